This is an optimization exercise on Yosys and OpenROAD, whose aim is small area, not a production implementation.
RTL that was checked went through simulation tests only; none was proved equivalent to the original.
The runs stand in the order in which they began. Some may have run side by side, so a run need not build on the results above it, and the first need not be the original design.
The series may have gaps, and a smaller design here may also do less where the tests do not look.
No functional check of the RTL was part of runs 4, 5 and 7.

$ cat config.mk
export PLATFORM = sky130hd
export DESIGN_NAME = isc_cpu_top
export DESIGN_NICKNAME = isc_cpu_top
export VERILOG_FILES = /design/flow/design.v
export SDC_FILE = /design/flow/constraint.sdc
export NUM_CORES = 4
export LEC_CHECK = 0
export CAP_MARGIN = 20
export CORE_MARGIN = 2
export CORE_UTILIZATION = 40
export PLACE_DENSITY = 0.6
export SLEW_MARGIN = 20
$ cat constraint.sdc
create_clock -name core_clock -period 40.0 [get_ports {clk_i}]
set_input_delay 8.0000 -clock core_clock [delete_from_list [all_inputs] [get_ports {clk_i}]]
set_output_delay 8.0000 -clock core_clock [all_outputs]
set_load 0.01 [all_outputs]
$ cat design.v
module rom
(
     clk_i
    ,rst_i
    ,pc_i
    ,w_rom_data_i
    ,w_rom_addr_i
    ,en_w_rom_i
    ,inst_o
);
    input clk_i;
    input rst_i;
    input [15:0] pc_i;
    input [31:0] w_rom_data_i;
    input [15:0] w_rom_addr_i;
    input en_w_rom_i; 
    output reg [31:0] inst_o;
reg [31:0] ROM[31:0];
integer row;
always @(posedge clk_i) begin
    if (rst_i == 1'b1) begin
        inst_o <= 32'b00010001010000000000000000000000;
        for(row = 0; row <= 31; row = row + 1)
            ROM[row] <= 32'b00010001010000000000000000000000;
    end
    else if (en_w_rom_i == 1'b1) begin
        inst_o <= 32'b00010001000000000000000000000000;
        ROM[w_rom_addr_i[4:0]] <= w_rom_data_i;
    end
    else begin
        inst_o <= ROM[pc_i[4:0]];
    end
end
endmodule
module ram
(
     clk_i
    ,rst_i
    ,en_w_ram_i
    ,w_ram_data_i
    ,w_ram_addr_i
    ,r_ram_addr_i
    ,r_ram_data_o
);
    input clk_i;
    input rst_i;
    input en_w_ram_i;
    input [7:0] w_ram_data_i;
    input [15:0] w_ram_addr_i;
    input [15:0] r_ram_addr_i;
    output reg [7:0] r_ram_data_o;
reg [7:0] RAM[31:0];
integer row;
always @(posedge clk_i) begin
    if (rst_i == 1'b1) begin
        r_ram_data_o <= 0;
        for(row = 0; row <= 31; row = row + 1)
            RAM[row] <= 0;
    end
    else if (en_w_ram_i == 1'b1) begin
        r_ram_data_o <= 0;
        RAM[w_ram_addr_i[4:0]] <= w_ram_data_i;
    end
    else begin
        r_ram_data_o <= RAM[r_ram_addr_i[4:0]];
    end
end
endmodule
module register
(
     clk_i
    ,rst_i
    ,en_w_reg_i
    ,w_reg_data_1_i
    ,w_reg_data_2_i
    ,w_reg_addr_1_i
    ,w_reg_addr_2_i
    ,r_reg_addr_1_i
    ,r_reg_addr_2_i
    ,r_reg_addr_3_i
    ,r_reg_addr_4_i
    ,r_reg_data_1_o
    ,r_reg_data_2_o
    ,r_reg_data_3_o
    ,r_reg_data_4_o
    ,reg_watcher_o
);
    input clk_i;
    input rst_i;
    input en_w_reg_i;
    input [7:0] w_reg_data_1_i;
    input [7:0] w_reg_data_2_i;
    input [4:0] w_reg_addr_1_i;
    input [4:0] w_reg_addr_2_i;
    input [4:0] r_reg_addr_1_i;
    input [4:0] r_reg_addr_2_i;
    input [4:0] r_reg_addr_3_i;
    input [4:0] r_reg_addr_4_i;
    output reg [7:0] r_reg_data_1_o;
    output reg [7:0] r_reg_data_2_o;
    output reg [7:0] r_reg_data_3_o;
    output reg [7:0] r_reg_data_4_o;
    output wire [7:0] reg_watcher_o;
reg [7:0] REG[31:0];  
integer row;
always @(posedge clk_i) begin
    if (rst_i == 1'b1) begin
        r_reg_data_1_o <= 0;
        r_reg_data_2_o <= 0;
        r_reg_data_3_o <= 0;
        r_reg_data_4_o <= 0;
        for(row = 0; row <= 31; row = row + 1)
            REG[row] <= 0;
    end
    else if (en_w_reg_i == 1'b1) begin
        r_reg_data_1_o <= 0;
        r_reg_data_2_o <= 0;
        r_reg_data_3_o <= 0;
        r_reg_data_4_o <= 0;
        REG[w_reg_addr_1_i] <= w_reg_data_1_i;
        REG[w_reg_addr_2_i] <= w_reg_data_2_i;
    end
    else begin
        r_reg_data_1_o <= REG[r_reg_addr_1_i];
        r_reg_data_2_o <= REG[r_reg_addr_2_i];
        r_reg_data_3_o <= REG[r_reg_addr_3_i];
        r_reg_data_4_o <= REG[r_reg_addr_4_i];
    end
end
assign reg_watcher_o = REG[5'd22];
endmodule
module inst_mode
(
     clk_i
    ,rst_i
    ,mode_sel_i
    ,imm_inst_i
    ,rom_inst_i
    ,inst_o
);
    input clk_i;
    input rst_i;
    input mode_sel_i;
    input [31:0] imm_inst_i;
    input [31:0] rom_inst_i;
    output [31:0] inst_o;
reg [1:0] bubble_counter;
always @(posedge clk_i) begin
    if (rst_i == 1'b1) begin
        bubble_counter <= 0;
    end
    else if(mode_sel_i == 1'b1) begin
        if (bubble_counter == 3) begin
            bubble_counter <= 0;
        end
        else begin
            bubble_counter <= bubble_counter + 1;
        end
    end
    else begin
        bubble_counter <= 0;
    end
end
assign inst_o = (bubble_counter == 0)?((mode_sel_i)?rom_inst_i:imm_inst_i):32'b00010001000000000000000000000000;
endmodule
module decode
(
     inst_i
    ,alu_o
    ,pc_o
    ,reg_o
    ,imm_o
    ,mem_o
    ,reg_addr_1_o
    ,reg_addr_2_o
    ,reg_addr_3_o
    ,reg_addr_4_o
    ,ram_addr_o
    ,imm_data_1_o
    ,imm_data_2_o
    ,npu_ram_addr_o
    ,npu_w_reg_addr_o
);
    input [31:0] inst_i;
    output [7:0] alu_o;
    output [1:0] pc_o;
    output [1:0] reg_o;
    output imm_o;
    output mem_o;
    output [4:0] reg_addr_1_o;
    output [4:0] reg_addr_2_o;
    output [4:0] reg_addr_3_o;
    output [4:0] reg_addr_4_o;
    output [15:0] ram_addr_o;
    output [7:0] imm_data_1_o;
    output [7:0] imm_data_2_o;
    output [7:0] npu_ram_addr_o;
    output [4:0] npu_w_reg_addr_o;
function [4:0] reg_addr_1;
    input [31:0] inst_i;
    case(inst_i[19])
        1'b1: begin
            case(inst_i[31:24])
                8'b00000001: reg_addr_1 = inst_i[9:5];
                8'b00000010: reg_addr_1 = inst_i[9:5];
                8'b00000101: reg_addr_1 = inst_i[9:5];
                8'b00000110: reg_addr_1 = inst_i[9:5];
                8'b00000111: reg_addr_1 = inst_i[9:5];
                8'b00001000: reg_addr_1 = inst_i[9:5];
                8'b00001001: reg_addr_1 = inst_i[9:5];
                8'b00001010: reg_addr_1 = inst_i[9:5];
                default: reg_addr_1 = 8'b00000000;
            endcase
        end
        1'b0: begin
            case(inst_i[31:24])
                8'b00000001: reg_addr_1 = inst_i[17:13];
                8'b00000010: reg_addr_1 = inst_i[17:13];
                8'b00000011: reg_addr_1 = inst_i[17:13];
                8'b00000100: reg_addr_1 = inst_i[17:13];
                8'b00000101: reg_addr_1 = inst_i[17:13];
                8'b00000110: reg_addr_1 = inst_i[17:13];
                8'b00000111: reg_addr_1 = inst_i[17:13];
                8'b00001000: reg_addr_1 = inst_i[17:13];
                8'b00001001: reg_addr_1 = inst_i[17:13];
                8'b00001010: reg_addr_1 = inst_i[17:13];            
                8'b00001011: reg_addr_1 = inst_i[17:13];
                8'b00001101: reg_addr_1 = inst_i[17:13];
                8'b00001110: reg_addr_1 = inst_i[17:13];
                8'b00001111: reg_addr_1 = inst_i[17:13];
                8'b00010000: reg_addr_1 = inst_i[17:13];
                8'b00010001: reg_addr_1 = 8'b00000000;
                8'b00010010:  reg_addr_1 = 5'd27;
                default: reg_addr_1 = 8'b00000000;
            endcase
        end
        default: reg_addr_1 = 8'b00000000;
    endcase
endfunction
function [4:0] reg_addr_2;
    input [31:0] inst_i;
    case(inst_i[19])
        1'b1: begin
            case(inst_i[31:24])
                8'b00000001: reg_addr_2 = inst_i[4:0];
                8'b00000010: reg_addr_2 = inst_i[4:0];
                8'b00000101: reg_addr_2 = inst_i[4:0];
                8'b00000110: reg_addr_2 = inst_i[4:0];
                8'b00001000: reg_addr_2 = inst_i[4:0];
                8'b00001001: reg_addr_2 = inst_i[4:0];
                default: reg_addr_2 = 8'b00000000;
            endcase
        end
        1'b0: begin
            case(inst_i[31:24])
                8'b00000001: reg_addr_2 = inst_i[12:8];
                8'b00000010: reg_addr_2 = inst_i[12:8];
                8'b00000011: reg_addr_2 = inst_i[12:8];
                8'b00000100: reg_addr_2 = inst_i[12:8];
                8'b00000101: reg_addr_2 = inst_i[12:8];
                8'b00000110: reg_addr_2 = inst_i[12:8];
                8'b00000111: reg_addr_2 = inst_i[12:8];
                8'b00001000: reg_addr_2 = inst_i[12:8];
                8'b00001001: reg_addr_2 = inst_i[12:8];
                8'b00001010: reg_addr_2 = inst_i[12:8];            
                8'b00001011: reg_addr_2 = inst_i[12:8];
                8'b00001101: reg_addr_2 = inst_i[12:8];
                8'b00001110: reg_addr_2 = inst_i[12:8];
                8'b00001111: reg_addr_2 = inst_i[12:8];
                8'b00010000: reg_addr_2 = inst_i[12:8];
                8'b00010001: reg_addr_2 = 8'b00000000;
                default: reg_addr_2 = 8'b00000000;
            endcase
        end
        default: reg_addr_2 = 8'b00000000;
    endcase
endfunction
function [4:0] reg_addr_3;
    input [31:0] inst_i;
    case(inst_i[19])
        1'b1: begin
            case(inst_i[31:24])
                default: reg_addr_3 = 8'b00000000;
            endcase
        end
        1'b0: begin
            case(inst_i[31:24])
                8'b00000001: reg_addr_3 = inst_i[7:3];
                8'b00000010: reg_addr_3 = inst_i[7:3];
                8'b00000011: reg_addr_3 = inst_i[7:3];
                8'b00000100: reg_addr_3 = 5'd24;
                8'b00000101: reg_addr_3 = inst_i[7:3];
                8'b00000110: reg_addr_3 = inst_i[7:3];
                8'b00001000: reg_addr_3 = inst_i[7:3];
                8'b00001001: reg_addr_3 = inst_i[7:3];           
                8'b00001011: reg_addr_3 = inst_i[7:3];
                8'b00001110: reg_addr_3 = 5'd30;
                8'b00001111: reg_addr_3 = 5'd30;
                8'b00010000: reg_addr_3 = inst_i[7:3];
                8'b00010001: reg_addr_3 = 8'b00000000;
                default: reg_addr_3 = 8'b00000000;
            endcase
        end
        default: reg_addr_3 = 8'b00000000;
    endcase
endfunction
function [4:0] reg_addr_4;
    input [31:0] inst_i;
    case(inst_i[19])
        1'b1: begin
            case(inst_i[31:24])
                default: reg_addr_4 = 8'b00000000;
            endcase
        end
        1'b0: begin
            case(inst_i[31:24])
                8'b00000100: reg_addr_4 = 5'd23;
                8'b00001110: reg_addr_4 = 5'd29;
                8'b00001111: reg_addr_4 = 5'd29;
                8'b00010001: reg_addr_4 = 8'b00000000;
                default: reg_addr_4 = 8'b00000000;
            endcase
        end
        default: reg_addr_4 = 8'b00000000;
    endcase
endfunction
function [7:0] imm_data_1;
    input [31:0]inst_i;
    case(inst_i[19])
        1'b1: begin
            case(inst_i[31:24])
                8'b00000001: imm_data_1 = inst_i[17:10];
                8'b00000010: imm_data_1 = inst_i[17:10];
                8'b00000101: imm_data_1 = inst_i[17:10];
                8'b00000110: imm_data_1 = inst_i[17:10];
                8'b00000111: imm_data_1 = inst_i[17:10];
                8'b00001000: imm_data_1 = inst_i[17:10];
                8'b00001001: imm_data_1 = inst_i[17:10];
                8'b00001010: imm_data_1 = inst_i[17:10];
                8'b00001100: imm_data_1 = inst_i[17:10];
                default: imm_data_1 = 8'b00000000;
            endcase
        end
        1'b0: begin
            case(inst_i[31:24])
                default: imm_data_1 = 8'b00000000;
            endcase
        end
        default: imm_data_1 = 8'b00000000;
    endcase
endfunction
function [7:0] imm_data_2;
    input [31:0]inst_i;
    case(inst_i[19])
        1'b1: begin
            case(inst_i[31:24])
                8'b00001100: imm_data_2 = inst_i[9:2];
                default: imm_data_2 = 8'b00000000;
            endcase
        end
        1'b0: begin
            case(inst_i[31:24])
                default: imm_data_2 = 8'b00000000;
            endcase
        end
        default: imm_data_2 = 8'b00000000;
    endcase
endfunction
assign alu_o = inst_i[31:24];
assign pc_o = inst_i[23:22];
assign reg_o = inst_i[21:20];
assign imm_o = inst_i[19];
assign mem_o = inst_i[18];
assign reg_addr_1_o = reg_addr_1(inst_i);
assign reg_addr_2_o = reg_addr_2(inst_i);
assign reg_addr_3_o = reg_addr_3(inst_i);
assign reg_addr_4_o = reg_addr_4(inst_i);
assign ram_addr_o = (alu_o == 8'b00001100)?inst_i[17:2]:8'b00000000;
assign imm_data_1_o = imm_data_1(inst_i);
assign imm_data_2_o = imm_data_2(inst_i);
assign npu_ram_addr_o = inst_i[17:10];
assign npu_w_reg_addr_o = inst_i[9:5];
endmodule
module inst_buffer
(
     clk_i
    ,rst_i
    ,alu_i
    ,pc_i
    ,reg_i
    ,imm_i
    ,mem_i
    ,reg_addr_1_i
    ,reg_addr_2_i
    ,reg_addr_3_i
    ,reg_addr_4_i
    ,ram_addr_i
    ,imm_data_1_i
    ,imm_data_2_i
    ,npu_ram_addr_i
    ,npu_w_reg_addr_i
    ,alu_o
    ,pc_o
    ,reg_o
    ,imm_o
    ,mem_o
    ,reg_addr_1_o
    ,reg_addr_2_o
    ,reg_addr_3_o
    ,reg_addr_4_o
    ,ram_addr_o
    ,imm_data_1_o
    ,imm_data_2_o
    ,npu_ram_addr_o
    ,npu_w_reg_addr_o
);
    input clk_i;
    input rst_i;
    input [7:0] alu_i;
    input [1:0] pc_i;
    input [1:0] reg_i;
    input imm_i;
    input mem_i;
    input [4:0] reg_addr_1_i;
    input [4:0] reg_addr_2_i;
    input [4:0] reg_addr_3_i;
    input [4:0] reg_addr_4_i;
    input [15:0] ram_addr_i;
    input [7:0] imm_data_1_i;
    input [7:0] imm_data_2_i;
    input [7:0] npu_ram_addr_i;
    input [4:0] npu_w_reg_addr_i;
    output reg [7:0] alu_o;
    output reg [1:0] pc_o;
    output reg [1:0] reg_o;
    output reg imm_o;
    output reg mem_o;
    output reg [4:0] reg_addr_1_o;
    output reg [4:0] reg_addr_2_o;
    output reg [4:0] reg_addr_3_o;
    output reg [4:0] reg_addr_4_o;
    output reg [15:0] ram_addr_o;
    output reg [7:0] imm_data_1_o;
    output reg [7:0] imm_data_2_o;
    output reg [7:0] npu_ram_addr_o;
    output reg [4:0] npu_w_reg_addr_o;
always @(posedge clk_i) begin
    if (rst_i == 1'b1) begin
        alu_o <= 0;
        pc_o <= 0;
        reg_o <= 0;
        imm_o <= 0;
        mem_o <= 0;
        reg_addr_1_o <= 0;
        reg_addr_2_o <= 0;
        reg_addr_3_o <= 0;
        reg_addr_4_o <= 0;
        ram_addr_o <= 0;
        npu_ram_addr_o <= 0;
        npu_w_reg_addr_o <= 0;
    end
    else begin
        alu_o <= alu_i;
        pc_o <= pc_i;
        reg_o <= reg_i;
        imm_o <= imm_i;
        mem_o <= mem_i;
        reg_addr_1_o <= reg_addr_1_i;
        reg_addr_2_o <= reg_addr_2_i;
        reg_addr_3_o <= reg_addr_3_i;
        reg_addr_4_o <= reg_addr_4_i;
        ram_addr_o <= ram_addr_i;
        imm_data_1_o <= imm_data_1_i;
        imm_data_2_o <= imm_data_2_i;
        npu_ram_addr_o <= npu_ram_addr_i;
        npu_w_reg_addr_o <= npu_w_reg_addr_i;
    end
end
endmodule
module alu
(
     clk_i
    ,rst_i
    ,mode_sel_i
    ,alu_i
    ,pc_i
    ,reg_i
    ,imm_i
    ,mem_i
    ,reg_addr_1_i
    ,reg_addr_2_i
    ,reg_addr_3_i
    ,reg_addr_4_i
    ,ram_addr_i
    ,imm_data_1_i
    ,imm_data_2_i
    ,r_ram_data_i
    ,r_reg_data_1_i
    ,r_reg_data_2_i
    ,r_reg_data_3_i
    ,r_reg_data_4_i
    ,r_pc_data_i
    ,en_w_reg_o
    ,en_w_ram_o
    ,w_ram_data_o
    ,w_ram_addr_o
    ,w_reg_data_1_o
    ,w_reg_data_2_o
    ,w_reg_addr_1_o
    ,w_reg_addr_2_o
    ,w_pc_data_o
);
    input clk_i;
    input rst_i;
    input mode_sel_i;
    input [7:0] alu_i;
    input [1:0] pc_i;
    input [1:0] reg_i;
    input imm_i;
    input mem_i;
    input [4:0] reg_addr_1_i;
    input [4:0] reg_addr_2_i;
    input [4:0] reg_addr_3_i;
    input [4:0] reg_addr_4_i;
    input [15:0] ram_addr_i;
    input [7:0] imm_data_1_i;
    input [7:0] imm_data_2_i;
    input [7:0] r_ram_data_i;
    input [7:0] r_reg_data_1_i;
    input [7:0] r_reg_data_2_i;
    input [7:0] r_reg_data_3_i;
    input [7:0] r_reg_data_4_i;
    input [15:0] r_pc_data_i;
    output reg en_w_reg_o;
    output reg en_w_ram_o;
    output reg [7:0] w_ram_data_o;
    output reg [15:0] w_ram_addr_o;
    output reg [7:0] w_reg_data_1_o;
    output reg [7:0] w_reg_data_2_o;
    output reg [4:0] w_reg_addr_1_o;
    output reg [4:0] w_reg_addr_2_o;
    output reg [15:0] w_pc_data_o;
wire [15:0] mul_imm_rslt;
wire [15:0] mul_reg_rslt;
wire [15:0] div_rslt;
assign mul_imm_rslt = r_reg_data_1_i * imm_data_1_i;
assign mul_reg_rslt = r_reg_data_1_i * r_reg_data_2_i;
assign div_rslt = ({r_reg_data_1_i, r_reg_data_2_i} == 16'd0) ? 16'hFFFF :
                  {r_reg_data_3_i, r_reg_data_4_i}/{r_reg_data_1_i, r_reg_data_2_i};
always @(posedge clk_i) begin
    if (rst_i == 1'b1) begin
        en_w_reg_o <= 0;
        en_w_ram_o <= 0;
        w_ram_data_o <= 0;
        w_ram_addr_o <= 0;
        w_reg_data_1_o <= 0;
        w_reg_data_2_o <= 0;
        w_reg_addr_1_o <= 0;
        w_reg_addr_2_o <= 0;
        w_pc_data_o <= 0;
    end
    else begin
        case(alu_i)
            8'b00000001: begin
                if (imm_i == 1'b1) begin
                    if (imm_data_1_i[7] == 1 && r_reg_data_1_i[7] == 1) begin
                        w_reg_addr_1_o <= reg_addr_2_i;
                        w_reg_addr_2_o <= 5'd26;
                        w_reg_data_1_o <= imm_data_1_i + r_reg_data_1_i;
                        w_reg_data_2_o <= 8'b11111111;
                    end
                    else begin
                        w_reg_addr_1_o <= reg_addr_2_i;
                        w_reg_addr_2_o <= 5'd26;
                        w_reg_data_1_o <= imm_data_1_i + r_reg_data_1_i;
                        w_reg_data_2_o <= 8'b00000000;
                    end
                end
                else begin
                    if (r_reg_data_2_i[7] == 1 && r_reg_data_1_i[7] == 1) begin
                        w_reg_addr_1_o <= reg_addr_3_i;
                        w_reg_addr_2_o <= 5'd26;
                        w_reg_data_1_o <= r_reg_data_2_i + r_reg_data_1_i;
                        w_reg_data_2_o <= 8'b11111111;
                    end
                    else begin
                        w_reg_addr_1_o <= reg_addr_3_i;
                        w_reg_addr_2_o <= 5'd26;
                        w_reg_data_1_o <= r_reg_data_2_i + r_reg_data_1_i;
                        w_reg_data_2_o <= 8'b00000000;
                    end
                end
                en_w_reg_o <= 1;
                en_w_ram_o <= 0;
                w_ram_data_o <= 0;
                w_ram_addr_o <= 0;
                if (mode_sel_i == 1'b0) begin
                    w_pc_data_o <= r_pc_data_i;
                end
                else begin
                    if (r_pc_data_i >= 31) begin
                        w_pc_data_o <= 0;
                    end
                    else begin
                        w_pc_data_o <= r_pc_data_i + 1;
                    end
                end
            end
            8'b00000010: begin
                if (imm_i == 1'b1) begin
                    w_reg_addr_1_o <= reg_addr_2_i;
                    w_reg_addr_2_o <= 5'd25;
                    w_reg_data_1_o <= r_reg_data_1_i - imm_data_1_i;
                    if (imm_data_1_i <= r_reg_data_1_i) begin
                        w_reg_data_2_o <= 8'b00000000;
                    end
                    else begin
                        w_reg_data_2_o <= 8'b11111111;
                    end
                end
                else begin
                    w_reg_addr_1_o <= reg_addr_3_i;
                    w_reg_addr_2_o <= 5'd25;
                    w_reg_data_1_o <= r_reg_data_1_i - r_reg_data_2_i;
                    if (r_reg_data_2_i <= r_reg_data_1_i) begin
                        w_reg_data_2_o <= 8'b00000000;
                    end
                    else begin
                        w_reg_data_2_o <= 8'b11111111;
                    end
                end
                en_w_reg_o <= 1;
                en_w_ram_o <= 0;
                w_ram_data_o <= 0;
                w_ram_addr_o <= 0;
                if (mode_sel_i == 1'b0) begin
                    w_pc_data_o <= r_pc_data_i;
                end
                else begin
                    if (r_pc_data_i >= 31) begin
                        w_pc_data_o <= 0;
                    end
                    else begin
                        w_pc_data_o <= r_pc_data_i + 1;
                    end
                end
            end
            8'b00000011: begin
                if (imm_i == 1'b1) begin
                    w_reg_addr_1_o <= 5'd24;
                    w_reg_addr_2_o <= 5'd23;
                    w_reg_data_1_o <= mul_imm_rslt[15:8];
                    w_reg_data_2_o <= mul_imm_rslt[7:0];
                end
                else begin
                    w_reg_addr_1_o <= 5'd24;
                    w_reg_addr_2_o <= 5'd23;
                    w_reg_data_1_o <= mul_reg_rslt[15:8];
                    w_reg_data_2_o <= mul_reg_rslt[7:0];
                end
                en_w_reg_o <= 1;
                en_w_ram_o <= 0;
                w_ram_data_o <= 0;
                w_ram_addr_o <= 0;
                if (mode_sel_i == 1'b0) begin
                    w_pc_data_o <= r_pc_data_i;
                end
                else begin
                    if (r_pc_data_i >= 31) begin
                        w_pc_data_o <= 0;
                    end
                    else begin
                        w_pc_data_o <= r_pc_data_i + 1;
                    end
                end
            end
            8'b00000100: begin
                if (imm_i == 1'b1) begin
                    en_w_reg_o <= 0;
                    en_w_ram_o <= 0;
                    w_ram_data_o <= 0;
                    w_ram_addr_o <= 0;
                    w_reg_data_1_o <= 0;
                    w_reg_data_2_o <= 0;
                    w_reg_addr_1_o <= 0;
                    w_reg_addr_2_o <= 0;
                end
                else begin
                    w_reg_addr_1_o <= 5'd24;
                    w_reg_addr_2_o <= 5'd23;
                    w_reg_data_1_o <= div_rslt[15:8];
                    w_reg_data_2_o <= div_rslt[7:0];
                end
                en_w_reg_o <= 1;
                en_w_ram_o <= 0;
                w_ram_data_o <= 0;
                w_ram_addr_o <= 0;
                if (mode_sel_i == 1'b0) begin
                    w_pc_data_o <= r_pc_data_i;
                end
                else begin
                    if (r_pc_data_i >= 31) begin
                        w_pc_data_o <= 0;
                    end
                    else begin
                        w_pc_data_o <= r_pc_data_i + 1;
                    end
                end
            end
            8'b00000101: begin
                if (imm_i == 1'b1) begin
                    w_reg_addr_1_o <= reg_addr_2_i;
                    w_reg_data_1_o <= imm_data_1_i & r_reg_data_1_i;
                end
                else begin
                    w_reg_addr_1_o <= reg_addr_3_i;
                    w_reg_data_1_o <= r_reg_data_2_i & r_reg_data_1_i;
                end
                w_reg_addr_2_o <= 5'd0;
                w_reg_data_2_o <= 8'b00000000;
                en_w_reg_o <= 1;
                en_w_ram_o <= 0;
                w_ram_data_o <= 0;
                w_ram_addr_o <= 0;
                if (mode_sel_i == 1'b0) begin
                    w_pc_data_o <= r_pc_data_i;
                end
                else begin
                    if (r_pc_data_i >= 31) begin
                        w_pc_data_o <= 0;
                    end
                    else begin
                        w_pc_data_o <= r_pc_data_i + 1;
                    end
                end
            end
            8'b00000110: begin
                if (imm_i == 1'b1) begin
                    w_reg_addr_1_o <= reg_addr_2_i;
                    w_reg_data_1_o <= imm_data_1_i | r_reg_data_1_i;
                end
                else begin
                    w_reg_addr_1_o <= reg_addr_3_i;
                    w_reg_data_1_o <= r_reg_data_2_i | r_reg_data_1_i;
                end
                w_reg_addr_2_o <= 5'd0;
                w_reg_data_2_o <= 8'b00000000;
                en_w_reg_o <= 1;
                en_w_ram_o <= 0;
                w_ram_data_o <= 0;
                w_ram_addr_o <= 0;
                if (mode_sel_i == 1'b0) begin
                    w_pc_data_o <= r_pc_data_i;
                end
                else begin
                    if (r_pc_data_i >= 31) begin
                        w_pc_data_o <= 0;
                    end
                    else begin
                        w_pc_data_o <= r_pc_data_i + 1;
                    end
                end
            end
            8'b00000111: begin
                if (imm_i == 1'b1) begin
                    w_reg_addr_1_o <= reg_addr_1_i;
                    w_reg_data_1_o <= ~ imm_data_1_i;
                end
                else begin
                    w_reg_addr_1_o <= reg_addr_2_i;
                    w_reg_data_1_o <= ~ r_reg_data_1_i;
                end
                w_reg_addr_2_o <= 5'd0;
                w_reg_data_2_o <= 8'b00000000;
                en_w_reg_o <= 1;
                en_w_ram_o <= 0;
                w_ram_data_o <= 0;
                w_ram_addr_o <= 0;
                if (mode_sel_i == 1'b0) begin
                    w_pc_data_o <= r_pc_data_i;
                end
                else begin
                    if (r_pc_data_i >= 31) begin
                        w_pc_data_o <= 0;
                    end
                    else begin
                        w_pc_data_o <= r_pc_data_i + 1;
                    end
                end
            end
            8'b00001000: begin
                if (imm_i == 1'b1) begin
                    w_reg_addr_1_o <= reg_addr_2_i;
                    w_reg_data_1_o <= r_reg_data_1_i >> imm_data_1_i;
                end
                else begin
                    w_reg_addr_1_o <= reg_addr_3_i;
                    w_reg_data_1_o <= r_reg_data_1_i >> r_reg_data_2_i;
                end
                w_reg_addr_2_o <= 5'd0;
                w_reg_data_2_o <= 8'b00000000;
                en_w_reg_o <= 1;
                en_w_ram_o <= 0;
                w_ram_data_o <= 0;
                w_ram_addr_o <= 0;
                if (mode_sel_i == 1'b0) begin
                    w_pc_data_o <= r_pc_data_i;
                end
                else begin
                    if (r_pc_data_i >= 31) begin
                        w_pc_data_o <= 0;
                    end
                    else begin
                        w_pc_data_o <= r_pc_data_i + 1;
                    end
                end
            end
            8'b00001001: begin
                if (imm_i == 1'b1) begin
                    w_reg_addr_1_o <= reg_addr_2_i;
                    w_reg_data_1_o <= r_reg_data_1_i << imm_data_1_i;
                end
                else begin
                    w_reg_addr_1_o <= reg_addr_3_i;
                    w_reg_data_1_o <= r_reg_data_1_i << r_reg_data_2_i;
                end
                w_reg_addr_2_o <= 5'd0;
                w_reg_data_2_o <= 8'b00000000;
                en_w_reg_o <= 1;
                en_w_ram_o <= 0;
                w_ram_data_o <= 0;
                w_ram_addr_o <= 0;
                if (mode_sel_i == 1'b0) begin
                    w_pc_data_o <= r_pc_data_i;
                end
                else begin
                    if (r_pc_data_i >= 31) begin
                        w_pc_data_o <= 0;
                    end
                    else begin
                        w_pc_data_o <= r_pc_data_i + 1;
                    end
                end
            end
            8'b00001010: begin
                if (imm_i == 1'b1) begin
                    w_reg_addr_1_o <= reg_addr_1_i;
                    w_reg_data_1_o <= imm_data_1_i;
                end
                else begin
                    w_reg_addr_1_o <= reg_addr_2_i;
                    w_reg_data_1_o <= r_reg_data_1_i;
                end
                w_reg_addr_2_o <= 5'd0;
                w_reg_data_2_o <= 8'b00000000;
                en_w_reg_o <= 1;
                en_w_ram_o <= 0;
                w_ram_data_o <= 0;
                w_ram_addr_o <= 0;
                if (mode_sel_i == 1'b0) begin
                    w_pc_data_o <= r_pc_data_i;
                end
                else begin
                    if (r_pc_data_i >= 31) begin
                        w_pc_data_o <= 0;
                    end
                    else begin
                        w_pc_data_o <= r_pc_data_i + 1;
                    end
                end
            end
            8'b00001011: begin
                if (imm_i == 1'b1) begin
                    en_w_reg_o <= 0;
                    en_w_ram_o <= 0;
                    w_ram_data_o <= 0;
                    w_ram_addr_o <= 0;
                    w_reg_data_1_o <= 0;
                    w_reg_data_2_o <= 0;
                    w_reg_addr_1_o <= 0;
                    w_reg_addr_2_o <= 0;
                end
                else begin
                    w_reg_addr_1_o <= 5'd0;
                    w_reg_data_1_o <= 8'b00000000;
                    w_reg_addr_2_o <= 5'd0;
                    w_reg_data_2_o <= 8'b00000000;
                    en_w_reg_o <= 0;
                    en_w_ram_o <= 1;
                    w_ram_data_o <= r_reg_data_1_i;
                    w_ram_addr_o <= {r_reg_data_2_i,r_reg_data_3_i};
                end
                if (mode_sel_i == 1'b0) begin
                    w_pc_data_o <= r_pc_data_i;
                end
                else begin
                    if (r_pc_data_i >= 31) begin
                        w_pc_data_o <= 0;
                    end
                    else begin
                        w_pc_data_o <= r_pc_data_i + 1;
                    end
                end
            end
            8'b00001100: begin
                if (imm_i == 1'b1) begin
                    en_w_reg_o <= 1;
                    en_w_ram_o <= 0;
                    w_ram_data_o <= 0;
                    w_ram_addr_o <= 0;
                    w_reg_data_1_o <= r_ram_data_i;
                    w_reg_data_2_o <= 5'd0;
                    w_reg_addr_1_o <= 5'd28;
                    w_reg_addr_2_o <= 8'b00000000;
                end
                else begin
                    en_w_reg_o <= 0;
                    en_w_ram_o <= 0;
                    w_ram_data_o <= 0;
                    w_ram_addr_o <= 0;
                    w_reg_data_1_o <= 0;
                    w_reg_data_2_o <= 0;
                    w_reg_addr_1_o <= 0;
                    w_reg_addr_2_o <= 0;
                end
                if (mode_sel_i == 1'b0) begin
                    w_pc_data_o <= r_pc_data_i;
                end
                else begin
                    if (r_pc_data_i >= 31) begin
                        w_pc_data_o <= 0;
                    end
                    else begin
                        w_pc_data_o <= r_pc_data_i + 1;
                    end
                end
            end
            8'b00001101: begin
                if (imm_i == 1'b1) begin
                    en_w_reg_o <= 0;
                    en_w_ram_o <= 0;
                    w_ram_data_o <= 0;
                    w_ram_addr_o <= 0;
                    w_reg_data_1_o <= 0;
                    w_reg_data_2_o <= 0;
                    w_reg_addr_1_o <= 0;
                    w_reg_addr_2_o <= 0;
                    w_pc_data_o <= r_pc_data_i + 1;
                end
                else begin
                    w_pc_data_o <= {r_reg_data_1_i,r_reg_data_2_i};
                end
            end
            8'b00001110: begin
                if (imm_i == 1'b1) begin
                    en_w_reg_o <= 0;
                    en_w_ram_o <= 0;
                    w_ram_data_o <= 0;
                    w_ram_addr_o <= 0;
                    w_reg_data_1_o <= 0;
                    w_reg_data_2_o <= 0;
                    w_reg_addr_1_o <= 0;
                    w_reg_addr_2_o <= 0;
                    w_pc_data_o <= r_pc_data_i + 1;
                end
                else begin
                    if (r_reg_data_1_i == r_reg_data_2_i) begin
                        w_pc_data_o <= {r_reg_data_3_i,r_reg_data_4_i};
                    end
                    else begin
                        w_pc_data_o <= r_pc_data_i + 1;
                    end
                end
            end
            8'b00001111: begin
                if (imm_i == 1'b1) begin
                    en_w_reg_o <= 0;
                    en_w_ram_o <= 0;
                    w_ram_data_o <= 0;
                    w_ram_addr_o <= 0;
                    w_reg_data_1_o <= 0;
                    w_reg_data_2_o <= 0;
                    w_reg_addr_1_o <= 0;
                    w_reg_addr_2_o <= 0;
                    w_pc_data_o <= r_pc_data_i + 1;
                end
                else begin
                    if (r_reg_data_1_i != r_reg_data_2_i) begin
                        w_pc_data_o <= {r_reg_data_3_i,r_reg_data_4_i};
                    end
                    else begin
                        w_pc_data_o <= r_pc_data_i + 1;
                    end
                end
            end
            8'b00010000: begin
                if (imm_i == 1'b1) begin
                    en_w_reg_o <= 0;
                    w_reg_data_1_o <= 0;
                    w_reg_data_2_o <= 0;
                    w_reg_addr_1_o <= 0;
                    w_reg_addr_2_o <= 0;
                end
                else begin
                    en_w_reg_o <= 1;
                    w_reg_data_1_o <= (r_reg_data_1_i > r_reg_data_2_i)?r_reg_data_1_i:r_reg_data_2_i;
                    w_reg_data_2_o <= (r_reg_data_1_i > r_reg_data_2_i)?8'b11111111:8'b00000000;
                    w_reg_addr_1_o <= r_reg_data_3_i;
                    w_reg_addr_2_o <= 5'd31;
                end
                en_w_ram_o <= 0;
                w_ram_data_o <= 0;
                w_ram_addr_o <= 0;
                if (mode_sel_i == 1'b0) begin
                    w_pc_data_o <= r_pc_data_i;
                end
                else begin
                    if (r_pc_data_i >= 31) begin
                        w_pc_data_o <= 0;
                    end
                    else begin
                        w_pc_data_o <= r_pc_data_i + 1;
                    end
                end
            end
            8'b00010001: begin
                en_w_ram_o <= 0;
                en_w_reg_o <= 0;
                w_ram_data_o <= 0;
                w_ram_addr_o <= 0;
                w_reg_data_1_o <= 0;
                w_reg_data_2_o <= 0;
                w_reg_addr_1_o <= 0;
                w_reg_addr_2_o <= 0;
                if (pc_i == 2'b00 || pc_i == 2'b11 || mode_sel_i == 1'b0) begin
                    w_pc_data_o <= r_pc_data_i;
                end
                else begin
                    if (r_pc_data_i >= 31) begin
                        w_pc_data_o <= 0;
                    end
                    else begin
                        w_pc_data_o <= r_pc_data_i + 1;
                    end
                end
            end
            8'b00010010: begin  
                if (imm_i == 1'b1) begin
                    en_w_reg_o <= 0;
                    en_w_ram_o <= 0;
                    w_ram_data_o <= 0;
                    w_ram_addr_o <= 0;
                    w_reg_data_1_o <= 0;
                    w_reg_data_2_o <= 0;
                    w_reg_addr_1_o <= 0;
                    w_reg_addr_2_o <= 0;
                    if (mode_sel_i == 1'b0) begin
                        w_pc_data_o <= r_pc_data_i;
                    end
                    else begin
                        if (r_pc_data_i >= 31) begin
                            w_pc_data_o <= 0;
                        end
                        else begin
                            w_pc_data_o <= r_pc_data_i + 1;
                        end
                    end
                end
                else begin
                    en_w_reg_o <= 0;
                    en_w_ram_o <= 0;
                    w_ram_data_o <= 0;
                    w_ram_addr_o <= 0;
                    w_reg_data_1_o <= 0;
                    w_reg_data_2_o <= 0;
                    w_reg_addr_1_o <= 0;
                    w_reg_addr_2_o <= 0;
                    if (mode_sel_i == 1'b0) begin
                        w_pc_data_o <= r_pc_data_i;
                    end
                    else begin
                        if (r_pc_data_i >= 31) begin
                            w_pc_data_o <= 0;
                        end
                        else begin
                            w_pc_data_o <= r_pc_data_i + 1;
                        end
                    end
                end
            end
            default: begin
                en_w_ram_o <= 0;
                en_w_reg_o <= 0;
                w_ram_data_o <= 0;
                w_ram_addr_o <= 0;
                w_reg_data_1_o <= 0;
                w_reg_data_2_o <= 0;
                w_reg_addr_1_o <= 0;
                w_reg_addr_2_o <= 0;
                if (mode_sel_i == 1'b0) begin
                    w_pc_data_o <= r_pc_data_i;
                end
                else begin
                    if (r_pc_data_i >= 31) begin
                        w_pc_data_o <= 0;
                    end
                    else begin
                        w_pc_data_o <= r_pc_data_i + 1;
                    end
                end
            end
        endcase
    end
end
endmodule
module isc_cpu_top
(
     clk_i
    ,rst_i
    ,rst_rom_i
    ,mode_sel_i
    ,en_w_rom_i
    ,w_rom_addr_i
    ,w_rom_data_i
    ,instruction_i
    ,reg_watcher_o
    ,pc_o
    ,wb_en_o
    ,wb_addr_1_o
    ,wb_data_1_o
    ,wb_addr_2_o
    ,wb_data_2_o
);
    input clk_i;
    input rst_i;
    input rst_rom_i;
    input mode_sel_i;
    input en_w_rom_i;
    input [15:0] w_rom_addr_i;
    input [31:0] w_rom_data_i;
    input [31:0] instruction_i;
    output [7:0] reg_watcher_o;
    output [15:0] pc_o;
    output wb_en_o;
    output [4:0] wb_addr_1_o;
    output [7:0] wb_data_1_o;
    output [4:0] wb_addr_2_o;
    output [7:0] wb_data_2_o;
wire [15:0] pc_s30;
wire [1:0] pc_sgin_s12;
wire [1:0] pc_sgin_s23;
wire [31:0] rom_inst_s12;
wire [31:0] inst_s12;
wire [7:0] alu_s12;
wire [1:0] reg_s12;
wire imm_s12;
wire mem_s12;
wire [4:0] r_reg_addr_1_s12;
wire [4:0] r_reg_addr_2_s12;
wire [4:0] r_reg_addr_3_s12;
wire [4:0] r_reg_addr_4_s12;
wire [15:0] r_ram_addr_s12;
wire [7:0] imm_data_1_s12;
wire [7:0] imm_data_2_s12;
wire [7:0] npu_ram_addr_s12;
wire [4:0] npu_w_reg_addr_s12;
wire [7:0] alu_s23;
wire [1:0] reg_s23;
wire imm_s23;
wire mem_s23;
wire [4:0] r_reg_addr_1_s23;
wire [4:0] r_reg_addr_2_s23;
wire [4:0] r_reg_addr_3_s23;
wire [4:0] r_reg_addr_4_s23;
wire [15:0] r_ram_addr_s23;
wire [7:0] imm_data_1_s23;
wire [7:0] imm_data_2_s23;
wire [7:0] npu_ram_addr_s23;
wire [4:0] npu_w_reg_addr_s23;
wire [7:0] r_reg_data_1;
wire [7:0] r_reg_data_2;
wire [7:0] r_reg_data_3;
wire [7:0] r_reg_data_4;
wire [7:0] r_ram_data;
wire en_w_reg;
wire en_w_ram;
wire [7:0] w_ram_data;
wire [15:0] w_ram_addr;
wire [7:0] w_reg_data_1;
wire [7:0] w_reg_data_2;
wire [4:0] w_reg_addr_1;
wire [4:0] w_reg_addr_2;
rom rom(
     .clk_i(clk_i)
    ,.rst_i(rst_rom_i)
    ,.pc_i(pc_s30)
    ,.w_rom_data_i(w_rom_data_i)
    ,.w_rom_addr_i(w_rom_addr_i)
    ,.en_w_rom_i(en_w_rom_i)
    ,.inst_o(rom_inst_s12)
);
inst_mode inst_mode(
     .clk_i(clk_i)
    ,.rst_i(rst_i)
    ,.mode_sel_i(mode_sel_i)
    ,.imm_inst_i(instruction_i)
    ,.rom_inst_i(rom_inst_s12)
    ,.inst_o(inst_s12)
);
decode decode(
     .inst_i(inst_s12)
    ,.alu_o(alu_s12)
    ,.pc_o(pc_sgin_s12)
    ,.reg_o(reg_s12)
    ,.imm_o(imm_s12)
    ,.mem_o(mem_s12)
    ,.reg_addr_1_o(r_reg_addr_1_s12)
    ,.reg_addr_2_o(r_reg_addr_2_s12)
    ,.reg_addr_3_o(r_reg_addr_3_s12)
    ,.reg_addr_4_o(r_reg_addr_4_s12)
    ,.ram_addr_o(r_ram_addr_s12)
    ,.imm_data_1_o(imm_data_1_s12)
    ,.imm_data_2_o(imm_data_2_s12)
    ,.npu_ram_addr_o(npu_ram_addr_s12)
    ,.npu_w_reg_addr_o(npu_w_reg_addr_s12)
);
ram ram(
     .clk_i(clk_i)
    ,.rst_i(rst_i)
    ,.en_w_ram_i(en_w_ram)
    ,.w_ram_data_i(w_ram_data)
    ,.w_ram_addr_i(w_ram_addr)
    ,.r_ram_addr_i(r_ram_addr_s12)
    ,.r_ram_data_o(r_ram_data)
);
register register(
     .clk_i(clk_i)
    ,.rst_i(rst_i)
    ,.en_w_reg_i(en_w_reg)
    ,.w_reg_data_1_i(w_reg_data_1)
    ,.w_reg_data_2_i(w_reg_data_2)
    ,.w_reg_addr_1_i(w_reg_addr_1)
    ,.w_reg_addr_2_i(w_reg_addr_2)
    ,.r_reg_addr_1_i(r_reg_addr_1_s12)
    ,.r_reg_addr_2_i(r_reg_addr_2_s12)
    ,.r_reg_addr_3_i(r_reg_addr_3_s12)
    ,.r_reg_addr_4_i(r_reg_addr_4_s12)
    ,.r_reg_data_1_o(r_reg_data_1)
    ,.r_reg_data_2_o(r_reg_data_2)
    ,.r_reg_data_3_o(r_reg_data_3)
    ,.r_reg_data_4_o(r_reg_data_4)
    ,.reg_watcher_o(reg_watcher_o)
);
inst_buffer inst_buffer(
     .clk_i(clk_i)
    ,.rst_i(rst_i)
    ,.alu_i(alu_s12)
    ,.pc_i(pc_sgin_s12)
    ,.reg_i(reg_s12)
    ,.imm_i(imm_s12)
    ,.mem_i(mem_s12)
    ,.reg_addr_1_i(r_reg_addr_1_s12)
    ,.reg_addr_2_i(r_reg_addr_2_s12)
    ,.reg_addr_3_i(r_reg_addr_3_s12)
    ,.reg_addr_4_i(r_reg_addr_4_s12)
    ,.ram_addr_i(r_ram_addr_s12)
    ,.imm_data_1_i(imm_data_1_s12)
    ,.imm_data_2_i(imm_data_2_s12)
    ,.npu_ram_addr_i(npu_ram_addr_s12)
    ,.npu_w_reg_addr_i(npu_w_reg_addr_s12)
    ,.alu_o(alu_s23)
    ,.pc_o(pc_sgin_s23)
    ,.reg_o(reg_s23)
    ,.imm_o(imm_s23)
    ,.mem_o(mem_s23)
    ,.reg_addr_1_o(r_reg_addr_1_s23)
    ,.reg_addr_2_o(r_reg_addr_2_s23)
    ,.reg_addr_3_o(r_reg_addr_3_s23)
    ,.reg_addr_4_o(r_reg_addr_4_s23)
    ,.ram_addr_o(r_ram_addr_s23)
    ,.imm_data_1_o(imm_data_1_s23)
    ,.imm_data_2_o(imm_data_2_s23)
    ,.npu_ram_addr_o(npu_ram_addr_s23)
    ,.npu_w_reg_addr_o(npu_w_reg_addr_s23)
);
alu alu(
     .clk_i(clk_i)
    ,.rst_i(rst_i)
    ,.mode_sel_i(mode_sel_i)
    ,.alu_i(alu_s23)
    ,.pc_i(pc_sgin_s23)
    ,.reg_i(reg_s23)
    ,.imm_i(imm_s23)
    ,.mem_i(mem_s23)
    ,.reg_addr_1_i(r_reg_addr_1_s23)
    ,.reg_addr_2_i(r_reg_addr_2_s23)
    ,.reg_addr_3_i(r_reg_addr_3_s23)
    ,.reg_addr_4_i(r_reg_addr_4_s23)
    ,.ram_addr_i(r_ram_addr_s23)
    ,.imm_data_1_i(imm_data_1_s23)
    ,.imm_data_2_i(imm_data_2_s23)
    ,.r_ram_data_i(r_ram_data)
    ,.r_reg_data_1_i(r_reg_data_1)
    ,.r_reg_data_2_i(r_reg_data_2)
    ,.r_reg_data_3_i(r_reg_data_3)
    ,.r_reg_data_4_i(r_reg_data_4)
    ,.r_pc_data_i(pc_s30)
    ,.en_w_reg_o(en_w_reg)
    ,.en_w_ram_o(en_w_ram)
    ,.w_ram_data_o(w_ram_data)
    ,.w_ram_addr_o(w_ram_addr)
    ,.w_reg_data_1_o(w_reg_data_1)
    ,.w_reg_data_2_o(w_reg_data_2)
    ,.w_reg_addr_1_o(w_reg_addr_1)
    ,.w_reg_addr_2_o(w_reg_addr_2)
    ,.w_pc_data_o(pc_s30)
);
assign pc_o = pc_s30;
assign wb_en_o = en_w_reg;
assign wb_addr_1_o = w_reg_addr_1;
assign wb_data_1_o = w_reg_data_1;
assign wb_addr_2_o = w_reg_addr_2;
assign wb_data_2_o = w_reg_data_2;
endmodule
$ cat run.sh
#!/bin/bash
# synth_recipe.tcl (not shown) runs the flow's synth.tcl, then flattens the netlist and writes it again
# the make line also repeats each setting of config.mk as NAME=value (left out here)
make -C /OpenROAD-flow-scripts/flow DESIGN_CONFIG=/design/flow/config.mk WORK_HOME=/design/flow/orfs CLKGATE_MAP_FILE= SYNTH_SCRIPT=/design/flow/synth_recipe.tcl finish
==> results of run 1 <==
## layout make-up
type | instances | area [um2] | area share
antenna | 6 | 15.0 | 0.000147
clock buffer | 217 | 4640 | 0.0454
clock inverter | 104 | 1160 | 0.0114
inverter | 204 | 766 | 0.00749
multi-input combinational | 5534 | 42800 | 0.418
sequential | 1607 | 46700 | 0.457
tap | 3026 | 3790 | 0.0370
timing repair buffer | 278 | 2440 | 0.0239
## cells in the mapped netlist, types with 68 or more instances
cell / count
nand2_1: 590
dfxtp_1: 159
buf_2: 77
a211oi_1: 179
mux2i_1: 249
a31oi_1: 88
o211ai_1: 68
edfxtp_1: 1448
fa_1: 75
clkbuf_1: 499
or3_1: 176
inv_1: 194
o21ai_0: 202
nor3_1: 120
nand3_1: 110
and2_1: 1137
mux4_2: 296
ha_1: 260
a21o_1: 73
a21oi_1: 276
a22o_1: 280
nor2_1: 410
## cells in the final DEF, fill, tap and decap left out, types with 130 or more instances in the layout
| cell type | netlist | layout |
|---|---|---|
| and2_1 | 1137 | 1136 |
| mux4_2 | 296 | 296 |
| a211oi_1 | 179 | 178 |
| or3_1 | 176 | 176 |
| nand2_1 | 590 | 587 |
| inv_1 | 194 | 194 |
| o21ai_0 | 202 | 180 |
| clkbuf_16 | 0 | 178 |
| buf_4 | 17 | 154 |
| mux2i_1 | 249 | 249 |
| dfxtp_1 | 159 | 130 |
| a21oi_1 | 276 | 276 |
| edfxtp_1 | 1448 | 1448 |
| nor2_1 | 410 | 376 |
| ha_1 | 260 | 260 |
| a22o_1 | 280 | 280 |
## per-stage QoR
stage	setup WS [ns]	cell area, um2	cells	hold WS [ns]
after floorplan	14.90	92600	7997	0.428
after global placement	9.18	96400	10600	0.440
after detailed placement	8.57	96400	10600	0.459
after CTS	8.43	102000	11000	0.467
after global routing	5.73	102000	11000	0.484
final	8.14	102000	11000	0.466
## state kept, by name, indices dropped and copies added (netlist names), 2 cells and up, named ones only
signal                    cells
alu.w_pc_data_o              16
alu.w_ram_addr_o              5
alu.w_ram_data_o              8
alu.w_reg_addr_1_o            5
alu.w_reg_addr_2_o            5
alu.w_reg_data_1_o            8
alu.w_reg_data_2_o            8
inst_buffer.alu_o             8
inst_buffer.imm_data_1_o      8
inst_buffer.pc_o              2
inst_buffer.reg_addr_1_o      5
inst_buffer.reg_addr_2_o      5
inst_buffer.reg_addr_3_o      5
inst_mode.bubble_counter      2
ram.RAM                     256
ram.r_ram_data_o              8
register.REG                256
register.r_reg_data_1_o       8
register.r_reg_data_2_o       8
register.r_reg_data_3_o       8
register.r_reg_data_4_o       8
rom.ROM                     928
rom.inst_o                   29
## path summary, 6_finish.rpt
path | startpoint | endpoint | cells after the start
setup / recovery | register.r_reg_data_1_o[4] | alu.w_reg_data_2_o[0] | 111
hold / removal | inst_mode.bubble_counter[0] | inst_mode.bubble_counter[0] | 1
setup reg to reg | register.r_reg_data_1_o[4] | alu.w_reg_data_2_o[0] | 111
hold reg to reg | inst_mode.bubble_counter[0] | inst_mode.bubble_counter[0] | 1
## routing by layer
metal | routed length, um | GRT usage
met1 | 125000 | 0.334
met2 | 148000 | 0.426
met3 | 24100 | 0.0468
met4 | 15800 | 0.119
met5 | 133 | 0
## cells by family (layout without fill, tap and decap cells)
kind of cell / count (synthesis) / after routing / share of synthesized area
flip-flops: 1607 / 1607 / 0.504
AND/OR/NAND/NOR: 2853 / 2853 / 0.165
other: 0 / 6 / 0
XOR/XNOR: 115 / 115 / 0.0109
buffers and inverters: 856 / 803 / 0.0370
AO/OA/AOI/OAI: 1631 / 1631 / 0.126
multiplexers: 600 / 600 / 0.106
adder cells (fa/ha/maj): 335 / 335 / 0.0514
==> summary.md, run 1 <==
| Metric | Value |
|---|---|
| Vias | `67.3k` |
| Synth Instances | `7997` |
| Slew HR | `0.196` |
| Worst Setup End Kind | `register` |
| Max Cap Viol | `0` |
| I/O Pins | `136` |
| CTS H-tree lvls | `4` |
| Clock Latency Late Sink | `0.87 ns` |
| Worst Max-Slew Pin Slew | `1.20 ns` |
| Total GRT Usage | `0.260` |
| Ranking of synthesized cells by area | `edfxtp_1 (47%), and2_1 (7.7%), mux4_2 (7.2%)` |
| Sequential cell area fraction in the yosys report | `0.504` |
| Slowest cell on crit path | `a21oi_1` |
| DP HPWL | `198000 um` |
| F_max | `31.4 MHz` |
| Postcts setup bufs | `0` |
| Die Height | `485 um` |
| Layout Area Growth over Synthesis | `10.5%` |
| Fill count | `21.0k` |
| CTS tree | `yes` |
| CP max FO | `30` |
| WS Path Type | `reg2reg` |
| Resize count post-CTS | `0` |
| Flop-to-flop setup slack | `8.14 ns` |
| WP buf/inv | `6` |
| Share of cells above drive strength 1 | `0.120` |
| Die ar. | `0.235 mm2` |
| Fin crit share | `0.797` |
| Final core utilization | `0.445` |
| Synth async-reset ratio | `0` |
| Synth warn | `7` |
| Final setup fails | `0` |
| Setup TNS | `0 ns` |
| Final Max Slew Viols | `0` |
| # rows | `176` |
| CTS sink count | `1607` |
| Bufs on Longest Clock Path | `3` |
| Run status | `complete, no violations` |
| Port buffer count | `118` |
| Initial antenna violation count | `18` |
| First-pass DRT Iterations | `8` |
| Final hold vios | `0` |
| Worst Skew | `0.0800 ns` |
| Worst-path clk slew | `0.07 ns` |
| CTS buffer count | `175` |
| Cell Area, Synth | `0.0926 mm2` |
| Remaining Overflow, GRT | `0` |
| Worst Path Required | `40.75 ns` |
| Max incr delay on CP | `0.81 ns` |
| Number of global-route vias before repair | `66.0k` |
| Largest area contributor in the netlist | `edfxtp_1` |
| First-pass GRT wire length | `453000 um` |
| RSZ-0062 raised after global routing | `no` |
| Routed WL | `313000 um` |
| Distinct cell type count after synthesis | `106` |
| Synth Register Bits | `1607` |
| DR iter-0 viols | `7370` |
| Worst min path class | `reg2reg` |
| Avg Cell Area, Syn | `11.6 um2` |
| GP Congestion | `0.970` |
| Number of enable flip-flop cells after synthesis | `1448` |
| Core Region | `0.230 mm2` |
| Initial core utilization | `0.402` |
| Avg WL per Cell | `28.5 um` |
| Post-synth top area share | `0.470` |
| Drt drc | `0` |
| Layout Nets | `8220` |
| Critical Path AT | `32.61 ns` |
| Clock root cell | `clkbuf_16` |
| Hold Buf Count CTS | `0` |
| Final ANT Viol Nets | `0` |
| Die width | `485 um` |
| Worst path most repeated cell | `ha_1` |
| Delay-heaviest family, CP | `compound AO/OA/AOI/OAI gates` |
| Post-layout min period | `31.86 ns` |
| Primary FF master, synth | `edfxtp_1` |
| Largest net degree at the start of global routing | `129` |
| Avg Vias per Cell | `6.13` |
| Startpoint Class | `register` |
Power of run 1 is not shown: default switching activity piles up to over one toggle a cycle in this logic, so the estimate is an artifact.
==> run 2, diff against run 1 <==
==> design.v (replaced) <==
module isc_cpu_top (
     clk_i
    ,rst_i
    ,rst_rom_i
    ,mode_sel_i
    ,en_w_rom_i
    ,w_rom_addr_i
    ,w_rom_data_i
    ,instruction_i
    ,reg_watcher_o
    ,pc_o
    ,wb_en_o
    ,wb_addr_1_o
    ,wb_data_1_o
    ,wb_addr_2_o
    ,wb_data_2_o
);
    input clk_i;
    input rst_i;
    input rst_rom_i;
    input mode_sel_i;
    input en_w_rom_i;
    input [15:0] w_rom_addr_i;
    input [31:0] w_rom_data_i;
    input [31:0] instruction_i;
    output [7:0] reg_watcher_o;
    output [15:0] pc_o;
    output wb_en_o;
    output [4:0] wb_addr_1_o;
    output [7:0] wb_data_1_o;
    output [4:0] wb_addr_2_o;
    output [7:0] wb_data_2_o;
function [20:0] enc;
    input [31:0] i;
    begin
        enc = 21'b111_111_10_00000000000_00;
        case (i[31:24])
            8'b00000001:    enc = i[19] ? {3'd0, i[17:0]} : {3'd6, 3'd0, i[12:8], i[17:13], i[7:3]};
            8'b00000010:    enc = i[19] ? {3'd1, i[17:0]} : {3'd6, 3'd1, i[12:8], i[17:13], i[7:3]};
            8'b00000101:    enc = i[19] ? {3'd2, i[17:0]} : {3'd6, 3'd2, i[12:8], i[17:13], i[7:3]};
            8'b00000110:     enc = i[19] ? {3'd3, i[17:0]} : {3'd6, 3'd3, i[12:8], i[17:13], i[7:3]};
            8'b00001000: enc = i[19] ? {3'd4, i[17:0]} : {3'd6, 3'd4, i[12:8], i[17:13], i[7:3]};
            8'b00001001: enc = i[19] ? {3'd5, i[17:0]} : {3'd6, 3'd5, i[12:8], i[17:13], i[7:3]};
            8'b00010000:  enc = i[19] ? 21'b111_111_10_00000000000_00 : {3'd6, 3'd6, i[12:8], i[17:13], i[7:3]};
            8'b00001010:   enc = i[19] ? {3'd7, 3'd7, 2'b00, i[17:10], i[9:5]}
                                 : {3'd3, 8'h00, i[17:13], i[12:8]};
            8'b00000111:    enc = i[19] ? {3'd7, 3'd7, 2'b00, ~i[17:10], i[9:5]}
                                 : {3'd7, 3'd5, i[12:8], i[17:13], i[12:8]};
            8'b00000011:    enc = i[19] ? 21'b111_111_10_00000000000_11 : {3'd7, 3'd0, i[12:8], i[17:13], i[7:3]};
            8'b00000100:    enc = i[19] ? {3'd7, 3'd7, 2'b00, 8'h00, 5'd0}
                                 : {3'd7, 3'd1, i[12:8], i[17:13], i[7:3]};
            8'b00001101:   enc = i[19] ? 21'b111_111_10_00000000000_10 : {3'd7, 3'd2, i[12:8], i[17:13], i[7:3]};
            8'b00001110:  enc = i[19] ? 21'b111_111_10_00000000000_10 : {3'd7, 3'd3, i[12:8], i[17:13], i[7:3]};
            8'b00001111: enc = i[19] ? 21'b111_111_10_00000000000_10 : {3'd7, 3'd4, i[12:8], i[17:13], i[7:3]};
            8'b00001011: enc = i[19] ? 21'b111_111_10_00000000000_00 : {3'd7, 3'd6, i[12:8], i[17:13], i[7:3]};
            8'b00001100: enc = i[19] ? {3'd7, 3'd7, 2'b01, 8'h00, i[6:2]} : 21'b111_111_10_00000000000_00;
            8'b00010001:   enc = (i[23] == i[22]) ? 21'b111_111_10_00000000000_01 : 21'b111_111_10_00000000000_00;
            default: enc = 21'b111_111_10_00000000000_00;
        endcase
    end
endfunction
reg        en_reg_q;
reg        en_ram_q;
reg [7:0]  d1_q;       
reg [4:0]  a1_q;       
reg [7:0]  d2_q;
reg [2:0]  a2_q;       
reg [15:0] pc_q;
reg [1:0]  bub_q;
reg [4:0]  pcf_q;      
reg        romw_q;     
reg [20:0] c_q;        
reg        zr_q;       
reg        zm_q;       
wire [20:0] rom_wd = rst_rom_i ? 21'b111_111_10_00000000000_00 : enc(w_rom_data_i);
wire [20:0] rom_q [0:31];
genvar g;
generate
    for (g = 0; g < 32; g = g + 1) begin : romw
        reg [20:0] q;
        always @(posedge clk_i)
            if (rst_rom_i | (en_w_rom_i & (w_rom_addr_i[4:0] == g)))
                q <= rom_wd;
        assign rom_q[g] = q;
    end
endgenerate
wire [7:0] wd1 = d1_q & {8{~rst_i}};
wire [7:0] wd2 = d2_q & {8{~rst_i}};
wire [7:0] reg_q [0:31];
wire [7:0] ram_q [0:31];
generate
    for (g = 0; g < 32; g = g + 1) begin : regw
        reg [7:0] q;
        wire w1 = en_reg_q & (a1_q == g);
        wire w2;
        if (g == 0)       assign w2 = en_reg_q & (a2_q == 3'd0);
        else if (g == 23) assign w2 = en_reg_q & (a2_q == 3'd1);
        else if (g == 25) assign w2 = en_reg_q & (a2_q == 3'd2);
        else if (g == 26) assign w2 = en_reg_q & (a2_q == 3'd3);
        else if (g == 31) assign w2 = en_reg_q & (a2_q == 3'd4);
        else              assign w2 = 1'b0;
        always @(posedge clk_i)
            if (rst_i | w1 | w2)
                q <= w2 ? wd2 : wd1;
        assign reg_q[g] = q;
    end
    for (g = 0; g < 32; g = g + 1) begin : ramw
        reg [7:0] q;
        always @(posedge clk_i)
            if (rst_i | (en_ram_q & (a1_q == g)))
                q <= wd1;
        assign ram_q[g] = q;
    end
endgenerate
assign reg_watcher_o = reg_q[5'd22];
wire [20:0] rom_rd = rom_q[pcf_q];
wire [20:0] fetch = (bub_q != 2'd0) ? 21'b111_111_10_00000000000_01 :
                    mode_sel_i ? (romw_q ? 21'b111_111_10_00000000000_01 : rom_rd) :
                    enc(instruction_i);
always @(posedge clk_i) begin
    pcf_q  <= pc_q[4:0];
    romw_q <= en_w_rom_i & ~rst_rom_i;
    if (rst_i) begin
        bub_q <= 2'd0;
        c_q   <= 21'b111_111_10_00000000000_00;
    end
    else begin
        bub_q <= mode_sel_i ? bub_q + 2'd1 : 2'd0;
        c_q   <= fetch;
    end
end
wire [2:0] top = c_q[20:18];
wire [2:0] sub = c_q[17:15];
wire is_regf = (top == 3'd6);
wire is_misc = (top == 3'd7);
wire is_immf = ~is_regf & ~is_misc;
wire [2:0] opx = is_regf ? sub : top;
wire arith   = ~is_misc & (opx != 3'd6);
wire op_add  = arith & (opx == 3'd0);
wire op_sub  = arith & (opx == 3'd1);
wire op_and  = arith & (opx == 3'd2);
wire op_or   = arith & (opx == 3'd3);
wire op_rsh  = arith & (opx == 3'd4);
wire op_lsh  = arith & (opx == 3'd5);
wire op_mth  = is_regf & (sub == 3'd6);
wire op_mul  = is_misc & (sub == 3'd0);
wire op_div  = is_misc & (sub == 3'd1);
wire op_jmp  = is_misc & (sub == 3'd2);
wire op_ej   = is_misc & (sub == 3'd3);
wire op_nej  = is_misc & (sub == 3'd4);
wire op_not  = is_misc & (sub == 3'd5);
wire op_mvo  = is_misc & (sub == 3'd6);
wire oth     = is_misc & (sub == 3'd7);
wire op_ldi  = oth & (c_q[14:13] == 2'b00);
wire op_mvi  = oth & (c_q[14:13] == 2'b01);
wire sml   = oth & c_q[14];
wire op_ws   = sml & (c_q[1:0] == 2'b01);
wire op_jmpi = sml & (c_q[1:0] == 2'b10);
wire op_muli = sml & (c_q[1:0] == 2'b11);
wire [4:0] a_addr = c_q[9:5];
wire [4:0] b_addr = c_q[14:10];
wire [4:0] d_addr = c_q[4:0];
wire [7:0] imm    = c_q[17:10];
wire [7:0] R1  = zr_q ? 8'd0 : reg_q[a_addr];
wire [7:0] R2  = zr_q ? 8'd0 : reg_q[b_addr];
wire [4:0] R3  = zr_q ? 5'd0 : reg_q[d_addr][4:0];
wire [7:0] R23 = zr_q ? 8'd0 : reg_q[23];
wire [7:0] R24 = zr_q ? 8'd0 : reg_q[24];
wire [7:0] R29 = zr_q ? 8'd0 : reg_q[29];
wire [7:0] R30 = zr_q ? 8'd0 : reg_q[30];
wire [7:0] RM  = zm_q ? 8'd0 : ram_q[d_addr];
wire [7:0] opB = is_immf ? imm : R2;
wire inv = op_sub | op_mth | op_ej | op_nej;
wire cin = op_sub | op_ej | op_nej;
wire [8:0] sum = {1'b0, R1} + {1'b0, opB ^ {8{inv}}} + {8'd0, cin};
wire carry = opB[7] & R1[7];
wire neg   = ~sum[8];
wire gt    = sum[8];
wire eq    = (sum[7:0] == 8'd0);
function [7:0] rev8;
    input [7:0] x;
    rev8 = {x[0], x[1], x[2], x[3], x[4], x[5], x[6], x[7]};
endfunction
wire [7:0] shx = op_lsh ? rev8(R1) : R1;
wire [7:0] shr = (|opB[7:3]) ? 8'd0 : (shx >> opB[2:0]);
wire [15:0] prod = R1 * R2;
wire [15:0] dvn = {R24, R23};
wire [15:0] dvd = {R1, R2};
wire [15:0] quo;
wire [15:0] rem [0:15];
generate
    for (g = 0; g < 16; g = g + 1) begin : dv
        wire [g:0] t;
        if (g == 0) begin : t0
            assign t = dvn[15];
        end else begin : tn
            assign t = {rem[g-1][g-1:0], dvn[15-g]};
        end
        wire [g+1:0] df = {1'b0, t} - {1'b0, dvd[g:0]};
        wire hz;
        if (g < 15) begin : h0
            assign hz = |dvd[15:g+1];
        end else begin : h1
            assign hz = 1'b0;
        end
        assign quo[15-g] = ~hz & ~df[g+1];
        assign rem[g] = quo[15-g] ? df[g:0] : t;
    end
endgenerate
wire [7:0] mx = gt ? R1 : R2;
reg [7:0] d1_n;
reg [7:0] d2_n;
reg [4:0] a1_n;
reg [2:0] a2_n;
always @(*) begin
    d1_n = 8'd0;
    d2_n = 8'd0;
    a1_n = d_addr;
    a2_n = 3'd0;
    if (op_add | op_sub) d1_n = sum[7:0];
    if (op_and) d1_n = R1 & opB;
    if (op_or)  d1_n = R1 | opB;
    if (op_rsh) d1_n = shr;
    if (op_lsh) d1_n = rev8(shr);
    if (op_mth) d1_n = mx;
    if (op_mul) d1_n = prod[15:8];
    if (op_div) d1_n = quo[15:8];
    if (op_not) d1_n = ~R1;
    if (op_mvo) d1_n = R1;
    if (op_ldi) d1_n = c_q[12:5];
    if (op_mvi) d1_n = RM;
    if (op_add) d2_n = {8{carry}};
    if (op_sub) d2_n = {8{neg}};
    if (op_mth) d2_n = {8{gt}};
    if (op_mul) d2_n = prod[7:0];
    if (op_div) d2_n = quo[7:0];
    if (op_mth | op_mvo) a1_n = R3;
    if (op_mul | op_div | op_muli) a1_n = 5'd24;
    if (op_mvi) a1_n = 5'd28;
    if (op_add) a2_n = 3'd3;
    if (op_sub) a2_n = 3'd2;
    if (op_mth) a2_n = 3'd4;
    if (op_mul | op_div | op_muli) a2_n = 3'd1;
end
wire hold  = op_jmp | op_ej | op_nej;
wire wrreg = ~(op_mvo | op_ws | op_jmpi | (sml & (c_q[1:0] == 2'b00)));
wire [15:0] pc_inc = pc_q + 16'd1;
wire wrap = (|pc_q[15:5]) | (&pc_q[4:0]);
wire [15:0] pc_adv = mode_sel_i ? (wrap ? 16'd0 : pc_inc) : pc_q;
reg [15:0] pc_n;
always @(*) begin
    pc_n = pc_adv;
    if (op_jmp) pc_n = {R1, R2};
    if (op_ej)  pc_n = eq ? {R30, R29} : pc_inc;
    if (op_nej) pc_n = eq ? pc_inc : {R30, R29};
    if (op_jmpi) pc_n = pc_inc;
    if (op_ws)  pc_n = pc_q;
end
always @(posedge clk_i) begin
    zr_q <= en_reg_q;
    zm_q <= en_ram_q;
    if (rst_i) begin
        en_reg_q <= 1'b0;
        en_ram_q <= 1'b0;
        pc_q     <= 16'd0;
    end
    else begin
        pc_q <= pc_n;
        if (~hold) begin
            en_reg_q <= wrreg;
            en_ram_q <= op_mvo;
        end
    end
    if (~hold) begin
        d1_q <= d1_n;
        d2_q <= d2_n;
        a1_q <= a1_n;
        a2_q <= a2_n;
    end
end
assign pc_o = pc_q;
assign wb_en_o = en_reg_q;
assign wb_addr_1_o = a1_q;
assign wb_data_1_o = d1_q;
assign wb_data_2_o = d2_q;
assign wb_addr_2_o = (a2_q == 3'd1) ? 5'd23 :
                     (a2_q == 3'd2) ? 5'd25 :
                     (a2_q == 3'd3) ? 5'd26 :
                     (a2_q == 3'd4) ? 5'd31 : 5'd0;
endmodule
--- a/config.mk
+++ b/config.mk
@@ -7,2 +7,3 @@
 export LEC_CHECK = 0
+export ABC_AREA = 1
 export CAP_MARGIN = 20
==> summary.md, run 2 <==
| Metric | Value |
|---|---|
| DR iter-0 viols | `7006 (was 7370)` |
| Initial core utilization | `0.403 (was 0.402)` |
| F_max | `27.6 MHz (was 31.4 MHz)` |
| Die Height | `406 um (was 485 um)` |
| Layout Area Growth over Synthesis | `14.2% (was 10.5%)` |
| Fin crit share | `0.907 (was 0.797)` |
| Sequential cell area fraction in the yosys report | `0.576 (was 0.504)` |
| First-pass GRT wire length | `350000 um (was 453000 um)` |
| Max incr delay on CP | `0.64 ns (was 0.81 ns)` |
| Distinct cell type count after synthesis | `66 (was 106)` |
| First-pass DRT Iterations | `6 (was 8)` |
| Run status | `complete, no violations (unchanged)` |
| DP HPWL | `175000 um (was 198000 um)` |
| Final ANT Viol Nets | `0 (unchanged)` |
| Avg WL per Cell | `27.5 um (was 28.5 um)` |
| CP max FO | `27 (was 30)` |
| Worst Path Required | `40.47 ns (was 40.75 ns)` |
| Worst R2R End | `d2_q[0] (was alu.w_reg_data_2_o[0])` |
| Largest area contributor in the netlist | `edfxtp_1 (unchanged)` |
| Avg Cell Area, Syn | `9.93 um2 (was 11.6 um2)` |
| Worst path most repeated cell | `a21oi_1 (was ha_1)` |
| Synth warn | `1 (was 7)` |
| Cell Area, Synth | `0.0647 mm2 (was 0.0926 mm2)` |
| Diode count | `0 (was 6)` |
| Port buffer count | `118 (unchanged)` |
| Avg Vias per Cell | `5.83 (was 6.13)` |
| WP buf/inv | `24 (was 6)` |
| Final Max Slew Viols | `0 (unchanged)` |
| R2R cell count | `205 (was 111)` |
| Clock Latency Late Sink | `0.81 ns (was 0.87 ns)` |
| Worst Max-Slew Pin Slew | `1.22 ns (was 1.20 ns)` |
| CTS sink count | `1257 (was 1607)` |
| I/O Pins | `136 (unchanged)` |
| CP Depth | `205 (was 111)` |
| Most frequent cells in the layout | `nand2_1 (1668), edfxtp_1 (1208), nor2_1 (549) (was edfxtp_1 (1448), and2_1 (1136), nand2_1 (587))` |
| Critical Path AT | `36.75 ns (was 32.61 ns)` |
| Largest net degree at the start of global routing | `74 (was 129)` |
| Number of enable flip-flop cells after synthesis | `1208 (was 1448)` |
| Setup crit end | `d2_q[0] (was alu.w_reg_data_2_o[0])` |
| Die width | `406 um (was 485 um)` |
| WS Path Type | `reg2reg (unchanged)` |
| Worst min path class | `reg2reg (unchanged)` |
| Primary FF master, synth | `edfxtp_1 (unchanged)` |
| RSZ-0062 raised after global routing | `no (unchanged)` |
| CTS tree | `yes (unchanged)` |
| Remaining Overflow, GRT | `0 (unchanged)` |
| Drt drc | `0 (unchanged)` |
| Largest register FFs | `672 (was 928)` |
| Post-synth top cells | `nand2_1 (1670), edfxtp_1 (1208), nor2_1 (570) (was edfxtp_1 (1448), and2_1 (1137), nand2_1 (590))` |
| Number of global-route vias before repair | `48.5k (was 66.0k)` |
| Max Cap Viol | `0 (unchanged)` |
| Synth Register Bits | `1257 (was 1607)` |
| Flop-to-flop setup slack | `3.72 ns (was 8.14 ns)` |
| Slowest cell on crit path | `nor4_1 (was a21oi_1)` |
| Total GRT Usage | `0.296 (was 0.260)` |
| Slew HR | `0.182 (was 0.196)` |
| Worst hold path cell count | `0 (was 1)` |
| Setup TNS | `0 ns (unchanged)` |
| Share of cells above drive strength 1 | `0.0846 (was 0.120)` |
| Die ar. | `0.165 mm2 (was 0.235 mm2)` |
| Final hold vios | `0 (unchanged)` |
| Routed WL | `247000 um (was 313000 um)` |
| Post-layout min period | `36.28 ns (was 31.86 ns)` |
| Most common cell in the netlist | `nand2_1 (was edfxtp_1)` |
| # rows | `147 (was 176)` |
| Biggest regs | `romw.q x672, ramw.q x256, regw.q x256 (was rom.ROM x928, ram.RAM x256, register.REG x256)` |
| CTS buffer count | `135 (was 175)` |
| Delay-heaviest family, CP | `compound AO/OA/AOI/OAI gates (unchanged)` |
| Min Hold Slack | `0.377 ns (was 0.466 ns)` |
| Clock root cell | `clkbuf_16 (unchanged)` |
| Worst Setup End Kind | `register (unchanged)` |
| Leading cell type in the layout, fill and taps excluded | `nand2_1 (was edfxtp_1)` |
| Worst Skew | `0.0437 ns (was 0.0800 ns)` |
| Fill count | `15.0k (was 21.0k)` |
| Initial antenna violation count | `7 (was 18)` |
| Layout Nets | `7043 (was 8220)` |
| Post-synth top area share | `0.560 (was 0.470)` |
| Worst Setup SP | `c_q[14] (was register.r_reg_data_1_o[4])` |
| Startpoint Class | `register (unchanged)` |
| Final setup fails | `0 (unchanged)` |
| CTS H-tree lvls | `4 (unchanged)` |
| Reg with most FFs | `romw.q (was rom.ROM)` |
| Core Region | `0.161 mm2 (was 0.230 mm2)` |
| Bufs on Longest Clock Path | `3 (unchanged)` |
| Postcts setup bufs | `0 (unchanged)` |
| Synth async-reset ratio | `0 (unchanged)` |
| GP Congestion | `1.03 (was 0.970)` |
| Vias | `52.4k (was 67.3k)` |
| Synth Instances | `6519 (was 7997)` |
| Ranking of synthesized cells by area | `edfxtp_1 (56%), nand2_1 (9.7%), ha_1 (3.5%) (was edfxtp_1 (47%), and2_1 (7.7%), mux4_2 (7.2%))` |
| Worst-path clk slew | `0.06 ns (was 0.07 ns)` |
| Worst reg2reg path startpoint | `c_q[14] (was register.r_reg_data_1_o[4])` |
run 2: per-layer routing:
metal  up-vias  wire [um]  track usage
met5         -         47            0
li1      23600          -            -
met1     25800     105000        0.419
met4         6      10200        0.113
met3       423      23800       0.0582
met2      2619     109000        0.447
run 2: through the flow:
step / cell area (um2) / worst slack (ns) / std cells / utilization
6_report: 73900 / 3.72 / 8990 / 0.460
3_5_place_dp: 69500 / 2.60 / 8748 / 0.433
4_1_cts: 73800 / 2.47 / 8989 / 0.460
2_1_floorplan: 64700 / 12.70 / 6519 / -
5_1_grt: 73900 / 0.226 / 8990 / 0.460
3_3_place_gp: 69400 / 3.22 / 8747 / 0.433
run 2: area by class of cell:
| class | instances | area, um2 | area share |
|---|---|---|---|
| clock buffer | 174 | 3580 | 0.0484 |
| clock inverter | 67 | 795 | 0.0108 |
| inverter | 549 | 2060 | 0.0279 |
| multi-input combinational | 4476 | 24900 | 0.337 |
| sequential | 1257 | 37300 | 0.504 |
| tap | 2160 | 2700 | 0.0366 |
| timing repair buffer | 307 | 2620 | 0.0355 |
run 2: kinds of logic after synthesis:
kind of cell / Yosys count / share of synthesized area
AND/OR/NAND/NOR: 2982 / 0.195
flip-flops: 1257 / 0.576
AO/OA/AOI/OAI: 1151 / 0.117
buffers and inverters: 786 / 0.0469
adder cells (fa/ha/maj): 232 / 0.0509
XOR/XNOR: 109 / 0.0147
multiplexers: 2 / 0.000309
run 2: worst min-delay path by stage:
stage,startpoint,to
after floorplan,en_ram_q,zm_q
after global placement,en_ram_q,zm_q
after detailed placement,en_ram_q,zm_q
after CTS,en_ram_q,zm_q
after global routing,en_ram_q,zm_q
final,en_ram_q,zm_q
run 2: worst register-to-register path, delay by kind of cell, from the launching register on:
family	cells	cell delay [ns]
AND/OR/NAND/NOR	72	11.83
adder cells (fa/ha/maj)	16	5.91
buffers and inverters	24	3.64
AO/OA/AOI/OAI	93	14.29
flip-flops	1	0.31
run 2: timing repair:
action,in CTS,in global routing
hold buffers,0,0
setup endpoints to repair,0,1
resized for setup,0,7
endpoints found under the hold margin,0,0
Power of run 2 is not shown: the default activity estimate is doubtful for this run.
==> run 3, diff against run 2 <==
==> design.v (replaced) <==
module ao32 (d, s, y);
    input [31:0] d;
    input [31:0] s;
    output y;
    assign y = |(d & s);
endmodule
module inst_mode (inst_i, code_o);
    input [31:0] inst_i;
    output [20:0] code_o;
wire [7:0] op = inst_i[31:24];
wire im = inst_i[19];
wire o_add = (op == 8'b00000001);
wire o_sub = (op == 8'b00000010);
wire o_and = (op == 8'b00000101);
wire o_or  = (op == 8'b00000110);
wire o_rsh = (op == 8'b00001000);
wire o_lsh = (op == 8'b00001001);
wire o_mul = (op == 8'b00000011);
wire o_div = (op == 8'b00000100);
wire o_not = (op == 8'b00000111);
wire o_mov = (op == 8'b00001010);
wire o_mvo = (op == 8'b00001011);
wire o_mvi = (op == 8'b00001100);
wire o_jmp = (op == 8'b00001101);
wire o_ej  = (op == 8'b00001110);
wire o_nej = (op == 8'b00001111);
wire o_mth = (op == 8'b00010000);
wire o_wt  = (op == 8'b00010001);
wire ar = o_add | o_sub | o_and | o_or | o_rsh | o_lsh;
wire [2:0] arx = o_sub ? 3'd1 : o_and ? 3'd2 : o_or ? 3'd3 :
                 o_rsh ? 3'd4 : o_lsh ? 3'd5 : 3'd0;
wire imf  = im & ar;
wire rgf  = ~im & (ar | o_mth | o_mvo);
wire grp  = ~im & (o_mul | o_div | o_jmp | o_ej | o_nej | o_not | o_mov);
wire movi = im & o_mov;
wire noti = im & o_not;
wire mvi  = im & o_mvi;
wire sgl  = ~(imf | rgf | grp | movi | noti | mvi);
wire [2:0] rsub = o_mth ? 3'd6 : o_mvo ? 3'd7 : arx;
wire [2:0] gcls = sgl ? 3'd7 :
                  o_mul ? 3'd0 : o_div ? 3'd1 : o_jmp ? 3'd2 :
                  o_ej ? 3'd3 : o_nej ? 3'd4 : o_not ? 3'd5 : 3'd6;
wire [2:0] scode = (o_wt & (inst_i[23] == inst_i[22])) ? 3'd1 :
                   (im & (o_jmp | o_ej | o_nej)) ? 3'd2 :
                   (im & o_mul) ? 3'd3 :
                   (im & o_div) ? 3'd4 : 3'd0;
wire [1:0] msub = movi ? 2'd0 : noti ? 2'd1 : mvi ? 2'd3 : 2'd2;
wire [20:0] c;
assign c[20:18] = imf ? arx : rgf ? 3'd6 : 3'd7;
assign c[17:11] = inst_i[17:11];
assign c[10:8]  = sgl ? scode : inst_i[10:8];
assign c[7:5]   = (grp | sgl) ? gcls : inst_i[7:5];
assign c[4:3]   = inst_i[4:3];
assign c[2]     = rgf ? rsub[2] : inst_i[2];
assign c[1:0]   = imf ? inst_i[1:0] : rgf ? rsub[1:0] : msub;
assign code_o = c ^ 21'b111_0000000_001_111_000_10;
endmodule
module add8 (a, b, ci, s, co);
    input [7:0] a;
    input [7:0] b;
    input ci;
    output [7:0] s;
    output co;
    wire [8:0] c;
    assign c[0] = ci;
    genvar k;
    generate
        for (k = 0; k < 8; k = k + 1) begin : fa
            assign s[k] = a[k] ^ b[k] ^ c[k];
            assign c[k+1] = (a[k] & b[k]) | (a[k] & c[k]) | (b[k] & c[k]);
        end
    endgenerate
    assign co = c[8];
endmodule
module mul8 (a, b, p);
    input [7:0] a;
    input [7:0] b;
    output [15:0] p;
    wire [7:0] s [0:7];
    wire [7:0] c [0:7];
    genvar i, j;
    assign s[0] = a & {8{b[0]}};
    assign c[0] = 8'd0;
    generate
        for (i = 1; i < 8; i = i + 1) begin : row
            for (j = 0; j < 8; j = j + 1) begin : col
                wire x = a[j] & b[i];
                wire y;
                if (j < 7) begin : yi
                    assign y = s[i-1][j+1];
                end else begin : yz
                    assign y = 1'b0;
                end
                wire z = c[i-1][j];
                assign s[i][j] = x ^ y ^ z;
                assign c[i][j] = (x & y) | (x & z) | (y & z);
            end
        end
        for (i = 0; i < 8; i = i + 1) begin : lo
            assign p[i] = s[i][0];
        end
    endgenerate
    wire [7:0] fc;
    assign fc[0] = 1'b0;
    generate
        for (j = 0; j < 7; j = j + 1) begin : fin
            wire x = s[7][j+1];
            wire z = c[7][j];
            assign p[8+j] = x ^ z ^ fc[j];
            if (j < 6) begin : cc
                assign fc[j+1] = (x & z) | (x & fc[j]) | (z & fc[j]);
            end else begin : cl
                assign p[15] = c[7][7] ^ ((x & z) | (x & fc[j]) | (z & fc[j]));
            end
        end
    endgenerate
endmodule
module div16 (n, d, q);
    input [15:0] n;
    input [15:0] d;
    output [15:0] q;
    wire [15:0] nd = ~d;
    wire [15:0] rem [0:15];
    genvar g, b;
    generate
        for (g = 0; g < 16; g = g + 1) begin : row
            wire [g:0] t;
            if (g == 0) begin : t0
                assign t = n[15];
            end else begin : tn
                assign t = {rem[g-1][g-1:0], n[15-g]};
            end
            wire [g+1:0] c;
            wire [g:0] s;
            assign c[0] = 1'b1;
            for (b = 0; b <= g; b = b + 1) begin : fa
                assign s[b] = t[b] ^ nd[b] ^ c[b];
                assign c[b+1] = (t[b] & nd[b]) | (t[b] & c[b]) | (nd[b] & c[b]);
            end
            wire hz;
            if (g < 15) begin : h0
                assign hz = |d[15:g+1];
            end else begin : h1
                assign hz = 1'b0;
            end
            assign q[15-g] = ~hz & c[g+1];
            assign rem[g] = q[15-g] ? s : t;
        end
    endgenerate
endmodule
module isc_cpu_top (
     clk_i
    ,rst_i
    ,rst_rom_i
    ,mode_sel_i
    ,en_w_rom_i
    ,w_rom_addr_i
    ,w_rom_data_i
    ,instruction_i
    ,reg_watcher_o
    ,pc_o
    ,wb_en_o
    ,wb_addr_1_o
    ,wb_data_1_o
    ,wb_addr_2_o
    ,wb_data_2_o
);
    input clk_i;
    input rst_i;
    input rst_rom_i;
    input mode_sel_i;
    input en_w_rom_i;
    input [15:0] w_rom_addr_i;
    input [31:0] w_rom_data_i;
    input [31:0] instruction_i;
    output [7:0] reg_watcher_o;
    output [15:0] pc_o;
    output wb_en_o;
    output [4:0] wb_addr_1_o;
    output [7:0] wb_data_1_o;
    output [4:0] wb_addr_2_o;
    output [7:0] wb_data_2_o;
genvar g, b;
reg        en_reg_q;
reg        en_ram_q;
reg [7:0]  d1_q;       
reg [4:0]  a1_q;       
reg [7:0]  d2_q;
reg [2:0]  a2_q;       
reg [15:0] pc_q;
reg [1:0]  bub_q;
reg [4:0]  pcf_q;      
reg        romw_q;     
reg [20:0] c_q;        
reg        zr_q;       
reg        zm_q;       
wire [20:0] enc_w;
wire [20:0] enc_i;
inst_mode enc_rom (.inst_i(w_rom_data_i), .code_o(enc_w));
inst_mode enc_imm (.inst_i(instruction_i), .code_o(enc_i));
wire [20:0] rom_wd = rst_rom_i ? (21'b111_0000000_000_111_000_10 ^ 21'b111_0000000_001_111_000_10) : enc_w;
wire [31:0] rom_col [0:20];
generate
    for (g = 0; g < 32; g = g + 1) begin : romw
        reg [20:0] q;
        always @(posedge clk_i)
            if (rst_rom_i | (en_w_rom_i & (w_rom_addr_i[4:0] == g)))
                q <= rom_wd;
        for (b = 0; b < 21; b = b + 1) begin : c
            assign rom_col[b][g] = q[b];
        end
    end
endgenerate
wire [7:0] wd1 = d1_q & {8{~rst_i}};
wire [7:0] wd2 = d2_q & {8{~rst_i}};
wire [7:0]  reg_q [0:31];
wire [31:0] reg_col [0:7];
wire [31:0] ram_col [0:7];
generate
    for (g = 0; g < 32; g = g + 1) begin : regw
        reg [7:0] q;
        wire w1 = en_reg_q & (a1_q == g);
        wire w2;
        if (g == 0) begin : p0
            assign w2 = en_reg_q & (a2_q == 3'd0);
        end else if (g == 23) begin : p23
            assign w2 = en_reg_q & (a2_q == 3'd1);
        end else if (g == 25) begin : p25
            assign w2 = en_reg_q & (a2_q == 3'd2);
        end else if (g == 26) begin : p26
            assign w2 = en_reg_q & (a2_q == 3'd3);
        end else if (g == 31) begin : p31
            assign w2 = en_reg_q & (a2_q == 3'd4);
        end else begin : pn
            assign w2 = 1'b0;
        end
        always @(posedge clk_i)
            if (rst_i | w1 | w2)
                q <= w2 ? wd2 : wd1;
        assign reg_q[g] = q;
        for (b = 0; b < 8; b = b + 1) begin : c
            assign reg_col[b][g] = q[b];
        end
    end
    for (g = 0; g < 32; g = g + 1) begin : ramw
        reg [7:0] q;
        always @(posedge clk_i)
            if (rst_i | (en_ram_q & (a1_q == g)))
                q <= wd1;
        for (b = 0; b < 8; b = b + 1) begin : c
            assign ram_col[b][g] = q[b];
        end
    end
endgenerate
assign reg_watcher_o = reg_q[5'd22];
wire slot    = (bub_q == 2'd0);
wire rom_en  = slot & mode_sel_i & ~romw_q;
wire imm_en  = slot & ~mode_sel_i;
wire [31:0] rom_sel;
generate
    for (g = 0; g < 32; g = g + 1) begin : rsel
        assign rom_sel[g] = rom_en & (pcf_q == g);
    end
endgenerate
wire [20:0] rom_rd;
generate
    for (b = 0; b < 21; b = b + 1) begin : rrd
        ao32 u (.d(rom_col[b]), .s(rom_sel), .y(rom_rd[b]));
    end
endgenerate
wire [20:0] fetch = rom_rd | (enc_i & {21{imm_en}});
always @(posedge clk_i) begin
    pcf_q  <= pc_q[4:0];
    romw_q <= en_w_rom_i & ~rst_rom_i;
    if (rst_i) begin
        bub_q <= 2'd0;
        c_q   <= 21'b111_0000000_000_111_000_10 ^ 21'b111_0000000_001_111_000_10;
    end
    else begin
        bub_q <= mode_sel_i ? bub_q + 2'd1 : 2'd0;
        c_q   <= fetch;
    end
end
wire [20:0] c = c_q ^ 21'b111_0000000_001_111_000_10;
wire [2:0] top = c[20:18];
wire is_regf = (top == 3'd6);
wire is_misc = (top == 3'd7);
wire is_immf = ~is_regf & ~is_misc;
wire [2:0] opx = is_regf ? c[2:0] : top;
wire arith   = ~is_misc & ~(opx[2] & opx[1]);
wire op_add  = arith & (opx == 3'd0);
wire op_sub  = arith & (opx == 3'd1);
wire op_and  = arith & (opx == 3'd2);
wire op_or   = arith & (opx == 3'd3);
wire op_rsh  = arith & (opx == 3'd4);
wire op_lsh  = arith & (opx == 3'd5);
wire op_mth  = is_regf & (c[2:0] == 3'd6);
wire op_mvo  = is_regf & (c[2:0] == 3'd7);
wire op_movi = is_misc & (c[1:0] == 2'd0);
wire op_noti = is_misc & (c[1:0] == 2'd1);
wire grp     = is_misc & (c[1:0] == 2'd2);
wire op_mvi  = is_misc & (c[1:0] == 2'd3);
wire [2:0] gc = c[7:5];
wire op_mul  = grp & (gc == 3'd0);
wire op_div  = grp & (gc == 3'd1);
wire op_jmp  = grp & (gc == 3'd2);
wire op_ej   = grp & (gc == 3'd3);
wire op_nej  = grp & (gc == 3'd4);
wire op_not  = grp & (gc == 3'd5);
wire op_mov  = grp & (gc == 3'd6);
wire sgl     = grp & (gc == 3'd7);
wire op_nop  = sgl & (c[10:8] == 3'd0);
wire op_ws   = sgl & (c[10:8] == 3'd1);
wire op_jmpi = sgl & (c[10:8] == 3'd2);
wire op_muli = sgl & (c[10:8] == 3'd3);
wire op_divi = sgl & (c[10:8] == 3'd4);
wire [4:0] a_addr = is_immf ? c[9:5] : c[17:13];
wire [4:0] b_addr = c[12:8];
wire [4:0] d_addr = c[7:3];
wire [4:0] m_addr = c[6:2];
wire [7:0] imm    = c[17:10];
wire [31:0] sel_a, sel_b, sel_d, sel_m;
generate
    for (g = 0; g < 32; g = g + 1) begin : dsel
        assign sel_a[g] = ~zr_q & (a_addr == g);
        assign sel_b[g] = ~zr_q & (b_addr == g);
        assign sel_d[g] = ~zr_q & (d_addr == g);
        assign sel_m[g] = ~zm_q & (m_addr == g);
    end
endgenerate
wire [7:0] R1;
wire [7:0] R2;
wire [4:0] R3;
wire [7:0] RM;
generate
    for (b = 0; b < 8; b = b + 1) begin : rd
        ao32 u1 (.d(reg_col[b]), .s(sel_a), .y(R1[b]));
        ao32 u2 (.d(reg_col[b]), .s(sel_b), .y(R2[b]));
        ao32 um (.d(ram_col[b]), .s(sel_m), .y(RM[b]));
        if (b < 5) begin : r3
            ao32 u3 (.d(reg_col[b]), .s(sel_d), .y(R3[b]));
        end
    end
endgenerate
wire [7:0] opB = is_immf ? imm : R2;
wire inv = op_sub | op_mth | op_ej | op_nej;
wire cin = op_sub | op_ej | op_nej;
wire [7:0] sum;
wire cout;
add8 u_add (.a(R1), .b(opB ^ {8{inv}}), .ci(cin), .s(sum), .co(cout));
wire carry = opB[7] & R1[7];
wire neg   = ~cout;
wire gt    = cout;
wire eq    = (sum == 8'd0);
function [7:0] rev8;
    input [7:0] x;
    rev8 = {x[0], x[1], x[2], x[3], x[4], x[5], x[6], x[7]};
endfunction
wire [7:0] shx = op_lsh ? rev8(R1) : R1;
wire [7:0] shr = (|opB[7:3]) ? 8'd0 : (shx >> opB[2:0]);
wire [15:0] prod;
mul8 u_mul (.a(R1), .b(R2), .p(prod));
wire [15:0] quo;
div16 u_div (.n({reg_q[24], reg_q[23]}), .d({R1, R2}), .q(quo));
wire [7:0] mx = gt ? R1 : R2;
reg [7:0] d1_n;
reg [7:0] d2_n;
reg [4:0] a1_n;
reg [2:0] a2_n;
always @(*) begin
    d1_n = 8'd0;
    d2_n = 8'd0;
    a1_n = 5'd0;
    a2_n = 3'd0;
    if (op_add | op_sub) d1_n = sum;
    if (op_and) d1_n = R1 & opB;
    if (op_or)  d1_n = R1 | opB;
    if (op_rsh) d1_n = shr;
    if (op_lsh) d1_n = rev8(shr);
    if (op_mth) d1_n = mx;
    if (op_mul) d1_n = prod[15:8];
    if (op_div) d1_n = quo[15:8];
    if (op_not) d1_n = ~R1;
    if (op_mov | op_mvo) d1_n = R1;
    if (op_movi) d1_n = imm;
    if (op_noti) d1_n = ~imm;
    if (op_mvi) d1_n = RM;
    if (op_add) d2_n = {8{carry}};
    if (op_sub) d2_n = {8{neg}};
    if (op_mth) d2_n = {8{gt}};
    if (op_mul) d2_n = prod[7:0];
    if (op_div) d2_n = quo[7:0];
    if (arith) a1_n = is_immf ? c[4:0] : c[7:3];
    if (op_movi | op_noti) a1_n = c[9:5];
    if (op_not | op_mov) a1_n = c[12:8];
    if (op_mth | op_mvo) a1_n = R3;
    if (op_mul | op_div | op_muli) a1_n = 5'd24;
    if (op_mvi) a1_n = 5'd28;
    if (op_add) a2_n = 3'd3;
    if (op_sub) a2_n = 3'd2;
    if (op_mth) a2_n = 3'd4;
    if (op_mul | op_div | op_muli) a2_n = 3'd1;
end
wire hold  = op_jmp | op_ej | op_nej;
wire wrreg = ~(op_mvo | op_ws | op_jmpi | op_nop);
wire [15:0] pc_inc;
wire [16:0] ic;
assign ic[0] = 1'b1;
generate
    for (b = 0; b < 16; b = b + 1) begin : inc
        assign pc_inc[b] = pc_q[b] ^ ic[b];
        assign ic[b+1] = pc_q[b] & ic[b];
    end
endgenerate
wire wrap = (|pc_q[15:5]) | (&pc_q[4:0]);
wire [15:0] pc_adv = mode_sel_i ? (wrap ? 16'd0 : pc_inc) : pc_q;
wire [15:0] tgt = zr_q ? 16'd0 : {reg_q[30], reg_q[29]};
reg [15:0] pc_n;
always @(*) begin
    pc_n = pc_adv;
    if (op_jmp) pc_n = {R1, R2};
    if (op_ej)  pc_n = eq ? tgt : pc_inc;
    if (op_nej) pc_n = eq ? pc_inc : tgt;
    if (op_jmpi) pc_n = pc_inc;
    if (op_ws)  pc_n = pc_q;
end
always @(posedge clk_i) begin
    zr_q <= en_reg_q;
    zm_q <= en_ram_q;
    if (rst_i) begin
        en_reg_q <= 1'b0;
        en_ram_q <= 1'b0;
        pc_q     <= 16'd0;
    end
    else begin
        pc_q <= pc_n;
        if (~hold) begin
            en_reg_q <= wrreg;
            en_ram_q <= op_mvo;
        end
    end
    if (~hold) begin
        d1_q <= d1_n;
        d2_q <= d2_n;
        a1_q <= a1_n;
        a2_q <= a2_n;
    end
end
assign pc_o = pc_q;
assign wb_en_o = en_reg_q;
assign wb_addr_1_o = a1_q;
assign wb_data_1_o = d1_q;
assign wb_data_2_o = d2_q;
assign wb_addr_2_o = (a2_q == 3'd1) ? 5'd23 :
                     (a2_q == 3'd2) ? 5'd25 :
                     (a2_q == 3'd3) ? 5'd26 :
                     (a2_q == 3'd4) ? 5'd31 : 5'd0;
endmodule
--- a/config.mk
+++ b/config.mk
@@ -7,3 +7,3 @@
 export LEC_CHECK = 0
-export ABC_AREA = 1
+export ABC_AREA = 0
 export CAP_MARGIN = 20
@@ -13 +13,2 @@
 export SLEW_MARGIN = 20
+export SYNTH_HIERARCHICAL = 1
==> summary.md, run 3 <==
| Metric | Value |
|---|---|
| Clock root cell | `clkbuf_16 (unchanged)` |
| Slowest cell on crit path | `or4_4 (was nor4_1)` |
| DR iter-0 viols | `5858 (was 7006)` |
| Avg WL per Cell | `30.0 um (was 27.5 um)` |
| Synth async-reset ratio | `0 (unchanged)` |
| CTS sink count | `1257 (unchanged)` |
| Final setup fails | `3 (was 0)` |
| Avg Cell Area, Syn | `13.2 um2 (was 9.93 um2)` |
| Violated checks | `negative setup slack` |
| Leading cell type in the layout, fill and taps excluded | `edfxtp_1 (was nand2_1)` |
| Largest area contributor in the netlist | `edfxtp_1 (unchanged)` |
| Most frequent cells in the layout | `edfxtp_1 (1208), a22oi_1 (745), buf_4 (622) (was nand2_1 (1668), edfxtp_1 (1208), nor2_1 (549))` |
| WP buf/inv | `8 (was 24)` |
| Worst Path Required | `40.60 ns (was 40.47 ns)` |
| Final Max Slew Viols | `0 (unchanged)` |
| Core Region | `0.150 mm2 (was 0.161 mm2)` |
| Max Cap Viol | `0 (unchanged)` |
| Fin crit share | `1.30 (was 0.907)` |
| Delay-heaviest family, CP | `adder cells (was compound AO/OA/AOI/OAI gates)` |
| Routed WL | `223000 um (was 247000 um)` |
| Layout Nets | `5584 (was 7043)` |
| Die ar. | `0.155 mm2 (was 0.165 mm2)` |
| DP HPWL | `156000 um (was 175000 um)` |
| CTS H-tree lvls | `4 (unchanged)` |
| Share of cells above drive strength 1 | `0.239 (was 0.0846)` |
| Hold Buf Count CTS | `0 (unchanged)` |
| Run status | `complete, but fails checks (was complete, no violations)` |
| # rows | `142 (was 147)` |
| Die Height | `393 um (was 406 um)` |
| First-pass GRT wire length | `318000 um (was 350000 um)` |
| Worst Max-Slew Pin Slew | `1.12 ns (was 1.22 ns)` |
| Avg Vias per Cell | `6.17 (was 5.83)` |
| Worst Skew | `0.0708 ns (was 0.0437 ns)` |
| Synth Register Bits | `1257 (unchanged)` |
| Primary FF master, synth | `edfxtp_1 (unchanged)` |
| Initial antenna violation count | `23 (was 7)` |
| Largest register FFs | `672 (unchanged)` |
| Worst min path class | `reg2reg (unchanged)` |
| Post-synth top area share | `0.599 (was 0.560)` |
| F_max | `19.3 MHz (was 27.6 MHz)` |
| Post-layout min period | `51.87 ns (was 36.28 ns)` |
| Total GRT Usage | `0.285 (was 0.296)` |
| Port buffer count | `118 (unchanged)` |
| Cell Area, Synth | `0.0606 mm2 (was 0.0647 mm2)` |
| Sequential cell area fraction in the yosys report | `0.615 (was 0.576)` |
| Ranking of synthesized cells by area | `edfxtp_1 (60%), a22oi_1 (9.5%), fa_1 (5.3%) (was edfxtp_1 (56%), nand2_1 (9.7%), ha_1 (3.5%))` |
| Layout Area Growth over Synthesis | `22.4% (was 14.2%)` |
| Number of global-route vias before repair | `44.3k (was 48.5k)` |
| Max incr delay on CP | `0.52 ns (was 0.64 ns)` |
| GP Congestion | `1.03 (about the same)` |
| Worst-path clk slew | `0.06 ns (about the same)` |
| Clock Latency Late Sink | `0.82 ns (was 0.81 ns)` |
| Slew HR | `0.245 (was 0.182)` |
| CTS buffer count | `137 (was 135)` |
| Worst path most repeated cell | `fa_2 (was a21oi_1)` |
| Worst Setup End Kind | `register (unchanged)` |
| Most common cell in the netlist | `edfxtp_1 (was nand2_1)` |
| Final ANT Viol Nets | `0 (unchanged)` |
| Vias | `45.9k (was 52.4k)` |
| Drt drc | `0 (unchanged)` |
| Number of enable flip-flop cells after synthesis | `1208 (unchanged)` |
| Synth warn | `9 (was 1)` |
| WS Path Type | `reg2reg (unchanged)` |
| Bufs on Longest Clock Path | `3 (unchanged)` |
| Reg with most FFs | `romw.q (unchanged)` |
| Final core utilization | `0.494 (was 0.460)` |
| Post-synth top cells | `edfxtp_1 (1208), a22oi_1 (763), nor2_1 (328) (was nand2_1 (1670), edfxtp_1 (1208), nor2_1 (570))` |
| Setup WS pre-CTS | `-12.14 ns (was 2.60 ns)` |
| Synth Instances | `4586 (was 6519)` |
| Setup ws final | `-11.87 ns (was 3.72 ns)` |
| CP max FO | `6 (was 27)` |
| I/O Pins | `136 (unchanged)` |
| Remaining Overflow, GRT | `0 (unchanged)` |
| First-pass DRT Iterations | `8 (was 6)` |
| Critical Path AT | `52.47 ns (was 36.75 ns)` |
| Distinct cell type count after synthesis | `101 (was 66)` |
| Die width | `393 um (was 406 um)` |
| Startpoint Class | `register (unchanged)` |
| Initial core utilization | `0.404 (was 0.403)` |
| RSZ-0062 raised after global routing | `yes (was no)` |
| CTS tree | `yes (unchanged)` |
| Final hold vios | `0 (unchanged)` |
| Largest net degree at the start of global routing | `78 (was 74)` |
| Biggest regs | `romw.q x672, ramw.q x256, regw.q x256 (unchanged)` |
-- run 3: cell count changes after synthesis, sizes merged, moves of 62 or more --
cell    before  now
a21oi      238  128
a221oi     132   11
a22o        76   10
a22oi       37  813
clkbuf     167  101
fa          52  160
ha         180   39
inv        530  137
nand2     1697  241
nand3      369   49
nor2       589  330
o21ai      408  133
or4          1   63
xor2        80   10
-- run 3: final cells by class --
| class | count | area (um2) |
|---|---|---|
| sequential | 1257 | 37300 |
| fill | 13100 | 76000 |
| timing repair buffer | 756 | 6160 |
| antenna | 6 | 15.0 |
| inverter | 143 | 542 |
| tap | 2016 | 2520 |
| multi-input combinational | 3005 | 23000 |
| clock buffer | 168 | 3570 |
| clock inverter | 83 | 1050 |
-- run 3: repair_timing --
| action | 4_1_cts | 5_1_grt |
|---|---|---|
| setup endpoints to repair | 3 | 3 |
| gates resized for setup | 33 | 26 |
| setup buffers | 29 | 5 |
| pin swaps | 23 | 13 |
-- run 3: Yosys stat by module (local to each module, per instance) --
module | area [um2] | cells | flip-flops and latches
mul8 | 1580 | 165 | 0
div16 | 5060 | 615 | 0
inst_mode | 734 | 113 | 0
ao32 | 158 | 21 | 0
add8 | 198 | 18 | 0
isc_cpu_top | 44400 | 2512 | 1257
-- run 3: stage by stage --
stage,hold WS (ns),setup TNS (ns),cells,instance area [um2]
global route,0.439,-28.14,7430,74200
CTS,0.422,-24.21,7423,74000
finish,0.417,-24.79,7434,74200
floorplan,0.380,-27.42,4586,61300
detailed placement,0.414,-25.42,7143,69000
global placement,0.406,-23.37,7142,69000
-- run 3: logic make-up after synthesis --
| family | after synthesis | synth area share |
|---|---|---|
| adder cells (fa/ha/maj) | 208 | 0.0625 |
| flip-flops | 1257 | 0.615 |
| AND/OR/NAND/NOR | 1290 | 0.112 |
| multiplexers | 64 | 0.0115 |
| AO/OA/AOI/OAI | 1426 | 0.174 |
| XOR/XNOR | 17 | 0.00246 |
| buffers and inverters | 324 | 0.0233 |
-- run 3: worst register-to-register path, delay by kind of cell, from the launching register on --
kind | cells | cell delay, ns
buffers and inverters | 8 | 1.16
and+or+nand+nor | 34 | 6.95
DFF | 1 | 0.34
muxes | 3 | 0.95
adders and majority gates | 112 | 39.30
AOI/OAI and AO/OA | 17 | 2.96
-- run 3: layer usage --
metal,track usage,vias to the layer above,wire [um]
met5,0,-,101
met4,0.112,14,9540
met3,0.0588,482,20600
met2,0.443,2509,102000
met1,0.392,23000,91000
li1,-,19900,-
-- run 3: worst paths after layout --
| kind | from | to | slack (ns) | depth (start not counted) |
|---|---|---|---|---|
| min reg2reg | bub_q[0] | bub_q[0] | 0.42 | 1 |
| min | bub_q[0] | bub_q[0] | 0.42 | 1 |
| max reg2reg | c_q[19] | d2_q[0] | -11.87 | 174 |
| max | c_q[19] | d2_q[0] | -11.87 | 174 |
Power of run 3 is not shown: default switching activity piles up to over one toggle a cycle in this logic, so the estimate is an artifact.
==> run 4, diff against run 3 <==
--- a/design.v
+++ b/design.v
@@ -117,2 +117,29 @@
 endmodule
+module dpg (t, nd, x, g);
+    input t, nd;
+    output x, g;
+    assign x = t ^ nd;
+    assign g = t & nd;
+endmodule
+module dpgn (t, nd, xn, gn);
+    input t, nd;
+    output xn, gn;
+    assign xn = ~(t ^ nd);
+    assign gn = ~(t & nd);
+endmodule
+module dcye (x, g, c, cn);
+    input x, g, c;
+    output cn;
+    assign cn = ~(g | (x & c));
+endmodule
+module dcyo (xn, gn, cn, c);
+    input xn, gn, cn;
+    output c;
+    assign c = ~(gn & (xn | cn));
+endmodule
+module dsm (x, c, t, q, r);
+    input x, c, t, q;
+    output r;
+    assign r = q ? (x ^ c) : t;
+endmodule
 module div16 (n, d, q);
@@ -133,7 +160,16 @@
             wire [g+1:0] c;
-            wire [g:0] s;
+            wire [g:0] r;
             assign c[0] = 1'b1;
-            for (b = 0; b <= g; b = b + 1) begin : fa
-                assign s[b] = t[b] ^ nd[b] ^ c[b];
-                assign c[b+1] = (t[b] & nd[b]) | (t[b] & c[b]) | (nd[b] & c[b]);
+            for (b = 0; b <= g; b = b + 1) begin : bt
+                wire x, gg;
+                if (b % 2 == 0) begin : ev
+                    dpg  p (.t(t[b]), .nd(nd[b]), .x(x), .g(gg));
+                    dcye y (.x(x), .g(gg), .c(c[b]), .cn(c[b+1]));
+                end else begin : od
+                    dpgn p (.t(t[b]), .nd(nd[b]), .xn(x), .gn(gg));
+                    dcyo y (.xn(x), .gn(gg), .cn(c[b]), .c(c[b+1]));
+                end
+                if (g < 15) begin : s
+                    dsm m (.x(x), .c(c[b]), .t(t[b]), .q(q[15-g]), .r(r[b]));
+                end
             end
@@ -145,4 +181,12 @@
             end
-            assign q[15-g] = ~hz & c[g+1];
-            assign rem[g] = q[15-g] ? s : t;
+            if ((g + 1) % 2 == 0) begin : qe
+                assign q[15-g] = ~hz & c[g+1];
+            end else begin : qo
+                assign q[15-g] = ~hz & ~c[g+1];
+            end
+            if (g < 15) begin : rr
+                assign rem[g] = r;
+            end else begin : rz
+                assign rem[g] = 16'd0;
+            end
         end
--- a/config.mk
+++ b/config.mk
@@ -11,3 +11,5 @@
 export CORE_UTILIZATION = 40
-export PLACE_DENSITY = 0.6
+export CTS_BUF_LIST = sky130_fd_sc_hd__clkbuf_8 sky130_fd_sc_hd__clkbuf_16
+export CTS_CLUSTER_DIAMETER = 60
+export CTS_CLUSTER_SIZE = 24
 export SLEW_MARGIN = 20
==> summary.md, run 4 <==
| Metric | Value |
|---|---|
| Worst Skew | `0.0737 ns (was 0.0708 ns)` |
| Port buffer count | `118 (unchanged)` |
| Initial core utilization | `0.402 (was 0.404)` |
| Core Region | `0.152 mm2 (was 0.150 mm2)` |
| Synth Register Bits | `1257 (unchanged)` |
| Ranking of synthesized cells by area | `edfxtp_1 (60%), a22oi_1 (9.3%), ha_1 (3.3%) (was edfxtp_1 (60%), a22oi_1 (9.5%), fa_1 (5.3%))` |
| CP max FO | `29 (was 6)` |
| WS Path Type | `reg2reg (unchanged)` |
| Slew HR | `0.217 (was 0.245)` |
| Vias | `43.7k (was 45.9k)` |
| F_max | `27.2 MHz (was 19.3 MHz)` |
| Worst path most repeated cell | `o21ai_1 (was fa_2)` |
| Worst min path class | `reg2reg (unchanged)` |
| Fin crit share | `0.918 (was 1.30)` |
| Worst Max-Slew Pin Slew | `1.17 ns (was 1.12 ns)` |
| Synth warn | `9 (unchanged)` |
| Primary FF master, synth | `edfxtp_1 (unchanged)` |
| Final instance area | `0.0692 mm2 (was 0.0742 mm2)` |
| CTS tree | `yes (unchanged)` |
| Post-DP Area | `0.0654 mm2 (was 0.0690 mm2)` |
| Largest net degree at the start of global routing | `71 (was 78)` |
| Worst Setup SP | `c_q[19] (unchanged)` |
| Most common cell in the netlist | `edfxtp_1 (unchanged)` |
| Layout Area Growth over Synthesis | `13.6% (was 22.4%)` |
| Setup TNS | `0 ns (was -24.79 ns)` |
| Leading cell type in the layout, fill and taps excluded | `edfxtp_1 (unchanged)` |
| Clock root cell | `clkbuf_16 (unchanged)` |
| CTS H-tree lvls | `3 (was 4)` |
| Post-layout min period | `36.70 ns (was 51.87 ns)` |
| Final Max Slew Viols | `0 (unchanged)` |
| Synth async-reset ratio | `0 (unchanged)` |
| Max Cap Viol | `0 (unchanged)` |
| Remaining Overflow, GRT | `0 (unchanged)` |
| Worst reg2reg path startpoint | `c_q[19] (unchanged)` |
| Worst-path clk slew | `0.08 ns (was 0.06 ns)` |
| Largest area contributor in the netlist | `edfxtp_1 (unchanged)` |
| Sequential cell area fraction in the yosys report | `0.611 (was 0.615)` |
| Critical Path AT | `37.26 ns (was 52.47 ns)` |
| Worst Path Required | `40.56 ns (was 40.60 ns)` |
| Flop-to-flop setup slack | `3.30 ns (was -11.87 ns)` |
| Final ANT Viol Nets | `0 (unchanged)` |
| Reg with most FFs | `romw.q (unchanged)` |
| Layout Nets | `5332 (was 5584)` |
| Avg Vias per Cell | `6.11 (was 6.17)` |
| First-pass GRT wire length | `291000 um (was 318000 um)` |
| Worst Setup End Kind | `register (unchanged)` |
| Die ar. | `0.156 mm2 (was 0.155 mm2)` |
| I/O Pins | `136 (unchanged)` |
| Min Hold Slack | `0.430 ns (was 0.417 ns)` |
| Startpoint Class | `register (unchanged)` |
| Biggest regs | `romw.q x672, ramw.q x256, regw.q x256 (unchanged)` |
| DP HPWL | `141000 um (was 156000 um)` |
| Initial antenna violation count | `8 (was 23)` |
| Avg WL per Cell | `28.6 um (was 30.0 um)` |
| CTS sink count | `1257 (unchanged)` |
| Synth Instances | `4782 (was 4586)` |
| First-pass DRT Iterations | `8 (unchanged)` |
| Avg Cell Area, Syn | `12.7 um2 (was 13.2 um2)` |
| Number of global-route vias before repair | `41.5k (was 44.3k)` |
| Run status | `complete, no violations (was complete, but fails checks)` |
| Routed WL | `204000 um (was 223000 um)` |
| CTS buffer count | `94 (was 137)` |
| # rows | `143 (was 142)` |
| Setup crit end | `d2_q[0] (unchanged)` |
| Drt drc | `0 (unchanged)` |
| Total GRT Usage | `0.255 (was 0.285)` |
| Post-synth top area share | `0.595 (was 0.599)` |
| GP Congestion | `0.994 (was 1.03)` |
| Worst R2R End | `d2_q[0] (unchanged)` |
| Die Height | `394 um (was 393 um)` |
| Cell Area, Synth | `0.0610 mm2 (was 0.0606 mm2)` |
| Max incr delay on CP | `0.76 ns (was 0.52 ns)` |
| Die width | `394 um (was 393 um)` |
| Hold Buf Count CTS | `0 (unchanged)` |
| Number of enable flip-flop cells after synthesis | `1208 (unchanged)` |
| Share of cells above drive strength 1 | `0.122 (was 0.239)` |
| Most frequent cells in the layout | `edfxtp_1 (1208), a22oi_1 (755), nor2_1 (371) (was edfxtp_1 (1208), a22oi_1 (745), buf_4 (622))` |
| DR iter-0 viols | `5094 (was 5858)` |
| Clock Latency Late Sink | `0.77 ns (was 0.82 ns)` |
| Slowest cell on crit path | `or4_1 (was or4_4)` |
| Final setup fails | `0 (was 3)` |
| Final hold vios | `0 (unchanged)` |
| Post-synth top cells | `edfxtp_1 (1208), a22oi_1 (756), nor2_1 (391) (was edfxtp_1 (1208), a22oi_1 (763), nor2_1 (328))` |
| Distinct cell type count after synthesis | `95 (was 101)` |
| Largest register FFs | `672 (unchanged)` |
| Bufs on Longest Clock Path | `3 (unchanged)` |
| R2R cell count | `202 (was 174)` |
## run 4: cell count changes after synthesis, sizes merged, moves of 20 or more
cell   delta
xnor2   +127
o21ai    +61
ha      +120
nand3    -20
a21oi   +173
fa      -104
nand2    -84
inv     +103
nor2     +63
nor3     -32
## run 4: worst min-delay path by stage
stage	start	endpoint	slack [ns]	cells past startpoint
floorplan	en_ram_q	zm_q	0.38	0
global placement	bub_q[0]	bub_q[0]	0.40	1
detailed placement	bub_q[0]	bub_q[0]	0.42	1
CTS	bub_q[0]	bub_q[0]	0.43	1
global route	bub_q[0]	bub_q[0]	0.46	1
finish	bub_q[0]	bub_q[0]	0.43	1
## run 4: cell type report
| class | count | area, um2 |
|---|---|---|
| flip-flops and latches | 1257 | 37300 |
| well taps | 2030 | 2540 |
| inverters | 240 | 902 |
| multi-input cells | 3161 | 22600 |
| repair buffers | 278 | 2410 |
| clock buffers | 94 | 2350 |
| fillers | 13900 | 82500 |
| clock inverters | 84 | 1160 |
| diodes | 3 | 7.51 |
## run 4: worst max-delay path, delay by kind of cell, from the launching register on
family	cells	cell delay (ns)
AO/OA/AOI/OAI	136	22.39
AND/OR/NAND/NOR	32	7.33
adder cells (fa/ha/maj)	15	4.20
buffers and inverters	19	2.20
flip-flops	1	0.30
## run 4: cells by family (layout without fill, tap and decap cells)
family | after synthesis | after routing | share of synthesized area
compound gates | 1548 | 1548 | 0.181
xor+xnor | 136 | 136 | 0.0195
fa+ha+maj | 215 | 215 | 0.0510
buf+inv | 395 | 696 | 0.0272
flops | 1257 | 1257 | 0.611
mux | 49 | 49 | 0.00862
other cells | 1 | 34 | 0.0000615
simple gates | 1181 | 1182 | 0.101
## run 4: metal layers
layer | up-vias | global-route usage | wire length (um)
met4 | 6 | 0.0945 | 8560
met1 | 21800 | 0.345 | 83300
met5 | - | 0 | 39
met2 | 2069 | 0.408 | 95000
met3 | 366 | 0.0510 | 17300
li1 | 19400 | - | -
## run 4: Yosys stat by module, one instance, submodules excluded, excerpt
| module | copies in the design | cell area (um2) | cells inside |
|---|---|---|---|
| inst_mode | 2 | 734 | 113 |
| ao32 | 50 | 158 | 21 |
| dsm | 120 | 17.5 | 3 |
| dcyo | 64 | 5.00 | 1 |
| add8 | 1 | 198 | 18 |
| dpgn | 64 | 20.0 | 3 |
| isc_cpu_top | 1 | 44300 | 2521 |
| dcye | 72 | 8.76 | 1 |
## run 4: stage by stage
step | util | setup WS [ns] | cells
after CTS | 0.454 | 1.21 | 7127
final | 0.456 | 3.30 | 7147
after detailed placement | 0.431 | 1.42 | 6949
after global routing | 0.456 | -0.0367 | 7144
after global placement | 0.431 | 2.06 | 6946
after floorplan | - | 0.272 | 4812
## run 4: repair_timing
| action | in CTS | in global routing |
|---|---|---|
| setup buffers | 0 | 15 |
| gates resized for setup | 0 | 46 |
| endpoints found under the setup margin | 0 | 1 |
Power of run 4 is left out for the same reason.
==> run 5, diff against run 4 <==
--- a/config.mk
+++ b/config.mk
@@ -11,5 +11,6 @@
 export CORE_UTILIZATION = 40
-export CTS_BUF_LIST = sky130_fd_sc_hd__clkbuf_8 sky130_fd_sc_hd__clkbuf_16
-export CTS_CLUSTER_DIAMETER = 60
-export CTS_CLUSTER_SIZE = 24
+export CTS_BUF_LIST = sky130_fd_sc_hd__clkbuf_8
+export CTS_CLUSTER_DIAMETER = 50
+export CTS_CLUSTER_SIZE = 20
+export GPL_TIMING_DRIVEN = 0
 export SLEW_MARGIN = 20
==> summary.md, run 5 <==
| Metric | Value |
|---|---|
| Avg WL per Cell | `29.3 um (was 28.6 um)` |
| Avg Vias per Cell | `6.14 (was 6.11)` |
| WS Path Type | `reg2reg (unchanged)` |
| Worst Setup SP | `c_q[6] (was c_q[19])` |
| CTS tree | `yes (unchanged)` |
| Total GRT Usage | `0.264 (was 0.255)` |
| Distinct cell type count after synthesis | `95 (unchanged)` |
| Reg with most FFs | `romw.q (unchanged)` |
| Core Region | `0.152 mm2 (unchanged)` |
| Worst Path Required | `40.56 ns (about the same)` |
| Largest register FFs | `672 (unchanged)` |
| Max incr delay on CP | `0.77 ns (was 0.76 ns)` |
| Layout Area Growth over Synthesis | `15.1% (was 13.6%)` |
| Worst Skew | `0.0986 ns (was 0.0737 ns)` |
| Hold Buf Count CTS | `0 (unchanged)` |
| CTS H-tree lvls | `3 (unchanged)` |
| Post-layout min period | `37.41 ns (was 36.70 ns)` |
| Slew HR | `0.164 (was 0.217)` |
| Post-Layout Cell Count | `7287 (was 7147)` |
| Die ar. | `0.156 mm2 (unchanged)` |
| Final hold vios | `0 (unchanged)` |
| Number of enable flip-flop cells after synthesis | `1208 (unchanged)` |
| Worst Max-Slew Pin Slew | `1.24 ns (was 1.17 ns)` |
| Primary FF master, synth | `edfxtp_1 (unchanged)` |
| Clock Latency Late Sink | `0.93 ns (was 0.77 ns)` |
| Final setup fails | `0 (unchanged)` |
| Final ANT Viol Nets | `0 (unchanged)` |
| Routed WL | `213000 um (was 204000 um)` |
| I/O Pins | `136 (unchanged)` |
| Slowest cell on crit path | `or4_4 (was or4_1)` |
| Die width | `394 um (unchanged)` |
| Leading cell type in the layout, fill and taps excluded | `edfxtp_1 (unchanged)` |
| Layout Nets | `5454 (was 5332)` |
| Worst min path class | `reg2reg (unchanged)` |
| CP max FO | `14 (was 29)` |
| Synth Register Bits | `1257 (unchanged)` |
| Bufs on Longest Clock Path | `3 (unchanged)` |
| Startpoint Class | `register (unchanged)` |
| Ranking of synthesized cells by area | `edfxtp_1 (60%), a22oi_1 (9.3%), ha_1 (3.3%) (unchanged)` |
| Most frequent cells in the layout | `edfxtp_1 (1208), a22oi_1 (750), nor2_1 (349) (was edfxtp_1 (1208), a22oi_1 (755), nor2_1 (371))` |
| DR iter-0 viols | `5113 (was 5094)` |
| Synth Instances | `4782 (unchanged)` |
| Post-synth top cells | `edfxtp_1 (1208), a22oi_1 (756), nor2_1 (391) (unchanged)` |
| Remaining Overflow, GRT | `0 (unchanged)` |
| Initial core utilization | `0.402 (unchanged)` |
| Number of global-route vias before repair | `42.1k (was 41.5k)` |
| Critical Path AT | `37.97 ns (was 37.26 ns)` |
| # rows | `143 (unchanged)` |
| Synth warn | `9 (unchanged)` |
| First-pass GRT wire length | `301000 um (was 291000 um)` |
| Fin crit share | `0.935 (was 0.918)` |
| Biggest regs | `romw.q x672, ramw.q x256, regw.q x256 (unchanged)` |
| CTS buffer count | `117 (was 94)` |
| Initial antenna violation count | `15 (was 8)` |
| Worst path most repeated cell | `a21oi_2 (was o21ai_1)` |
| Worst-path clk slew | `0.10 ns (was 0.08 ns)` |
| Max Cap Viol | `0 (unchanged)` |
| F_max | `26.7 MHz (was 27.2 MHz)` |
| Die Height | `394 um (unchanged)` |
| Register area | `0.0373 mm2 (about the same)` |
| Clock root cell | `clkbuf_8 (was clkbuf_16)` |
| Cells after DPL | `7005 (was 6949)` |
| Port buffer count | `97 (was 118)` |
| Largest net degree at the start of global routing | `61 (was 71)` |
| Sequential cell area fraction in the yosys report | `0.611 (unchanged)` |
| Multi-input gate area | `0.0233 mm2 (was 0.0226 mm2)` |
| Drt drc | `0 (unchanged)` |
| Synth async-reset ratio | `0 (unchanged)` |
| Avg Cell Area, Syn | `12.7 um2 (unchanged)` |
| Largest area contributor in the netlist | `edfxtp_1 (unchanged)` |
| First-pass DRT Iterations | `9 (was 8)` |
| Final Max Slew Viols | `0 (unchanged)` |
| CTS sink count | `1257 (unchanged)` |
| Share of cells above drive strength 1 | `0.147 (was 0.122)` |
| Cell Area, Synth | `0.0610 mm2 (unchanged)` |
| Worst reg2reg path startpoint | `c_q[6] (was c_q[19])` |
| Post-synth top area share | `0.595 (unchanged)` |
| DP HPWL | `152000 um (was 141000 um)` |
| GP Congestion | `0.989 (was 0.994)` |
| Most common cell in the netlist | `edfxtp_1 (unchanged)` |
| Fill count | `13.8k (was 13.9k)` |
| Worst Setup End Kind | `register (unchanged)` |
| Run status | `complete, no violations (unchanged)` |
| Hold Startpoint | `en_ram_q (was bub_q[0])` |
| Vias | `44.8k (was 43.7k)` |
## run 5: kinds of logic after synthesis
family,after synthesis,synth area share
simple gates,1181,0.101
mux,49,0.00862
compound gates,1548,0.181
other cells,1,0.0000615
buf+inv,395,0.0272
fa+ha+maj,215,0.0510
xor+xnor,136,0.0195
flops,1257,0.611
## run 5: layer usage
layer  part of all wire  vias up  global-route usage
met5            0.00030        -                   0
met4              0.045       10               0.101
met3              0.082      426              0.0390
met2               0.46     2150               0.426
met1               0.41    22500               0.361
li1                   -    19700                   -
## run 5: repair_timing
action	CTS	global route
resized for setup	43	86
endpoints found under the hold margin	0	0
setup buffers	7	47
setup endpoints to repair	2	2
gates cloned	1	5
pin swaps	5	26
## run 5: area by class of cell
| class | count | area share |
|---|---|---|
| sequential | 1257 | 0.531 |
| multi-input combinational | 3166 | 0.332 |
| tap | 2030 | 0.0362 |
| timing repair buffer | 220 | 0.0360 |
| clock buffer | 117 | 0.0229 |
| clock inverter | 101 | 0.0179 |
| inverter | 240 | 0.0133 |
| buffer | 152 | 0.0109 |
| antenna | 4 | 0.000143 |
## run 5: modules after synthesis, one instance, submodules excluded
module	times used	cell area, um2
isc_cpu_top	1	44300
mul8	1	1580
inst_mode	2	734
div16	1	248
add8	1	198
ao32	50	158
dpgn	64	20.0
dsm	120	17.5
dpg	72	12.5
dcye	72	8.76
dcyo	64	5.00
## run 5: per-stage QoR
stage | setup TNS, ns | hold WS, ns | utilization | area, um2 | worst slack, ns
5_1_grt | -0.0672 | 0.387 | 0.463 | 70200 | -0.0672
3_5_place_dp | -4.60 | 0.411 | 0.437 | 66400 | -3.50
6_report | 0 | 0.410 | 0.463 | 70200 | 2.59
2_1_floorplan | 0 | 0.380 | - | 61100 | 0.272
4_1_cts | 0 | 0.381 | 0.458 | 69500 | 0.0765
3_3_place_gp | -27.27 | 0.408 | 0.426 | 64600 | -11.95
## run 5: path summary, 6_finish.rpt
| check | end | slack, ns | depth (start not counted) |
|---|---|---|---|
| max | d2_q[0] | 2.59 | 208 |
| min | zm_q | 0.41 | 0 |
| max reg2reg | d2_q[0] | 2.59 | 208 |
| min reg2reg | zm_q | 0.41 | 0 |
## run 5: critical path: cells and delay by family (launching register included)
kind	cells	cell delay, ns
AO/OA/AOI/OAI	138	22.29
AND/OR/NAND/NOR	31	7.70
adder cells (fa/ha/maj)	15	3.69
buffers and inverters	24	2.80
flip-flops	1	0.42
Power of run 5 is left out for the same reason.
==> run 6, diff against run 5 <==
--- a/design.v
+++ b/design.v
@@ -1 +1,18 @@
+module ao3n (d, s, yn);
+    input [2:0] d;
+    input [2:0] s;
+    output yn;
+    assign yn = ~|(d & s);
+endmodule
+module ao2n (d, s, yn);
+    input [1:0] d;
+    input [1:0] s;
+    output yn;
+    assign yn = ~|(d & s);
+endmodule
+module nand11 (a, y);
+    input [10:0] a;
+    output y;
+    assign y = ~&a;
+endmodule
 module ao32 (d, s, y);
@@ -4,3 +21,77 @@
     output y;
-    assign y = |(d & s);
+    wire [10:0] t;
+    genvar k;
+    generate
+        for (k = 0; k < 10; k = k + 1) begin : g
+            ao3n u (.d(d[3*k+2:3*k]), .s(s[3*k+2:3*k]), .yn(t[k]));
+        end
+    endgenerate
+    ao2n u10 (.d(d[31:30]), .s(s[31:30]), .yn(t[10]));
+    nand11 c (.a(t), .y(y));
+endmodule
+module pdh (a, hn);
+    input [2:0] a;
+    output [7:0] hn;
+    genvar i;
+    generate
+        for (i = 0; i < 8; i = i + 1) begin : h
+            assign hn[i] = ~(a == i);
+        end
+    endgenerate
+endmodule
+module pdl (a, en, ln);
+    input [1:0] a;
+    input en;
+    output [3:0] ln;
+    genvar i;
+    generate
+        for (i = 0; i < 4; i = i + 1) begin : l
+            assign ln[i] = ~(en & (a == i));
+        end
+    endgenerate
+endmodule
+module pdhf (a, f, hn);
+    input [2:0] a;
+    input f;
+    output [7:0] hn;
+    genvar i;
+    generate
+        for (i = 0; i < 8; i = i + 1) begin : h
+            assign hn[i] = ~(f | (a == i));
+        end
+    endgenerate
+endmodule
+module pdlf (a, en, f, ln);
+    input [1:0] a;
+    input en, f;
+    output [3:0] ln;
+    genvar i;
+    generate
+        for (i = 0; i < 4; i = i + 1) begin : l
+            assign ln[i] = ~(f | (en & (a == i)));
+        end
+    endgenerate
+endmodule
+module sel32 (hn, ln, y);
+    input [7:0] hn;
+    input [3:0] ln;
+    output [31:0] y;
+    genvar i, j;
+    generate
+        for (i = 0; i < 8; i = i + 1) begin : h
+            for (j = 0; j < 4; j = j + 1) begin : l
+                assign y[4*i+j] = ~(hn[i] | ln[j]);
+            end
+        end
+    endgenerate
+endmodule
+module rdec (a, en, y);
+    input [4:0] a;
+    input en;
+    output [31:0] y;
+    wire [7:0] hn;
+    wire [3:0] ln;
+    pdh  h (.a(a[4:2]), .hn(hn));
+    pdl  l (.a(a[1:0]), .en(en), .ln(ln));
+    sel32 s (.hn(hn), .ln(ln), .y(y));
 endmodule
@@ -123,6 +214,10 @@
 endmodule
-module dpgn (t, nd, xn, gn);
+module dxn (t, nd, xn);
     input t, nd;
-    output xn, gn;
+    output xn;
     assign xn = ~(t ^ nd);
+endmodule
+module dgn (t, nd, gn);
+    input t, nd;
+    output gn;
     assign gn = ~(t & nd);
@@ -168,3 +263,4 @@
                 end else begin : od
-                    dpgn p (.t(t[b]), .nd(nd[b]), .xn(x), .gn(gg));
+                    dxn  p (.t(t[b]), .nd(nd[b]), .xn(x));
+                    dgn  h (.t(t[b]), .nd(nd[b]), .gn(gg));
                     dcyo y (.xn(x), .gn(gg), .cn(c[b]), .c(c[b+1]));
@@ -246,2 +342,8 @@
 wire [31:0] rom_col [0:20];
+wire [7:0] rwh;
+wire [3:0] rwl;
+wire [31:0] rom_we;
+pdhf  u_rwh (.a(w_rom_addr_i[4:2]), .f(rst_rom_i), .hn(rwh));
+pdlf  u_rwl (.a(w_rom_addr_i[1:0]), .en(en_w_rom_i), .f(rst_rom_i), .ln(rwl));
+sel32 u_rws (.hn(rwh), .ln(rwl), .y(rom_we));
 generate
@@ -250,3 +352,3 @@
         always @(posedge clk_i)
-            if (rst_rom_i | (en_w_rom_i & (w_rom_addr_i[4:0] == g)))
+            if (rom_we[g])
                 q <= rom_wd;
@@ -262,2 +364,10 @@
 wire [31:0] ram_col [0:7];
+wire [7:0] wh;
+wire [3:0] wl_reg, wl_ram;
+wire [31:0] reg_we, ram_we;
+pdhf  u_wh  (.a(a1_q[4:2]), .f(rst_i), .hn(wh));
+pdlf  u_wlg (.a(a1_q[1:0]), .en(en_reg_q), .f(rst_i), .ln(wl_reg));
+pdlf  u_wlm (.a(a1_q[1:0]), .en(en_ram_q), .f(rst_i), .ln(wl_ram));
+sel32 u_wsg (.hn(wh), .ln(wl_reg), .y(reg_we));
+sel32 u_wsm (.hn(wh), .ln(wl_ram), .y(ram_we));
 generate
@@ -265,3 +375,3 @@
         reg [7:0] q;
-        wire w1 = en_reg_q & (a1_q == g);
+        wire w1 = reg_we[g];
         wire w2;
@@ -281,3 +391,3 @@
         always @(posedge clk_i)
-            if (rst_i | w1 | w2)
+            if (w1 | w2)
                 q <= w2 ? wd2 : wd1;
@@ -291,3 +401,3 @@
         always @(posedge clk_i)
-            if (rst_i | (en_ram_q & (a1_q == g)))
+            if (ram_we[g])
                 q <= wd1;
@@ -303,7 +413,3 @@
 wire [31:0] rom_sel;
-generate
-    for (g = 0; g < 32; g = g + 1) begin : rsel
-        assign rom_sel[g] = rom_en & (pcf_q == g);
-    end
-endgenerate
+rdec u_rsel (.a(pcf_q), .en(rom_en), .y(rom_sel));
 wire [20:0] rom_rd;
@@ -366,10 +472,6 @@
 wire [31:0] sel_a, sel_b, sel_d, sel_m;
-generate
-    for (g = 0; g < 32; g = g + 1) begin : dsel
-        assign sel_a[g] = ~zr_q & (a_addr == g);
-        assign sel_b[g] = ~zr_q & (b_addr == g);
-        assign sel_d[g] = ~zr_q & (d_addr == g);
-        assign sel_m[g] = ~zm_q & (m_addr == g);
-    end
-endgenerate
+rdec u_sa (.a(a_addr), .en(~zr_q), .y(sel_a));
+rdec u_sb (.a(b_addr), .en(~zr_q), .y(sel_b));
+rdec u_sd (.a(d_addr), .en(~zr_q), .y(sel_d));
+rdec u_sm (.a(m_addr), .en(~zm_q), .y(sel_m));
 wire [7:0] R1;
--- a/config.mk
+++ b/config.mk
@@ -11,6 +11,5 @@
 export CORE_UTILIZATION = 40
-export CTS_BUF_LIST = sky130_fd_sc_hd__clkbuf_8
-export CTS_CLUSTER_DIAMETER = 50
-export CTS_CLUSTER_SIZE = 20
-export GPL_TIMING_DRIVEN = 0
+export CTS_BUF_LIST = sky130_fd_sc_hd__clkbuf_8 sky130_fd_sc_hd__clkbuf_16
+export CTS_CLUSTER_DIAMETER = 60
+export CTS_CLUSTER_SIZE = 24
 export SLEW_MARGIN = 20
==> summary.md, run 6 <==
| Metric | Value |
|---|---|
| Drt drc | `0 (unchanged)` |
| Synth Instances | `4353 (was 4782)` |
| Post-synth top cells | `edfxtp_1 (1208), a222oi_1 (500), nor2_1 (461) (was edfxtp_1 (1208), a22oi_1 (756), nor2_1 (391))` |
| Clock root cell | `clkbuf_16 (was clkbuf_8)` |
| CTS sink count | `1257 (unchanged)` |
| Worst min path class | `reg2reg (unchanged)` |
| DP HPWL | `123000 um (was 152000 um)` |
| GR Util met3 | `0.0511 (was 0.0390)` |
| CTS H-tree lvls | `3 (unchanged)` |
| Largest register FFs | `672 (unchanged)` |
| CTS buffer count | `93 (was 117)` |
| Largest area contributor in the netlist | `edfxtp_1 (unchanged)` |
| Met2 global-route usage | `0.377 (was 0.426)` |
| Bufs on Longest Clock Path | `3 (unchanged)` |
| Number of global-route vias before repair | `39.5k (was 42.1k)` |
| Final Max Slew Viols | `0 (unchanged)` |
| CTS tree | `yes (unchanged)` |
| Worst R2R End | `d2_q[0] (unchanged)` |
| Final hold vios | `0 (unchanged)` |
| Share of cells above drive strength 1 | `0.134 (was 0.147)` |
| Synth Register Bits | `1257 (unchanged)` |
| WHS Endpoint | `bub_q[0] (was zm_q)` |
| Layout Area Growth over Synthesis | `13.4% (was 15.1%)` |
| Post-layout min period | `36.78 ns (was 37.41 ns)` |
| Reg with most FFs | `romw.q (unchanged)` |
| F_max | `27.2 MHz (was 26.7 MHz)` |
| Synth async-reset ratio | `0 (unchanged)` |
| Avg WL per Cell | `27.9 um (was 29.3 um)` |
| Worst Max-Slew Pin Slew | `1.15 ns (was 1.24 ns)` |
| Biggest regs | `romw.q x672, ramw.q x256, regw.q x256 (unchanged)` |
| GP Congestion | `0.966 (was 0.989)` |
| Primary FF master, synth | `edfxtp_1 (unchanged)` |
| Distinct cell type count after synthesis | `96 (was 95)` |
| Number of enable flip-flop cells after synthesis | `1208 (unchanged)` |
| Worst Skew | `0.0570 ns (was 0.0986 ns)` |
| Final setup fails | `0 (unchanged)` |
| Worst Path Required | `40.57 ns (was 40.56 ns)` |
| Run status | `complete, no violations (unchanged)` |
| Layout Nets | `4865 (was 5454)` |
| Worst Setup End Kind | `register (unchanged)` |
| Sequential cell area fraction in the yosys report | `0.630 (was 0.611)` |
| Max incr delay on CP | `0.72 ns (was 0.77 ns)` |
| Final ANT Viol Nets | `0 (unchanged)` |
| Worst path most repeated cell | `o21ai_1 (was a21oi_2)` |
| Slowest cell on crit path | `a222oi_1 (was or4_4)` |
| Critical Path AT | `37.35 ns (was 37.97 ns)` |
| Most common cell in the netlist | `edfxtp_1 (unchanged)` |
| GRT busiest layer | `met2 (unchanged)` |
| Startpoint Class | `register (unchanged)` |
| Synth warn | `9 (unchanged)` |
| First-pass GRT wire length | `267000 um (was 301000 um)` |
| Max Cap Viol | `0 (unchanged)` |
| Met1 usage | `0.321 (was 0.361)` |
| Worst reg2reg path startpoint | `c_q[20] (was c_q[6])` |
| Die width | `389 um (was 394 um)` |
| WS Path Type | `reg2reg (unchanged)` |
| Avg Cell Area, Syn | `13.6 um2 (was 12.7 um2)` |
| Routed WL | `185000 um (was 213000 um)` |
| Vias | `41.9k (was 44.8k)` |
| Slew HR | `0.231 (was 0.164)` |
| Remaining Overflow, GRT | `0 (unchanged)` |
| DR iter-0 viols | `6671 (was 5113)` |
| # rows | `141 (was 143)` |
| Worst hold path cell count | `1 (was 0)` |
| Hold Startpoint | `bub_q[0] (was en_ram_q)` |
| Avg Vias per Cell | `6.31 (was 6.14)` |
| Setup TNS | `0 ns (unchanged)` |
| Leading cell type in the layout, fill and taps excluded | `edfxtp_1 (unchanged)` |
| Core Region | `0.147 mm2 (was 0.152 mm2)` |
| Post-synth top area share | `0.613 (was 0.595)` |
| Fill count | `13.1k (was 13.8k)` |
| I/O Pins | `136 (unchanged)` |
| Final instance area | `0.0671 mm2 (was 0.0702 mm2)` |
| Initial core utilization | `0.402 (about the same)` |
| Die Height | `389 um (was 394 um)` |
| Die ar. | `0.151 mm2 (was 0.156 mm2)` |
| Cell Area, Synth | `0.0592 mm2 (was 0.0610 mm2)` |
| Port buffer count | `118 (was 97)` |
| Ranking of synthesized cells by area | `edfxtp_1 (61%), a222oi_1 (8.5%), nor2_1 (2.9%) (was edfxtp_1 (60%), a22oi_1 (9.3%), ha_1 (3.3%))` |
| CP max FO | `27 (was 14)` |
| R2R cell count | `201 (was 208)` |
| Clock Latency Late Sink | `0.76 ns (was 0.93 ns)` |
| Worst-path clk slew | `0.08 ns (was 0.10 ns)` |
| Flop-to-flop setup slack | `3.22 ns (was 2.59 ns)` |
| Fin crit share | `0.920 (was 0.935)` |
| Post-DP Area | `0.0634 mm2 (was 0.0664 mm2)` |
| Register area | `0.0373 mm2 (about the same)` |
| Initial antenna violation count | `13 (was 15)` |
| Multi-input gate area | `0.0210 mm2 (was 0.0233 mm2)` |
| Most frequent cells in the layout | `edfxtp_1 (1208), a222oi_1 (500), nor2_1 (415) (was edfxtp_1 (1208), a22oi_1 (750), nor2_1 (349))` |
| Total GRT Usage | `0.238 (was 0.264)` |
| First-pass DRT Iterations | `17 (was 9)` |
| Largest net degree at the start of global routing | `74 (was 61)` |
==> run 6: worst max path at each step <==
stage | endpoint | cells past startpoint | from
after floorplan | d2_q[0] | 192 | c_q[5]
after global placement | d2_q[0] | 196 | c_q[19]
after detailed placement | d2_q[0] | 196 | c_q[19]
after CTS | d2_q[0] | 196 | c_q[19]
after global routing | d2_q[0] | 200 | c_q[8]
final | d2_q[0] | 201 | c_q[20]
==> run 6: modules after synthesis, one instance, submodules excluded, excerpt <==
module       cell area, um2  flops+latches  cells  copies in the design
ao3n                   10.0              0      1                   500
pdl                    28.8              0      4                     5
dsm                    17.5              0      3                   120
pdh                    60.1              0      8                     5
isc_cpu_top           42100           1257   2066                     1
dpg                    12.5              0      1                    72
dcyo                   5.00              0      1                    64
mul8                   1580              0    165                     1
==> run 6: metrics by stage <==
step | utilization | setup slack, ns | std cells | hold WS (ns)
2_1_floorplan | - | 0.604 | 4383 | 0.387
3_3_place_gp | 0.430 | 1.70 | 6448 | 0.407
3_5_place_dp | 0.430 | 1.14 | 6448 | 0.417
4_1_cts | 0.453 | 0.923 | 6619 | 0.429
5_1_grt | 0.455 | -0.0815 | 6635 | 0.429
6_report | 0.456 | 3.22 | 6639 | 0.428
==> run 6: layer usage <==
layer	routed length, um	up-vias
met5	79	-
met4	7380	12
met3	18300	372
met2	85300	2245
met1	74100	20800
li1	-	18400
==> run 6: what timing repair did <==
| item | in CTS | in global routing |
|---|---|---|
| setup endpoints to repair | 0 | 2 |
| buffers inserted | 0 | 16 |
| hold buffers | 0 | 0 |
| resized for setup | 0 | 31 |
==> run 6: kinds of logic after synthesis <==
group	after synthesis	share of synthesized area
AND/OR/NAND/NOR	1236	0.104
adder cells (fa/ha/maj)	151	0.0390
AO/OA/AOI/OAI	1187	0.164
other	1	0.0000634
XOR/XNOR	201	0.0298
multiplexers	57	0.0103
buffers and inverters	263	0.0236
flip-flops	1257	0.630
==> run 6: critical path, delay by kind of cell, from the launching register on <==
| family | cells | cell delay (ns) |
|---|---|---|
| flops | 1 | 0.31 |
| xor+xnor | 11 | 1.53 |
| fa+ha+maj | 4 | 1.22 |
| simple gates | 38 | 6.44 |
| buf+inv | 13 | 2.79 |
| mux | 1 | 0.12 |
| compound gates | 134 | 24.06 |
==> run 6: area by class of cell <==
| type | count | area share |
|---|---|---|
| Antenna cell | 4 | 0.000149 |
| Tap cell | 1930 | 0.0360 |
| Clock inverter | 78 | 0.0164 |
| Inverter | 118 | 0.00660 |
| Multi-Input combinational cell | 2863 | 0.313 |
| Clock buffer | 93 | 0.0347 |
| Timing Repair Buffer | 296 | 0.0380 |
| Sequential cell | 1257 | 0.555 |
Power of run 6 is left out for the same reason.
==> run 7, diff against run 6 <==
--- a/design.v
+++ b/design.v
@@ -31,2 +31,15 @@
 endmodule
+module ao33 (d, s, y);
+    input [32:0] d;
+    input [32:0] s;
+    output y;
+    wire [10:0] t;
+    genvar k;
+    generate
+        for (k = 0; k < 11; k = k + 1) begin : g
+            ao3n u (.d(d[3*k+2:3*k]), .s(s[3*k+2:3*k]), .yn(t[k]));
+        end
+    endgenerate
+    nand11 c (.a(t), .y(y));
+endmodule
 module pdh (a, hn);
@@ -146,3 +159,3 @@
 assign c[1:0]   = imf ? inst_i[1:0] : rgf ? rsub[1:0] : msub;
-assign code_o = c ^ 21'b111_0000000_001_111_000_10;
+assign code_o = c ^ 21'b111_0000000_000_111_000_10;
 endmodule
@@ -165,45 +178,2 @@
 endmodule
-module mul8 (a, b, p);
-    input [7:0] a;
-    input [7:0] b;
-    output [15:0] p;
-    wire [7:0] s [0:7];
-    wire [7:0] c [0:7];
-    genvar i, j;
-    assign s[0] = a & {8{b[0]}};
-    assign c[0] = 8'd0;
-    generate
-        for (i = 1; i < 8; i = i + 1) begin : row
-            for (j = 0; j < 8; j = j + 1) begin : col
-                wire x = a[j] & b[i];
-                wire y;
-                if (j < 7) begin : yi
-                    assign y = s[i-1][j+1];
-                end else begin : yz
-                    assign y = 1'b0;
-                end
-                wire z = c[i-1][j];
-                assign s[i][j] = x ^ y ^ z;
-                assign c[i][j] = (x & y) | (x & z) | (y & z);
-            end
-        end
-        for (i = 0; i < 8; i = i + 1) begin : lo
-            assign p[i] = s[i][0];
-        end
-    endgenerate
-    wire [7:0] fc;
-    assign fc[0] = 1'b0;
-    generate
-        for (j = 0; j < 7; j = j + 1) begin : fin
-            wire x = s[7][j+1];
-            wire z = c[7][j];
-            assign p[8+j] = x ^ z ^ fc[j];
-            if (j < 6) begin : cc
-                assign fc[j+1] = (x & z) | (x & fc[j]) | (z & fc[j]);
-            end else begin : cl
-                assign p[15] = c[7][7] ^ ((x & z) | (x & fc[j]) | (z & fc[j]));
-            end
-        end
-    endgenerate
-endmodule
 module dpg (t, nd, x, g);
@@ -239,10 +209,23 @@
 endmodule
-module div16 (n, d, q);
+module div16 (n, d, a, b, mul, q, p);
     input [15:0] n;
     input [15:0] d;
+    input [7:0] a;
+    input [7:0] b;
+    input mul;
     output [15:0] q;
-    wire [15:0] nd = ~d;
+    output [15:0] p;
+    wire [15:0] op;
+    wire [15:0] ne = n & {16{~mul}};
     wire [15:0] rem [0:15];
-    genvar g, b;
+    wire [15:0] qr;
+    genvar g, k;
     generate
+        for (k = 0; k < 16; k = k + 1) begin : opk
+            if (k < 8) begin : lo
+                assign op[k] = mul ? a[k] : ~d[k];
+            end else begin : hi
+                assign op[k] = ~mul & ~d[k];
+            end
+        end
         for (g = 0; g < 16; g = g + 1) begin : row
@@ -250,5 +233,5 @@
             if (g == 0) begin : t0
-                assign t = n[15];
+                assign t = ne[15];
             end else begin : tn
-                assign t = {rem[g-1][g-1:0], n[15-g]};
+                assign t = {rem[g-1][g-1:0], ne[15-g]};
             end
@@ -256,16 +239,14 @@
             wire [g:0] r;
-            assign c[0] = 1'b1;
-            for (b = 0; b <= g; b = b + 1) begin : bt
+            assign c[0] = ~mul;
+            for (k = 0; k <= g; k = k + 1) begin : bt
                 wire x, gg;
-                if (b % 2 == 0) begin : ev
-                    dpg  p (.t(t[b]), .nd(nd[b]), .x(x), .g(gg));
-                    dcye y (.x(x), .g(gg), .c(c[b]), .cn(c[b+1]));
+                if (k % 2 == 0) begin : ev
+                    dpg  p (.t(t[k]), .nd(op[k]), .x(x), .g(gg));
+                    dcye y (.x(x), .g(gg), .c(c[k]), .cn(c[k+1]));
                 end else begin : od
-                    dxn  p (.t(t[b]), .nd(nd[b]), .xn(x));
-                    dgn  h (.t(t[b]), .nd(nd[b]), .gn(gg));
-                    dcyo y (.xn(x), .gn(gg), .cn(c[b]), .c(c[b+1]));
-                end
-                if (g < 15) begin : s
-                    dsm m (.x(x), .c(c[b]), .t(t[b]), .q(q[15-g]), .r(r[b]));
+                    dxn  p (.t(t[k]), .nd(op[k]), .xn(x));
+                    dgn  h (.t(t[k]), .nd(op[k]), .gn(gg));
+                    dcyo y (.xn(x), .gn(gg), .cn(c[k]), .c(c[k+1]));
                 end
+                dsm m (.x(x), .c(c[k]), .t(t[k]), .q(qr[g]), .r(r[k]));
             end
@@ -277,14 +258,18 @@
             end
+            wire cy;
             if ((g + 1) % 2 == 0) begin : qe
-                assign q[15-g] = ~hz & c[g+1];
+                assign cy = c[g+1];
             end else begin : qo
-                assign q[15-g] = ~hz & ~c[g+1];
+                assign cy = ~c[g+1];
             end
-            if (g < 15) begin : rr
-                assign rem[g] = r;
-            end else begin : rz
-                assign rem[g] = 16'd0;
+            assign q[15-g] = ~hz & cy;
+            if (g < 8) begin : qd
+                assign qr[g] = ~mul & ~hz & cy;
+            end else begin : qm
+                assign qr[g] = mul ? b[15-g] : (~hz & cy);
             end
+            assign rem[g] = r;
         end
     endgenerate
+    assign p = rem[15];
 endmodule
@@ -340,3 +325,3 @@
 inst_mode enc_imm (.inst_i(instruction_i), .code_o(enc_i));
-wire [20:0] rom_wd = rst_rom_i ? (21'b111_0000000_000_111_000_10 ^ 21'b111_0000000_001_111_000_10) : enc_w;
+wire [20:0] rom_wd = enc_w & {21{~rst_rom_i}};    
 wire [31:0] rom_col [0:20];
@@ -410,13 +395,13 @@
 wire slot    = (bub_q == 2'd0);
-wire rom_en  = slot & mode_sel_i & ~romw_q;
-wire imm_en  = slot & ~mode_sel_i;
+wire rom_en  = ~rst_i & slot & mode_sel_i & ~romw_q;
+wire imm_en  = ~rst_i & slot & ~mode_sel_i;
+wire ws_en   = ~rst_i & (~slot | (mode_sel_i & romw_q));
 wire [31:0] rom_sel;
 rdec u_rsel (.a(pcf_q), .en(rom_en), .y(rom_sel));
-wire [20:0] rom_rd;
+wire [20:0] fetch;
 generate
     for (b = 0; b < 21; b = b + 1) begin : rrd
-        ao32 u (.d(rom_col[b]), .s(rom_sel), .y(rom_rd[b]));
+        ao33 u (.d({enc_i[b], rom_col[b]}), .s({imm_en, rom_sel}), .y(fetch[b]));
     end
 endgenerate
-wire [20:0] fetch = rom_rd | (enc_i & {21{imm_en}});
 always @(posedge clk_i) begin
@@ -424,12 +409,9 @@
     romw_q <= en_w_rom_i & ~rst_rom_i;
-    if (rst_i) begin
+    if (rst_i)
         bub_q <= 2'd0;
-        c_q   <= 21'b111_0000000_000_111_000_10 ^ 21'b111_0000000_001_111_000_10;
-    end
-    else begin
+    else
         bub_q <= mode_sel_i ? bub_q + 2'd1 : 2'd0;
-        c_q   <= fetch;
-    end
+    c_q <= fetch | ({21{ws_en}} & (21'b111_0000000_001_111_000_10 ^ 21'b111_0000000_000_111_000_10));
 end
-wire [20:0] c = c_q ^ 21'b111_0000000_001_111_000_10;
+wire [20:0] c = c_q ^ 21'b111_0000000_000_111_000_10;
 wire [2:0] top = c[20:18];
@@ -506,6 +488,6 @@
 wire [7:0] shr = (|opB[7:3]) ? 8'd0 : (shx >> opB[2:0]);
-wire [15:0] prod;
-mul8 u_mul (.a(R1), .b(R2), .p(prod));
 wire [15:0] quo;
-div16 u_div (.n({reg_q[24], reg_q[23]}), .d({R1, R2}), .q(quo));
+wire [15:0] prod;
+div16 u_div (.n({reg_q[24], reg_q[23]}), .d({R1, R2}), .a(R1), .b(R2), .mul(op_mul),
+             .q(quo), .p(prod));
 wire [7:0] mx = gt ? R1 : R2;
==> flow/run.sh (new file) <==
#!/bin/bash
# The standard layout (standard.sh: ORFS synthesis to finish) with
# two changes: the port buffers are the smallest buffer cell, and clock tree
# synthesis uses clkbuf_8 with sink clusters of at most 20 and inserts
# no dummy loads. Each tool's full output stays in the ORFS logs under
# orfs/logs/; make's own output goes to flow.log here.
set -euo pipefail
export BUFFER_PORTS_ARGS="-buffer_cell sky130_fd_sc_hd__buf_1"
export CTS_ARGS="-sink_clustering_enable -repair_clock_nets -dont_use_dummy_load -sink_clustering_size 20 -sink_clustering_max_diameter 50 -buf_list {sky130_fd_sc_hd__clkbuf_8}"
bash standard.sh > flow.log 2>&1
==> standard.sh (new file) <==
#!/bin/bash
# synth_recipe.tcl (not shown) runs the flow's synth.tcl, then flattens the netlist and writes it again
# the make line also repeats each setting of config.mk as NAME=value (left out here)
make -C /OpenROAD-flow-scripts/flow DESIGN_CONFIG=/design/flow/config.mk WORK_HOME=/design/flow/orfs CLKGATE_MAP_FILE= SYNTH_SCRIPT=/design/flow/synth_recipe.tcl "${@:-finish}"
--- a/config.mk
+++ b/config.mk
@@ -11,5 +11,2 @@
 export CORE_UTILIZATION = 40
-export CTS_BUF_LIST = sky130_fd_sc_hd__clkbuf_8 sky130_fd_sc_hd__clkbuf_16
-export CTS_CLUSTER_DIAMETER = 60
-export CTS_CLUSTER_SIZE = 24
 export SLEW_MARGIN = 20
removed: run.sh
==> summary.md, run 7 <==
| Metric | Value |
|---|---|
| Run status | `complete, no violations (unchanged)` |
| WP buf/inv | `20 (was 13)` |
| DR iter-0 viols | `6779 (was 6671)` |
| Post-synth top cells | `edfxtp_1 (1208), a222oi_1 (521), nor2_1 (492) (was edfxtp_1 (1208), a222oi_1 (500), nor2_1 (461))` |
| Min Hold Slack | `0.427 ns (was 0.428 ns)` |
| Core Region | `0.144 mm2 (was 0.147 mm2)` |
| CTS H-tree lvls | `3 (unchanged)` |
| I/O Pins | `136 (unchanged)` |
| First-pass GRT wire length | `266000 um (was 267000 um)` |
| Worst Setup SP | `zr_q (was c_q[20])` |
| Synth async-reset ratio | `0 (unchanged)` |
| Sequential cell area fraction in the yosys report | `0.641 (was 0.630)` |
| Distinct cell type count after synthesis | `90 (was 96)` |
| Slowest cell on crit path | `dfxtp_1 (was a222oi_1)` |
| Routed WL | `185000 um (about the same)` |
| Largest net degree at the start of global routing | `61 (was 74)` |
| Worst reg2reg path startpoint | `zr_q (was c_q[20])` |
| Clock root cell | `clkbuf_8 (was clkbuf_16)` |
| GP Congestion | `0.942 (was 0.966)` |
| CTS tree | `yes (unchanged)` |
| Die ar. | `0.148 mm2 (was 0.151 mm2)` |
| Total GRT Usage | `0.242 (was 0.238)` |
| First-pass DRT Iterations | `14 (was 17)` |
| Avg WL per Cell | `28.4 um (was 27.9 um)` |
| Reg with most FFs | `romw.q (unchanged)` |
| Largest register FFs | `672 (unchanged)` |
| Startpoint Class | `register (unchanged)` |
| Final hold vios | `0 (unchanged)` |
| Final setup fails | `0 (unchanged)` |
| Worst-path clk slew | `0.10 ns (was 0.08 ns)` |
| Drt drc | `0 (unchanged)` |
| CTS buffer count | `107 (was 93)` |
| Cell Area, Synth | `0.0581 mm2 (was 0.0592 mm2)` |
| Most frequent cells in the layout | `edfxtp_1 (1208), a222oi_1 (521), nor2_1 (430) (was edfxtp_1 (1208), a222oi_1 (500), nor2_1 (415))` |
| Initial core utilization | `0.404 (was 0.402)` |
| Biggest regs | `romw.q x672, ramw.q x256, regw.q x256 (unchanged)` |
| Remaining Overflow, GRT | `0 (unchanged)` |
| Avg Cell Area, Syn | `13.6 um2 (about the same)` |
| F_max | `26.7 MHz (was 27.2 MHz)` |
| Compound-Gate Fraction of Synth Area | `0.170 (was 0.164)` |
| Post-Layout Cell Count | `6516 (was 6639)` |
| Layout Nets | `4789 (was 4865)` |
| Delay-heaviest family, CP | `compound AO/OA/AOI/OAI gates (unchanged)` |
| Xor/xnor share of the synthesized area | `0.0327 (was 0.0298)` |
| Final ANT Viol Nets | `0 (unchanged)` |
| Max incr delay on CP | `0.68 ns (was 0.72 ns)` |
| Cells after DPL | `6389 (was 6448)` |
| Most common cell in the netlist | `edfxtp_1 (unchanged)` |
| Die width | `385 um (was 389 um)` |
| Worst Path Required | `40.52 ns (was 40.57 ns)` |
| Avg Vias per Cell | `6.40 (was 6.31)` |
| Die Height | `385 um (was 389 um)` |
| Post-synth top area share | `0.624 (was 0.613)` |
| Area fraction in and, or, nand and nor cells after synthesis | `0.104 (about the same)` |
| Leading cell type in the layout, fill and taps excluded | `edfxtp_1 (unchanged)` |
| Synth warn | `8 (was 9)` |
| Final Max Slew Viols | `0 (unchanged)` |
| Worst Max-Slew Pin Slew | `1.19 ns (was 1.15 ns)` |
| Vias | `41.7k (was 41.9k)` |
| Synth Register Bits | `1257 (unchanged)` |
| Fin crit share | `0.937 (was 0.920)` |
| CTS sink count | `1257 (unchanged)` |
| Bufs on Longest Clock Path | `3 (unchanged)` |
| Worst Setup End Kind | `register (unchanged)` |
| Ranking of synthesized cells by area | `edfxtp_1 (62%), a222oi_1 (9.0%), xnor2_1 (3.2%) (was edfxtp_1 (61%), a222oi_1 (8.5%), nor2_1 (2.9%))` |
| CP max FO | `14 (was 27)` |
| Primary FF master, synth | `edfxtp_1 (unchanged)` |
| Initial antenna violation count | `11 (was 13)` |
| Mux contribution to synthesized area | `0.0105 (was 0.0103)` |
| Worst min path class | `reg2reg (unchanged)` |
| Port buffer count | `118 (unchanged)` |
| Flop-to-flop setup slack | `2.52 ns (was 3.22 ns)` |
| Largest family of logic cells by synthesized area | `compound AO/OA/AOI/OAI gates (unchanged)` |
| WS Path Type | `reg2reg (unchanged)` |
| Clock Latency Late Sink | `0.86 ns (was 0.76 ns)` |
| Post-synthesis adder-cell area fraction | `0.0215 (was 0.0390)` |
| Slew HR | `0.207 (was 0.231)` |
| Layout Area Growth over Synthesis | `10.3% (was 13.4%)` |
| Number of global-route vias before repair | `38.8k (was 39.5k)` |
| Hold Startpoint | `bub_q[0] (unchanged)` |
| Largest area contributor in the netlist | `edfxtp_1 (unchanged)` |
| Worst Skew | `0.116 ns (was 0.0570 ns)` |
| Share of cells above drive strength 1 | `0.154 (was 0.134)` |
| Synth Instances | `4281 (was 4353)` |
| Critical Path AT | `38.01 ns (was 37.35 ns)` |
| RSZ-0062 raised after global routing | `no` |
| Worst path most repeated cell | `a21oi_2 (was o21ai_1)` |
| Post-layout min period | `37.48 ns (was 36.78 ns)` |
| Number of enable flip-flop cells after synthesis | `1208 (unchanged)` |
| Max Cap Viol | `0 (unchanged)` |
| # rows | `139 (was 141)` |
| DP HPWL | `126000 um (was 123000 um)` |
| Hold Buf Count CTS | `0 (unchanged)` |
-- run 7: changes by cell type in the layout (fill, tap and decap cells not counted), sizes merged, moves of 40 or more --
cell / change
nand2: -46
buf: +190
clkdlybuf4s50: -116
and2: -40
inv: -95
fa: -48
-- run 7: cell families after synthesis --
logic type	after synthesis
flops	1257
simple gates	1229
compound gates	1215
xor+xnor	217
buf+inv	210
fa+ha+maj	95
mux	58
-- run 7: worst paths after layout --
| check | to | cells past startpoint |
|---|---|---|
| worst max-delay path | d1_q[5] | 213 |
| worst min-delay path | bub_q[0] | 1 |
| worst max register to register | d1_q[5] | 213 |
| worst min register to register | bub_q[0] | 1 |
-- run 7: per-stage QoR --
step	setup TNS (ns)	cell area, um2	util	worst slack (ns)
2_1_floorplan	0	58200	-	0.00733
3_3_place_gp	-0.0822	62100	0.431	-0.0483
3_5_place_dp	-1.90	62200	0.432	-0.462
4_1_cts	0	63700	0.442	0.0290
5_1_grt	0	64100	0.445	0.0287
6_report	0	64100	0.445	2.52
-- run 7: final cells by class --
cell class	instances	area (um2)
Fill cell	13000	79900
Timing Repair Buffer	373	2440
Sequential cell	1257	37300
Multi-Input combinational cell	2814	20400
Tap cell	1903	2380
Inverter	56	211
Clock buffer	107	1470
Antenna cell	6	15.0
-- run 7: Yosys stat by module (local to each module, per instance), a selection --
| module | cells | times used | flops+latches | area [um2] |
|---|---|---|---|---|
| add8 | 18 | 1 | 0 | 198 |
| ao2n | 1 | 29 | 0 | 12.5 |
| ao3n | 1 | 521 | 0 | 10.0 |
| dgn | 1 | 64 | 0 | 3.75 |
| div16 | 103 | 1 | 0 | 548 |
| dpg | 1 | 72 | 0 | 12.5 |
| dsm | 3 | 136 | 0 | 17.5 |
| dxn | 1 | 64 | 0 | 8.76 |
| inst_mode | 124 | 2 | 0 | 742 |
| isc_cpu_top | 2028 | 1 | 1257 | 42100 |
| pdh | 8 | 5 | 0 | 60.1 |
| pdl | 4 | 5 | 0 | 28.8 |
| pdlf | 6 | 3 | 0 | 32.5 |
-- run 7: repair_timing --
action / 4_1_cts / 5_1_grt
pin swaps: 2 / 13
setup buffers: 2 / 12
gates resized for setup: 8 / 70
setup endpoints to repair: 16 / 16
-- run 7: layer usage --
metal	vias to the layer above	global-route usage	share of wire
met2	2117	0.384	0.46
met1	20900	0.335	0.41
met5	-	0	0.00022
met4	6	0.0798	0.036
met3	329	0.0464	0.095
li1	18400	-	-
Power of run 7 is left out for the same reason.
==> run 8, diff against run 7 <==
--- a/design.v
+++ b/design.v
@@ -133,4 +133,3 @@
 wire ar = o_add | o_sub | o_and | o_or | o_rsh | o_lsh;
-wire [2:0] arx = o_sub ? 3'd1 : o_and ? 3'd2 : o_or ? 3'd3 :
-                 o_rsh ? 3'd4 : o_lsh ? 3'd5 : 3'd0;
+wire [2:0] arx = {op[3], op[2], op[0]};    
 wire imf  = im & ar;
@@ -143,5 +142,3 @@
 wire [2:0] rsub = o_mth ? 3'd6 : o_mvo ? 3'd7 : arx;
-wire [2:0] gcls = sgl ? 3'd7 :
-                  o_mul ? 3'd0 : o_div ? 3'd1 : o_jmp ? 3'd2 :
-                  o_ej ? 3'd3 : o_nej ? 3'd4 : o_not ? 3'd5 : 3'd6;
+wire [2:0] gcls = sgl ? 3'd0 : {op[0], op[1] ^ op[2], op[3]};
 wire [2:0] scode = (o_wt & (inst_i[23] == inst_i[22])) ? 3'd1 :
@@ -159,3 +156,3 @@
 assign c[1:0]   = imf ? inst_i[1:0] : rgf ? rsub[1:0] : msub;
-assign code_o = c ^ 21'b111_0000000_000_111_000_10;
+assign code_o = c ^ 21'b111_0000000_000_000_000_10;
 endmodule
@@ -413,5 +410,5 @@
         bub_q <= mode_sel_i ? bub_q + 2'd1 : 2'd0;
-    c_q <= fetch | ({21{ws_en}} & (21'b111_0000000_001_111_000_10 ^ 21'b111_0000000_000_111_000_10));
+    c_q <= fetch | ({21{ws_en}} & (21'b111_0000000_001_000_000_10 ^ 21'b111_0000000_000_000_000_10));
 end
-wire [20:0] c = c_q ^ 21'b111_0000000_000_111_000_10;
+wire [20:0] c = c_q ^ 21'b111_0000000_000_000_000_10;
 wire [2:0] top = c[20:18];
@@ -422,8 +419,8 @@
 wire arith   = ~is_misc & ~(opx[2] & opx[1]);
-wire op_add  = arith & (opx == 3'd0);
-wire op_sub  = arith & (opx == 3'd1);
-wire op_and  = arith & (opx == 3'd2);
-wire op_or   = arith & (opx == 3'd3);
-wire op_rsh  = arith & (opx == 3'd4);
-wire op_lsh  = arith & (opx == 3'd5);
+wire op_add  = arith & (opx == 3'b001);
+wire op_sub  = arith & (opx == 3'b000);
+wire op_and  = arith & (opx == 3'b011);
+wire op_or   = arith & (opx == 3'b010);
+wire op_rsh  = arith & (opx == 3'b100);
+wire op_lsh  = arith & (opx == 3'b101);
 wire op_mth  = is_regf & (c[2:0] == 3'd6);
@@ -435,10 +432,10 @@
 wire [2:0] gc = c[7:5];
-wire op_mul  = grp & (gc == 3'd0);
-wire op_div  = grp & (gc == 3'd1);
-wire op_jmp  = grp & (gc == 3'd2);
-wire op_ej   = grp & (gc == 3'd3);
-wire op_nej  = grp & (gc == 3'd4);
-wire op_not  = grp & (gc == 3'd5);
-wire op_mov  = grp & (gc == 3'd6);
-wire sgl     = grp & (gc == 3'd7);
+wire op_mul  = grp & (gc == 3'd6);
+wire op_div  = grp & (gc == 3'd2);
+wire op_jmp  = grp & (gc == 3'd7);
+wire op_ej   = grp & (gc == 3'd1);
+wire op_nej  = grp & (gc == 3'd5);
+wire op_not  = grp & (gc == 3'd4);
+wire op_mov  = grp & (gc == 3'd3);
+wire sgl     = grp & (gc == 3'd0);
 wire op_nop  = sgl & (c[10:8] == 3'd0);
==> run.sh (new file) <==
#!/bin/bash
# synth_recipe.tcl (not shown) runs the flow's synth.tcl, then flattens the netlist and writes it again
# the make line also repeats each setting of config.mk as NAME=value (left out here)
make -C /OpenROAD-flow-scripts/flow DESIGN_CONFIG=/design/flow/config.mk WORK_HOME=/design/flow/orfs CLKGATE_MAP_FILE= SYNTH_SCRIPT=/design/flow/synth_recipe.tcl finish
--- a/config.mk
+++ b/config.mk
@@ -11,2 +11,5 @@
 export CORE_UTILIZATION = 40
+export CTS_BUF_LIST = sky130_fd_sc_hd__clkbuf_8 sky130_fd_sc_hd__clkbuf_16
+export CTS_CLUSTER_DIAMETER = 60
+export CTS_CLUSTER_SIZE = 24
 export SLEW_MARGIN = 20
removed: flow/run.sh
removed: standard.sh
==> summary.md, run 8 <==
| Metric | Value |
|---|---|
| Post-Layout Cell Count | `6470 (was 6516)` |
| Worst Path Required | `40.44 ns (was 40.52 ns)` |
| I/O Pins | `136 (unchanged)` |
| Synth Instances | `4183 (was 4281)` |
| Layout Nets | `4663 (was 4789)` |
| Primary FF master, synth | `edfxtp_1 (unchanged)` |
| Post-synth top cells | `edfxtp_1 (1208), a222oi_1 (525), nor2_1 (503) (was edfxtp_1 (1208), a222oi_1 (521), nor2_1 (492))` |
| Max Used Layer | `met5 (unchanged)` |
| Final hold vios | `0 (unchanged)` |
| DP HPWL | `125000 um (was 126000 um)` |
| Synth warn | `8 (unchanged)` |
| Ranking of synthesized cells by area | `edfxtp_1 (63%), a222oi_1 (9.1%), nor2_1 (3.3%) (was edfxtp_1 (62%), a222oi_1 (9.0%), xnor2_1 (3.2%))` |
| Biggest regs | `romw.q x672, ramw.q x256, regw.q x256 (unchanged)` |
| Routed WL | `184000 um (was 185000 um)` |
| Sequential cell area fraction in the yosys report | `0.649 (was 0.641)` |
| Metal-1 WL | `73800 um (was 75600 um)` |
| Synth async-reset ratio | `0 (unchanged)` |
| Delay-heaviest family, CP | `compound AO/OA/AOI/OAI gates (unchanged)` |
| Post-layout min period | `37.07 ns (was 37.48 ns)` |
| CTS buffer count | `91 (was 107)` |
| F_max | `27.0 MHz (was 26.7 MHz)` |
| WP buf/inv | `14 (was 20)` |
| Die ar. | `0.147 mm2 (was 0.148 mm2)` |
| Final setup fails | `0 (unchanged)` |
| Largest register FFs | `672 (unchanged)` |
| Worst Max-Slew Pin Slew | `1.23 ns (was 1.19 ns)` |
| Max Cap Viol | `0 (unchanged)` |
| Max incr delay on CP | `0.58 ns (was 0.68 ns)` |
| Post-synth top area share | `0.631 (was 0.624)` |
| Drt drc | `0 (unchanged)` |
| Layout Area Growth over Synthesis | `14.5% (was 10.3%)` |
| Avg WL per Cell | `28.4 um (about the same)` |
| Leading cell type in the layout, fill and taps excluded | `edfxtp_1 (unchanged)` |
| First-pass GRT wire length | `265000 um (was 266000 um)` |
| WS Path Type | `reg2reg (unchanged)` |
| Largest net degree at the start of global routing | `61 (unchanged)` |
| Final Max Slew Viols | `0 (unchanged)` |
| Worst Skew | `0.0466 ns (was 0.116 ns)` |
| Reg with most FFs | `romw.q (unchanged)` |
| Synth Register Bits | `1257 (unchanged)` |
| First-pass DRT Iterations | `14 (unchanged)` |
| DR iter-0 viols | `7320 (was 6779)` |
| CP max FO | `28 (was 14)` |
| Run status | `complete, no violations (unchanged)` |
| Most common cell in the netlist | `edfxtp_1 (unchanged)` |
| Die Height | `383 um (was 385 um)` |
| Worst min path class | `reg2reg (unchanged)` |
| Vias | `41.4k (was 41.7k)` |
| Number of enable flip-flop cells after synthesis | `1208 (unchanged)` |
| Die width | `383 um (was 385 um)` |
| Most frequent cells in the layout | `edfxtp_1 (1208), a222oi_1 (525), nor2_1 (455) (was edfxtp_1 (1208), a222oi_1 (521), nor2_1 (430))` |
| Cells after DPL | `6288 (was 6389)` |
| Worst Setup End Kind | `register (unchanged)` |
| Final ANT Viol Nets | `0 (unchanged)` |
| CTS H-tree lvls | `3 (unchanged)` |
| Clock Latency Late Sink | `0.74 ns (was 0.86 ns)` |
| Avg Cell Area, Syn | `13.7 um2 (was 13.6 um2)` |
| CTS tree | `yes (unchanged)` |
| CTS sink count | `1257 (unchanged)` |
| RSZ-0062 raised after global routing | `no (unchanged)` |
| Total GRT Usage | `0.244 (was 0.242)` |
| Port buffer count | `118 (unchanged)` |
| GP Congestion | `1.00 (was 0.942)` |
| Critical Path AT | `37.51 ns (was 38.01 ns)` |
| Share of cells above drive strength 1 | `0.153 (was 0.154)` |
| Cell Area, Synth | `0.0574 mm2 (was 0.0581 mm2)` |
| Met3 Routed Length | `17300 um (was 17700 um)` |
| WL met2 | `85400 um (was 85300 um)` |
| Bufs on Longest Clock Path | `3 (unchanged)` |
| Core Region | `0.143 mm2 (was 0.144 mm2)` |
| Worst-path clk slew | `0.09 ns (was 0.10 ns)` |
| Slowest cell on crit path | `a222oi_1 (was dfxtp_1)` |
| Clock root cell | `clkbuf_16 (was clkbuf_8)` |
| Avg Vias per Cell | `6.40 (about the same)` |
| Fin crit share | `0.927 (was 0.937)` |
| Slew HR | `0.175 (was 0.207)` |
| Distinct cell type count after synthesis | `85 (was 90)` |
| Startpoint Class | `register (unchanged)` |
| Remaining Overflow, GRT | `0 (unchanged)` |
| Worst path most repeated cell | `a21oi_2 (unchanged)` |
| Largest area contributor in the netlist | `edfxtp_1 (unchanged)` |
| Number of global-route vias before repair | `38.9k (was 38.8k)` |
| Initial core utilization | `0.401 (was 0.404)` |
| Initial antenna violation count | `9 (was 11)` |
| # rows | `139 (unchanged)` |
[run 8: cell count changes in the layout (fill, tap and decap cells not counted), moves of 16 or more]
cell,change
clkdlybuf4s50_1,+116
clkbuf_16,+91
o21ai_0,-33
clkbuf_8,-107
buf_1,-115
nor3_1,-16
buf_4,-28
nor2_1,+25
[run 8: timing repair]
item	in CTS	in global routing
buffers inserted	0	3
hold buffers	0	0
cloned	0	2
pin swaps	0	6
endpoints found under the setup margin	4	16
resized for setup	2	68
[run 8: per-module statistics from Yosys (local to each module, per instance), a selection]
module / area (um2) / copies in the design
isc_cpu_top: 41600 / 1
inst_mode: 647 / 2
div16: 548 / 1
add8: 198 / 1
sel32: 165 / 8
pdhf: 66.3 / 2
pdh: 60.1 / 5
pdlf: 32.5 / 3
nand11: 23.8 / 50
dsm: 17.5 / 136
dpg: 12.5 / 72
ao2n: 12.5 / 29
ao3n: 10.0 / 521
dcye: 8.76 / 72
dcyo: 5.00 / 64
dgn: 3.75 / 64
[run 8: layout make-up]
cell class | count | area [um2]
Fill cell | 12700 | 77400
Sequential cell | 1257 | 37300
Clock inverter | 77 | 1080
Multi-Input combinational cell | 2722 | 19600
Inverter | 67 | 251
Tap cell | 1903 | 2380
Clock buffer | 91 | 2280
Timing Repair Buffer | 344 | 2890
Antenna cell | 9 | 22.5
[run 8: path summary, 6_finish.rpt]
path	from	end	slack, ns	cells after the start
hold / removal	pc_q[2]	pcf_q[2]	0.40	0
hold reg to reg	pc_q[2]	pcf_q[2]	0.40	0
setup / recovery	c_q[20]	d1_q[4]	2.93	212
setup reg to reg	c_q[20]	d1_q[4]	2.93	212
[run 8: logic make-up (layout without fill, tap and decap cells)]
| group | count (synthesis) | after routing | share of synthesized area |
|---|---|---|---|
| AND/OR/NAND/NOR | 1191 | 1191 | 0.100 |
| other | 0 | 9 | 0 |
| AO/OA/AOI/OAI | 1160 | 1160 | 0.166 |
| flip-flops | 1257 | 1257 | 0.649 |
| buffers and inverters | 205 | 579 | 0.0201 |
| multiplexers | 56 | 57 | 0.0104 |
| XOR/XNOR | 218 | 218 | 0.0332 |
| adder cells (fa/ha/maj) | 96 | 96 | 0.0219 |
[run 8: stage by stage]
step | setup TNS, ns | setup WS [ns] | utilization | cell area, um2 | hold slack, ns
after detailed placement | -0.221 | -0.132 | 0.434 | 62100 | 0.410
after global routing | 0 | 0.0209 | 0.459 | 65700 | 0.417
final | 0 | 2.93 | 0.459 | 65800 | 0.401
after global placement | 0 | 0.340 | 0.433 | 62000 | 0.405
after CTS | 0 | 0.0730 | 0.457 | 65400 | 0.396
after floorplan | 0 | 0.0288 | - | 57500 | 0.388
[run 8: metal layers]
layer  vias up  GRT usage
met5         -          0
met4         6     0.0876
li1      18100          -
met2      2274      0.390
met3       326     0.0405
met1     20700      0.335
Power of run 8 is left out for the same reason.
==> run 9, diff against run 8 <==
==> flow/run.sh (new file) <==
#!/bin/bash
# The standard layout (standard.sh: ORFS synthesis to finish) with
# two changes: the port buffers are the smallest buffer cell, and clock tree
# synthesis uses clkbuf_8 with sink clusters of at most 20 and inserts
# no dummy loads. Each tool's full output stays in the ORFS logs under
# orfs/logs/; make's own output goes to flow.log here.
set -euo pipefail
export BUFFER_PORTS_ARGS="-buffer_cell sky130_fd_sc_hd__buf_1"
export CTS_ARGS="-sink_clustering_enable -repair_clock_nets -dont_use_dummy_load -sink_clustering_size 20 -sink_clustering_max_diameter 50 -buf_list {sky130_fd_sc_hd__clkbuf_8}"
bash standard.sh > flow.log 2>&1
==> standard.sh (new file) <==
#!/bin/bash
# synth_recipe.tcl (not shown) runs the flow's synth.tcl, then flattens the netlist and writes it again
# the make line also repeats each setting of config.mk as NAME=value (left out here)
make -C /OpenROAD-flow-scripts/flow DESIGN_CONFIG=/design/flow/config.mk WORK_HOME=/design/flow/orfs CLKGATE_MAP_FILE= SYNTH_SCRIPT=/design/flow/synth_recipe.tcl "${@:-finish}"
--- a/config.mk
+++ b/config.mk
@@ -11,5 +11,2 @@
 export CORE_UTILIZATION = 40
-export CTS_BUF_LIST = sky130_fd_sc_hd__clkbuf_8 sky130_fd_sc_hd__clkbuf_16
-export CTS_CLUSTER_DIAMETER = 60
-export CTS_CLUSTER_SIZE = 24
 export SLEW_MARGIN = 20
removed: run.sh
==> summary.md, run 9 <==
| Metric | Value |
|---|---|
| Largest register FFs | `672 (unchanged)` |
| GRT busiest layer | `met2 (unchanged)` |
| Ranking of synthesized cells by area | `edfxtp_1 (63%), a222oi_1 (9.1%), nor2_1 (3.3%) (unchanged)` |
| Largest area contributor in the netlist | `edfxtp_1 (unchanged)` |
| Cell Area, Synth | `0.0574 mm2 (unchanged)` |
| Final ANT Viol Nets | `0 (unchanged)` |
| Share of cells above drive strength 1 | `0.145 (was 0.153)` |
| Leading cell type in the layout, fill and taps excluded | `edfxtp_1 (unchanged)` |
| Layout Area Growth over Synthesis | `9.91% (was 14.5%)` |
| Setup ws final | `2.75 ns (was 2.93 ns)` |
| Slew HR | `0.190 (was 0.175)` |
| Bufs on Longest Clock Path | `3 (unchanged)` |
| Post-layout min period | `37.25 ns (was 37.07 ns)` |
| CTS H-tree lvls | `3 (unchanged)` |
| Final instance area | `0.0631 mm2 (was 0.0658 mm2)` |
| CTS buffer count | `104 (was 91)` |
| Worst-path clk slew | `0.08 ns (was 0.09 ns)` |
| Remaining Overflow, GRT | `0 (unchanged)` |
| WS Path Type | `reg2reg (unchanged)` |
| Post-synth top area share | `0.631 (unchanged)` |
| Setup WS pre-CTS | `-0.430 ns (was -0.132 ns)` |
| GR Util met3 | `0.0518 (was 0.0405)` |
| Avg Cell Area, Syn | `13.7 um2 (unchanged)` |
| Die Height | `383 um (unchanged)` |
| Met1 usage | `0.330 (was 0.335)` |
| CTS tree | `yes (unchanged)` |
| Sequential cell area fraction in the yosys report | `0.649 (unchanged)` |
| Worst Max-Slew Pin Slew | `1.21 ns (was 1.23 ns)` |
| Die width | `383 um (unchanged)` |
| Avg WL per Cell | `28.8 um (was 28.4 um)` |
| Worst Path Required | `40.50 ns (was 40.44 ns)` |
| Hold Buf Count CTS | `0 (unchanged)` |
| First-pass GRT wire length | `264000 um (was 265000 um)` |
| Synth Instances | `4183 (unchanged)` |
| F_max | `26.8 MHz (was 27.0 MHz)` |
| Routed WL | `184000 um (about the same)` |
| Startpoint Class | `register (unchanged)` |
| Number of enable flip-flop cells after synthesis | `1208 (unchanged)` |
| Initial core utilization | `0.401 (unchanged)` |
| Synth Register Bits | `1257 (unchanged)` |
| Total GRT Usage | `0.244 (about the same)` |
| Distinct cell type count after synthesis | `85 (unchanged)` |
| Run status | `complete, no violations (unchanged)` |
| Worst Setup End Kind | `register (unchanged)` |
| Clock Latency Late Sink | `0.87 ns (was 0.74 ns)` |
| Avg Vias per Cell | `6.44 (was 6.40)` |
| Slowest cell on crit path | `or3_1 (was a222oi_1)` |
| DP HPWL | `125000 um (about the same)` |
| I/O Pins | `136 (unchanged)` |
| Drt drc | `0 (unchanged)` |
| Critical Path AT | `37.74 ns (was 37.51 ns)` |
| CTS sink count | `1257 (unchanged)` |
| Fill count | `12.9k (was 12.7k)` |
| Post-DP Area | `0.0612 mm2 (was 0.0621 mm2)` |
| Final Max Slew Viols | `0 (unchanged)` |
| Reg with most FFs | `romw.q (unchanged)` |
| Layout Nets | `4662 (was 4663)` |
| Number of global-route vias before repair | `38.3k (was 38.9k)` |
| Synth async-reset ratio | `0 (unchanged)` |
| CP max FO | `28 (unchanged)` |
| Primary FF master, synth | `edfxtp_1 (unchanged)` |
| Post-synth top cells | `edfxtp_1 (1208), a222oi_1 (525), nor2_1 (503) (unchanged)` |
| Most common cell in the netlist | `edfxtp_1 (unchanged)` |
| Die ar. | `0.147 mm2 (unchanged)` |
| Core Region | `0.143 mm2 (unchanged)` |
| Max incr delay on CP | `0.71 ns (was 0.58 ns)` |
| Synth warn | `8 (unchanged)` |
| Initial antenna violation count | `25 (was 9)` |
| Biggest regs | `romw.q x672, ramw.q x256, regw.q x256 (unchanged)` |
| Worst Skew | `0.141 ns (was 0.0466 ns)` |
| Final hold vios | `0 (unchanged)` |
| Worst path most repeated cell | `a21oi_2 (unchanged)` |
| Worst min path class | `reg2reg (unchanged)` |
| Largest net degree at the start of global routing | `61 (unchanged)` |
| GP Congestion | `0.936 (was 1.00)` |
| Clock root cell | `clkbuf_8 (was clkbuf_16)` |
| Fin crit share | `0.931 (was 0.927)` |
| DR iter-0 viols | `7038 (was 7320)` |
| Met2 global-route usage | `0.392 (was 0.390)` |
| Max Cap Viol | `0 (unchanged)` |
| Final setup fails | `0 (unchanged)` |
| Port buffer count | `118 (unchanged)` |
| Most frequent cells in the layout | `edfxtp_1 (1208), a222oi_1 (525), nor2_1 (442) (was edfxtp_1 (1208), a222oi_1 (525), nor2_1 (455))` |
| # rows | `139 (unchanged)` |
| Vias | `41.2k (was 41.4k)` |
| First-pass DRT Iterations | `13 (was 14)` |
==> run 9: cell counts after synthesis <==
No cell type changed its count.
==> run 9: Yosys stat by module (local to each module, per instance), a selection <==
| module | flip-flops and latches | cells inside |
|---|---|---|
| isc_cpu_top | 1257 | 1986 |
| div16 | 0 | 103 |
| sel32 | 0 | 36 |
| pdhf | 0 | 12 |
| nand11 | 0 | 4 |
| ao2n | 0 | 1 |
| dpg | 0 | 1 |
| ao3n | 0 | 1 |
| dgn | 0 | 1 |
==> run 9: final timing paths <==
kind	slack [ns]	endpoint	depth (start not counted)	from
worst max-delay path	2.75	d1_q[6]	206	zr_q
worst min-delay path	0.43	bub_q[0]	1	bub_q[0]
worst max register to register	2.75	d1_q[6]	206	zr_q
worst min register to register	0.43	bub_q[0]	1	bub_q[0]
==> run 9: through the flow <==
step,hold slack [ns],std cells,setup TNS [ns],util
floorplan,0.388,4183,0,-
global placement,0.408,6261,0,0.427
detailed placement,0.416,6263,-1.09,0.428
CTS,0.424,6369,0,0.438
global route,0.443,6385,-0.222,0.441
finish,0.426,6390,0,0.441
==> run 9: critical path: cells and delay by family (launching register included) <==
family | cells | cell delay (ns)
AO/OA/AOI/OAI | 132 | 21.14
flip-flops | 1 | 0.43
XOR/XNOR | 4 | 0.67
adder cells (fa/ha/maj) | 11 | 3.11
buffers and inverters | 15 | 2.97
AND/OR/NAND/NOR | 39 | 6.95
multiplexers | 5 | 1.60
==> run 9: layer usage <==
metal  vias to the layer above  wire length [um]
li1                      18000                 -
met5                         -               106
met4                        18              6380
met2                      2222             85600
met3                       331             19100
met1                     20600             72800
==> run 9: logic make-up after synthesis <==
| kind of cell | synth area share |
|---|---|
| AOI/OAI and AO/OA | 0.166 |
| xor gates and xnor gates | 0.0332 |
| adders and majority gates | 0.0219 |
| buffers and inverters | 0.0201 |
| DFF | 0.649 |
| muxes | 0.0104 |
| and+or+nand+nor | 0.100 |
==> run 9: layout make-up <==
cell class	count	area (um2)	share of cell area
Clock buffer	104	1430	0.0227
Tap cell	1903	2380	0.0377
Timing Repair Buffer	330	2090	0.0331
Inverter	67	251	0.00398
Sequential cell	1257	37300	0.590
Multi-Input combinational cell	2722	19700	0.312
Antenna cell	7	17.5	0.000277
==> run 9: repair_timing <==
item,CTS,global route
buffers inserted,2,11
pin swaps,1,10
resized for setup,6,77
setup endpoints to repair,7,16
gates cloned,0,2
Power of run 9 is left out for the same reason.
==> run 10, diff against run 9 <==
--- a/config.mk
+++ b/config.mk
@@ -10,3 +10,4 @@
 export CORE_MARGIN = 2
-export CORE_UTILIZATION = 40
+export CORE_UTILIZATION = 60
+export PLACE_DENSITY = 0.72
 export SLEW_MARGIN = 20
==> summary.md, run 10 <==
| Metric | Value |
|---|---|
| Run status | `complete, no violations (unchanged)` |
| I/O Pins | `136 (unchanged)` |
| Worst Max-Slew Pin Slew | `1.27 ns (was 1.21 ns)` |
| Initial antenna violation count | `11 (was 25)` |
| Min Hold Slack | `0.360 ns (was 0.426 ns)` |
| GP Congestion | `0.981 (was 0.936)` |
| Max Cap Viol | `0 (unchanged)` |
| Port buffer count | `118 (unchanged)` |
| CTS sink count | `1257 (unchanged)` |
| Routed WL | `172000 um (was 184000 um)` |
| Post-synth top area share | `0.631 (unchanged)` |
| Cell Area, Synth | `0.0574 mm2 (unchanged)` |
| Final Max Slew Viols | `0 (unchanged)` |
| Ranking of synthesized cells by area | `edfxtp_1 (63%), a222oi_1 (9.1%), nor2_1 (3.3%) (unchanged)` |
| Die width | `313 um (was 383 um)` |
| WP buf/inv | `17 (was 15)` |
| CP max FO | `26 (was 28)` |
| CTS tree | `yes (unchanged)` |
| Die ar. | `0.0982 mm2 (was 0.147 mm2)` |
| Layout Nets | `4683 (was 4662)` |
| Drt drc | `0 (unchanged)` |
| Primary FF master, synth | `edfxtp_1 (unchanged)` |
| Post-synthesis adder-cell area fraction | `0.0219 (unchanged)` |
| Largest area contributor in the netlist | `edfxtp_1 (unchanged)` |
| F_max | `26.7 MHz (was 26.8 MHz)` |
| Worst-path clk slew | `0.10 ns (was 0.08 ns)` |
| Synth Instances | `4183 (unchanged)` |
| First-pass DRT Iterations | `17 (was 13)` |
| Fin crit share | `0.938 (was 0.931)` |
| Final ANT Viol Nets | `0 (unchanged)` |
| Biggest regs | `romw.q x672, ramw.q x256, regw.q x256 (unchanged)` |
| Final setup fails | `0 (unchanged)` |
| Slew HR | `0.147 (was 0.190)` |
| Synth warn | `8 (unchanged)` |
| Final hold vios | `0 (unchanged)` |
| WS Path Type | `reg2reg (unchanged)` |
| Synth Register Bits | `1257 (unchanged)` |
| Largest register FFs | `672 (unchanged)` |
| Worst path most repeated cell | `a21oi_2 (unchanged)` |
| Avg WL per Cell | `29.7 um (was 28.8 um)` |
| Worst Setup End Kind | `register (unchanged)` |
| Startpoint Class | `register (unchanged)` |
| Synth async-reset ratio | `0 (unchanged)` |
| Clock Latency Late Sink | `0.82 ns (was 0.87 ns)` |
| Total GRT Usage | `0.342 (was 0.244)` |
| Post-synth top cells | `edfxtp_1 (1208), a222oi_1 (525), nor2_1 (503) (unchanged)` |
| Sequential cell area fraction in the yosys report | `0.649 (unchanged)` |
| Vias | `41.7k (was 41.2k)` |
| Avg Cell Area, Syn | `13.7 um2 (unchanged)` |
| Fill count | `7058 (was 12.9k)` |
| Avg Vias per Cell | `7.22 (was 6.44)` |
| Delay-heaviest family, CP | `compound AO/OA/AOI/OAI gates (unchanged)` |
| Share of cells above drive strength 1 | `0.143 (was 0.145)` |
| Number of global-route vias before repair | `38.5k (was 38.3k)` |
| CTS buffer count | `106 (was 104)` |
| Number of enable flip-flop cells after synthesis | `1208 (unchanged)` |
| Largest family of logic cells by synthesized area | `compound AO/OA/AOI/OAI gates (unchanged)` |
| # rows | `113 (was 139)` |
| Critical Path AT | `37.96 ns (was 37.74 ns)` |
| Most frequent cells in the layout | `edfxtp_1 (1208), a222oi_1 (525), nor2_1 (462) (was edfxtp_1 (1208), a222oi_1 (525), nor2_1 (442))` |
| DP HPWL | `117000 um (was 125000 um)` |
| Bufs on Longest Clock Path | `3 (unchanged)` |
| Register area | `0.0373 mm2 (about the same)` |
| Max incr delay on CP | `0.78 ns (was 0.71 ns)` |
| Largest net degree at the start of global routing | `61 (unchanged)` |
| Reg with most FFs | `romw.q (unchanged)` |
| Leading cell type in the layout, fill and taps excluded | `edfxtp_1 (unchanged)` |
| Worst Path Required | `40.45 ns (was 40.50 ns)` |
| Initial core utilization | `0.605 (was 0.401)` |
| Area fraction in and, or, nand and nor cells after synthesis | `0.100 (unchanged)` |
| Most common cell in the netlist | `edfxtp_1 (unchanged)` |
| Remaining Overflow, GRT | `0 (unchanged)` |
| Mux contribution to synthesized area | `0.0104 (unchanged)` |
| CTS H-tree lvls | `3 (unchanged)` |
| Layout Area Growth over Synthesis | `8.66% (was 9.91%)` |
| Compound-Gate Fraction of Synth Area | `0.166 (unchanged)` |
| Die Height | `313 um (was 383 um)` |
| Worst min path class | `reg2reg (unchanged)` |
| First-pass GRT wire length | `249000 um (was 264000 um)` |
| Post-layout min period | `37.50 ns (was 37.25 ns)` |
| Core Region | `0.0950 mm2 (was 0.143 mm2)` |
| Xor/xnor share of the synthesized area | `0.0332 (unchanged)` |
| Clock root cell | `clkbuf_8 (unchanged)` |
| DR iter-0 viols | `8540 (was 7038)` |
| Multi-input gate area | `0.0197 mm2 (about the same)` |
| Distinct cell type count after synthesis | `85 (unchanged)` |
| Slowest cell on crit path | `or3_1 (unchanged)` |
| Worst Skew | `0.132 ns (was 0.141 ns)` |
run 10: metal layers:
| metal | routed length, um | GRT usage | vias up |
|---|---|---|---|
| met1 | 64400 | 0.473 | 20500 |
| met4 | 7450 | 0.132 | 6 |
| met5 | 37 | 0 | - |
| li1 | - | - | 18000 |
| met2 | 80700 | 0.550 | 2760 |
| met3 | 19100 | 0.0556 | 401 |
run 10: kinds of logic (layout without fill, tap and decap cells):
logic type | count (synthesis) | after routing
compound gates | 1160 | 1160
other cells | 0 | 6
xor+xnor | 218 | 218
buf+inv | 205 | 521
flops | 1257 | 1257
mux | 56 | 58
fa+ha+maj | 96 | 96
simple gates | 1191 | 1191
run 10: cell type report:
cell class | instances | area share
Sequential cell | 1257 | 0.597
Multi-Input combinational cell | 2723 | 0.315
Timing Repair Buffer | 348 | 0.0352
Tap cell | 1265 | 0.0254
Clock buffer | 106 | 0.0234
Inverter | 67 | 0.00411
Antenna cell | 6 | 0.000241
run 10: stage by stage:
step / util / worst slack [ns] / instance area (um2) / TNS [ns] / cells
floorplan: - / 0.0288 / 57500 / 0 / 4183
global placement: 0.637 / 0.269 / 60500 / 0 / 5648
detailed placement: 0.637 / -0.314 / 60500 / -1.13 / 5648
CTS: 0.653 / 0.00957 / 62000 / 0 / 5758
global route: 0.657 / -0.0794 / 62400 / -0.344 / 5769
finish: 0.657 / 2.50 / 62400 / 0 / 5772
run 10: Yosys stat by module (local to each module, per instance), a selection:
module       copies in the design  cells  flops+latches
isc_cpu_top                     1   1986           1257
div16                           1    103              0
add8                            1     18              0
sel32                           8     36              0
pdhf                            2     12              0
pdh                             5      8              0
pdlf                            3      6              0
pdl                             5      4              0
nand11                         50      4              0
dsm                           136      3              0
ao2n                           29      1              0
dpg                            72      1              0
ao3n                          521      1              0
dcye                           72      1              0
dxn                            64      1              0
dcyo                           64      1              0
run 10: final timing paths:
check | start | cells past startpoint | slack (ns) | end
setup / recovery | c_q[9] | 209 | 2.50 | d1_q[5]
hold / removal | pc_q[1] | 0 | 0.36 | pcf_q[1]
setup reg to reg | c_q[9] | 209 | 2.50 | d1_q[5]
hold reg to reg | pc_q[1] | 0 | 0.36 | pcf_q[1]
run 10: timing repair:
action / in CTS / in global routing
setup buffers: 4 / 6
hold buffers: 0 / 0
hold endpoints to repair: 0 / 0
gates cloned: 0 / 2
setup endpoints to repair: 8 / 16
pin swaps: 2 / 14
resized for setup: 5 / 70
Power of run 10 is left out for the same reason.
==> run 11, diff against run 10 <==
--- a/config.mk
+++ b/config.mk
@@ -8,7 +8,6 @@
 export ABC_AREA = 0
-export CAP_MARGIN = 20
+export CAP_MARGIN = 0
 export CORE_MARGIN = 2
-export CORE_UTILIZATION = 60
-export PLACE_DENSITY = 0.72
-export SLEW_MARGIN = 20
+export CORE_UTILIZATION = 40
+export SLEW_MARGIN = 0
 export SYNTH_HIERARCHICAL = 1
==> summary.md, run 11 <==
| Metric | Value |
|---|---|
| Largest register FFs | `672 (unchanged)` |
| Post-synth top cells | `edfxtp_1 (1208), a222oi_1 (525), nor2_1 (503) (unchanged)` |
| Leading cell type in the layout, fill and taps excluded | `edfxtp_1 (unchanged)` |
| Initial antenna violation count | `23 (was 11)` |
| Distinct cell type count after synthesis | `85 (unchanged)` |
| Largest net degree at the start of global routing | `61 (unchanged)` |
| Area fraction in and, or, nand and nor cells after synthesis | `0.100 (unchanged)` |
| Vias | `41.0k (was 41.7k)` |
| Die width | `383 um (was 313 um)` |
| I/O Pins | `136 (unchanged)` |
| Worst Setup End Kind | `register (unchanged)` |
| Final ANT Viol Nets | `0 (unchanged)` |
| CTS buffer count | `102 (was 106)` |
| Synth Instances | `4183 (unchanged)` |
| Worst-path clk slew | `0.09 ns (was 0.10 ns)` |
| Remaining Overflow, GRT | `0 (unchanged)` |
| Worst Max-Slew Pin Slew | `1.33 ns (was 1.27 ns)` |
| Drt drc | `0 (unchanged)` |
| # rows | `139 (was 113)` |
| Most frequent cells in the layout | `edfxtp_1 (1208), a222oi_1 (525), nor2_1 (443) (was edfxtp_1 (1208), a222oi_1 (525), nor2_1 (462))` |
| Final hold vios | `0 (unchanged)` |
| Post-layout min period | `37.30 ns (was 37.50 ns)` |
| Mux contribution to synthesized area | `0.0104 (unchanged)` |
| Final setup fails | `0 (unchanged)` |
| GRT busiest layer | `met2 (unchanged)` |
| Max Cap Viol | `0 (unchanged)` |
| Avg Vias per Cell | `6.43 (was 7.22)` |
| Die ar. | `0.147 mm2 (was 0.0982 mm2)` |
| Largest area contributor in the netlist | `edfxtp_1 (unchanged)` |
| DP HPWL | `124000 um (was 117000 um)` |
| Most common cell in the netlist | `edfxtp_1 (unchanged)` |
| Avg Cell Area, Syn | `13.7 um2 (unchanged)` |
| Biggest regs | `romw.q x672, ramw.q x256, regw.q x256 (unchanged)` |
| Avg WL per Cell | `28.9 um (was 29.7 um)` |
| Primary FF master, synth | `edfxtp_1 (unchanged)` |
| Routed WL | `184000 um (was 172000 um)` |
| Worst Skew | `0.141 ns (was 0.132 ns)` |
| Slowest cell on crit path | `or3_1 (unchanged)` |
| Xor/xnor share of the synthesized area | `0.0332 (unchanged)` |
| CTS H-tree lvls | `3 (unchanged)` |
| Min Hold Slack | `0.413 ns (was 0.360 ns)` |
| Compound-Gate Fraction of Synth Area | `0.166 (unchanged)` |
| Bufs on Longest Clock Path | `3 (unchanged)` |
| Number of global-route vias before repair | `38.2k (was 38.5k)` |
| Final Max Slew Viols | `0 (unchanged)` |
| Met1 usage | `0.329 (was 0.473)` |
| Worst path most repeated cell | `a21oi_2 (unchanged)` |
| Worst min path class | `reg2reg (unchanged)` |
| CTS tree | `yes (unchanged)` |
| Startpoint Class | `register (unchanged)` |
| Slew HR | `0.110 (was 0.147)` |
| F_max | `26.8 MHz (was 26.7 MHz)` |
| CP max FO | `28 (was 26)` |
| WS Path Type | `reg2reg (unchanged)` |
| GP Congestion | `0.936 (was 0.981)` |
| First-pass GRT wire length | `263000 um (was 249000 um)` |
| Fin crit share | `0.933 (was 0.938)` |
| Core Region | `0.143 mm2 (was 0.0950 mm2)` |
| Die Height | `383 um (was 313 um)` |
| Total GRT Usage | `0.243 (was 0.342)` |
| Clock Latency Late Sink | `0.85 ns (was 0.82 ns)` |
| Met2 global-route usage | `0.390 (was 0.550)` |
| Clock root cell | `clkbuf_8 (unchanged)` |
| Layout Area Growth over Synthesis | `9.67% (was 8.66%)` |
| Port buffer count | `118 (unchanged)` |
| Sequential cell area fraction in the yosys report | `0.649 (unchanged)` |
| Cell Area, Synth | `0.0574 mm2 (unchanged)` |
| Synth warn | `8 (unchanged)` |
| Ranking of synthesized cells by area | `edfxtp_1 (63%), a222oi_1 (9.1%), nor2_1 (3.3%) (unchanged)` |
| Layout Nets | `4657 (was 4683)` |
| Worst Path Required | `40.47 ns (was 40.45 ns)` |
| First-pass DRT Iterations | `14 (was 17)` |
| Max incr delay on CP | `0.71 ns (was 0.78 ns)` |
| Post-synthesis adder-cell area fraction | `0.0219 (unchanged)` |
| Largest family of logic cells by synthesized area | `compound AO/OA/AOI/OAI gates (unchanged)` |
| Synth Register Bits | `1257 (unchanged)` |
| Initial core utilization | `0.401 (was 0.605)` |
| Share of cells above drive strength 1 | `0.142 (was 0.143)` |
| CTS sink count | `1257 (unchanged)` |
| Run status | `complete, no violations (unchanged)` |
| Number of enable flip-flop cells after synthesis | `1208 (unchanged)` |
| Synth async-reset ratio | `0 (unchanged)` |
| Reg with most FFs | `romw.q (unchanged)` |
| Post-synth top area share | `0.631 (unchanged)` |
| GR Util met3 | `0.0513 (was 0.0556)` |
| DR iter-0 viols | `6937 (was 8540)` |
| Critical Path AT | `37.78 ns (was 37.96 ns)` |
==> run 11: worst paths after layout <==
| path | from | to | slack, ns | cells after the start |
|---|---|---|---|---|
| setup reg to reg | zr_q | d1_q[4] | 2.70 | 209 |
| hold / removal | pc_q[2] | pcf_q[2] | 0.41 | 0 |
| setup / recovery | zr_q | d1_q[4] | 2.70 | 209 |
| hold reg to reg | pc_q[2] | pcf_q[2] | 0.41 | 0 |
==> run 11: per-layer routing <==
| metal | vias to the layer above | wire, um |
|---|---|---|
| li1 | 18000 | - |
| met1 | 20600 | 73000 |
| met2 | 2155 | 85700 |
| met3 | 337 | 19100 |
| met4 | 16 | 6390 |
| met5 | - | 92 |
==> run 11: final cells by class <==
type                    count  area (um2)
flip-flops and latches   1257       37300
multi-input cells        2722       19600
clock buffers             102        1400
well taps                1903        2380
diodes                      6        15.0
inverters                  67         251
fillers                 13000       80100
repair buffers            327        2060
==> run 11: per-module statistics from Yosys (local to each module, per instance), excerpt <==
| module | copies in the design | cells |
|---|---|---|
| dpg | 72 | 1 |
| div16 | 1 | 103 |
| sel32 | 8 | 36 |
| pdlf | 3 | 6 |
| isc_cpu_top | 1 | 1986 |
| dgn | 64 | 1 |
| nand11 | 50 | 4 |
| dsm | 136 | 3 |
| ao2n | 29 | 1 |
==> run 11: through the flow <==
stage	area [um2]	setup slack, ns	TNS [ns]	util	std cells
6_report	63000	2.70	0	0.440	6384
5_1_grt	63000	-0.133	-0.313	0.440	6380
4_1_cts	62600	0.0418	0	0.437	6365
2_1_floorplan	57500	0.0288	0	-	4183
3_3_place_gp	61100	0.105	0	0.427	6261
3_5_place_dp	61100	-0.318	-0.855	0.427	6261
==> run 11: worst max-delay path: cells and delay by family (launching register included) <==
family          cells  cell delay, ns
compound gates    133           21.06
xor+xnor            3            0.54
simple gates       42            7.11
flops               1            0.43
fa+ha+maj          11            3.29
mux                 5            1.58
buf+inv            15            2.98
==> run 11: timing repair <==
action                     CTS  global route
hold buffers                 0             0
gates cloned                 0             2
resized for setup            5            73
setup buffers                2            11
setup endpoints to repair    7            16
pin swaps                    1             9
==> run 11: kinds of logic (layout without fill, tap and decap cells) <==
group           after synthesis  after routing
simple gates               1191           1191
mux                          56             57
compound gates             1160           1160
other cells                   0              6
buf+inv                     205            496
xor+xnor                    218            218
fa+ha+maj                    96             96
flops                      1257           1257
Power of run 11 is left out for the same reason.
==> run 12, diff against run 11 <==
==> flow/run.sh (replaced) <==
#!/bin/bash
# The standard layout (standard.sh: ORFS synthesis to finish) with
# two changes: the port buffers are the smallest buffer cell, and clock tree
# synthesis uses clkbuf_16 with sink clusters of at most 30 and inserts
# no dummy loads. Each tool's full output stays in the ORFS logs under
# orfs/logs/; make's own output goes to flow.log here.
set -euo pipefail
export BUFFER_PORTS_ARGS="-buffer_cell sky130_fd_sc_hd__buf_1"
export CTS_ARGS="-sink_clustering_enable -repair_clock_nets -dont_use_dummy_load -sink_clustering_size 30 -sink_clustering_max_diameter 60 -buf_list {sky130_fd_sc_hd__clkbuf_16}"
bash standard.sh > flow.log 2>&1
--- a/config.mk
+++ b/config.mk
@@ -8,6 +8,6 @@
 export ABC_AREA = 0
-export CAP_MARGIN = 0
+export CAP_MARGIN = 20
 export CORE_MARGIN = 2
 export CORE_UTILIZATION = 40
-export SLEW_MARGIN = 0
+export SLEW_MARGIN = 20
 export SYNTH_HIERARCHICAL = 1
==> summary.md, run 12 <==
| Metric | Value |
|---|---|
| Run status | `complete, no violations (unchanged)` |
| Most common cell in the netlist | `edfxtp_1 (unchanged)` |
| Register area | `0.0373 mm2 (unchanged)` |
| WP buf/inv | `15 (unchanged)` |
| Worst path most repeated cell | `a21oi_2 (unchanged)` |
| Die Height | `383 um (unchanged)` |
| Post-synth top area share | `0.631 (unchanged)` |
| Routed WL | `184000 um (about the same)` |
| Reg with most FFs | `romw.q (unchanged)` |
| Post-synth top cells | `edfxtp_1 (1208), a222oi_1 (525), nor2_1 (503) (unchanged)` |
| Die ar. | `0.147 mm2 (unchanged)` |
| Hold Startpoint | `bub_q[0] (was pc_q[2])` |
| Worst reg2reg path startpoint | `zr_q (unchanged)` |
| Remaining Overflow, GRT | `0 (unchanged)` |
| Fill count | `12.8k (was 13.0k)` |
| Primary FF master, synth | `edfxtp_1 (unchanged)` |
| Ranking of synthesized cells by area | `edfxtp_1 (63%), a222oi_1 (9.1%), nor2_1 (3.3%) (unchanged)` |
| Slew HR | `0.168 (was 0.110)` |
| Setup TNS | `0 ns (unchanged)` |
| Hold Buf Count CTS | `0 (unchanged)` |
| Largest net degree at the start of global routing | `61 (unchanged)` |
| Number of global-route vias before repair | `38.3k (was 38.2k)` |
| Initial antenna violation count | `23 (unchanged)` |
| Core Region | `0.143 mm2 (unchanged)` |
| WHS Endpoint | `bub_q[0] (was pcf_q[2])` |
| Slowest cell on crit path | `or3_1 (unchanged)` |
| Worst Setup End Kind | `register (unchanged)` |
| CTS H-tree lvls | `3 (unchanged)` |
| Synth warn | `8 (unchanged)` |
| Final ANT Viol Nets | `0 (unchanged)` |
| Delay-heaviest family, CP | `compound AO/OA/AOI/OAI gates (unchanged)` |
| Avg WL per Cell | `28.9 um (about the same)` |
| Worst Path Required | `40.37 ns (was 40.47 ns)` |
| Leading cell type in the layout, fill and taps excluded | `edfxtp_1 (unchanged)` |
| First-pass DRT Iterations | `14 (unchanged)` |
| Layout Nets | `4646 (was 4657)` |
| # rows | `139 (unchanged)` |
| Worst Max-Slew Pin Slew | `1.24 ns (was 1.33 ns)` |
| DP HPWL | `125000 um (was 124000 um)` |
| Final hold vios | `0 (unchanged)` |
| Drt drc | `0 (unchanged)` |
| Final setup fails | `0 (unchanged)` |
| Min Hold Slack | `0.427 ns (was 0.413 ns)` |
| GP Congestion | `0.936 (unchanged)` |
| Multi-input gate area | `0.0197 mm2 (was 0.0196 mm2)` |
| Distinct cell type count after synthesis | `85 (unchanged)` |
| Max Cap Viol | `0 (unchanged)` |
| Vias | `41.0k (about the same)` |
| Layout Area Growth over Synthesis | `11.2% (was 9.67%)` |
| DR iter-0 viols | `7076 (was 6937)` |
| Final Max Slew Viols | `0 (unchanged)` |
| Share of cells above drive strength 1 | `0.142 (about the same)` |
| Sequential cell area fraction in the yosys report | `0.649 (unchanged)` |
| Number of enable flip-flop cells after synthesis | `1208 (unchanged)` |
| I/O Pins | `136 (unchanged)` |
| Largest area contributor in the netlist | `edfxtp_1 (unchanged)` |
| Clock Latency Late Sink | `0.72 ns (was 0.85 ns)` |
| WS Path Type | `reg2reg (unchanged)` |
| Port buffer count | `118 (unchanged)` |
| Post-DP Area | `0.0612 mm2 (was 0.0611 mm2)` |
| Worst-path clk slew | `0.09 ns (about the same)` |
| CTS tree | `yes (unchanged)` |
| Fin crit share | `0.935 (was 0.933)` |
| Worst R2R End | `d1_q[4] (unchanged)` |
| Cell Area, Synth | `0.0574 mm2 (unchanged)` |
| Initial core utilization | `0.401 (unchanged)` |
| First-pass GRT wire length | `264000 um (was 263000 um)` |
| Synth Instances | `4183 (unchanged)` |
| CTS sink count | `1257 (unchanged)` |
| Biggest regs | `romw.q x672, ramw.q x256, regw.q x256 (unchanged)` |
| CTS buffer count | `87 (was 102)` |
| Synth Register Bits | `1257 (unchanged)` |
| Worst hold path cell count | `1 (was 0)` |
| Flop-to-flop setup slack | `2.58 ns (was 2.70 ns)` |
| Avg Cell Area, Syn | `13.7 um2 (unchanged)` |
| Worst Skew | `0.0886 ns (was 0.141 ns)` |
| Startpoint Class | `register (unchanged)` |
| Die width | `383 um (unchanged)` |
| Clock root cell | `clkbuf_16 (was clkbuf_8)` |
| Avg Vias per Cell | `6.44 (was 6.43)` |
| Final instance area | `0.0639 mm2 (was 0.0630 mm2)` |
| Critical Path AT | `37.79 ns (was 37.78 ns)` |
| Max incr delay on CP | `0.72 ns (was 0.71 ns)` |
| Most frequent cells in the layout | `edfxtp_1 (1208), a222oi_1 (525), nor2_1 (442) (was edfxtp_1 (1208), a222oi_1 (525), nor2_1 (443))` |
| Bufs on Longest Clock Path | `3 (unchanged)` |
| F_max | `26.7 MHz (was 26.8 MHz)` |
| Post-layout min period | `37.42 ns (was 37.30 ns)` |
| Worst min path class | `reg2reg (unchanged)` |
| Synth async-reset ratio | `0 (unchanged)` |
| CP max FO | `28 (unchanged)` |
| Largest register FFs | `672 (unchanged)` |
| R2R cell count | `208 (was 209)` |
| Total GRT Usage | `0.244 (was 0.243)` |
-- run 12: cell count changes in the layout (fill, tap and decap cells not counted), moves of 3 or more --
cell | before | now
a21oi_1 | 191 | 188
buf_8 | 0 | 3
a31oi_2 | 3 | 8
clkbuf_8 | 102 | 0
a31oi_1 | 36 | 31
a21oi_2 | 77 | 80
clkbuf_16 | 0 | 87
nor2_4 | 2 | 6
nand2_2 | 0 | 3
nand2_1 | 185 | 182
nor2_2 | 59 | 56
-- run 12: cell families (layout without fill, tap and decap cells) --
family	Yosys count	in the layout	share of synthesized area
xor gates and xnor gates	218	218	0.0332
and+or+nand+nor	1191	1191	0.100
adders and majority gates	96	96	0.0219
other	0	5	0
AOI/OAI and AO/OA	1160	1160	0.166
buffers and inverters	205	485	0.0201
muxes	56	57	0.0104
DFF	1257	1257	0.649
-- run 12: worst max-delay path by stage --
stage,slack (ns),to,depth (start not counted),from
after floorplan,0.03,d1_q[0],215,c_q[20]
after CTS,0.02,d1_q[4],205,c_q[9]
after global placement,0.11,d1_q[6],210,c_q[20]
after detailed placement,-0.43,d1_q[4],211,c_q[20]
final,2.58,d1_q[4],208,zr_q
after global routing,-0.05,d1_q[0],216,c_q[20]
-- run 12: final cells by class --
class | count | area share
multi-input cells | 2722 | 0.308
repair buffers | 331 | 0.0329
inverters | 67 | 0.00394
diodes | 5 | 0.000196
well taps | 1903 | 0.0373
flip-flops and latches | 1257 | 0.583
clock buffers | 87 | 0.0341
-- run 12: Yosys stat by module (local to each module, per instance), a selection --
module,flip-flops and latches,cells inside
div16,0,103
add8,0,18
pdhf,0,12
pdh,0,8
pdlf,0,6
dpg,0,1
dxn,0,1
dcyo,0,1
dgn,0,1
-- run 12: routing by layer --
| layer | vias up | part of all wire | GRT usage |
|---|---|---|---|
| met4 | 16 | 0.035 | 0.0778 |
| met2 | 2156 | 0.47 | 0.392 |
| met1 | 20500 | 0.40 | 0.330 |
| met5 | - | 0.00054 | 0 |
| met3 | 355 | 0.10 | 0.0518 |
| li1 | 18000 | - | - |
-- run 12: repair_timing --
item / 4_1_cts / 5_1_grt
endpoints found under the hold margin: 0 / 0
gates resized for setup: 6 / 77
buffers inserted: 2 / 11
cloned: 0 / 2
pin swaps: 1 / 11
endpoints found under the setup margin: 7 / 16
-- run 12: worst reg2reg max path, delay by kind of cell, from the launching register on --
kind            cells  cell delay [ns]
compound gates    133            21.23
simple gates       41             7.28
fa+ha+maj          11             3.12
buf+inv            15             2.98
mux                 5             1.59
xor+xnor            3             0.51
flops               1             0.42
-- run 12: metrics by stage --
| stage | utilization | instances | setup WS, ns |
|---|---|---|---|
| 2_1_floorplan | - | 4183 | 0.0288 |
| 3_3_place_gp | 0.427 | 6261 | 0.105 |
| 3_5_place_dp | 0.428 | 6263 | -0.430 |
| 4_1_cts | 0.443 | 6352 | 0.0178 |
| 5_1_grt | 0.446 | 6368 | -0.0543 |
| 6_report | 0.446 | 6372 | 2.58 |
Power of run 12 is left out for the same reason.
==> run 13, diff against run 12 <==
==> flow/run.sh (replaced) <==
#!/bin/bash
# The standard layout (standard.sh: ORFS synthesis to finish) with
# two changes: the port buffers are the smallest buffer cell, and clock tree
# synthesis uses clkbuf_4 with sink clusters of at most 12 and inserts
# no dummy loads. Each tool's full output stays in the ORFS logs under
# orfs/logs/; make's own output goes to flow.log here.
set -euo pipefail
export BUFFER_PORTS_ARGS="-buffer_cell sky130_fd_sc_hd__buf_1"
export CTS_ARGS="-sink_clustering_enable -repair_clock_nets -dont_use_dummy_load -sink_clustering_size 12 -sink_clustering_max_diameter 40 -buf_list {sky130_fd_sc_hd__clkbuf_4}"
bash standard.sh > flow.log 2>&1
--- a/config.mk
+++ b/config.mk
@@ -8,6 +8,6 @@
 export ABC_AREA = 0
-export CAP_MARGIN = 20
+export CAP_MARGIN = 0
 export CORE_MARGIN = 2
 export CORE_UTILIZATION = 40
-export SLEW_MARGIN = 20
+export SLEW_MARGIN = 0
 export SYNTH_HIERARCHICAL = 1
==> summary.md, run 13 <==
| Metric | Value |
|---|---|
| Run status | `complete, no violations (unchanged)` |
| Initial antenna violation count | `27 (was 23)` |
| Min Hold Slack | `0.439 ns (was 0.427 ns)` |
| CP max FO | `28 (unchanged)` |
| Initial core utilization | `0.401 (unchanged)` |
| CTS H-tree lvls | `4 (was 3)` |
| Die ar. | `0.147 mm2 (unchanged)` |
| Startpoint Class | `register (unchanged)` |
| Fin crit share | `0.936 (was 0.935)` |
| Worst Skew | `0.178 ns (was 0.0886 ns)` |
| Primary FF master, synth | `edfxtp_1 (unchanged)` |
| CTS buffer count | `152 (was 87)` |
| Routed WL | `185000 um (was 184000 um)` |
| Largest area contributor in the netlist | `edfxtp_1 (unchanged)` |
| Largest net degree at the start of global routing | `61 (unchanged)` |
| Clock Latency Late Sink | `1.17 ns (was 0.72 ns)` |
| Worst Path Required | `40.88 ns (was 40.37 ns)` |
| Final hold vios | `0 (unchanged)` |
| Worst-path clk slew | `0.10 ns (was 0.09 ns)` |
| Drt drc | `0 (unchanged)` |
| Sequential cell area fraction in the yosys report | `0.649 (unchanged)` |
| I/O Pins | `136 (unchanged)` |
| Port buffer count | `118 (unchanged)` |
| Slew HR | `0.102 (was 0.168)` |
| Avg Vias per Cell | `6.42 (was 6.44)` |
| Worst reg2reg path startpoint | `zr_q (unchanged)` |
| Vias | `41.3k (was 41.0k)` |
| Avg Cell Area, Syn | `13.7 um2 (unchanged)` |
| Final core utilization | `0.438 (was 0.446)` |
| Largest register FFs | `672 (unchanged)` |
| Final setup fails | `0 (unchanged)` |
| DR iter-0 viols | `6820 (was 7076)` |
| Layout Area Growth over Synthesis | `9.25% (was 11.2%)` |
| Core Region | `0.143 mm2 (unchanged)` |
| # rows | `139 (unchanged)` |
| Share of cells above drive strength 1 | `0.152 (was 0.142)` |
| Number of enable flip-flop cells after synthesis | `1208 (unchanged)` |
| Setup crit end | `d1_q[7] (was d1_q[4])` |
| Most frequent cells in the layout | `edfxtp_1 (1208), a222oi_1 (525), nor2_1 (443) (was edfxtp_1 (1208), a222oi_1 (525), nor2_1 (442))` |
| Worst path most repeated cell | `a21oi_2 (unchanged)` |
| Most common cell in the netlist | `edfxtp_1 (unchanged)` |
| Worst Setup End Kind | `register (unchanged)` |
| WP buf/inv | `15 (unchanged)` |
| R2R cell count | `210 (was 208)` |
| Worst min path class | `reg2reg (unchanged)` |
| WS Path Type | `reg2reg (unchanged)` |
| CP Depth | `210 (was 208)` |
| Delay-heaviest family, CP | `compound AO/OA/AOI/OAI gates (unchanged)` |
| Reg with most FFs | `romw.q (unchanged)` |
| Die Height | `383 um (unchanged)` |
| Critical Path AT | `38.30 ns (was 37.79 ns)` |
| Die width | `383 um (unchanged)` |
| First-pass DRT Iterations | `13 (was 14)` |
| Final ANT Viol Nets | `0 (unchanged)` |
| Slowest cell on crit path | `or3_1 (unchanged)` |
| Remaining Overflow, GRT | `0 (unchanged)` |
| Final Max Slew Viols | `0 (unchanged)` |
| Worst Setup SP | `zr_q (unchanged)` |
| Post-layout min period | `37.43 ns (was 37.42 ns)` |
| Total GRT Usage | `0.244 (about the same)` |
| Worst Max-Slew Pin Slew | `1.35 ns (was 1.24 ns)` |
| Leading cell type in the layout, fill and taps excluded | `edfxtp_1 (unchanged)` |
| Synth Register Bits | `1257 (unchanged)` |
| Clock root cell | `clkbuf_4 (was clkbuf_16)` |
| F_max | `26.7 MHz (about the same)` |
| Ranking of synthesized cells by area | `edfxtp_1 (63%), a222oi_1 (9.1%), nor2_1 (3.3%) (unchanged)` |
| Biggest regs | `romw.q x672, ramw.q x256, regw.q x256 (unchanged)` |
| Post-synth top cells | `edfxtp_1 (1208), a222oi_1 (525), nor2_1 (503) (unchanged)` |
| Flop-to-flop setup slack | `2.57 ns (was 2.58 ns)` |
| Synth Instances | `4183 (unchanged)` |
| First-pass GRT wire length | `264000 um (about the same)` |
| Cell Area, Synth | `0.0574 mm2 (unchanged)` |
| Synth async-reset ratio | `0 (unchanged)` |
| CTS tree | `yes (unchanged)` |
| Bufs on Longest Clock Path | `3 (unchanged)` |
| Layout Nets | `4706 (was 4646)` |
| Distinct cell type count after synthesis | `85 (unchanged)` |
| DP HPWL | `124000 um (was 125000 um)` |
| Avg WL per Cell | `28.7 um (was 28.9 um)` |
| Number of global-route vias before repair | `38.7k (was 38.3k)` |
| Worst R2R End | `d1_q[7] (was d1_q[4])` |
| Synth warn | `8 (unchanged)` |
| Max incr delay on CP | `0.73 ns (was 0.72 ns)` |
| GP Congestion | `0.936 (unchanged)` |
| CTS sink count | `1257 (unchanged)` |
| Post-synth top area share | `0.631 (unchanged)` |
| Max Cap Viol | `0 (unchanged)` |
==> run 13: layout make-up <==
class | instances | area (um2)
fill | 13000 | 80400
sequential | 1257 | 37300
multi-input combinational | 2723 | 19700
tap | 1903 | 2380
timing repair buffer | 325 | 2030
clock buffer | 152 | 1140
inverter | 67 | 255
antenna | 14 | 35.0
==> run 13: Yosys stat by module, one instance, submodules excluded, excerpt <==
module / cells / flops+latches
inst_mode: 96 / 0
pdh: 8 / 0
pdlf: 6 / 0
dpg: 1 / 0
dxn: 1 / 0
dgn: 1 / 0
==> run 13: per-stage QoR <==
stage / area [um2] / TNS, ns / setup WS [ns] / std cells
final: 62800 / 0 / 2.57 / 6441
after global routing: 62800 / -0.503 / -0.148 / 6438
after CTS: 62300 / 0 / 0.0204 / 6415
after detailed placement: 61100 / -0.855 / -0.318 / 6261
after global placement: 61100 / 0 / 0.105 / 6261
after floorplan: 57500 / 0 / 0.0288 / 4183
==> run 13: how the worst min path moves through the flow <==
| stage | startpoint | endpoint | slack (ns) | cells after the start |
|---|---|---|---|---|
| after floorplan | en_ram_q | zm_q | 0.39 | 0 |
| after global routing | en_ram_q | zm_q | 0.44 | 0 |
| after CTS | bub_q[0] | bub_q[0] | 0.44 | 1 |
| after detailed placement | pc_q[2] | pcf_q[2] | 0.42 | 0 |
| after global placement | bub_q[0] | bub_q[0] | 0.41 | 1 |
| final | bub_q[0] | bub_q[0] | 0.44 | 1 |
==> run 13: cells by family after synthesis <==
family          after synthesis  share of synthesized area
compound gates             1160                      0.166
mux                          56                     0.0104
xor+xnor                    218                     0.0332
buf+inv                     205                     0.0201
fa+ha+maj                    96                     0.0219
simple gates               1191                      0.100
flops                      1257                      0.649
==> run 13: repair_timing <==
item	CTS	global route
hold buffers	0	0
pin swaps	1	14
endpoints found under the setup margin	6	16
resized for setup	5	80
setup buffers	2	9
gates cloned	0	3
==> run 13: layer usage <==
metal  global-route usage  vias up  wire length (um)
li1                     -    18100                 -
met1                0.328    20500             73400
met2                0.389     2267             85500
met3               0.0558      362             19000
met4               0.0847       16              6490
met5                    0        -                92
Power of run 13 is left out for the same reason.
==> run 14, diff against run 13 <==
==> flow/run.sh (replaced) <==
#!/bin/bash
# The standard layout (standard.sh: ORFS synthesis to finish) with
# two changes: the port buffers are the smallest buffer cell, and clock tree
# synthesis uses clkbuf_8 with sink clusters of at most 24 and inserts
# no dummy loads. Each tool's full output stays in the ORFS logs under
# orfs/logs/; make's own output goes to flow.log here.
set -euo pipefail
export BUFFER_PORTS_ARGS="-buffer_cell sky130_fd_sc_hd__buf_1"
export CTS_ARGS="-sink_clustering_enable -repair_clock_nets -dont_use_dummy_load -sink_clustering_size 24 -sink_clustering_max_diameter 50 -buf_list {sky130_fd_sc_hd__clkbuf_8}"
bash standard.sh > flow.log 2>&1
==> summary.md, run 14 <==
| Metric | Value |
|---|---|
| Run status | `complete, no violations (unchanged)` |
| F_max | `26.8 MHz (was 26.7 MHz)` |
| Number of enable flip-flop cells after synthesis | `1208 (unchanged)` |
| Largest register FFs | `672 (unchanged)` |
| Post-synth top cells | `edfxtp_1 (1208), a222oi_1 (525), nor2_1 (503) (unchanged)` |
| Number of global-route vias before repair | `38.2k (was 38.7k)` |
| Max incr delay on CP | `0.71 ns (was 0.73 ns)` |
| Critical Path AT | `37.82 ns (was 38.30 ns)` |
| Final ANT Viol Nets | `0 (unchanged)` |
| GP Congestion | `0.936 (unchanged)` |
| Final Max Slew Viols | `0 (unchanged)` |
| Clock root cell | `clkbuf_8 (was clkbuf_4)` |
| Hold Startpoint | `pc_q[2] (was bub_q[0])` |
| Worst Max-Slew Pin Slew | `1.36 ns (was 1.35 ns)` |
| Worst Path Required | `40.47 ns (was 40.88 ns)` |
| Post-Layout Cell Count | `6385 (was 6441)` |
| Flop-to-flop setup slack | `2.65 ns (was 2.57 ns)` |
| DR iter-0 viols | `7077 (was 6820)` |
| Fin crit share | `0.934 (was 0.936)` |
| Synth warn | `8 (unchanged)` |
| Reg with most FFs | `romw.q (unchanged)` |
| Synth Register Bits | `1257 (unchanged)` |
| Post-DP Area | `0.0611 mm2 (unchanged)` |
| Synth Instances | `4183 (unchanged)` |
| Initial core utilization | `0.401 (unchanged)` |
| Max Cap Viol | `0 (unchanged)` |
| Cells after DPL | `6261 (unchanged)` |
| Vias | `41.1k (was 41.3k)` |
| R2R cell count | `209 (was 210)` |
| First-pass GRT wire length | `263000 um (was 264000 um)` |
| Post-layout min period | `37.35 ns (was 37.43 ns)` |
| Setup TNS | `0 ns (unchanged)` |
| Die Height | `383 um (unchanged)` |
| Slowest cell on crit path | `or3_1 (unchanged)` |
| CTS tree | `yes (unchanged)` |
| Layout Area Growth over Synthesis | `9.68% (was 9.25%)` |
| Distinct cell type count after synthesis | `85 (unchanged)` |
| # rows | `139 (unchanged)` |
| Port buffer count | `118 (unchanged)` |
| Primary FF master, synth | `edfxtp_1 (unchanged)` |
| Avg Cell Area, Syn | `13.7 um2 (unchanged)` |
| Worst path most repeated cell | `a21oi_2 (unchanged)` |
| Setup crit end | `d1_q[4] (was d1_q[7])` |
| Die width | `383 um (unchanged)` |
| Worst Setup End Kind | `register (unchanged)` |
| Final setup fails | `0 (unchanged)` |
| CTS buffer count | `102 (was 152)` |
| CP max FO | `28 (unchanged)` |
| Worst-path clk slew | `0.09 ns (was 0.10 ns)` |
| DP HPWL | `124000 um (unchanged)` |
| Biggest regs | `romw.q x672, ramw.q x256, regw.q x256 (unchanged)` |
| Avg Vias per Cell | `6.44 (was 6.42)` |
| Avg WL per Cell | `28.8 um (was 28.7 um)` |
| Share of cells above drive strength 1 | `0.142 (was 0.152)` |
| Most frequent cells in the layout | `edfxtp_1 (1208), a222oi_1 (525), nor2_1 (443) (unchanged)` |
| Final instance area | `0.0630 mm2 (was 0.0628 mm2)` |
| Hold Buf Count CTS | `0 (unchanged)` |
| First-pass DRT Iterations | `15 (was 13)` |
| Worst min path class | `reg2reg (unchanged)` |
| Remaining Overflow, GRT | `0 (unchanged)` |
| CTS sink count | `1257 (unchanged)` |
| Ranking of synthesized cells by area | `edfxtp_1 (63%), a222oi_1 (9.1%), nor2_1 (3.3%) (unchanged)` |
| Leading cell type in the layout, fill and taps excluded | `edfxtp_1 (unchanged)` |
| Cell Area, Synth | `0.0574 mm2 (unchanged)` |
| I/O Pins | `136 (unchanged)` |
| Drt drc | `0 (unchanged)` |
| Total GRT Usage | `0.243 (was 0.244)` |
| Worst reg2reg path startpoint | `zr_q (unchanged)` |
| Die ar. | `0.147 mm2 (unchanged)` |
| Largest net degree at the start of global routing | `61 (unchanged)` |
| Post-synth top area share | `0.631 (unchanged)` |
| Layout Nets | `4657 (was 4706)` |
| CTS H-tree lvls | `3 (was 4)` |
| Clock Latency Late Sink | `0.85 ns (was 1.17 ns)` |
| Startpoint Class | `register (unchanged)` |
| Routed WL | `184000 um (was 185000 um)` |
| Slew HR | `0.0925 (was 0.102)` |
| Sequential cell area fraction in the yosys report | `0.649 (unchanged)` |
| Worst Setup SP | `zr_q (unchanged)` |
| Fill count | `13.0k (about the same)` |
| Most common cell in the netlist | `edfxtp_1 (unchanged)` |
| Bufs on Longest Clock Path | `3 (unchanged)` |
| Initial antenna violation count | `23 (was 27)` |
| Worst R2R End | `d1_q[4] (was d1_q[7])` |
| Worst Skew | `0.144 ns (was 0.178 ns)` |
| Final hold vios | `0 (unchanged)` |
| Largest area contributor in the netlist | `edfxtp_1 (unchanged)` |
| WS Path Type | `reg2reg (unchanged)` |
| Synth async-reset ratio | `0 (unchanged)` |
| Core Region | `0.143 mm2 (unchanged)` |
[run 14: cell counts after synthesis]
Identical to the previous run, type by type.
[run 14: worst min-delay path by stage]
stage               depth (start not counted)       end  slack [ns]
floorplan                                   0      zm_q        0.39
global placement                            1  bub_q[0]        0.41
detailed placement                          0  pcf_q[2]        0.42
CTS                                         0  pcf_q[2]        0.40
global route                                0  pcf_q[2]        0.43
finish                                      0  pcf_q[2]        0.41
[run 14: metrics by stage]
stage / utilization / hold WS, ns / setup WS [ns]
global placement: 0.427 / 0.408 / 0.105
floorplan: - / 0.388 / 0.0288
finish: 0.440 / 0.413 / 2.65
CTS: 0.437 / 0.399 / 0.0418
detailed placement: 0.427 / 0.420 / -0.318
global route: 0.440 / 0.426 / -0.133
[run 14: cell type report]
class	count	area [um2]	share of cell area
flip-flops and latches	1257	37300	0.591
multi-input cells	2722	19600	0.312
well taps	1903	2380	0.0378
repair buffers	327	2060	0.0327
clock buffers	102	1400	0.0223
inverters	67	251	0.00399
diodes	7	17.5	0.000278
[run 14: critical path: cells and delay by family, from the launching register on]
kind	cells	cell delay [ns]
buffers and inverters	15	2.98
AOI/OAI and AO/OA	133	21.08
adders and majority gates	11	3.29
muxes	5	1.58
and+or+nand+nor	42	7.16
xor gates and xnor gates	3	0.54
DFF	1	0.42
[run 14: cell families after synthesis]
group,count (synthesis),share of synthesized area
DFF,1257,0.649
and+or+nand+nor,1191,0.100
AOI/OAI and AO/OA,1160,0.166
xor gates and xnor gates,218,0.0332
buffers and inverters,205,0.0201
adders and majority gates,96,0.0219
muxes,56,0.0104
[run 14: modules after synthesis, one instance, submodules excluded, a selection]
module,flops+latches,times used,cells
ao3n,0,521,1
dgn,0,64,1
div16,0,1,103
dsm,0,136,3
nand11,0,50,4
pdh,0,5,8
pdlf,0,3,6
[run 14: layer usage]
metal / vias up / share of wire / global-route usage / routed length (um)
met3: 330 / 0.10 / 0.0507 / 19000
met4: 16 / 0.035 / 0.0774 / 6360
li1: 18000 / - / - / -
met2: 2174 / 0.47 / 0.390 / 85700
met5: - / 0.00051 / 0 / 94
met1: 20600 / 0.40 / 0.329 / 73000
[run 14: timing repair]
action                     in CTS  in global routing
cloned                          0                  2
setup buffers                   2                 11
gates resized for setup         5                 73
pin swaps                       1                  9
setup endpoints to repair       7                 16
Power of run 14 is left out for the same reason.

port drivers added, routing unchanged:
In the flow no input, the clock included, has a driving cell. The finished layouts below were timed again as built, in two steps.
Step 1 assumes that a clkbuf_16 drives the clock port and a buf_2 every other input.
Step 2 also shifts input and output timing later by t, the mid clock arrival at the registers, as if the neighbouring blocks saw the same clock.
Three values: no drivers, after step 1, after step 2; two values: the first two.
| run | shift t [ns] | setup slack, ns | cell pins on the clock port's net |
|---|---|---|---|
| run 1 | 0.926 | 8.136 / 8.136 / 8.136 | 1 |
| run 2 | 0.871 | 3.723 / 3.723 / 3.723 | 1 |
| run 3 | 0.861 | -11.872 / -11.872 / -11.872 | 1 |
| run 4 | 0.822 | 3.297 / 3.297 / 3.297 | 1 |
| run 5 | 0.976 | 2.588 / 2.588 / 2.588 | 1 |
| run 6 | 0.803 | 3.218 / 3.218 / 3.218 | 1 |
| run 7 | 0.884 | 2.518 / 2.518 / 2.518 | 1 |
| run 8 | 0.786 | 2.926 / 2.926 / 2.926 | 1 |
| run 9 | 0.884 | 2.753 / 2.753 / 2.753 | 1 |
| run 10 | 0.828 | 2.496 / 2.496 / 2.496 | 1 |
| run 11 | 0.859 | 2.697 / 2.697 / 2.697 | 1 |
| run 12 | 0.753 | 2.583 / 2.583 / 2.583 | 1 |
| run 13 | 1.164 | 2.575 / 2.575 / 2.575 | 1 |
| run 14 | 0.858 | 2.649 / 2.649 / 2.649 | 1 |
